This is an optimization exercise on Yosys and OpenROAD, whose aim is small area, not a production implementation. RTL that was checked went through simulation tests only; none was proved equivalent to the original. Order is by start time. A run may have started before the one above it ended, and the first run may already hold edits. Not every run is shown, and edits may drop behaviour that the tests do not exercise. For runs 17 and 22, only the layout was checked, not whether the RTL still works. No driver is modelled on the clock port, so clocking that relies on it looks cheaper here than on a real chip.

## flow/constraint.sdc

```tcl
create_clock -name core_clock -period 5.0 [get_ports {CLOCK_50_I}]
set_input_delay 1.0000 -clock core_clock [delete_from_list [all_inputs] [get_ports {CLOCK_50_I}]]
set_output_delay 1.0000 -clock core_clock [all_outputs]
set_load 0.01 [all_outputs]
```

## flow/run.sh

```bash
#!/bin/bash
# synth_recipe.tcl (not shown) runs the flow's synth.tcl, then flattens the netlist and writes it again
# the make line also repeats each setting of config.mk as NAME=value (left out here)
make -C /OpenROAD-flow-scripts/flow DESIGN_CONFIG=/design/flow/config.mk WORK_HOME=/design/flow/orfs CLKGATE_MAP_FILE= SYNTH_SCRIPT=/design/flow/synth_recipe.tcl finish
```

## flow/config.mk

```make
export PLATFORM = sky130hd
export DESIGN_NAME = exercise2
export DESIGN_NICKNAME = exercise2
export VERILOG_FILES = /design/flow/design.v
export SDC_FILE = /design/flow/constraint.sdc
export NUM_CORES = 4
export LEC_CHECK = 0
export CAP_MARGIN = 20
export CORE_MARGIN = 2
export CORE_UTILIZATION = 40
export SLEW_MARGIN = 20
```

## flow/design.v

```verilog
`timescale 1ns/100ps
`default_nettype none
module convert_hex_to_seven_segment (
	input logic [3:0] hex_value,
	output logic [6:0] converted_value
);
always_comb begin
	case(hex_value)
		4'h1: converted_value = 7'b1111001;
		4'h2: converted_value = 7'b0100100;
		4'h3: converted_value = 7'b0110000;
		4'h4: converted_value = 7'b0011001;
		4'h5: converted_value = 7'b0010010;
		4'h6: converted_value = 7'b0000010;
		4'h7: converted_value = 7'b1111000;
		4'h8: converted_value = 7'b0000000;
		4'h9: converted_value = 7'b0011000;
		4'ha: converted_value = 7'b0001000;
		4'hb: converted_value = 7'b0000011;
		4'hc: converted_value = 7'b1000110;
		4'hd: converted_value = 7'b0100001;
		4'he: converted_value = 7'b0000110;
		4'hf: converted_value = 7'b0001110;
		4'h0: converted_value = 7'b1000000;
	endcase
end
endmodule
`timescale 1ns/100ps
`default_nettype none
module exercise2 (
		input logic CLOCK_50_I,                    
		input logic[3:0] PUSH_BUTTON_I,            
		input logic[17:0] SWITCH_I,                
		output logic[13:0] SEVEN_SEGMENT_N_O,      
		output logic[8:0] LED_GREEN_O              
);
logic resetn;
logic [4:0] clock_div_count;
logic clock_1kHz, clock_1kHz_buf;
logic [11:0] clock_1Hz_div_count;
logic clock_1Hz, clock_1Hz_buf;
logic [9:0] debounce_shift_reg [3:0];
logic [3:0] push_button_status, push_button_status_buf;
logic [3:0] led_green;
logic [7:0] counter;
logic [6:0] value_7_segment0, value_7_segment1;
logic stop_count;
logic direction;
assign resetn = ~SWITCH_I[17];
always_ff @ (posedge CLOCK_50_I or negedge resetn) begin
	if (resetn == 1'b0) begin
		clock_div_count <= 5'h00;
	end else begin
		if (clock_div_count < 'd24) begin
			clock_div_count <= clock_div_count + 5'd1;
		end else 
			clock_div_count <= 5'h00;		
	end
end
always_ff @ (posedge CLOCK_50_I or negedge resetn) begin
	if (resetn == 1'b0) begin
		clock_1kHz <= 1'b1;
	end else begin
		if (clock_div_count == 'd0) clock_1kHz <= ~clock_1kHz;
	end
end
always_ff @ (posedge CLOCK_50_I or negedge resetn) begin
	if (resetn == 1'b0) begin
		clock_1kHz_buf <= 1'b1;	
	end else begin
		clock_1kHz_buf <= clock_1kHz;
	end
end
always_ff @ (posedge CLOCK_50_I or negedge resetn) begin
	if (resetn == 1'b0) begin
		clock_1Hz_div_count <= 12'h000;
	end else begin
		if (clock_1Hz_div_count < 'd2499) begin
			clock_1Hz_div_count <= clock_1Hz_div_count + 12'd1;
		end else 
			clock_1Hz_div_count <= 12'h000;		
	end
end
always_ff @ (posedge CLOCK_50_I or negedge resetn) begin
	if (resetn == 1'b0) begin
		clock_1Hz <= 1'b1;
	end else begin
		if (clock_1Hz_div_count == 'd0) clock_1Hz <= ~clock_1Hz;
	end
end
always_ff @ (posedge CLOCK_50_I or negedge resetn) begin
	if (resetn == 1'b0) begin
		clock_1Hz_buf <= 1'b1;	
	end else begin
		clock_1Hz_buf <= clock_1Hz;
	end
end
always_ff @ (posedge CLOCK_50_I or negedge resetn) begin
	if (resetn == 1'b0) begin
		debounce_shift_reg[0] <= 10'd0;
		debounce_shift_reg[1] <= 10'd0;
		debounce_shift_reg[2] <= 10'd0;
		debounce_shift_reg[3] <= 10'd0;						
	end else begin
		if (clock_1kHz_buf == 1'b0 && clock_1kHz == 1'b1) begin
			debounce_shift_reg[0] <= {debounce_shift_reg[0][8:0], ~PUSH_BUTTON_I[0]};
			debounce_shift_reg[1] <= {debounce_shift_reg[1][8:0], ~PUSH_BUTTON_I[1]};
			debounce_shift_reg[2] <= {debounce_shift_reg[2][8:0], ~PUSH_BUTTON_I[2]};
			debounce_shift_reg[3] <= {debounce_shift_reg[3][8:0], ~PUSH_BUTTON_I[3]};									
		end
	end
end
always_ff @ (posedge CLOCK_50_I or negedge resetn) begin
	if (resetn == 1'b0) begin
		push_button_status <= 4'h0;
		push_button_status_buf <= 4'h0;
	end else begin
		push_button_status_buf <= push_button_status;
		push_button_status[0] <= |debounce_shift_reg[0];
		push_button_status[1] <= |debounce_shift_reg[1];
		push_button_status[2] <= |debounce_shift_reg[2];
		push_button_status[3] <= |debounce_shift_reg[3];						
	end
end
always_ff @ (posedge CLOCK_50_I or negedge resetn) begin
	if (resetn == 1'b0) begin
		led_green <= 4'h0;
		stop_count <= 1'b0;
		direction <= 1'b0;
	end else begin
		if (((counter[7:4] == 4'd5) && (counter[3:0] == 4'd9) && (direction == 1'b0)) ||
			((counter[7:4] == 4'd0) && (counter[3:0] == 4'd0) && (direction == 1'b1)))
			stop_count <= 1'b1;
		if (push_button_status_buf[0] == 1'b0 && push_button_status[0] == 1'b1) begin
			led_green[0] <= ~led_green[0];		
			stop_count <= ~stop_count;
			if ((counter[7:4] == 4'd5) && (counter[3:0] == 4'd9) && (direction == 1'b0))
				direction <= 1'b1;
			if ((counter[7:4] == 4'd0) && (counter[3:0] == 4'd0) && (direction == 1'b1))
				direction <= 1'b0;
		end
		if (push_button_status_buf[1] == 1'b0 && push_button_status[1] == 1'b1) begin
			led_green[1] <= ~led_green[1];
			if (!(((counter[7:4] == 4'd5) && (counter[3:0] == 4'd9)) ||
				((counter[7:4] == 4'd0) && (counter[3:0] == 4'd0))))
				direction <= 1'b0;
		end
		if (push_button_status_buf[2] == 1'b0 && push_button_status[2] == 1'b1) begin
			led_green[2] <= ~led_green[2];		
			if (!(((counter[7:4] == 4'd5) && (counter[3:0] == 4'd9)) ||
				((counter[7:4] == 4'd0) && (counter[3:0] == 4'd0))))
				direction <= 1'b1;
		end
		if (push_button_status_buf[3] == 1'b0 && push_button_status[3] == 1'b1) 
			led_green[3] <= ~led_green[3];
	end
end
always_ff @ (posedge CLOCK_50_I or negedge resetn) begin
	if (resetn == 1'b0) begin
		counter <= 8'h00;
	end else begin
		if (clock_1Hz_buf == 1'b0 && clock_1Hz == 1'b1) begin
			if (stop_count == 1'b0) begin
				if (direction == 1'b0) begin
					counter[3:0] <= counter[3:0] + 4'd1;
					if (counter[3:0] == 4'd9) begin
						counter[3:0] <= 4'd0;
						counter[7:4] <= counter[7:4] + 4'd1;
						if (counter[7:4] == 4'd5) begin
							counter[7:4] <= 4'd0;
						end
					end
				end else begin
					counter[3:0] <= counter[3:0] - 4'd1;
					if (counter[3:0] == 4'd0) begin
						counter[3:0] <= 4'd9;
						counter[7:4] <= counter[7:4] - 4'd1;
						if (counter[7:4] == 4'd0) begin
							counter[7:4] <= 4'd5;
						end
					end
				end
			end
		end
	end
end
convert_hex_to_seven_segment unit0 (
	.hex_value(counter[3:0]), 
	.converted_value(value_7_segment0)
);
convert_hex_to_seven_segment unit1 (
	.hex_value(counter[7:4]), 
	.converted_value(value_7_segment1)
);
assign	SEVEN_SEGMENT_N_O[6:0]   = value_7_segment0,
		SEVEN_SEGMENT_N_O[13:7]  = value_7_segment1;
assign LED_GREEN_O = {1'b0, 
						~PUSH_BUTTON_I[3], led_green[3], 
						~PUSH_BUTTON_I[2], led_green[2], 
						~PUSH_BUTTON_I[1], led_green[1], 
						~PUSH_BUTTON_I[0], led_green[0]};
endmodule
```

==> results of run 1 <==
==> synthesized netlist by cell type, drive strengths merged, types with 2 or more instances <==
cell type / number / share of area [%]
mux2: 38 / 11
nor2: 37 / 3.4
o21ai: 21 / 2.6
dfrtp: 79 / 49
nor2b: 9 / 1.4
o31ai: 3 / 0.55
mux2i: 7 / 1.7
a22o: 2 / 0.43
nand3: 16 / 2.0
nor3b: 2 / 0.37
a21boi: 2 / 0.37
buf: 6 / 0.83
dfstp: 4 / 2.6
nand2: 16 / 1.5
xor2: 6 / 1.3
or3b: 5 / 1.1
nand4: 3 / 0.46
nor3: 6 / 0.74
nand3b: 5 / 0.92
clkbuf: 13 / 1.2
xnor2: 10 / 2.2
o41ai: 2 / 0.43
nor4: 8 / 1.2
a21oi: 19 / 2.3
a211o: 3 / 0.86
ha: 14 / 4.3
a2111oi: 2 / 0.43
nand2b: 7 / 1.1
inv: 16 / 1.5
==> logic make-up after synthesis <==
kind of cell	count (synthesis)	share of synthesized area [%]
mux	45	12.2
simple gates	119	15.1
other cells	1	0.0922
xor+xnor	16	3.44
compound gates	65	10.1
buf+inv	35	3.51
fa+ha+maj	14	4.31
flops	83	51.2
==> critical path: stages, from the launching register on <==
cell and delay [ns]:
dfrtp_1 0.47, inv_1 0.14, ha_1 0.29, nor2b_1 0.10
or3b_2 0.47, o31ai_1 0.07, clkdlybuf4s50_1 0.57
==> per-stage QoR <==
stage          util (%)  std cells
2_1_floorplan         -        378
3_3_place_gp       45.1        520
3_5_place_dp       45.1        520
4_1_cts            47.0        535
5_1_grt            47.0        535
6_report           47.0        535
==> metal layers <==
metal	vias to the layer above	part of all wire, %	GRT usage, %
li1	1358	-	-
met1	1335	48	16.9
met2	55	47	22.4
met3	11	3.5	2.25
met4	0	1.4	5.81
met5	-	0	0
==> path summary, 6_finish.rpt <==
| kind | slack [ns] | to | start | depth (start not counted) |
|---|---|---|---|---|
| max in group asynchronous | 3.09 | debounce_shift_reg[3][8] | SWITCH_I[17] | 3 |
| min in group asynchronous | 1.13 | clock_1Hz_div_count[4] | SWITCH_I[17] | 2 |
| setup / recovery | 1.56 | SEVEN_SEGMENT_N_O[7] | counter[5] | 6 |
| setup reg to reg | 2.85 | counter[5] | counter[4] | 6 |
| hold / removal | 0.38 | push_button_status_buf[1] | push_button_status[1] | 0 |
| hold reg to reg | 0.38 | push_button_status_buf[1] | push_button_status[1] | 0 |
==> layout make-up <==
class	instances	area share, %
timing repair buffer	28	6.02
sequential	83	45.1
inverter	16	1.36
clock inverter	5	1.19
tap	133	3.60
multi-input combinational	260	40.0
clock buffer	10	2.76
==> run notes, run 1 <==
* Outcome: timing/DRC/antenna clean
* Vias at 2759
* Syn avg cell area at 10.8 um^2
* # nets final at 435
* Post-Syn Instances at 378
* WHS at 0.383 ns
* Syn. warnings at 3
* Final Cell Area at 4620 um^2
* Mapped Area at 4070 um^2
* Most common cell after layout, fill and taps aside: dfrtp_1
* Total Wirelength at 6.73 mm
* Final hold violations at 0
* Slew @ Worst Pin at 0.974 ns
* Clock Tree Buf Depth at 2
* Max Freq at 0.291 GHz
* First-pass GRT wire length at 12.2 mm
* Die Ht at 105 um
* Primary FF master, synth: dfrtp_1
* CTS tree: yes
* RSZ-0062 raised after global routing: false
* Post-synth EDFFs at 0
* GR Overflow Total at 0
* CP Data Required Time at 4.00 ns
* Relative slew margins at 35.1%
* Crit path kind: flop to output pin
* Most frequent cells in the layout: dfrtp_1 (79), mux2_2 (37), nor2_1 (37)
* Detailed-route DRC error count at 0
* # port buffers at 27
* Core area at 9820 um^2
* Final clock skew at 0.00934 ns
* Pin count of the biggest net entering global routing at 63
* Max Slew Vio Count at 0
* Total I/O pin count at 46
* Iter 0 DRT Violations at 160
* Worst-Skew Late Latency at 0.34 ns
* Vias per Instance at 5.16
* Post-synthesis cell type count at 53
* Overall global routing resource usage at 13.3%
* Max_cap viols at 0
* Initial antenna violation count at 0
* First drt pass iteration count at 4
* Tcrit/Tclk final at 68.8%
* Routed wire per std cell at 12.6 um
* Flops & latches, synth at 83
* Initial Util at 41.4%
* Filler Cell Count at 943
* Post-Place Setup Slack at 1.91 ns
* Async set or reset register ratio after synthesis at 100%
* Share of layout cells above drive strength 1 at 15.7%
* Cts repair resizes at 0
* Final ANT Viol Nets at 0
* Root Buffer: clkbuf_8
* Worst EP arrival at 2.44 ns
* Inserted Clock Buffers at 9
* Final GP Congestion at 0.757
* Multi-input gate area at 1850 um^2
* Sequential area share after synthesis at 51.2%
* Post-CTS Setup Repair Bufs at 0
* Worst-path fanout max at 8
* Horiz. Die Dim at 105 um
* Ant. Diodes at 0
* Depth of the CTS H-tree at 3
* Register Area at 2080 um^2
* Area post-placement at 4430 um^2
* Vias in the first global route at 2751
* # clock sinks at 83
* Hold Buf Count CTS at 0
* Die area at 11000 um^2
* Final setup fails at 0
* Clk slew on worst S/H paths at 0.08 ns
* Worst setup SP type: flop
* Standard-cell rows at 36
* PnR worst setup slack at 1.56 ns
* Area Overhead vs Synth at 13.5%
* Minimum clock period at 3.44 ns
* HP Class: flop to flop
* Final TNS setup at 0 ns
* CP endpoint kind: output pin
* Max FFs per register at 40
* Placed wire-length estimate at 4.50 mm
Power of run 1 is not shown: the default activity estimate is doubtful for this run.
==> run 2, diff against run 1 <==
==> flow/design.v (replaced) <==
`timescale 1ns/100ps
`default_nettype none
module convert_hex_to_seven_segment (
	input logic [3:0] hex_value,
	output logic [6:0] converted_value
);
always_comb begin
	case(hex_value)
		4'h1: converted_value = 7'b1111001;
		4'h2: converted_value = 7'b0100100;
		4'h3: converted_value = 7'b0110000;
		4'h4: converted_value = 7'b0011001;
		4'h5: converted_value = 7'b0010010;
		4'h6: converted_value = 7'b0000010;
		4'h7: converted_value = 7'b1111000;
		4'h8: converted_value = 7'b0000000;
		4'h9: converted_value = 7'b0011000;
		4'ha: converted_value = 7'b0001000;
		4'hb: converted_value = 7'b0000011;
		4'hc: converted_value = 7'b1000110;
		4'hd: converted_value = 7'b0100001;
		4'he: converted_value = 7'b0000110;
		4'hf: converted_value = 7'b0001110;
		4'h0: converted_value = 7'b1000000;
	endcase
end
endmodule
`timescale 1ns/100ps
`default_nettype none
module exercise2 (
		input logic CLOCK_50_I,
		input logic[3:0] PUSH_BUTTON_I,
		input logic[17:0] SWITCH_I,
		output logic[13:0] SEVEN_SEGMENT_N_O,
		output logic[8:0] LED_GREEN_O
);
localparam logic [3:0] PEND = 4'd15;
logic resetn;
logic [5:0] lo;
logic [6:0] hi;
logic [3:0] deb [3:0];
logic [3:0] led_green;
logic [3:0] units;
logic [2:0] tens;
logic stop_count, direction;
logic sample_tick, event_slot, count_tick;
logic [3:0] press;
logic at59, at00, at_limit;
assign resetn = ~SWITCH_I[17];
assign sample_tick = (lo == 6'd26);
assign event_slot  = (lo == 6'd28);
assign count_tick  = (hi == 7'd50) && (lo == 6'd1);
always_ff @ (posedge CLOCK_50_I or negedge resetn) begin
	if (resetn == 1'b0) begin
		lo <= 6'd0;
		hi <= 7'd0;
	end else begin
		if (lo == 6'd49) begin
			lo <= 6'd0;
			hi <= (hi == 7'd99) ? 7'd0 : hi + 7'd1;
		end else
			lo <= lo + 6'd1;
	end
end
genvar gi;
generate
for (gi = 0; gi < 4; gi = gi + 1) begin : g_deb
	always_ff @ (posedge CLOCK_50_I or negedge resetn) begin
		if (resetn == 1'b0) begin
			deb[gi] <= 4'd0;
		end else if (sample_tick) begin
			if (~PUSH_BUTTON_I[gi])
				deb[gi] <= (deb[gi] == 4'd0) ? PEND : 4'd10;
			else if (deb[gi] == PEND)
				deb[gi] <= 4'd9;
			else if (deb[gi] != 4'd0)
				deb[gi] <= deb[gi] - 4'd1;
		end
	end
	assign press[gi] = event_slot && (deb[gi] == PEND);
end
endgenerate
assign at59 = (tens == 3'd5) && (units == 4'd9);
assign at00 = (tens == 3'd0) && (units == 4'd0);
assign at_limit = (at59 && !direction) || (at00 && direction);
always_ff @ (posedge CLOCK_50_I or negedge resetn) begin
	if (resetn == 1'b0) begin
		led_green <= 4'h0;
		stop_count <= 1'b0;
		direction <= 1'b0;
	end else begin
		led_green <= led_green ^ press;
		if (press[0])
			stop_count <= ~stop_count;
		else if (at_limit)
			stop_count <= 1'b1;
		if (press[0] && at_limit)
			direction <= ~direction;
		if (!(at59 || at00)) begin
			if (press[2])
				direction <= 1'b1;
			else if (press[1])
				direction <= 1'b0;
		end
	end
end
always_ff @ (posedge CLOCK_50_I or negedge resetn) begin
	if (resetn == 1'b0) begin
		units <= 4'd0;
		tens <= 3'd0;
	end else if (count_tick && !stop_count) begin
		if (!direction) begin
			if (units == 4'd9) begin
				units <= 4'd0;
				tens <= (tens == 3'd5) ? 3'd0 : tens + 3'd1;
			end else
				units <= units + 4'd1;
		end else begin
			if (units == 4'd0) begin
				units <= 4'd9;
				tens <= (tens == 3'd0) ? 3'd5 : tens - 3'd1;
			end else
				units <= units - 4'd1;
		end
	end
end
convert_hex_to_seven_segment unit0 (
	.hex_value(units),
	.converted_value(SEVEN_SEGMENT_N_O[6:0])
);
convert_hex_to_seven_segment unit1 (
	.hex_value({1'b0, tens}),
	.converted_value(SEVEN_SEGMENT_N_O[13:7])
);
assign LED_GREEN_O = {1'b0,
						~PUSH_BUTTON_I[3], led_green[3],
						~PUSH_BUTTON_I[2], led_green[2],
						~PUSH_BUTTON_I[1], led_green[1],
						~PUSH_BUTTON_I[0], led_green[0]};
endmodule
==> run notes, run 2 <==
* Outcome: timing/DRC/antenna clean
* Adder-cell share of the synthesized area at 7.52% (+3.2 points)
* Depth of the CTS H-tree at 2 (-1)
* Inserted Clock Buffers at 5 (-4)
* Ant. Diodes at 0 (unchanged)
* Initial Util at 41.3% (-0.13 points)
* Max FFs per register at 16 (-60%)
* Initial antenna violation count at 0 (unchanged)
* HP Class: flop to flop
* Die area at 8200 um^2 (-25%)
* CP Data Required Time at 4.00 ns (about the same)
* Largest area contributor in the netlist: dfrtp_1
* Crit path kind: input port to output pin
* First-pass GRT wire length at 10.3 mm (-15%)
* Routed wire per std cell at 13.4 um (+6.5%)
* Final hold violations at 0 (unchanged)
* R2r startpoint: lo[0]
* # port buffers at 27 (unchanged)
* Largest family of logic cells by synthesized area: simple AND/OR/NAND/NOR gates
* CP endpoint kind: output pin
* Post-synth EDFFs at 0 (unchanged)
* Vias in the first global route at 2281 (-17%)
* Vias per Instance at 5.46 (+5.9%)
* Post-synth top area share at 35.1% (-14 points)
* Iter 0 DRT Violations at 115 (-28%)
* Vias at 2474 (-10%)
* Synth Area in Compound Gates at 20.1% (+9.9 points)
* Cts repair resizes at 0 (unchanged)
* Primary FF master, synth: dfrtp_1
* Hold Startpoint: led_green[0]
* Clk slew on worst S/H paths at 0.08 ns (about the same)
* Post-CTS Setup Repair Bufs at 0 (unchanged)
* Final clock skew at 0.00839 ns (-0.000947 ns)
* Placed wire-length estimate at 4.26 mm (-5.5%)
* Total I/O pin count at 46 (unchanged)
* Syn. warnings at 3 (unchanged)
* WHS at 0.468 ns (+0.0855 ns)
* Worst-Skew Late Latency at 0.29 ns (-0.05 ns)
* Slew @ Worst Pin at 0.678 ns (-0.296 ns)
* Post-synthesis mux area share at 3.76% (-8.5 points)
* Max_cap viols at 0 (unchanged)
* Hold Buf Count CTS at 0 (unchanged)
* GR Overflow Total at 0 (unchanged)
* Tcrit/Tclk final at 64.1% (-4.7 points)
* Standard-cell rows at 31 (-14%)
* Flops & latches, synth at 42 (-49%)
* Post-Syn Instances at 342 (-9.5%)
* Worst setup SP type: input port
* Most common cell in the netlist: dfrtp_1
* Die Ht at 90.5 um (-14%)
* Total Wirelength at 6.07 mm (-9.9%)
* Root Buffer: clkbuf_8
* Final setup fails at 0 (unchanged)
* RSZ-0062 raised after global routing: false
* Core area at 7250 um^2 (-26%)
* # clock sinks at 42 (-49%)
* Final Non-Filler Cells at 453 (-15%)
* CTS tree: yes
* Max Freq at 0.312 GHz (+7.4%)
* Minimum clock period at 3.20 ns (-0.237 ns)
* Final GP Congestion at 0.815 (+7.6%)
* Most common cell after layout, fill and taps aside: dfrtp_1
* Worst EP arrival at 2.20 ns (-0.24 ns)
* # nets final at 394 (-9.4%)
* Area Overhead vs Synth at 13.0%
* Horiz. Die Dim at 90.5 um (-14%)
* Final TNS setup at 0 ns (unchanged)
* Post-synthesis simple-gate area fraction at 23.3% (+8.2 points)
* First drt pass iteration count at 4 (unchanged)
* Post-Place Setup Slack at 1.81 ns (-0.108 ns)
* Syn avg cell area at 8.76 um^2 (-19%)
* Crit path launch: PUSH_BUTTON_I[1]
* Sequential area share after synthesis at 35.1% (-16 points)
* Detailed-route DRC error count at 0 (unchanged)
* Post-synth top cells: dfrtp_1 (42), o21ai_0 (26), nor2_1 (25), nand2_1 (23), inv_1 (21)
* Mapped Area at 3000 um^2 (-26%)
* Most frequent cells in the layout: dfrtp_1 (42), clkdlybuf4s50_1 (27), o21ai_0 (26)
* Ranking of synthesized cells by area: dfrtp_1 (35%), ha_1 (7.5%), o21ai_0 (4.3%)
* Async set or reset register ratio after synthesis at 100% (unchanged)
* Post-synthesis cell type count at 66 (+25%)
* Pin count of the biggest net entering global routing at 43 (-32%)
* Overall global routing resource usage at 15.0% (+1.6 points)
* Relative slew margins at 54.8% (+20 points)
* Worst-path fanout max at 6 (-2)
* Clock Tree Buf Depth at 2 (unchanged)
* Final ANT Viol Nets at 0 (unchanged)
* PnR worst setup slack at 1.80 ns (+0.237 ns)
* Max Slew Vio Count at 0 (unchanged)
* Cell Count Post-Placement at 445 (-14%)
* Post-Synth XOR/XNOR Area at 3.80% (+0.36 points)
* Share of layout cells above drive strength 1 at 6.21% (-9.5 points)
==> run 2: cells by family (layout without fill, tap and decap cells) <==
logic type / after synthesis / count (layout)
buffers and inverters: 46 / 58
AOI/OAI and AO/OA: 86 / 86
adders and majority gates: 18 / 18
muxes: 11 / 11
xor gates and xnor gates: 13 / 13
other: 1 / 1
and+or+nand+nor: 125 / 125
DFF: 42 / 42
==> run 2: final cells by class <==
class	instances	area, um^2
multi-input combinational	254	1750
timing repair buffer	28	278
clock inverter	2	12.5
inverter	22	82.6
clock buffer	6	82.6
fill	739	3870
tap	99	124
sequential	42	1050
==> run 2: worst max-delay path, cell delays in order <==
cell and delay (ns):
clkdlybuf4s50_1 0.52, inv_1 0.14, clkdlybuf4s50_1 0.54
==> run 2: through the flow <==
step | area [um^2] | util, %
after floorplan | 3000 | -
after global routing | 3380 | 46.7
after CTS | 3380 | 46.7
after detailed placement | 3290 | 45.4
final | 3380 | 46.7
after global placement | 3290 | 45.4
==> run 2: path summary, 6_finish.rpt <==
kind / endpoint / slack [ns] / cells after the start
hold reg to reg: led_green[0] / 0.47 / 1
hold / removal: led_green[0] / 0.47 / 1
max in group asynchronous: deb[3][0] / 3.48 / 3
setup / recovery: LED_GREEN_O[3] / 1.80 / 3
min in group asynchronous: lo[5] / 1.15 / 3
setup reg to reg: deb[2][3] / 2.43 / 6
==> run 2: routing by layer <==
layer | wire, um | part of all wire (%) | global-route usage, %
met4 | 27 | 0.45 | 3.97
met1 | 3010 | 50 | 20.5
met5 | 0 | 0 | 0
met3 | 230 | 3.8 | 2.59
met2 | 2790 | 46 | 24.3
Power of run 2 is not shown: the default activity estimate is doubtful for this run.
==> run 3, diff against run 2 <==
--- a/flow/config.mk
+++ b/flow/config.mk
@@ -5,6 +5,7 @@
 export SDC_FILE = /design/flow/constraint.sdc
 export NUM_CORES = 4
 export LEC_CHECK = 0
+export ABC_AREA = 1
 export CAP_MARGIN = 20
 export CORE_MARGIN = 2
 export CORE_UTILIZATION = 40
==> run notes, run 3 <==
* Global routing usage on met3 at 2.60% (+0.011 points)
* CTS tree: yes
* Clock Tree Buf Depth at 2 (unchanged)
* Routed wire per std cell at 10.7 um (-20%)
* Cts repair resizes at 0 (unchanged)
* Final clock skew at 0.00864 ns (+0.000244 ns)
* Core area at 7210 um^2 (-0.53%)
* Most common cell after layout, fill and taps aside: nand2_1
* First-pass GRT wire length at 10.5 mm (+2.1%)
* Max Slew Vio Count at 0 (unchanged)
* Final ANT Viol Nets at 0 (unchanged)
* Total Wirelength at 5.87 mm (-3.3%)
* Async set or reset register ratio after synthesis at 100% (unchanged)
* Final hold violations at 0 (unchanged)
* Final TNS setup at 0 ns (unchanged)
* Initial Util at 40.9% (-0.38 points)
* Relative slew margins at 42.0% (-13 points)
* Final GP Congestion at 0.802 (-1.6%)
* Ranking of synthesized cells by area: dfrtp_1 (36%), nand2_1 (14%), ha_1 (7.6%)
* Share of layout cells above drive strength 1 at 7.78% (+1.6 points)
* Overall global routing resource usage at 15.3% (+0.38 points)
* GR Overflow Total at 0 (unchanged)
* Depth of the CTS H-tree at 2 (unchanged)
* Fin util at 47.2% (+0.51 points)
* Syn. warnings at 3 (unchanged)
* Tcrit/Tclk final at 66.1% (+2.0 points)
* Pin count of the biggest net entering global routing at 24 (-44%)
* Post-synth EDFFs at 0 (unchanged)
* Syn avg cell area at 7.03 um^2 (-20%)
* Vias in the first global route at 2488 (+9.1%)
* Vias at 2677 (+8.2%)
* Vias per Instance at 4.88 (-11%)
* Detailed-route DRC error count at 0 (unchanged)
* Mapped Area at 2950 um^2 (-1.5%)
* Total I/O pin count at 46 (unchanged)
* Iter 0 DRT Violations at 135 (+17%)
* CP endpoint kind: output pin
* Hold Buf Count CTS at 0 (unchanged)
* Most frequent cells in the layout: nand2_1 (109), inv_1 (58), nor2_1 (43)
* # port buffers at 27 (unchanged)
* Max FFs per register at 16 (unchanged)
* Grt peak-use layer: met2
* Ant. Diodes at 0 (unchanged)
* Worst EP arrival at 2.30 ns (+0.10 ns)
* Post-Syn Instances at 420 (+23%)
* Final setup fails at 0 (unchanged)
* Worst-path fanout max at 8 (+2)
* Max Freq at 0.303 GHz (-3.0%)
* Post-CTS Setup Repair Bufs at 0 (unchanged)
* Placed wire-length estimate at 4.46 mm (+4.8%)
* Inserted Clock Buffers at 5 (unchanged)
* CP Data Required Time at 4.00 ns (about the same)
* Hold path depth at 1 (unchanged)
* Minimum clock period at 3.30 ns (+0.0995 ns)
* Horiz. Die Dim at 89.9 um (-0.70%)
* Primary FF master, synth: dfrtp_1
* Standard-cell rows at 31 (unchanged)
* # nets final at 490 (+24%)
* Worst-Skew Late Latency at 0.30 ns (about the same)
* Sequential area share after synthesis at 35.6% (+0.52 points)
* Root Buffer: clkbuf_8
* Post-synth top area share at 35.6% (+0.52 points)
* M2 GR Usage at 27.1% (+2.8 points)
* Slew @ Worst Pin at 0.869 ns (+0.191 ns)
* Outcome: timing/DRC/antenna clean
* Max_cap viols at 0 (unchanged)
* Post-synthesis cell type count at 33 (-50%)
* Initial antenna violation count at 0 (unchanged)
* # clock sinks at 42 (unchanged)
* Post-synth top cells: nand2_1 (109), inv_1 (58), nor2_1 (43), dfrtp_1 (42), o21ai_0 (41)
* Clk slew on worst S/H paths at 0.08 ns (about the same)
* RSZ-0062 raised after global routing: false
* Flops & latches, synth at 42 (unchanged)
* Die Ht at 89.9 um (-0.70%)
* First drt pass iteration count at 4 (unchanged)
* Most common cell in the netlist: nand2_1
* Worst R2R Path Depth at 6 (unchanged)
* Met1 Usage GRT at 19.4% (-1.2 points)
* Area Overhead vs Synth at 15.3%
* Crit path kind: flop to output pin
* HP Class: flop to flop
* Worst setup SP type: flop
* Die area at 8080 um^2 (-1.4%)
* Largest area contributor in the netlist: dfrtp_1
[run 3: cell count changes after synthesis, moves of 7 or more]
cell,delta
clkbuf_1,-14
inv_1,+37
mux2i_1,-9
nand2_1,+86
nand3_1,+18
nor2_1,+18
nor2b_1,-7
o21ai_0,+15
[run 3: worst paths after layout]
path	start	end	slack [ns]
max in group asynchronous	SWITCH_I[17]	tens[0]	3.04
min in group asynchronous	SWITCH_I[17]	deb[1][1]	1.18
worst min register to register	led_green[0]	led_green[0]	0.47
worst max-delay path	units[0]	SEVEN_SEGMENT_N_O[5]	1.70
worst min-delay path	led_green[0]	led_green[0]	0.47
worst max register to register	lo[1]	hi[3]	3.21
[run 3: per-stage QoR]
step                setup WS [ns]  std cells  hold slack (ns)  area [um^2]
floorplan                    2.70        420            0.486         2950
global placement             1.85        541            0.457         3310
detailed placement           1.85        541            0.460         3310
CTS                          1.69        549            0.477         3400
global route                 1.51        549            0.502         3400
finish                       1.70        549            0.468         3400
[run 3: area by class of cell]
| class | instances | area [um^2] |
|---|---|---|
| Timing Repair Buffer | 28 | 278 |
| Inverter | 64 | 241 |
| Multi-Input combinational cell | 308 | 1610 |
| Sequential cell | 42 | 1050 |
| Tap cell | 99 | 124 |
| Clock buffer | 6 | 82.6 |
| Clock inverter | 2 | 12.5 |
| Fill cell | 784 | 3810 |
[run 3: kinds of logic after synthesis]
| group | Yosys count | share of synthesized area (%) |
|---|---|---|
| xor+xnor | 7 | 2.08 |
| flops | 42 | 35.6 |
| buf+inv | 70 | 9.71 |
| compound gates | 71 | 13.1 |
| fa+ha+maj | 18 | 7.63 |
| simple gates | 211 | 31.8 |
| other cells | 1 | 0.127 |
[run 3: worst max-delay path, cell delays in order, from the launching register on]
cell and delay [ns]:
dfrtp_1 0.50, inv_1 0.19, ha_1 0.24, or2_2 0.28, a21oi_1 0.15, a31o_2 0.12
clkdlybuf4s50_1 0.52
[run 3: per-layer routing]
layer / part of all wire [%] / wire, um
met3: 3.4 / 197
met5: 0 / 0
met4: 1.1 / 65
met2: 46 / 2710
met1: 49 / 2890
Power of run 3 is not shown: the default activity estimate is doubtful for this run.
==> run 4, diff against run 3 <==
==> flow/flow/run.sh (new file) <==
#!/bin/bash
# Own layout flow: the standard ORFS flow with three changes that only
# affect how the layout is built:
#  * synthesis is the standard one (synth_recipe.tcl, same registers, names and
#    flip-flop cells) except that ABC maps the combinational logic with an
#    area-oriented script (flow/area.abc);
#  * port buffers are sky130_fd_sc_hd__buf_1 instead of the default pick;
#  * clock tree synthesis uses small clock buffers and no dummy loads.
# Every tool's full output goes to a log file in the work folder.
set -euo pipefail
W=$(pwd)
F=$W/flow
cp standard.sh flow_standard_copy.log
# synthesis script: synth_recipe.tcl with ORFS's synth.tcl replaced by a copy
# whose ABC step uses flow/area.abc
sed -e "s|^source \$::env(SCRIPTS_DIR)/synth_preamble.tcl|&\nset abc_args [lreplace \$abc_args 1 1 $F/area.abc]|" \
    "$FLOW_HOME/scripts/synth.tcl" > "$W/own_synth_core.tcl"
sed -e "s|\$::env(SCRIPTS_DIR)/synth.tcl|$W/own_synth_core.tcl|" synth_recipe.tcl > "$W/own_synth.tcl"
grep -q "area.abc" "$W/own_synth_core.tcl"
grep -q "own_synth_core" "$W/own_synth.tcl"
export BUFFER_PORTS_ARGS="-buffer_cell sky130_fd_sc_hd__buf_1"
export CTS_ARGS="$(cat $F/cts_args.txt)"
bash standard.sh SYNTH_SCRIPT="$W/own_synth.tcl" finish > "$W/flow_make.log" 2>&1
test -f out/final.def
==> flow/flow/area.abc (new file) <==
strash
&get -n
&deepsyn -T 20
&put
&get -n
&dch -f
&nf -a -R 1000
&put
topo
==> flow/flow/cts_args.txt (new file) <==
-sink_clustering_enable -repair_clock_nets -dont_use_dummy_load -root_buf sky130_fd_sc_hd__clkbuf_8 -buf_list sky130_fd_sc_hd__clkbuf_8 -sink_clustering_size 50 -sink_clustering_max_diameter 200
==> flow/standard.sh (new file) <==
#!/bin/bash
# synth_recipe.tcl (not shown) runs the flow's synth.tcl, then flattens the netlist and writes it again
# the make line also repeats each setting of config.mk as NAME=value (left out here)
make -C /OpenROAD-flow-scripts/flow DESIGN_CONFIG=/design/flow/config.mk WORK_HOME=/design/flow/orfs CLKGATE_MAP_FILE= SYNTH_SCRIPT=/design/flow/synth_recipe.tcl "${@:-finish}"
--- a/flow/config.mk
+++ b/flow/config.mk
@@ -5,7 +5,6 @@
 export SDC_FILE = /design/flow/constraint.sdc
 export NUM_CORES = 4
 export LEC_CHECK = 0
-export ABC_AREA = 1
 export CAP_MARGIN = 20
 export CORE_MARGIN = 2
 export CORE_UTILIZATION = 40
removed: flow/run.sh
==> run notes, run 4 <==
* Final ANT Viol Nets at 0 (unchanged)
* Most frequent cells in the layout: dfrtp_1 (42), nand2_1 (37), nor2_1 (33)
* Worst-path fanout max at 7 (-1)
* # clock sinks at 42 (unchanged)
* HP Class: flop to flop
* # port buffers at 27 (unchanged)
* Largest family of logic cells by synthesized area: simple AND/OR/NAND/NOR gates
* Routed wire per std cell at 12.2 um (+14%)
* Max FFs per register at 16 (unchanged)
* Max_cap viols at 0 (unchanged)
* Max Slew Vio Count at 0 (unchanged)
* Vias at 2011 (-25%)
* Inserted Clock Buffers at 5 (unchanged)
* Vias per Instance at 5.14 (+5.5%)
* Mapped Area at 2450 um^2 (-17%)
* Iter 0 DRT Violations at 98 (-27%)
* Flops & latches, synth at 42 (unchanged)
* Area Overhead vs Synth at 11.1%
* Sequential area share after synthesis at 42.9% (+7.3 points)
* Final setup fails at 0 (unchanged)
* Ranking of synthesized cells by area: dfrtp_1 (43%), ha_1 (9.2%), o21ai_0 (5.9%)
* RSZ-0062 raised after global routing: false
* Slew @ Worst Pin at 0.676 ns (-0.194 ns)
* Worst setup SP type: flop
* Primary FF master, synth: dfrtp_1
* Pin count of the biggest net entering global routing at 43 (+79%)
* Post-Synth XOR/XNOR Area at 5.01% (+2.9 points)
* Syn. warnings at 3 (unchanged)
* CP Data Required Time at 4.00 ns (about the same)
* Final clock skew at 0.00927 ns (+0.000639 ns)
* First-pass GRT wire length at 8.13 mm (-23%)
* Max Freq at 0.344 GHz (+14%)
* Post-synth EDFFs at 0 (unchanged)
* Worst-Skew Late Latency at 0.28 ns (-0.02 ns)
* Relative slew margins at 54.7% (+13 points)
* Ant. Diodes at 0 (unchanged)
* Die Ht at 82.3 um (-8.5%)
* Post-Syn Instances at 283 (-33%)
* Core area at 5920 um^2 (-18%)
* GR Overflow Total at 0 (unchanged)
* Die area at 6770 um^2 (-16%)
* Synth Area in Compound Gates at 17.7% (+4.6 points)
* Standard-cell rows at 28 (-9.7%)
* Initial Util at 41.4% (+0.47 points)
* Final TNS setup at 0 ns (unchanged)
* Post-synth top area share at 42.9% (+7.3 points)
* Most common cell in the netlist: dfrtp_1
* Final GP Congestion at 0.760 (-5.2%)
* Async set or reset register ratio after synthesis at 100% (unchanged)
* Depth of the CTS H-tree at 2 (unchanged)
* First drt pass iteration count at 4 (unchanged)
* Clock Tree Buf Depth at 2 (unchanged)
* Share of layout cells above drive strength 1 at 2.22% (-5.6 points)
* Detailed-route DRC error count at 0 (unchanged)
* Crit path kind: flop to output pin
* Post-CTS Setup Repair Bufs at 0 (unchanged)
* Root Buffer: clkbuf_8
* Worst EP arrival at 1.91 ns (-0.39 ns)
* Syn avg cell area at 8.66 um^2 (+23%)
* CTS tree: yes
* Total Wirelength at 4.77 mm (-19%)
* Outcome: timing/DRC/antenna clean
* Vias in the first global route at 1767 (-29%)
* Minimum clock period at 2.91 ns (-0.395 ns)
* Cts repair resizes at 0 (unchanged)
* CP endpoint kind: output pin
* Initial antenna violation count at 0 (unchanged)
* Post-synthesis cell type count at 37 (+12%)
* Clk slew on worst S/H paths at 0.07 ns (about the same)
* Horiz. Die Dim at 82.3 um (-8.5%)
* Placed wire-length estimate at 3.39 mm (-24%)
* Post-synthesis simple-gate area fraction at 22.3% (-9.5 points)
* Tcrit/Tclk final at 58.2% (-7.9 points)
* Final hold violations at 0 (unchanged)
* Total I/O pin count at 46 (unchanged)
* Post-synthesis mux area share at 0% (unchanged)
* Post-synth top cells: dfrtp_1 (42), nand2_1 (37), nor2_1 (33), o21ai_0 (29), a21oi_1 (19)
* # nets final at 359 (-27%)
* Adder-cell share of the synthesized area at 9.19% (+1.6 points)
* Overall global routing resource usage at 15.3% (-0.059 points)
* Most common cell after layout, fill and taps aside: dfrtp_1
* Hold Buf Count CTS at 0 (unchanged)
* Largest area contributor in the netlist: dfrtp_1
-- run 4: changes by cell type after synthesis, sizes merged, moves of 4 or more --
cell	before	now
nand2	112	37
inv	63	0
nand3	30	11
nor2	51	33
o21ai	46	29
clkinv	1	16
a21oi	11	19
buf	6	1
nor2b	0	5
xor2	4	9
nor4	0	4
o22ai	5	1
-- run 4: area by class of cell --
type / instances / area, um^2
fill: 597 / 3200
clock buffer: 5 / 68.8
sequential: 42 / 1050
inverter: 16 / 60.1
timing repair buffer: 29 / 116
multi-input combinational: 224 / 1330
tap: 75 / 93.8
-- run 4: final timing paths --
| kind | endpoint | cells after the start | slack, ns | startpoint |
|---|---|---|---|---|
| max in group asynchronous | tens[0] | 3 | 3.82 | SWITCH_I[17] |
| worst min-delay path | led_green[3] | 1 | 0.47 | led_green[3] |
| worst min register to register | led_green[3] | 1 | 0.47 | led_green[3] |
| worst max register to register | deb[3][3] | 5 | 2.74 | lo[4] |
| min in group asynchronous | deb[3][3] | 3 | 0.80 | SWITCH_I[17] |
| worst max-delay path | SEVEN_SEGMENT_N_O[3] | 6 | 2.09 | units[0] |
-- run 4: stage by stage --
| step | instances | hold WS [ns] | util [%] | cell area (um^2) | worst slack [ns] |
|---|---|---|---|---|---|
| 2_1_floorplan | 283 | 0.446 | - | 2450 | 2.62 |
| 3_3_place_gp | 386 | 0.454 | 44.8 | 2650 | 2.37 |
| 3_5_place_dp | 386 | 0.456 | 44.8 | 2650 | 2.40 |
| 4_1_cts | 391 | 0.474 | 46.0 | 2720 | 2.08 |
| 5_1_grt | 391 | 0.501 | 46.0 | 2720 | 1.85 |
| 6_report | 391 | 0.468 | 46.0 | 2720 | 2.09 |
-- run 4: layer usage --
layer  global-route usage [%]  share of wire, %  wire length (um)  vias to the layer above
li1                         -                 -                 -                     1070
met1                     21.8                52              2480                      904
met3                     2.93               3.4               160                        5
met5                        0                 0                 0                        -
met2                     23.8                43              2070                       32
met4                     4.00               1.1                54                        0
-- run 4: worst max-delay path: stages, from the launching register on --
cell and delay (ns):
dfrtp_1 0.47, clkinv_1 0.22, ha_1 0.37, o21ai_0 0.22, a21oi_1 0.06, a21oi_1 0.13
buf_1 0.16
-- run 4: cell families (layout without fill, tap and decap cells) --
logic type	after synthesis	after routing
simple gates	117	117
compound gates	74	74
flops	42	42
fa+ha+maj	18	18
buf+inv	17	50
xor+xnor	14	14
other cells	1	1
Power of run 4 is not shown: the default activity estimate is doubtful for this run.
==> run 5, diff against run 4 <==
--- a/flow/design.v
+++ b/flow/design.v
@@ -4,26 +4,29 @@
 	input logic [3:0] hex_value,
 	output logic [6:0] converted_value
 );
-always_comb begin
-	case(hex_value)
-		4'h1: converted_value = 7'b1111001;
-		4'h2: converted_value = 7'b0100100;
-		4'h3: converted_value = 7'b0110000;
-		4'h4: converted_value = 7'b0011001;
-		4'h5: converted_value = 7'b0010010;
-		4'h6: converted_value = 7'b0000010;
-		4'h7: converted_value = 7'b1111000;
-		4'h8: converted_value = 7'b0000000;
-		4'h9: converted_value = 7'b0011000;
-		4'ha: converted_value = 7'b0001000;
-		4'hb: converted_value = 7'b0000011;
-		4'hc: converted_value = 7'b1000110;
-		4'hd: converted_value = 7'b0100001;
-		4'he: converted_value = 7'b0000110;
-		4'hf: converted_value = 7'b0001110;
-		4'h0: converted_value = 7'b1000000;
-	endcase
-end
+logic [3:0] u;
+assign u = hex_value;
+assign converted_value[0] = ~(u[3] | u[1]) & (u[2] ^ u[0]);                    
+assign converted_value[1] = u[2] & (u[1] ^ u[0]);                               
+assign converted_value[2] = ~u[2] & u[1] & ~u[0];                               
+assign converted_value[3] = u[2] ? ~(u[1] ^ u[0]) : (~u[1] & u[0]);             
+assign converted_value[4] = u[0] | (u[2] & ~u[1]);                              
+assign converted_value[5] = ~u[3] & ((~u[2] & (u[1] | u[0])) | (u[1] & u[0]));  
+assign converted_value[6] = ~u[3] & ((~u[2] & ~u[1]) | (u[2] & u[1] & u[0]));  
+endmodule
+module convert_tens_to_seven_segment (
+	input logic [2:0] tens_value,
+	output logic [6:0] converted_value
+);
+logic [2:0] t;
+assign t = tens_value;
+assign converted_value[0] = ~t[1] & (t[2] ^ t[0]);    
+assign converted_value[1] = t[2] & t[0];              
+assign converted_value[2] = t[1] & ~t[0];             
+assign converted_value[3] = ~t[1] & (t[2] ^ t[0]);    
+assign converted_value[4] = t[2] | t[0];              
+assign converted_value[5] = ~t[2] & (t[1] | t[0]);    
+assign converted_value[6] = ~t[2] & ~t[1];            
 endmodule
 `timescale 1ns/100ps
 `default_nettype none
@@ -35,6 +38,10 @@
 		output logic[8:0] LED_GREEN_O
 );
 localparam logic [3:0] PEND = 4'd15;
+localparam logic [15:0] LO_F = 16'd40290;    
+localparam logic [5:0]  LO_RESET = 6'd34;
+localparam logic [15:0] HI_F = 16'd14790;    
+localparam logic [6:0]  HI_RESET = 7'd33;
 logic resetn;
 logic [5:0] lo;
 logic [6:0] hi;
@@ -47,19 +54,17 @@
 logic [3:0] press;
 logic at59, at00, at_limit;
 assign resetn = ~SWITCH_I[17];
-assign sample_tick = (lo == 6'd26);
-assign event_slot  = (lo == 6'd28);
-assign count_tick  = (hi == 7'd50) && (lo == 6'd1);
+assign sample_tick = (lo & 6'b101011) == 6'b000000;
+assign event_slot  = (lo & 6'b101110) == 6'b000000;
+assign count_tick  = ((lo & 6'b111010) == 6'b000000) && ((hi & 7'b1111010) == 7'b0110000);
 always_ff @ (posedge CLOCK_50_I or negedge resetn) begin
 	if (resetn == 1'b0) begin
-		lo <= 6'd0;
-		hi <= 7'd0;
+		lo <= LO_RESET;
+		hi <= HI_RESET;
 	end else begin
-		if (lo == 6'd49) begin
-			lo <= 6'd0;
-			hi <= (hi == 7'd99) ? 7'd0 : hi + 7'd1;
-		end else
-			lo <= lo + 6'd1;
+		lo <= {lo[4:0], LO_F[{lo[5], lo[3], lo[1], lo[0]}]};
+		if (sample_tick)
+			hi <= {hi[5:0], HI_F[{hi[6], hi[4], hi[1], hi[0]}]};
 	end
 end
 genvar gi;
@@ -128,8 +133,8 @@
 	.hex_value(units),
 	.converted_value(SEVEN_SEGMENT_N_O[6:0])
 );
-convert_hex_to_seven_segment unit1 (
-	.hex_value({1'b0, tens}),
+convert_tens_to_seven_segment unit1 (
+	.tens_value(tens),
 	.converted_value(SEVEN_SEGMENT_N_O[13:7])
 );
 assign LED_GREEN_O = {1'b0,
==> flow/flow/run.sh (replaced) <==
#!/bin/bash
# Own layout flow: the standard ORFS flow (standard.sh) with changes that
# only affect how the layout is built, not what it is measured against:
#  * synthesis is the standard one (synth_recipe.tcl: same registers, names and
#    flip-flop cells), except that adders are not pre-mapped to ha/fa cells
#    and ABC maps the combinational logic with an area script (flow/area.abc);
#  * port buffers are sky130_fd_sc_hd__buf_1;
#  * clock tree synthesis uses the arguments in flow/cts_args.txt.
# Each tool's full output is kept in the ORFS logs and in flow_make.log.
set -euo pipefail
W=$(pwd)
F=$W/flow
cp standard.sh flow_standard_copy.log
sed -e "s|^source \$::env(SCRIPTS_DIR)/synth_preamble.tcl|&\nset abc_args [lreplace \$abc_args 1 1 $F/area.abc]|" \
    "$FLOW_HOME/scripts/synth.tcl" > "$W/own_synth_core.tcl"
sed -e "s|\$::env(SCRIPTS_DIR)/synth.tcl|$W/own_synth_core.tcl|" synth_recipe.tcl > "$W/own_synth.tcl"
grep -q "area.abc" "$W/own_synth_core.tcl"
grep -q "own_synth_core" "$W/own_synth.tcl"
export BUFFER_PORTS_ARGS="-buffer_cell sky130_fd_sc_hd__buf_1"
export CTS_ARGS="$(cat $F/cts_args.txt)"
bash standard.sh SYNTH_SCRIPT="$W/own_synth.tcl" ADDER_MAP_FILE= finish > "$W/flow_make.log" 2>&1
test -f out/final.def
==> flow/flow/area.abc (replaced) <==
strash
&get -n
&deepsyn -I 4 -J 50
&put
&get -n
&dch -f
&nf -a -R 1000
&put
topo
==> flow/flow/cts_args.txt (replaced) <==
-sink_clustering_enable -repair_clock_nets -dont_use_dummy_load -root_buf sky130_fd_sc_hd__clkbuf_8 -buf_list sky130_fd_sc_hd__clkbuf_8
==> run notes, run 5 <==
* Inserted Clock Buffers at 5 (unchanged)
* Crit path kind: flop to output pin
* Core area at 4750 um^2 (-20%)
* Largest stage delay, worst path at 0.58 ns (+0.11 ns)
* Cts repair resizes at 0 (unchanged)
* Final hold violations at 0 (unchanged)
* Pin count of the biggest net entering global routing at 43 (unchanged)
* Standard-cell rows at 25 (-11%)
* Total Wirelength at 3.69 mm (-23%)
* Max Freq at 0.373 GHz (+8.6%)
* Post-CTS Setup Repair Bufs at 0 (unchanged)
* Max Slew Vio Count at 0 (unchanged)
* Final setup fails at 0 (unchanged)
* Crit path launch: units[0]
* Final TNS setup at 0 ns (unchanged)
* First drt pass iteration count at 4 (unchanged)
* Post-synthesis cell type count at 34 (-8.1%)
* CP endpoint kind: output pin
* Post-synth EDFFs at 0 (unchanged)
* Total I/O pin count at 46 (unchanged)
* Primary FF master, synth: dfrtp_1
* Syn. warnings at 2 (-1)
* Post-synth top cells: dfrtp_1 (38), nor2_1 (38), nand2_1 (24), o21ai_0 (16), a21oi_1 (12)
* Vias per Instance at 5.19 (+0.86%)
* Routed wire per std cell at 11.7 um (-4.0%)
* RSZ-0062 raised after global routing: false
* HP Class: flop to flop
* Vias at 1634 (-19%)
* Minimum clock period at 2.68 ns (-0.229 ns)
* # nets final at 273 (-24%)
* Ranking of synthesized cells by area: dfrtp_1 (48%), nor2_1 (7.2%), dfstp_2 (5.3%)
* Async set or reset register ratio after synthesis at 100% (unchanged)
* CTS tree: yes
* Detailed-route DRC error count at 0 (unchanged)
* Horiz. Die Dim at 74.4 um (-9.5%)
* Largest area contributor in the netlist: dfrtp_1
* Slew @ Worst Pin at 1.01 ns (+0.333 ns)
* # clock sinks at 42 (unchanged)
* Worst setup SP type: flop
* Most frequent cells in the layout: nor2_1 (38), dfrtp_1 (38), buf_1 (27)
* Flops & latches, synth at 42 (unchanged)
* R2r startpoint: hi[5]
* CP max stage cell: dfrtp_1
* Vias in the first global route at 1484 (-16%)
* Worst-path fanout max at 12 (+5)
* # port buffers at 27 (unchanged)
* Buf/Inv on CP at 1 (-1)
* Mapped Area at 1980 um^2 (-19%)
* CP top delay family: flip-flops
* Area Overhead vs Synth at 13.2%
* Max_cap viols at 0 (unchanged)
* Worst EP arrival at 1.68 ns (-0.23 ns)
* Die area at 5540 um^2 (-18%)
* Final ANT Viol Nets at 0 (unchanged)
* Iter 0 DRT Violations at 38 (-61%)
* Die Ht at 74.4 um (-9.5%)
* Hold Startpoint: lo[2]
* Ant. Diodes at 0 (unchanged)
* GR Overflow Total at 0 (unchanged)
* Sequential area share after synthesis at 53.2% (+10 points)
* Overall global routing resource usage at 15.6% (+0.34 points)
* Outcome: timing/DRC/antenna clean
* Placed wire-length estimate at 2.57 mm (-24%)
* Clock Tree Buf Depth at 2 (unchanged)
* Depth of the CTS H-tree at 2 (unchanged)
* First-pass GRT wire length at 6.60 mm (-19%)
* Relative slew margins at 32.1% (-23 points)
* Syn avg cell area at 9.22 um^2 (+6.6%)
* CP Data Required Time at 4.00 ns (about the same)
* Initial Util at 41.7% (+0.33 points)
* Worst path most repeated cell: nand2_1
* Final clock skew at 0.00852 ns (-0.000754 ns)
* Tcrit/Tclk final at 53.6% (-4.6 points)
* Hold Buf Count CTS at 0 (unchanged)
* Final GP Congestion at 0.769 (+1.2%)
* Root Buffer: clkbuf_8
* Clk slew on worst S/H paths at 0.07 ns (about the same)
* Share of layout cells above drive strength 1 at 4.84% (+2.6 points)
* Max FFs per register at 16 (unchanged)
* Post-Syn Instances at 215 (-24%)
* Critical path cell sequence: nand2_1, nand2_1, o221ai_1, nor3_1, buf_1
* Worst-Skew Late Latency at 0.28 ns (about the same)
* Initial antenna violation count at 0 (unchanged)
* Post-synth top area share at 47.9% (+5.0 points)
run 5: cell count changes in the layout (fill, tap and decap cells not counted), sizes merged, moves of 7 or more:
cell / before / now
nand2: 37 / 24
ha: 18 / 0
nand3: 11 / 4
a21oi: 19 / 12
o21ai: 29 / 16
clkinv: 16 / 9
run 5: cell type report:
class	instances	area, um^2
Tap cell	67	83.8
Timing Repair Buffer	30	124
Sequential cell	42	1060
Fill cell	491	2510
Multi-Input combinational cell	162	878
Inverter	9	33.8
Clock buffer	5	68.8
run 5: cell families after synthesis:
kind of cell | after synthesis | synth area share [%]
muxes | 2 | 1.14
xor gates and xnor gates | 14 | 6.18
AOI/OAI and AO/OA | 45 | 13.5
other | 1 | 0.189
DFF | 42 | 53.2
and+or+nand+nor | 100 | 23.3
buffers and inverters | 11 | 2.46
run 5: through the flow:
stage	cell area, um^2	setup slack (ns)	utilization, %	hold WS, ns	std cells
final	2240	2.32	47.2	0.386	315
after global routing	2240	2.16	47.2	0.408	315
after CTS	2240	2.31	47.2	0.394	315
after detailed placement	2180	2.62	45.8	0.379	310
after global placement	2180	2.62	45.8	0.365	310
after floorplan	1980	2.78	-	0.354	215
run 5: per-layer routing:
metal / share of wire, % / up-vias / GRT usage (%) / wire [um]
met5: 0 / - / 0 / 0
met4: 1.6 / 0 / 6.94 / 59
met1: 49 / 771 / 20.3 / 1820
met2: 44 / 45 / 24.4 / 1630
li1: - / 811 / - / -
met3: 4.8 / 7 / 4.47 / 176
run 5: path summary, 6_finish.rpt:
kind | to | slack [ns] | depth (start not counted)
min in group asynchronous | lo[4] | 0.80 | 3
max in group asynchronous | deb[2][3] | 3.83 | 3
worst min-delay path | lo[3] | 0.39 | 0
worst max register to register | tens[1] | 2.62 | 6
worst max-delay path | SEVEN_SEGMENT_N_O[0] | 2.32 | 5
worst min register to register | lo[3] | 0.39 | 0
Power of run 5 is not shown: the default activity estimate is doubtful for this run.
==> run 6, diff against run 5 <==
==> flow/flow/cts_args.txt (replaced) <==
-sink_clustering_enable -repair_clock_nets -dont_use_dummy_load -root_buf sky130_fd_sc_hd__clkbuf_4 -buf_list sky130_fd_sc_hd__clkbuf_4
--- a/flow/config.mk
+++ b/flow/config.mk
@@ -7,5 +7,5 @@
 export LEC_CHECK = 0
 export CAP_MARGIN = 20
 export CORE_MARGIN = 2
-export CORE_UTILIZATION = 40
+export CORE_UTILIZATION = 60
 export SLEW_MARGIN = 20
==> run notes, run 6 <==
* Relative slew margins at 42.6% (+10 points)
* Ranking of synthesized cells by area: dfrtp_1 (48%), nor2_1 (7.2%), dfstp_2 (5.3%)
* Filler Cell Count at 258 (-47%)
* Worst setup SP type: flop
* Primary FF master, synth: dfrtp_1
* Final GP Congestion at 0.794 (+3.3%)
* Max_cap viols at 0 (unchanged)
* Die area at 3780 um^2 (-32%)
* Post-Place Setup Slack at 2.61 ns (-0.0133 ns)
* Cts repair resizes at 0 (unchanged)
* Final clock skew at 0.00948 ns (+0.000961 ns)
* Post-synth top cells: dfrtp_1 (38), nor2_1 (38), nand2_1 (24), o21ai_0 (16), a21oi_1 (12)
* Core area at 3100 um^2 (-35%)
* Hold Startpoint: lo[2]
* Max FFs per register at 16 (unchanged)
* Final ANT Viol Nets at 0 (unchanged)
* Critical R2R Capture: tens[1]
* Crit path kind: flop to output pin
* Iter 0 DRT Violations at 59 (+55%)
* Depth of the CTS H-tree at 2 (unchanged)
* Ant. Diodes at 0 (unchanged)
* Clock Tree Buf Depth at 2 (unchanged)
* Root Buffer: clkbuf_4
* Multi-input gate area at 878 um^2 (unchanged)
* Detailed-route DRC error count at 0 (unchanged)
* Post-CTS Setup Repair Bufs at 0 (unchanged)
* Placed wire-length estimate at 2.84 mm (+11%)
* Post-Syn Instances at 215 (unchanged)
* Flops & latches, synth at 42 (unchanged)
* Post-synth EDFFs at 0 (unchanged)
* Register Area at 1060 um^2 (unchanged)
* # clock sinks at 42 (unchanged)
* Inserted Clock Buffers at 5 (unchanged)
* Worst reg-to-reg setup slack at 2.61 ns (about the same)
* Sequential area share after synthesis at 53.2% (unchanged)
* Clk slew on worst S/H paths at 0.11 ns (+0.04 ns)
* Worst-Skew Late Latency at 0.34 ns (+0.06 ns)
* Hold Buf Count CTS at 0 (unchanged)
* Total I/O pin count at 46 (unchanged)
* Initial Util at 63.9% (+22 points)
* Standard-cell rows at 20 (-20%)
* Tcrit/Tclk final at 55.5% (+1.9 points)
* Worst EP arrival at 1.78 ns (+0.10 ns)
* Async set or reset register ratio after synthesis at 100% (unchanged)
* Die Ht at 61.5 um (-17%)
* CP Data Required Time at 4.00 ns (about the same)
* Share of layout cells above drive strength 1 at 4.45% (-0.39 points)
* Worst R2R Path Depth at 6 (unchanged)
* Most frequent cells in the layout: nor2_1 (38), dfrtp_1 (38), buf_1 (27)
* Total Wirelength at 3.87 mm (+4.8%)
* First-pass GRT wire length at 6.35 mm (-3.9%)
* CP endpoint kind: output pin
* # nets final at 272 (-0.37%)
* Slew @ Worst Pin at 0.854 ns (-0.155 ns)
* Final setup fails at 0 (unchanged)
* Vias in the first global route at 1499 (+1.0%)
* Max Slew Vio Count at 0 (unchanged)
* Final TNS setup at 0 ns (unchanged)
* Routed wire per std cell at 13.3 um (+13%)
* Outcome: timing/DRC/antenna clean
* Overall global routing resource usage at 23.6% (+7.9 points)
* Pin count of the biggest net entering global routing at 43 (unchanged)
* HP Class: flop to flop
* Worst-path fanout max at 12 (unchanged)
* Mapped Area at 1980 um^2 (unchanged)
* Worst hold endpoint: lo[3]
* CTS tree: yes
* GR Overflow Total at 0 (unchanged)
* Post-synth top area share at 47.9% (unchanged)
* Minimum clock period at 2.78 ns (+0.0961 ns)
* Vias per Instance at 5.57 (+7.3%)
* Max Freq at 0.360 GHz (-3.5%)
* Syn. warnings at 2 (unchanged)
* RSZ-0062 raised after global routing: false
* Largest area contributor in the netlist: dfrtp_1
* Vias at 1620 (-0.86%)
* Initial antenna violation count at 0 (unchanged)
* Final hold violations at 0 (unchanged)
* Horiz. Die Dim at 61.5 um (-17%)
* PnR worst setup slack at 2.22 ns (-0.0961 ns)
* # port buffers at 27 (unchanged)
* Hold path depth at 0 (unchanged)
* Syn avg cell area at 9.22 um^2 (unchanged)
* R2r startpoint: hi[5]
* Post-synthesis cell type count at 34 (unchanged)
* First drt pass iteration count at 4 (unchanged)
* Area Overhead vs Synth at 9.78%
[run 6: cell count changes in the layout (fill, tap and decap cells not counted)]
cell	before	now
buf_4	3	2
clkbuf_4	0	5
clkbuf_8	5	0
[run 6: per-layer routing]
metal | part of all wire (%) | track usage [%] | vias up
met5 | 0 | 0 | -
met4 | 1.4 | 8.51 | 0
met3 | 3.9 | 6.30 | 7
met2 | 51 | 42.7 | 40
met1 | 43 | 26.4 | 764
li1 | - | - | 809
[run 6: logic make-up after synthesis]
| group | after synthesis | synth area share, % |
|---|---|---|
| AO/OA/AOI/OAI | 45 | 13.5 |
| XOR/XNOR | 14 | 6.18 |
| buffers and inverters | 11 | 2.46 |
| flip-flops | 42 | 53.2 |
| multiplexers | 2 | 1.14 |
| other | 1 | 0.189 |
| AND/OR/NAND/NOR | 100 | 23.3 |
[run 6: layout make-up]
type	instances	area share, %
timing repair buffer	29	5.34
tap	44	2.53
inverter	9	1.55
multi-input combinational	162	40.3
clock buffer	5	1.72
sequential	42	48.5
[run 6: how the worst max path moves through the flow]
stage	slack, ns	endpoint	from
4_1_cts	2.21	SEVEN_SEGMENT_N_O[0]	units[0]
3_5_place_dp	2.61	LED_GREEN_O[3]	PUSH_BUTTON_I[1]
5_1_grt	2.06	SEVEN_SEGMENT_N_O[0]	units[0]
3_3_place_gp	2.65	LED_GREEN_O[3]	PUSH_BUTTON_I[1]
6_report	2.22	SEVEN_SEGMENT_N_O[0]	units[0]
2_1_floorplan	2.78	SEVEN_SEGMENT_N_O[10]	tens[0]
[run 6: stage by stage]
stage | cell area (um^2) | std cells | hold slack, ns | util (%)
detailed placement | 2140 | 286 | 0.368 | 69.0
global route | 2180 | 291 | 0.416 | 70.2
finish | 2180 | 291 | 0.396 | 70.2
CTS | 2180 | 291 | 0.397 | 70.2
global placement | 2140 | 286 | 0.365 | 69.0
floorplan | 1980 | 215 | 0.354 | -
[run 6: worst max-delay path, stage by stage (launching register included)]
cell and delay (ns):
dfrtp_1 0.59, nand2_1 0.18, nand2_1 0.14, o221ai_1 0.18
nor3_1 0.17, buf_1 0.17
Power of run 6 is not shown: the default activity estimate is doubtful for this run.
==> run 7, diff against run 6 <==
--- a/flow/flow/run.sh
+++ b/flow/flow/run.sh
@@ -5,7 +5,10 @@
 #    flip-flop cells), except that adders are not pre-mapped to ha/fa cells
 #    and ABC maps the combinational logic with an area script (flow/area.abc);
 #  * port buffers are sky130_fd_sc_hd__buf_1;
-#  * clock tree synthesis uses the arguments in flow/cts_args.txt.
+#  * the clock: if flow/clkbufs.txt exists ("K cell"), just before CTS the
+#    clock sinks are split by position into K groups, each driven by its own
+#    clock buffer at the group's centroid (flow/clkbufs.tcl), and TritonCTS
+#    then has nothing left to do; otherwise CTS runs with flow/cts_args.txt.
 # Each tool's full output is kept in the ORFS logs and in flow_make.log.
 set -euo pipefail
 W=$(pwd)
@@ -16,7 +19,13 @@
 sed -e "s|\$::env(SCRIPTS_DIR)/synth.tcl|$W/own_synth_core.tcl|" synth_recipe.tcl > "$W/own_synth.tcl"
 grep -q "area.abc" "$W/own_synth_core.tcl"
 grep -q "own_synth_core" "$W/own_synth.tcl"
+export OWN_FLOW_DIR=$F
 export BUFFER_PORTS_ARGS="-buffer_cell sky130_fd_sc_hd__buf_1"
-export CTS_ARGS="$(cat $F/cts_args.txt)"
+if [[ -f $F/clkbufs.txt ]]; then
+  export PRE_CTS_TCL=$F/clkbufs.tcl
+  export CTS_ARGS="-sink_clustering_enable -repair_clock_nets -dont_use_dummy_load"
+else
+  export CTS_ARGS="$(cat $F/cts_args.txt)"
+fi
 bash standard.sh SYNTH_SCRIPT="$W/own_synth.tcl" ADDER_MAP_FILE= finish > "$W/flow_make.log" 2>&1
 test -f out/final.def
==> flow/flow/clkbufs.tcl (new file) <==
# Split the clock sinks into K groups by position and drive each group from
# its own clock buffer placed at the group's centroid; the clock port then
# feeds only these K buffers.
proc own_clock_buffers {K cell} {
  set block [ord::get_db_block]
  set dbu [$block getDbUnitsPerMicron]
  set sinks {}
  foreach pin [get_pins -of_objects [get_nets CLOCK_50_I]] {
    if {[get_property $pin direction] != "input"} { continue }
    set inst [[sta::sta_to_db_pin $pin] getInst]
    set b [$inst getBBox]
    lappend sinks [list [expr {([$b xMin] + [$b xMax]) / 2}] [expr {([$b yMin] + [$b yMax]) / 2}] $pin]
  }
  set n [llength $sinks]
  set xs [lsort -integer [lmap s $sinks {lindex $s 0}]]
  set ys [lsort -integer [lmap s $sinks {lindex $s 1}]]
  set axis [expr {([lindex $xs end] - [lindex $xs 0]) >= ([lindex $ys end] - [lindex $ys 0]) ? 0 : 1}]
  set sinks [lsort -integer -index $axis $sinks]
  for {set k 0} {$k < $K} {incr k} {
    set first [expr {$k * $n / $K}]
    set last [expr {($k + 1) * $n / $K - 1}]
    set grp [lrange $sinks $first $last]
    set sx 0; set sy 0; set pins {}
    foreach s $grp { incr sx [lindex $s 0]; incr sy [lindex $s 1]; lappend pins [lindex $s 2] }
    set cx [expr {double($sx) / [llength $grp] / $dbu}]
    set cy [expr {double($sy) / [llength $grp] / $dbu}]
    insert_buffer -buffer_cell $cell -net CLOCK_50_I -load_pins $pins \
      -location [list $cx $cy] -buffer_name clkbuf_own_$k -net_name clknet_own_$k
  }
}

# K and the buffer cell come from flow/clkbufs.txt
set own_clk_cfg [split [string trim [read [open $::env(OWN_FLOW_DIR)/clkbufs.txt]]]]
own_clock_buffers [lindex $own_clk_cfg 0] [lindex $own_clk_cfg 1]
--- a/flow/config.mk
+++ b/flow/config.mk
@@ -8,4 +8,5 @@
 export CAP_MARGIN = 20
 export CORE_MARGIN = 2
 export CORE_UTILIZATION = 60
+export GPL_TIMING_DRIVEN = 0
 export SLEW_MARGIN = 20
==> run notes, run 7 <==
* Final GP Congestion at 0.791 (-0.44%)
* Area post-placement at 2150 um^2 (+0.70%)
* RSZ-0062 raised after global routing: false
* Multi-input gate area at 885 um^2 (+0.71%)
* Die Ht at 61.5 um (unchanged)
* Detailed-route DRC error count at 0 (unchanged)
* Initial antenna violation count at 0 (unchanged)
* Post-synth top area share at 47.9% (unchanged)
* Largest stage delay, worst path at 0.58 ns (about the same)
* Sequential area share after synthesis at 53.2% (unchanged)
* Hold Buf Count CTS at 0 (unchanged)
* Horiz. Die Dim at 61.5 um (unchanged)
* Total I/O pin count at 46 (unchanged)
* Vias in the first global route at 1431 (-4.5%)
* Clk slew on worst S/H paths at 0.11 ns (about the same)
* Final ANT Viol Nets at 0 (unchanged)
* Max FFs per register at 16 (unchanged)
* Overall global routing resource usage at 22.2% (-1.3 points)
* Initial Util at 63.9% (unchanged)
* Ant. Diodes at 0 (unchanged)
* Max Freq at 0.367 GHz (+1.8%)
* Syn avg cell area at 9.22 um^2 (unchanged)
* Die area at 3780 um^2 (unchanged)
* CP Data Required Time at 4.00 ns (about the same)
* Vias per Instance at 5.53 (-0.65%)
* Filler Cell Count at 265 (+2.7%)
* Vias at 1615 (-0.31%)
* Max_cap viols at 0 (unchanged)
* Relative slew margins at 28.7% (-14 points)
* Total Wirelength at 3.65 mm (-5.7%)
* # clock sinks at 42 (unchanged)
* Slew @ Worst Pin at 1.06 ns (+0.206 ns)
* HP Class: flop to flop
* Worst reg-to-reg setup slack at 2.64 ns (+0.03 ns)
* Most frequent cells in the layout: nor2_1 (38), dfrtp_1 (38), buf_1 (27)
* First drt pass iteration count at 4 (unchanged)
* Flops & latches, synth at 42 (unchanged)
* Syn. warnings at 2 (unchanged)
* Post-synth top cells: dfrtp_1 (38), nor2_1 (38), nand2_1 (24), o21ai_0 (16), a21oi_1 (12)
* Fin util at 70.6% (+0.48 points)
* Area Overhead vs Synth at 10.5%
* Cts repair resizes at 0 (unchanged)
* Core area at 3100 um^2 (unchanged)
* Final hold violations at 0 (unchanged)
* First-pass GRT wire length at 6.11 mm (-3.8%)
* CP max stage cell: dfrtp_1
* Routed wire per std cell at 12.5 um (-6.0%)
* Share of layout cells above drive strength 1 at 5.65% (+1.2 points)
* Mapped Area at 1980 um^2 (unchanged)
* Worst setup SP type: flop
* PnR worst setup slack at 2.27 ns (+0.0493 ns)
* Worst path most repeated cell: nand2_1
* Ranking of synthesized cells by area: dfrtp_1 (48%), nor2_1 (7.2%), dfstp_2 (5.3%)
* Max Slew Vio Count at 0 (unchanged)
* Inserted Clock Buffers at 5 (unchanged)
* Placed wire-length estimate at 2.69 mm (-5.5%)
* Outcome: timing/DRC/antenna clean
* Post-synthesis cell type count at 34 (unchanged)
* Iter 0 DRT Violations at 61 (+3.4%)
* Register Area at 1060 um^2 (unchanged)
* Async set or reset register ratio after synthesis at 100% (unchanged)
* Final TNS setup at 0 ns (unchanged)
* Tcrit/Tclk final at 54.5% (-0.99 points)
* Critical path cell sequence: nand2_1, nand2_1, o221ai_1, nor3_1, buf_1
* Post-Syn Instances at 215 (unchanged)
* Final Cell Area at 2190 um^2 (+0.69%)
* # port buffers at 27 (unchanged)
* CTS tree: yes
* Worst-path fanout max at 12 (unchanged)
* CP endpoint kind: output pin
* GR Overflow Total at 0 (unchanged)
* Final setup fails at 0 (unchanged)
* Largest area contributor in the netlist: dfrtp_1
* Crit path kind: flop to output pin
* Post-CTS Setup Repair Bufs at 0 (unchanged)
* Final clock skew at 0.0147 ns (+0.00524 ns)
* Minimum clock period at 2.73 ns (-0.0493 ns)
* Pin count of the biggest net entering global routing at 43 (unchanged)
* Post-synth EDFFs at 0 (unchanged)
* Primary FF master, synth: dfrtp_1
* Worst-Skew Late Latency at 0.34 ns (about the same)
* Standard-cell rows at 20 (unchanged)
* Post-Place Setup Slack at 2.63 ns (+0.0243 ns)
* # nets final at 273 (+0.37%)
* Worst EP arrival at 1.73 ns (-0.05 ns)
[run 7: worst paths after layout]
path                               from                   end  cells past startpoint
min                               lo[2]                 lo[3]                      0
min in group asynchronous  SWITCH_I[17]             deb[1][2]                      2
max                            units[0]  SEVEN_SEGMENT_N_O[0]                      5
min reg2reg                       lo[2]                 lo[3]                      0
max reg2reg                       lo[3]             deb[1][3]                      6
max in group asynchronous  SWITCH_I[17]             deb[2][3]                      2
[run 7: per-stage QoR]
step,std cells,hold slack (ns)
4_1_cts,292,0.397
3_5_place_dp,287,0.373
6_report,292,0.408
5_1_grt,292,0.428
3_3_place_gp,286,0.364
2_1_floorplan,215,0.354
[run 7: layer usage]
| metal | GRT usage [%] | routed length, um |
|---|---|---|
| met1 | 27.4 | 1660 |
| met5 | 0 | 0 |
| met2 | 37.1 | 1770 |
| met4 | 8.81 | 68 |
| met3 | 5.88 | 155 |
[run 7: layout make-up, without the clock buffers]
class,count,area share (%)
Sequential cell,42,48.2
Tap cell,44,2.51
Buffer,2,0.685
Timing Repair Buffer,28,4.97
Multi-Input combinational cell,162,40.4
Inverter,9,1.60
[run 7: critical path: cells and delay by family, from the launching register on]
| kind | cells | cell delay (ns) |
|---|---|---|
| buf+inv | 1 | 0.17 |
| flops | 1 | 0.58 |
| simple gates | 3 | 0.45 |
| compound gates | 1 | 0.18 |
[run 7: logic make-up after synthesis]
| group | after synthesis | share of synthesized area, % |
|---|---|---|
| other | 1 | 0.189 |
| DFF | 42 | 53.2 |
| buffers and inverters | 11 | 2.46 |
| AOI/OAI and AO/OA | 45 | 13.5 |
| and+or+nand+nor | 100 | 23.3 |
| xor gates and xnor gates | 14 | 6.18 |
| muxes | 2 | 1.14 |
Power of run 7 is not shown: the default activity estimate is doubtful for this run.
==> run 8, diff against run 7 <==
==> flow/flow/clkbufs.txt (new file) <==
4 sky130_fd_sc_hd__clkbuf_4
==> run notes, run 8 <==
* GR Overflow Total at 0 (unchanged)
* Final ANT Viol Nets at 0 (unchanged)
* Vias in the first global route at 1450 (+1.3%)
* Clk slew on worst S/H paths at 0.11 ns (about the same)
* Worst EP arrival at 1.55 ns (-0.18 ns)
* First drt pass iteration count at 4 (unchanged)
* Tcrit/Tclk final at 51.1% (-3.4 points)
* Worst-path fanout max at 12 (unchanged)
* Relative slew margins at 31.4% (+2.7 points)
* Ant. Diodes at 0 (unchanged)
* Post-Syn Instances at 215 (unchanged)
* Initial Util at 63.9% (unchanged)
* Final clock skew at 0.0133 ns (-0.00140 ns)
* Max_cap viols at 0 (unchanged)
* Area Overhead vs Synth at 10.2%
* Initial antenna violation count at 0 (unchanged)
* Overall global routing resource usage at 20.7% (-1.5 points)
* # port buffers at 27 (unchanged)
* Flops & latches, synth at 42 (unchanged)
* Max FFs per register at 16 (unchanged)
* Post-synthesis cell type count at 34 (unchanged)
* Most frequent cells in the layout: nor2_1 (38), dfrtp_1 (38), buf_1 (27)
* CP endpoint kind: output pin
* Primary FF master, synth: dfrtp_1
* Syn. warnings at 2 (unchanged)
* Detailed-route DRC error count at 0 (unchanged)
* Post-CTS Setup Repair Bufs at 0 (unchanged)
* Core area at 3100 um^2 (unchanged)
* Hold Buf Count CTS at 0 (unchanged)
* Pin count of the biggest net entering global routing at 43 (unchanged)
* Vias at 1605 (-0.62%)
* Fin util at 70.4% (-0.24 points)
* Worst-Skew Late Latency at 0.17 ns (-0.17 ns)
* Largest area contributor in the netlist: dfrtp_1
* Max Freq at 0.392 GHz (+6.8%)
* Mapped Area at 1980 um^2 (unchanged)
* Outcome: timing/DRC/antenna clean
* Max Slew Vio Count at 0 (unchanged)
* Async set or reset register ratio after synthesis at 100% (unchanged)
* Crit path kind: flop to output pin
* Final TNS setup at 0 ns (unchanged)
* Slew @ Worst Pin at 1.02 ns (-0.0402 ns)
* Hold path depth at 0 (unchanged)
* Cell Count Post-Placement at 287 (unchanged)
* Filler Cell Count at 267 (+0.75%)
* Syn avg cell area at 9.22 um^2 (unchanged)
* Standard-cell rows at 20 (unchanged)
* Final setup fails at 0 (unchanged)
* Horiz. Die Dim at 61.5 um (unchanged)
* Final GP Congestion at 0.791 (unchanged)
* Post-synth top cells: dfrtp_1 (38), nor2_1 (38), nand2_1 (24), o21ai_0 (16), a21oi_1 (12)
* Final hold violations at 0 (unchanged)
* Minimum clock period at 2.55 ns (-0.172 ns)
* Share of layout cells above drive strength 1 at 5.26% (-0.38 points)
* Final Non-Filler Cells at 291 (-0.34%)
* Cts repair resizes at 0 (unchanged)
* # nets final at 272 (-0.37%)
* Post-synth EDFFs at 0 (unchanged)
* Vias per Instance at 5.52 (-0.28%)
* Sequential area share after synthesis at 53.2% (unchanged)
* Ranking of synthesized cells by area: dfrtp_1 (48%), nor2_1 (7.2%), dfstp_2 (5.3%)
* Routed wire per std cell at 12.5 um (about the same)
* Total I/O pin count at 46 (unchanged)
* Worst R2R Path Depth at 6 (unchanged)
* RSZ-0062 raised after global routing: false
* Worst setup SP type: flop
* Die Ht at 61.5 um (unchanged)
* First-pass GRT wire length at 6.10 mm (-0.11%)
* Iter 0 DRT Violations at 69 (+13%)
* Die area at 3780 um^2 (unchanged)
* HP Class: flop to flop
* Post-synth top area share at 47.9% (unchanged)
* Placed wire-length estimate at 2.69 mm (unchanged)
* Total Wirelength at 3.64 mm (-0.33%)
* CP Data Required Time at 4.00 ns (about the same)
[run 8: cell counts after synthesis]
Identical to the previous run, type by type.
[run 8: final timing paths]
path | start | to | slack (ns)
max reg2reg | lo[3] | deb[1][3] | 2.66
min in group asynchronous | SWITCH_I[17] | lo[3] | 0.88
min reg2reg | lo[2] | lo[3] | 0.38
min | lo[2] | lo[3] | 0.38
max | units[0] | SEVEN_SEGMENT_N_O[0] | 2.45
max in group asynchronous | SWITCH_I[17] | hi[6] | 3.70
[run 8: cells by family after synthesis]
kind of cell	after synthesis	synth area share, %
flops	42	53.2
compound gates	45	13.5
buf+inv	11	2.46
simple gates	100	23.3
mux	2	1.14
other cells	1	0.189
xor+xnor	14	6.18
[run 8: worst max-delay path: stages (launching register included)]
cell	delay, ns
dfrtp_1	0.59
nand2_1	0.15
nand2_1	0.14
o221ai_1	0.18
nor3_1	0.17
buf_1	0.17
[run 8: final cells by class, without the clock buffers]
type | instances | area (um^2) | area share, %
Sequential cell | 42 | 1060 | 48.3
Buffer | 2 | 15.0 | 0.687
Timing Repair Buffer | 28 | 109 | 4.98
Multi-Input combinational cell | 162 | 885 | 40.5
Tap cell | 44 | 55.1 | 2.52
Inverter | 9 | 35.0 | 1.60
[run 8: stage by stage]
step                instance area (um^2)  worst slack [ns]  hold slack (ns)
floorplan                           1980              2.78            0.354
global placement                    2140              2.29            0.364
detailed placement                  2150              2.63            0.373
CTS                                 2180              2.63            0.367
global route                        2180              2.36            0.411
finish                              2180              2.45            0.376
[run 8: per-layer routing]
layer / share of wire, % / GRT usage [%] / up-vias
met5: 0 / 0 / -
met4: 1.7 / 3.65 / 0
met3: 4.2 / 1.89 / 7
met2: 48 / 37.6 / 40
met1: 46 / 27.4 / 751
li1: - / - / 807
Power of run 8 is not shown: the default activity estimate is doubtful for this run.
==> run 9, diff against run 8 <==
--- a/flow/flow/run.sh
+++ b/flow/flow/run.sh
@@ -4,7 +4,8 @@
 #  * synthesis is the standard one (synth_recipe.tcl: same registers, names and
 #    flip-flop cells), except that adders are not pre-mapped to ha/fa cells
 #    and ABC maps the combinational logic with an area script (flow/area.abc);
-#  * port buffers are sky130_fd_sc_hd__buf_1;
+#  * port buffers are sky130_fd_sc_hd__buf_1, and buffers from synthesis are
+#    removed at floorplan (REMOVE_ABC_BUFFERS);
 #  * the clock: if flow/clkbufs.txt exists ("K cell"), just before CTS the
 #    clock sinks are split by position into K groups, each driven by its own
 #    clock buffer at the group's centroid (flow/clkbufs.tcl), and TritonCTS
@@ -21,6 +22,9 @@
 grep -q "own_synth_core" "$W/own_synth.tcl"
 export OWN_FLOW_DIR=$F
 export BUFFER_PORTS_ARGS="-buffer_cell sky130_fd_sc_hd__buf_1"
+# drop the buffers synthesis put between ports at floorplan, as the
+# timing-driven placement would otherwise do
+export REMOVE_ABC_BUFFERS=1
 if [[ -f $F/clkbufs.txt ]]; then
   export PRE_CTS_TCL=$F/clkbufs.tcl
   export CTS_ARGS="-sink_clustering_enable -repair_clock_nets -dont_use_dummy_load"
removed: flow/flow/clkbufs.txt
==> run notes, run 9 <==
* Multi-input gate area at 885 um^2 (unchanged)
* Horiz. Die Dim at 61.5 um (unchanged)
* Final setup fails at 0 (unchanged)
* Max FFs per register at 16 (unchanged)
* Largest area contributor in the netlist: dfrtp_1
* Filler Cell Count at 269 (+0.75%)
* First-pass GRT wire length at 6.24 mm (+2.3%)
* Post-synthesis cell type count at 34 (unchanged)
* Worst path most repeated cell: nand2_1
* Placed wire-length estimate at 2.65 mm (-1.3%)
* Largest stage delay, worst path at 0.58 ns (about the same)
* # clock sinks at 42
* Worst setup SP type: flop
* Post-CTS Setup Repair Bufs at 0 (unchanged)
* Initial Util at 63.9% (unchanged)
* Relative slew margins at 30.5% (-0.92 points)
* Overall global routing resource usage at 22.9% (+2.1 points)
* Routed wire per std cell at 12.6 um (+0.48%)
* # nets final at 271 (-0.37%)
* CP endpoint kind: output pin
* Crit path kind: flop to output pin
* Syn. warnings at 2 (unchanged)
* Total Wirelength at 3.64 mm (+0.14%)
* CTS tree: yes
* Post-synth top area share at 47.9% (unchanged)
* Final Cell Area at 2170 um^2 (-0.46%)
* Max Freq at 0.369 GHz (-5.8%)
* # port buffers at 27 (unchanged)
* Hold Buf Count CTS at 0 (unchanged)
* Worst EP arrival at 1.71 ns (+0.16 ns)
* Final hold violations at 0 (unchanged)
* GR Overflow Total at 0 (unchanged)
* CP top delay family: flip-flops
* Minimum clock period at 2.71 ns (+0.156 ns)
* Core area at 3100 um^2 (unchanged)
* Sequential area share after synthesis at 53.2% (unchanged)
* Inserted Clock Buffers at 5
* Final ANT Viol Nets at 0 (unchanged)
* Vias at 1637 (+2.0%)
* Flops & latches, synth at 42 (unchanged)
* Syn avg cell area at 9.22 um^2 (unchanged)
* Tcrit/Tclk final at 54.2% (+3.1 points)
* Async set or reset register ratio after synthesis at 100% (unchanged)
* Most frequent cells in the layout: nor2_1 (38), dfrtp_1 (38), buf_1 (27)
* Ant. Diodes at 0 (unchanged)
* Die area at 3780 um^2 (unchanged)
* Slew @ Worst Pin at 1.03 ns (+0.0137 ns)
* CP Data Required Time at 4.00 ns (about the same)
* Detailed-route DRC error count at 0 (unchanged)
* Post-synth top cells: dfrtp_1 (38), nor2_1 (38), nand2_1 (24), o21ai_0 (16), a21oi_1 (12)
* Final GP Congestion at 0.828 (+4.7%)
* Primary FF master, synth: dfrtp_1
* Buf/Inv on CP at 1 (unchanged)
* RSZ-0062 raised after global routing: false
* Ranking of synthesized cells by area: dfrtp_1 (48%), nor2_1 (7.2%), dfstp_2 (5.3%)
* Cts repair resizes at 0 (unchanged)
* Fin util at 70.1% (-0.32 points)
* Area post-placement at 2140 um^2 (-0.81%)
* Area Overhead vs Synth at 9.65%
* Post-Syn Instances at 215 (unchanged)
* Register Area at 1060 um^2 (unchanged)
* Mapped Area at 1980 um^2 (unchanged)
* Post-synth EDFFs at 0 (unchanged)
* CP max stage cell: dfrtp_1
* Vias in the first global route at 1481 (+2.1%)
* HP Class: flop to flop
* Iter 0 DRT Violations at 114 (+65%)
* Initial antenna violation count at 0 (unchanged)
* Worst-Skew Late Latency at 0.34 ns (+0.17 ns)
* Total I/O pin count at 46 (unchanged)
* PnR worst setup slack at 2.29 ns (-0.156 ns)
* Max_cap viols at 0 (unchanged)
* Max Slew Vio Count at 0 (unchanged)
* Vias per Instance at 5.64 (+2.3%)
* First drt pass iteration count at 4 (unchanged)
* Final clock skew at 0.0192 ns (+0.00587 ns)
* Pin count of the biggest net entering global routing at 43 (unchanged)
* Share of layout cells above drive strength 1 at 4.88% (-0.39 points)
* Clk slew on worst S/H paths at 0.11 ns (about the same)
* Die Ht at 61.5 um (unchanged)
* Worst-path fanout max at 12 (unchanged)
* Outcome: timing/DRC/antenna clean
* Final TNS setup at 0 ns (unchanged)
* Critical path cell sequence: nand2_1, nand2_1, o221ai_1, nor3_1, buf_1
* Standard-cell rows at 20 (unchanged)
* Post-Place Setup Slack at 2.64 ns (+0.00529 ns)
==> run 9: final cells by class, without the clock buffers <==
class                      instances  share of cell area, %
sequential                        42                   48.6
multi-input combinational        162                   40.7
tap                               44                   2.53
inverter                           9                   1.61
timing repair buffer              28                   4.89
==> run 9: kinds of logic after synthesis <==
family | share of synthesized area [%]
flip-flops | 53.2
AND/OR/NAND/NOR | 23.3
AO/OA/AOI/OAI | 13.5
other | 0.189
buffers and inverters | 2.46
multiplexers | 1.14
XOR/XNOR | 6.18
==> run 9: worst paths after layout <==
| check | startpoint | to | slack [ns] | cells after the start |
|---|---|---|---|---|
| max | units[0] | SEVEN_SEGMENT_N_O[0] | 2.29 | 5 |
| min | lo[2] | lo[3] | 0.39 | 0 |
| max reg2reg | hi[5] | tens[1] | 2.61 | 6 |
| min reg2reg | lo[2] | lo[3] | 0.39 | 0 |
| max in group asynchronous | SWITCH_I[17] | deb[1][2] | 3.85 | 2 |
| min in group asynchronous | SWITCH_I[17] | deb[2][2] | 0.72 | 2 |
==> run 9: through the flow <==
| stage | hold slack, ns | cells |
|---|---|---|
| floorplan | 0.354 | 213 |
| global placement | 0.364 | 284 |
| detailed placement | 0.371 | 285 |
| CTS | 0.398 | 290 |
| global route | 0.402 | 290 |
| finish | 0.394 | 290 |
==> run 9: metal layers <==
metal / GRT usage (%) / share of wire (%) / wire [um] / up-vias
li1: - / - / - / 806
met1: 27.3 / 44 / 1610 / 781
met2: 40.0 / 50 / 1830 / 48
met3: 5.67 / 5.2 / 188 / 2
met4: 8.21 / 0.49 / 18 / 0
met5: 0 / 0 / 0 / -
Power of run 9 is not shown: the default activity estimate is doubtful for this run.
==> run 10, diff against run 9 <==
==> flow/flow/clkbufs.txt (new file) <==
4 sky130_fd_sc_hd__clkbuf_4
==> run notes, run 10 <==
* # port buffers at 27 (unchanged)
* Vias in the first global route at 1480 (-0.068%)
* Standard-cell rows at 20 (unchanged)
* Routed wire per std cell at 12.7 um (+1.5%)
* Post-synthesis cell type count at 34 (unchanged)
* Worst setup SP type: flop
* GR Overflow Total at 0 (unchanged)
* Register Area at 1060 um^2 (unchanged)
* Ant. Diodes at 0 (unchanged)
* Post-Synth XOR/XNOR Area at 6.18% (unchanged)
* Outcome: timing/DRC/antenna clean
* Total Wirelength at 3.68 mm (+1.2%)
* Top routing layer in use: met4
* CP endpoint kind: output pin
* Overall global routing resource usage at 21.3% (-1.6 points)
* Async set or reset register ratio after synthesis at 100% (unchanged)
* Share of layout cells above drive strength 1 at 4.49% (-0.39 points)
* Initial antenna violation count at 0 (unchanged)
* Post-Syn Instances at 215 (unchanged)
* Total I/O pin count at 46 (unchanged)
* Final hold violations at 0 (unchanged)
* Tcrit/Tclk final at 51.0% (-3.2 points)
* Synth Area in Compound Gates at 13.5% (unchanged)
* DR WL met3 at 119 um (-37%)
* # nets final at 270 (-0.37%)
* Met2 WL at 1.80 mm (-1.8%)
* Hold Buf Count CTS at 0 (unchanged)
* Multi-input gate area at 885 um^2 (unchanged)
* Syn avg cell area at 9.22 um^2 (unchanged)
* Ranking of synthesized cells by area: dfrtp_1 (48%), nor2_1 (7.2%), dfstp_2 (5.3%)
* Mapped Area at 1980 um^2 (unchanged)
* Crit path kind: flop to output pin
* M1 WL at 1.72 mm (+7.2%)
* HP Class: flop to flop
* Final TNS setup at 0 ns (unchanged)
* Worst EP arrival at 1.55 ns (-0.16 ns)
* Max_cap viols at 0 (unchanged)
* Max Slew Vio Count at 0 (unchanged)
* Iter 0 DRT Violations at 120 (+5.3%)
* Primary FF master, synth: dfrtp_1
* Clk slew on worst S/H paths at 0.12 ns (about the same)
* Pin count of the biggest net entering global routing at 43 (unchanged)
* Final GP Congestion at 0.828 (unchanged)
* Vias per Instance at 5.63 (-0.33%)
* Worst-Skew Late Latency at 0.17 ns (-0.17 ns)
* Post-CTS Setup Repair Bufs at 0 (unchanged)
* Adder-cell share of the synthesized area at 0% (unchanged)
* First drt pass iteration count at 4 (unchanged)
* Final setup fails at 0 (unchanged)
* Max FFs per register at 16 (unchanged)
* Area Overhead vs Synth at 9.27%
* Post-synth top cells: dfrtp_1 (38), nor2_1 (38), nand2_1 (24), o21ai_0 (16), a21oi_1 (12)
* Final ANT Viol Nets at 0 (unchanged)
* Minimum clock period at 2.55 ns (-0.159 ns)
* Post-synthesis simple-gate area fraction at 23.3% (unchanged)
* CP Data Required Time at 4.00 ns (about the same)
* Vias at 1626 (-0.67%)
* Flops & latches, synth at 42 (unchanged)
* Final clock skew at 0.0124 ns (-0.00674 ns)
* Post-synth EDFFs at 0 (unchanged)
* Post-synthesis mux area share at 1.14% (unchanged)
* Filler Cell Count at 273 (+1.5%)
* Relative slew margins at 30.1% (-0.39 points)
* Core area at 3100 um^2 (unchanged)
* Syn. warnings at 2 (unchanged)
* Detailed-route DRC error count at 0 (unchanged)
* Sequential area share after synthesis at 53.2% (unchanged)
* Slew @ Worst Pin at 1.04 ns (+0.00580 ns)
* Worst-path fanout max at 12 (unchanged)
* Largest area contributor in the netlist: dfrtp_1
* Horiz. Die Dim at 61.5 um (unchanged)
* Placed wire-length estimate at 2.65 mm (unchanged)
* RSZ-0062 raised after global routing: false
* Post-synth top area share at 47.9% (unchanged)
* Initial Util at 63.9% (unchanged)
* Max Freq at 0.392 GHz (+6.2%)
* Largest family of logic cells by synthesized area: simple AND/OR/NAND/NOR gates
* Die Ht at 61.5 um (unchanged)
* Die area at 3780 um^2 (unchanged)
* First-pass GRT wire length at 6.20 mm (-0.55%)
* Most frequent cells in the layout: nor2_1 (38), dfrtp_1 (38), buf_1 (27)
* Cts repair resizes at 0 (unchanged)
## run 10: layer usage
layer | vias up | GRT usage, %
li1 | 807 | -
met1 | 774 | 28.3
met2 | 39 | 39.5
met3 | 6 | 0.840
met4 | 0 | 3.04
met5 | - | 0
## run 10: through the flow
stage                     util [%]  worst slack, ns  area [um^2]  instances  hold slack [ns]
after floorplan                  -             2.82         1970        213            0.354
after global placement        68.5             2.33         2120        284            0.364
after detailed placement      68.9             2.64         2140        285            0.371
after CTS                     69.8             2.63         2170        289            0.370
after global routing          69.8             2.29         2170        289            0.400
final                         69.8             2.45         2170        289            0.394
## run 10: area by class of cell, without the clock buffers
| cell class | instances | share of cell area, % |
|---|---|---|
| sequential | 42 | 48.7 |
| timing repair buffer | 28 | 4.91 |
| tap | 44 | 2.54 |
| multi-input combinational | 162 | 40.8 |
| inverter | 9 | 1.62 |
## run 10: critical path: stages, from the launching register on
cell      delay, ns
dfrtp_1        0.58
nand2_1        0.15
nand2_1        0.14
o221ai_1       0.18
nor3_1         0.16
buf_1          0.17
## run 10: final timing paths
kind	startpoint	end	slack, ns	cells after the start
max in group asynchronous	SWITCH_I[17]	stop_count	3.69	2
hold reg to reg	lo[2]	lo[3]	0.39	0
setup / recovery	units[0]	SEVEN_SEGMENT_N_O[0]	2.45	5
setup reg to reg	hi[5]	tens[1]	2.65	6
hold / removal	lo[2]	lo[3]	0.39	0
min in group asynchronous	SWITCH_I[17]	deb[3][2]	0.88	2
## run 10: kinds of logic (layout without fill, tap and decap cells)
kind of cell,Yosys count,after routing
xor gates and xnor gates,14,14
DFF,42,42
buffers and inverters,11,41
AOI/OAI and AO/OA,45,45
and+or+nand+nor,100,100
muxes,2,2
other,1,1
Power of run 10 is not shown: the default activity estimate is doubtful for this run.
==> run 11, diff against run 10 <==
--- a/flow/design.v
+++ b/flow/design.v
@@ -37,7 +37,6 @@
 		output logic[13:0] SEVEN_SEGMENT_N_O,
 		output logic[8:0] LED_GREEN_O
 );
-localparam logic [3:0] PEND = 4'd15;
 localparam logic [15:0] LO_F = 16'd40290;    
 localparam logic [5:0]  LO_RESET = 6'd34;
 localparam logic [15:0] HI_F = 16'd14790;    
@@ -70,19 +69,21 @@
 genvar gi;
 generate
 for (gi = 0; gi < 4; gi = gi + 1) begin : g_deb
+	logic [3:0] q, n;
+	logic s;
+	assign q = deb[gi];
+	assign s = ~PUSH_BUTTON_I[gi];
+	assign n[0] = s | (q[0] & ~q[2] & q[3]) | (~q[0] & q[1] & ~q[3]) | (~q[0] & ~q[1] & q[2] & q[3]);
+	assign n[1] = s | q[0];
+	assign n[2] = s | q[1];
+	assign n[3] = q[2] | (s & (q[3] | q[0]));
 	always_ff @ (posedge CLOCK_50_I or negedge resetn) begin
-		if (resetn == 1'b0) begin
-			deb[gi] <= 4'd0;
-		end else if (sample_tick) begin
-			if (~PUSH_BUTTON_I[gi])
-				deb[gi] <= (deb[gi] == 4'd0) ? PEND : 4'd10;
-			else if (deb[gi] == PEND)
-				deb[gi] <= 4'd9;
-			else if (deb[gi] != 4'd0)
-				deb[gi] <= deb[gi] - 4'd1;
-		end
+		if (resetn == 1'b0)
+			deb[gi] <= 4'b0000;
+		else if (sample_tick)
+			deb[gi] <= n;
 	end
-	assign press[gi] = event_slot && (deb[gi] == PEND);
+	assign press[gi] = event_slot && (q[0] & q[2] & ~q[3]);    
 end
 endgenerate
 assign at59 = (tens == 3'd5) && (units == 4'd9);
==> run notes, run 11 <==
* Most frequent cells in the layout: dfrtp_1 (38), buf_1 (27), nor2_1 (14)
* Worst EP arrival at 2.72 ns (+1.17 ns)
* Tcrit/Tclk final at 51.9% (+0.91 points)
* Global routing usage on met3 at 1.28% (+0.44 points)
* Met1 Usage GRT at 25.5% (-2.8 points)
* Die Ht at 60.9 um (-1.0%)
* Post-synth top area share at 49.0% (+1.1 points)
* CP endpoint kind: flop
* M2 GR Usage at 31.8% (-7.8 points)
* CP Data Required Time at 5.12 ns (+1.12 ns)
* Final ANT Viol Nets at 0 (unchanged)
* GR Overflow Total at 0 (unchanged)
* Worst-Skew Late Latency at 0.17 ns (about the same)
* Max_cap viols at 0 (unchanged)
* Adder-cell share of the synthesized area at 0% (unchanged)
* PnR worst setup slack at 2.40 ns (-0.0456 ns)
* Largest stage delay, worst path at 0.54 ns (-0.04 ns)
* Slew @ Worst Pin at 0.854 ns (-0.184 ns)
* Grt peak-use layer: met2
* Buf/Inv on CP at 1 (unchanged)
* Routed wire per std cell at 12.7 um (-0.40%)
* Iter 0 DRT Violations at 100 (-17%)
* Post-synth EDFFs at 0 (unchanged)
* Share of layout cells above drive strength 1 at 6.28% (+1.8 points)
* Worst-path fanout max at 4 (-8)
* Ant. Diodes at 0 (unchanged)
* Final TNS setup at 0 ns (unchanged)
* Post-synth top cells: dfrtp_1 (38), nor2_1 (14), o22a_1 (12), o21ai_0 (11)
* Syn. warnings at 2 (unchanged)
* Worst setup SP type: flop
* Post-synthesis mux area share at 2.90% (+1.8 points)
* Critical path cell sequence: clkinv_1, nor4_1, nand3_1, or2_0, nor4_1, nand2_1, or4_1, nand2_1
* Vias at 1398 (-14%)
* Flops & latches, synth at 42 (unchanged)
* Hold Buf Count CTS at 0 (unchanged)
* Mapped Area at 1940 um^2 (-2.1%)
* Final setup fails at 0 (unchanged)
* Post-Place Setup Slack at 2.34 ns (-0.297 ns)
* Overall global routing resource usage at 18.1% (-3.1 points)
* RSZ-0062 raised after global routing: false
* Minimum clock period at 2.60 ns (+0.0456 ns)
* CP top delay family: simple AND/OR/NAND/NOR gates
* Horiz. Die Dim at 60.9 um (-1.0%)
* CP max stage cell: dfstp_2
* Clk slew on worst S/H paths at 0.11 ns (about the same)
* Vias in the first global route at 1255 (-15%)
* First-pass GRT wire length at 5.30 mm (-15%)
* Initial Util at 63.6% (-0.35 points)
* Detailed-route DRC error count at 0 (unchanged)
* Max Slew Vio Count at 0 (unchanged)
* Final GP Congestion at 0.743 (-10%)
* Pin count of the biggest net entering global routing at 43 (unchanged)
* Total I/O pin count at 46 (unchanged)
* Synth Area in Compound Gates at 16.6% (+3.1 points)
* Largest family of logic cells by synthesized area: compound AO/OA/AOI/OAI gates
* Vias per Instance at 5.57 (-1.0%)
* Post-Synth XOR/XNOR Area at 7.22% (+1.0 points)
* Standard-cell rows at 20 (unchanged)
* Post-CTS Setup Repair Bufs at 0 (unchanged)
* Multi-input gate area at 808 um^2 (-8.6%)
* Initial antenna violation count at 0 (unchanged)
* Syn avg cell area at 10.8 um^2 (+18%)
* Most common cell in the netlist: dfrtp_1
* Async set or reset register ratio after synthesis at 100% (unchanged)
* Most common cell after layout, fill and taps aside: dfrtp_1
* Relative slew margins at 42.5% (+12 points)
* Max Freq at 0.385 GHz (-1.8%)
* Core area at 3050 um^2 (-1.6%)
* Register Area at 1060 um^2 (unchanged)
* Post-synthesis cell type count at 31 (-8.8%)
* # port buffers at 27 (unchanged)
* Outcome: timing/DRC/antenna clean
* HP Class: flop to flop
* Max FFs per register at 16 (unchanged)
* Placed wire-length estimate at 2.36 mm (-11%)
* Largest area contributor in the netlist: dfrtp_1
* Post-synthesis simple-gate area fraction at 14.4% (-8.8 points)
* Final hold violations at 0 (unchanged)
* Cts repair resizes at 0 (unchanged)
* Area Overhead vs Synth at 8.45%
* Ranking of synthesized cells by area: dfrtp_1 (49%), dfstp_2 (5.4%), o22a_1 (5.4%)
* Sequential area share after synthesis at 54.4% (+1.2 points)
* Final clock skew at 0.00969 ns (-0.00276 ns)
* # nets final at 232 (-14%)
* Primary FF master, synth: dfrtp_1
* Filler Cell Count at 273 (unchanged)
* Die area at 3710 um^2 (-2.0%)
* Crit path kind: flop to flop
* First drt pass iteration count at 4 (unchanged)
* Post-Syn Instances at 179 (-17%)
* Total Wirelength at 3.19 mm (-13%)
-- run 11: cell count changes in the layout (fill, tap and decap cells not counted), sizes merged, moves of 4 or more --
cell / previous run / this run
a22o: 1 / 5
o22a: 0 / 12
and3: 7 / 1
nor3: 9 / 4
a21oi: 12 / 7
o31ai: 0 / 4
o21a: 0 / 4
nor2b: 1 / 5
nor2: 38 / 14
nand2: 24 / 10
o21ai: 16 / 11
-- run 11: per-stage QoR --
| step | util (%) | hold slack [ns] | instance area [um^2] | cells |
|---|---|---|---|---|
| floorplan | - | 0.354 | 1900 | 173 |
| global placement | 67.2 | 0.361 | 2050 | 244 |
| detailed placement | 68.0 | 0.362 | 2070 | 247 |
| CTS | 68.9 | 0.362 | 2100 | 251 |
| global route | 68.9 | 0.395 | 2100 | 251 |
| finish | 68.9 | 0.384 | 2100 | 251 |
-- run 11: kinds of logic after synthesis --
| logic type | Yosys count |
|---|---|
| AND/OR/NAND/NOR | 53 |
| AO/OA/AOI/OAI | 46 |
| XOR/XNOR | 16 |
| buffers and inverters | 16 |
| other | 1 |
| flip-flops | 42 |
| multiplexers | 5 |
-- run 11: layout make-up, without the clock buffers --
class / instances / share of cell area, %
sequential: 42 / 50.2
multi-input combinational: 121 / 38.4
timing repair buffer: 30 / 5.53
tap: 44 / 2.62
inverter: 10 / 1.84
-- run 11: final timing paths --
kind | from | to | slack [ns] | cells past startpoint
worst max register to register | hi[5] | tens[2] | 2.40 | 8
min in group asynchronous | SWITCH_I[17] | deb[1][0] | 0.88 | 2
worst min-delay path | lo[2] | lo[3] | 0.38 | 0
max in group asynchronous | SWITCH_I[17] | deb[3][3] | 3.71 | 2
worst max-delay path | hi[5] | tens[2] | 2.40 | 8
worst min register to register | lo[2] | lo[3] | 0.38 | 0
-- run 11: layer usage --
layer	vias up	share of wire, %	wire length [um]
met5	-	0	0
met4	0	1.3	40
met3	4	3.0	94
met2	26	49	1550
met1	679	47	1500
li1	689	-	-
Power of run 11 is not shown: the default activity estimate is doubtful for this run.
==> run 12, diff against run 11 <==
--- a/flow/config.mk
+++ b/flow/config.mk
@@ -5,8 +5,8 @@
 export SDC_FILE = /design/flow/constraint.sdc
 export NUM_CORES = 4
 export LEC_CHECK = 0
-export CAP_MARGIN = 20
+export CAP_MARGIN = 0
 export CORE_MARGIN = 2
 export CORE_UTILIZATION = 60
 export GPL_TIMING_DRIVEN = 0
-export SLEW_MARGIN = 20
+export SLEW_MARGIN = 0
==> run notes, run 12 <==
* Overall global routing resource usage at 18.4% (+0.26 points)
* First-pass GRT wire length at 5.40 mm (+1.9%)
* Post-synth EDFFs at 0 (unchanged)
* RSZ-0062 raised after global routing: false
* Horiz. Die Dim at 60.9 um (unchanged)
* Mapped Area at 1940 um^2 (unchanged)
* Relative slew margins at 36.6% (-5.9 points)
* Post-Syn Instances at 179 (unchanged)
* Initial antenna violation count at 0 (unchanged)
* Final TNS setup at 0 ns (unchanged)
* Syn avg cell area at 10.8 um^2 (unchanged)
* Max Freq at 0.371 GHz (-3.7%)
* Routed wire per std cell at 13.2 um (+3.8%)
* Final ANT Viol Nets at 0 (unchanged)
* Cts repair resizes at 0 (unchanged)
* Tcrit/Tclk final at 53.9% (+2.0 points)
* Max_cap viols at 0 (unchanged)
* Total I/O pin count at 46 (unchanged)
* Ant. Diodes at 0 (unchanged)
* Worst-path fanout max at 4 (unchanged)
* Filler Cell Count at 263 (-3.7%)
* Ranking of synthesized cells by area: dfrtp_1 (49%), dfstp_2 (5.4%), o22a_1 (5.4%)
* Die area at 3710 um^2 (unchanged)
* Most frequent cells in the layout: dfrtp_1 (38), buf_1 (27), nor2_1 (14)
* Vias per Instance at 5.69 (+2.1%)
* Clk slew on worst S/H paths at 0.11 ns (about the same)
* Area Overhead vs Synth at 8.45% (unchanged)
* Final GP Congestion at 0.743 (unchanged)
* Total Wirelength at 3.29 mm (+3.4%)
* Max Slew Vio Count at 0 (unchanged)
* Syn. warnings at 2 (unchanged)
* Async set or reset register ratio after synthesis at 100% (unchanged)
* Largest area contributor in the netlist: dfrtp_1
* Final setup fails at 0 (unchanged)
* Hold Buf Count CTS at 0 (unchanged)
* HP Class: flop to flop
* Vias in the first global route at 1244 (-0.88%)
* Most common cell in the netlist: dfrtp_1
* Flops & latches, synth at 42 (unchanged)
* Final clock skew at 0.00428 ns (-0.00540 ns)
* Primary FF master, synth: dfrtp_1
* Pin count of the biggest net entering global routing at 43 (unchanged)
* # port buffers at 27 (unchanged)
* First drt pass iteration count at 4 (unchanged)
* GR Overflow Total at 0 (unchanged)
* Minimum clock period at 2.70 ns (+0.0984 ns)
* Post-CTS Setup Repair Bufs at 0 (unchanged)
* Placed wire-length estimate at 2.38 mm (+0.78%)
* Max FFs per register at 16 (unchanged)
* Core area at 3050 um^2 (unchanged)
* Standard-cell rows at 20 (unchanged)
* Sequential area share after synthesis at 54.4% (unchanged)
* Initial Util at 63.6% (unchanged)
* Share of layout cells above drive strength 1 at 5.83% (-0.45 points)
* Slew @ Worst Pin at 0.942 ns (+0.0881 ns)
* Worst setup SP type: flop
* Post-synth top cells: dfrtp_1 (38), nor2_1 (14), o22a_1 (12), o21ai_0 (11)
* # nets final at 231 (-0.43%)
* Post-synth top area share at 49.0% (unchanged)
* Vias at 1422 (+1.7%)
* Detailed-route DRC error count at 0 (unchanged)
* Crit path kind: flop to flop
* Worst EP arrival at 2.81 ns (+0.09 ns)
* Worst-Skew Late Latency at 0.17 ns (about the same)
* Outcome: timing/DRC/antenna clean
* Most common cell after layout, fill and taps aside: dfrtp_1
* Post-synthesis cell type count at 31 (unchanged)
* CP Data Required Time at 5.11 ns (about the same)
* Die Ht at 60.9 um (unchanged)
* Final hold violations at 0 (unchanged)
* Iter 0 DRT Violations at 100 (unchanged)
* CP endpoint kind: flop
run 12: stage by stage:
step	instances	util [%]	cell area, um^2	hold WS (ns)	worst slack, ns
4_1_cts	250	68.9	2100	0.362	2.27
3_3_place_gp	244	67.2	2050	0.361	0.353
3_5_place_dp	246	68.0	2070	0.362	2.34
2_1_floorplan	173	-	1900	0.354	1.32
5_1_grt	250	68.9	2100	0.397	2.15
6_report	250	68.9	2100	0.385	2.30
run 12: cells by family after synthesis:
| group | Yosys count | synth area share [%] |
|---|---|---|
| DFF | 42 | 54.4 |
| xor gates and xnor gates | 16 | 7.22 |
| buffers and inverters | 16 | 4.26 |
| muxes | 5 | 2.90 |
| AOI/OAI and AO/OA | 46 | 16.6 |
| and+or+nand+nor | 53 | 14.4 |
| other | 1 | 0.193 |
run 12: path summary, 6_finish.rpt:
check	startpoint	to	slack (ns)	cells after the start
worst max-delay path	hi[5]	tens[2]	2.30	8
worst min register to register	lo[2]	lo[3]	0.39	0
worst max register to register	hi[5]	tens[2]	2.30	8
max in group asynchronous	SWITCH_I[17]	deb[3][3]	3.71	2
worst min-delay path	lo[2]	lo[3]	0.39	0
min in group asynchronous	SWITCH_I[17]	hi[2]	0.88	2
run 12: routing by layer:
| metal | track usage [%] | part of all wire (%) | vias up |
|---|---|---|---|
| li1 | - | - | 688 |
| met1 | 25.6 | 47 | 690 |
| met2 | 33.0 | 48 | 39 |
| met3 | 1.28 | 3.6 | 5 |
| met4 | 1.86 | 1.1 | 0 |
| met5 | 0 | 0 | - |
run 12: critical path, cell delays in order (launching register included):
cell	delay, ns
dfstp_2	0.54
clkinv_1	0.09
nor4_1	0.34
nand3_1	0.16
or2_0	0.30
nor4_1	0.48
nand2_1	0.17
or4_1	0.48
nand2_1	0.08
run 12: final cells by class, without the clock buffers:
| cell class | instances | area, um^2 | area share [%] |
|---|---|---|---|
| inverters | 10 | 38.8 | 1.84 |
| well taps | 44 | 55.1 | 2.62 |
| repair buffers | 29 | 116 | 5.53 |
| flip-flops and latches | 42 | 1060 | 50.2 |
| multi-input cells | 121 | 808 | 38.4 |
Power of run 12 is not shown: the default activity estimate is doubtful for this run.
==> run 13, diff against run 12 <==
==> flow/config.mk (replaced) <==
export PLATFORM = sky130hd
export DESIGN_NAME = exercise2
export DESIGN_NICKNAME = exercise2
export VERILOG_FILES = /design/flow/design.v
export SDC_FILE = /design/flow/constraint.sdc
export NUM_CORES = 4
export LEC_CHECK = 0
export CAP_MARGIN = 5
export CORE_MARGIN = 2
export CORE_UTILIZATION = 70
export GPL_TIMING_DRIVEN = 0
export SLEW_MARGIN = 5
==> run notes, run 13 <==
* Total I/O pin count at 46 (unchanged)
* Most frequent cells in the layout: dfrtp_1 (38), buf_1 (27), nor2_1 (14)
* Async set or reset register ratio after synthesis at 100% (unchanged)
* Final GP Congestion at 0.799 (+7.5%)
* Most common cell after layout, fill and taps aside: dfrtp_1
* Met1 Usage GRT at 29.5% (+4.0 points)
* Minimum clock period at 2.67 ns (-0.0271 ns)
* Largest stage delay, worst path at 0.54 ns (about the same)
* Synth Area in Compound Gates at 16.6% (unchanged)
* Relative slew margins at 34.2% (-2.4 points)
* # port buffers at 27 (unchanged)
* Worst EP arrival at 2.78 ns (-0.03 ns)
* Final clock skew at 0.00979 ns (+0.00550 ns)
* HP Class: flop to flop
* Tcrit/Tclk final at 53.4% (-0.54 points)
* Adder-cell share of the synthesized area at 0% (unchanged)
* Area Overhead vs Synth at 7.61%
* Post-synth top cells: dfrtp_1 (38), nor2_1 (14), o22a_1 (12), o21ai_0 (11)
* Max Freq at 0.375 GHz (+1.0%)
* Total Wirelength at 3.23 mm (-1.8%)
* Post-Syn Instances at 179 (unchanged)
* Final setup fails at 0 (unchanged)
* CP endpoint kind: flop
* Post-synthesis mux area share at 2.90% (unchanged)
* Die Ht at 56.7 um (-6.9%)
* Sequential area share after synthesis at 54.4% (unchanged)
* Horiz. Die Dim at 56.7 um (-6.9%)
* Largest family of logic cells by synthesized area: compound AO/OA/AOI/OAI gates
* Worst-path fanout max at 4 (unchanged)
* Placed wire-length estimate at 2.38 mm (about the same)
* Post-synth top area share at 49.0% (unchanged)
* Initial antenna violation count at 0 (unchanged)
* CP Data Required Time at 5.11 ns (about the same)
* Post-synth EDFFs at 0 (unchanged)
* Syn avg cell area at 10.8 um^2 (unchanged)
* Cts repair resizes at 0 (unchanged)
* Most common cell in the netlist: dfrtp_1
* Max_cap viols at 0 (unchanged)
* Die area at 3210 um^2 (-13%)
* Final ANT Viol Nets at 0 (unchanged)
* Grt peak-use layer: met2
* Initial Util at 72.2% (+8.7 points)
* GR Overflow Total at 0 (unchanged)
* Post-synthesis simple-gate area fraction at 14.4% (unchanged)
* Post-synthesis cell type count at 31 (unchanged)
* Syn. warnings at 2 (unchanged)
* Iter 0 DRT Violations at 100 (unchanged)
* First drt pass iteration count at 4 (unchanged)
* Global routing usage on met3 at 0.922% (-0.36 points)
* Worst setup SP type: flop
* Routed wire per std cell at 13.6 um (+3.6%)
* Clk slew on worst S/H paths at 0.11 ns (about the same)
* Crit path kind: flop to flop
* First-pass GRT wire length at 5.66 mm (+4.7%)
* Vias per Instance at 5.84 (+2.7%)
* Core area at 2690 um^2 (-12%)
* CP max stage cell: dfstp_2
* CP top delay family: simple AND/OR/NAND/NOR gates
* Outcome: timing/DRC/antenna clean
* Ant. Diodes at 0 (unchanged)
* Final hold violations at 0 (unchanged)
* Post-Synth XOR/XNOR Area at 7.22% (unchanged)
* Detailed-route DRC error count at 0 (unchanged)
* Post-CTS Setup Repair Bufs at 0 (unchanged)
* Share of layout cells above drive strength 1 at 5.83% (unchanged)
* RSZ-0062 raised after global routing: false
* Overall global routing resource usage at 21.5% (+3.1 points)
* # nets final at 231 (unchanged)
* Ranking of synthesized cells by area: dfrtp_1 (49%), dfstp_2 (5.4%), o22a_1 (5.4%)
* Vias at 1384 (-2.7%)
* Vias in the first global route at 1336 (+7.4%)
* Slew @ Worst Pin at 0.978 ns (+0.0358 ns)
* M2 GR Usage at 38.5% (+5.5 points)
* Mapped Area at 1940 um^2 (unchanged)
* Critical path cell sequence: clkinv_1, nor4_1, nand3_1, or2_0, nor4_1, nand2_1, or4_1, nand2_1
* Primary FF master, synth: dfrtp_1
* Pin count of the biggest net entering global routing at 43 (unchanged)
* Max Slew Vio Count at 0 (unchanged)
* Hold Buf Count CTS at 0 (unchanged)
* Worst-Skew Late Latency at 0.17 ns (about the same)
* Buf/Inv on CP at 1 (unchanged)
* Flops & latches, synth at 42 (unchanged)
* Final TNS setup at 0 ns (unchanged)
* Standard-cell rows at 19 (-5.0%)
* Largest area contributor in the netlist: dfrtp_1
* Max FFs per register at 16 (unchanged)
-- run 13: cell counts after synthesis --
Identical to the previous run, type by type.
-- run 13: logic make-up after synthesis --
logic type | count (synthesis)
and+or+nand+nor | 53
muxes | 5
other | 1
xor gates and xnor gates | 16
buffers and inverters | 16
AOI/OAI and AO/OA | 46
DFF | 42
-- run 13: area by class of cell, without the clock buffers --
class,instances,area [um^2]
sequential,42,1060
multi-input combinational,121,808
fill,185,598
timing repair buffer,29,116
inverter,10,38.8
tap,31,38.8
-- run 13: per-layer routing --
layer	share of wire, %	up-vias
li1	-	683
met1	45	666
met2	49	30
met3	4.1	5
met4	1.9	0
met5	0	-
-- run 13: worst paths after layout --
path / from / end / slack, ns / depth (start not counted)
min reg2reg: lo[4] / lo[5] / 0.39 / 0
min: lo[4] / lo[5] / 0.39 / 0
max reg2reg: hi[5] / tens[2] / 2.33 / 8
max in group asynchronous: SWITCH_I[17] / direction / 3.69 / 2
max: hi[5] / tens[2] / 2.33 / 8
min in group asynchronous: SWITCH_I[17] / deb[1][0] / 0.87 / 2
-- run 13: stage by stage --
step | cells | cell area (um^2) | utilization [%] | hold WS [ns] | setup slack, ns
floorplan | 173 | 1900 | - | 0.354 | 1.32
global placement | 231 | 2040 | 75.8 | 0.361 | 0.422
detailed placement | 233 | 2060 | 76.6 | 0.366 | 2.33
CTS | 237 | 2090 | 77.7 | 0.366 | 2.33
global route | 237 | 2090 | 77.7 | 0.403 | 2.13
finish | 237 | 2090 | 77.7 | 0.390 | 2.33
Power of run 13 is not shown: the default activity estimate is doubtful for this run.
==> run 14, diff against run 13 <==
==> flow/flow/run.sh (replaced) <==
#!/bin/bash
# Own layout flow: the standard ORFS flow (standard.sh) with changes that
# only affect how the layout is built, not what it is measured against:
#  * synthesis is the standard one (synth_recipe.tcl: same registers, names and
#    flip-flop cells), except that adders are not pre-mapped to ha/fa cells
#    and ABC maps the combinational logic with an area script.  Each script
#    in flow/abc/ is tried (in parallel, in scratch copies of the ORFS work
#    folder) and the one giving the smallest synthesised area is used for the
#    real run;
#  * port buffers are sky130_fd_sc_hd__buf_1, and buffers from synthesis are
#    removed at floorplan (REMOVE_ABC_BUFFERS);
#  * the clock: if flow/clkbufs.txt exists ("K cell"), just before CTS the
#    clock sinks are split by position into K groups, each driven by its own
#    clock buffer at the group's centroid (flow/clkbufs.tcl), and TritonCTS
#    then has nothing left to do; otherwise CTS runs with flow/cts_args.txt.
# Each tool's full output is kept in the ORFS logs and in the *.log files here.
set -euo pipefail
W=$(pwd)
F=$W/flow
cp standard.sh flow_standard_copy.log
export OWN_FLOW_DIR=$F
export BUFFER_PORTS_ARGS="-buffer_cell sky130_fd_sc_hd__buf_1"
# drop the buffers synthesis put between ports at floorplan, as the
# timing-driven placement would otherwise do
export REMOVE_ABC_BUFFERS=1
if [[ -f $F/clkbufs.txt ]]; then
  export PRE_CTS_TCL=$F/clkbufs.tcl
  export CTS_ARGS="-sink_clustering_enable -repair_clock_nets -dont_use_dummy_load"
else
  export CTS_ARGS="$(cat $F/cts_args.txt)"
fi

# synthesis scripts: synth_recipe.tcl with ORFS's synth.tcl replaced by a copy
# whose ABC step uses the given script
make_synth() {  # name abc-script
  sed -e "s|^source \$::env(SCRIPTS_DIR)/synth_preamble.tcl|&\nset abc_args [lreplace \$abc_args 1 1 $2]|" \
      "$FLOW_HOME/scripts/synth.tcl" > "$W/own_synth_core_$1.tcl"
  sed -e "s|\$::env(SCRIPTS_DIR)/synth.tcl|$W/own_synth_core_$1.tcl|" synth_recipe.tcl > "$W/own_synth_$1.tcl"
  grep -q "$2" "$W/own_synth_core_$1.tcl"
  grep -q "own_synth_core_$1" "$W/own_synth_$1.tcl"
}

names=()
for s in "$F"/abc/*.abc; do
  n=$(basename "$s" .abc)
  names+=("$n")
  make_synth "$n" "$s"
  sed -e "s|$W/orfs|$W/try_$n|g" standard.sh > "$W/try_$n.sh"
  grep -q "try_$n" "$W/try_$n.sh"
  bash "$W/try_$n.sh" SYNTH_SCRIPT="$W/own_synth_$n.tcl" ADDER_MAP_FILE= synth > "$W/try_$n.log" 2>&1 &
done
wait
best=""
best_area=""
for n in "${names[@]}"; do
  st=$(find "$W/try_$n" -name synth_stat.txt | head -1)
  a=$(grep -m1 "Chip area for module" "$st" | awk '{print $NF}' || true)
  echo "$n $a" >> "$W/synth_choice.log"
  cp "$(find "$W/try_$n" -name 1_2_yosys.log | head -1)" "$W/try_${n}_yosys.log" || true
  if [[ -n "$a" ]] && { [[ -z "$best_area" ]] || awk -v a="$a" -v b="$best_area" 'BEGIN{exit !(a < b)}'; }; then
    best=$n; best_area=$a
  fi
done
echo "chosen $best $best_area" >> "$W/synth_choice.log"
rm -rf "$W"/try_*/
test -n "$best"
bash standard.sh SYNTH_SCRIPT="$W/own_synth_$best.tcl" ADDER_MAP_FILE= finish > "$W/flow_make.log" 2>&1
test -f out/final.def
==> flow/flow/abc/a1_base.abc (new file) <==
strash
&get -n
&deepsyn -I 4 -J 50
&put
&get -n
&dch -f
&nf -a -R 1000
&put
topo
==> flow/flow/abc/a2_ds2.abc (new file) <==
strash
&get -n
&deepsyn -I 10 -J 200 -S 2
&put
&get -n
&dch -f
&nf -a -R 1000
&put
topo
==> flow/flow/abc/a3_mapa.abc (new file) <==
strash
&get -n
&deepsyn -I 4 -J 50
&put
dch -f
map -a
topo
==> flow/flow/abc/a4_nfE.abc (new file) <==
strash
&get -n
&deepsyn -I 4 -J 50
&put
&get -n
&dch -f
&nf -a -R 1000 -E 10
&put
topo
==> flow/flow/abc/a5_nfp.abc (new file) <==
strash
&get -n
&deepsyn -I 4 -J 50
&put
&get -n
&dch -f
&nf -p -a -R 1000
&put
topo
==> flow/config.mk (replaced) <==
export PLATFORM = sky130hd
export DESIGN_NAME = exercise2
export DESIGN_NICKNAME = exercise2
export VERILOG_FILES = /design/flow/design.v
export SDC_FILE = /design/flow/constraint.sdc
export NUM_CORES = 4
export LEC_CHECK = 0
export CAP_MARGIN = 20
export CORE_MARGIN = 2
export CORE_UTILIZATION = 60
export GPL_TIMING_DRIVEN = 0
export SLEW_MARGIN = 20
removed: flow/flow/area.abc
removed: flow/flow/cts_args.txt
==> run notes, run 14 <==
* Slew @ Worst Pin at 0.688 ns (-0.290 ns)
* Tcrit/Tclk final at 51.2% (-2.1 points)
* Total Wirelength at 3.33 mm (+3.0%)
* Vias at 1401 (+1.2%)
* Syn avg cell area at 10.6 um^2 (-2.4%)
* Post-Syn Instances at 183 (+2.2%)
* Sequential area share after synthesis at 54.5% (+0.11 points)
* Total I/O pin count at 46 (unchanged)
* Die Ht at 60.8 um (+7.4%)
* Clk slew on worst S/H paths at 0.11 ns (about the same)
* Most frequent cells in the layout: dfrtp_1 (38), buf_1 (27)
* Die area at 3700 um^2 (+15%)
* GR Overflow Total at 0 (unchanged)
* Flops & latches, synth at 42 (unchanged)
* CP endpoint kind: output pin
* Final clock skew at 0.0121 ns (+0.00228 ns)
* Worst-path fanout max at 12 (+8)
* Final hold violations at 0 (unchanged)
* Final TNS setup at 0 ns (unchanged)
* Max_cap viols at 0 (unchanged)
* Filler Cell Count at 268 (+45%)
* Core area at 3050 um^2 (+14%)
* Post-synth EDFFs at 0 (unchanged)
* Max FFs per register at 16 (unchanged)
* Routed wire per std cell at 13.1 um (-4.2%)
* Iter 0 DRT Violations at 81 (-19%)
* Cts repair resizes at 0 (unchanged)
* Share of layout cells above drive strength 1 at 6.16% (+0.34 points)
* Hold Buf Count CTS at 0 (unchanged)
* Most common cell after layout, fill and taps aside: dfrtp_1
* Minimum clock period at 2.56 ns (-0.107 ns)
* Primary FF master, synth: dfrtp_1
* Ant. Diodes at 0 (unchanged)
* Mapped Area at 1940 um^2 (-0.19%)
* Ranking of synthesized cells by area: dfrtp_1 (49%), dfstp_2 (5.4%), o22a_1 (5.4%)
* Grt peak-use layer: met2
* HP Class: flop to flop
* Initial antenna violation count at 0 (unchanged)
* Vias in the first global route at 1243 (-7.0%)
* Pin count of the biggest net entering global routing at 43 (unchanged)
* Register Area at 1060 um^2 (unchanged)
* Overall global routing resource usage at 18.7% (-2.7 points)
* Largest area contributor in the netlist: dfrtp_1
* CP Data Required Time at 4.00 ns (-1.11 ns)
* Post-synth top area share at 49.1% (+0.095 points)
* RSZ-0062 raised after global routing: false
* Post-CTS Setup Repair Bufs at 0 (unchanged)
* Syn. warnings at 2 (unchanged)
* Horiz. Die Dim at 60.8 um (+7.4%)
* # nets final at 236 (+2.2%)
* Met1 Usage GRT at 27.6% (-1.9 points)
* Post-synthesis cell type count at 32 (+3.2%)
* First-pass GRT wire length at 5.46 mm (-3.6%)
* Multi-input gate area at 790 um^2 (-2.3%)
* Standard-cell rows at 20 (+1)
* First drt pass iteration count at 4 (unchanged)
* Most common cell in the netlist: dfrtp_1
* Final setup fails at 0 (unchanged)
* Crit path kind: flop to output pin
* Relative slew margins at 54.1% (+20 points)
* Worst-Skew Late Latency at 0.17 ns (about the same)
* M2 GR Usage at 32.4% (-6.1 points)
* Post-synth top cells: dfrtp_1 (38), clkinv_1 (14), nand2_1 (13), nor2_1 (13), o21ai_0 (13)
* Worst EP arrival at 1.56 ns (-1.22 ns)
* Area Overhead vs Synth at 8.59%
* Detailed-route DRC error count at 0 (unchanged)
* CP max stage cell: dfrtp_1
* Vias per Instance at 5.49 (-5.9%)
* Max Freq at 0.390 GHz (+4.2%)
* Async set or reset register ratio after synthesis at 100% (unchanged)
* Final GP Congestion at 0.748 (-6.4%)
* Largest stage delay, worst path at 0.55 ns (about the same)
* # port buffers at 27 (unchanged)
* Outcome: timing/DRC/antenna clean
* Final ANT Viol Nets at 0 (unchanged)
* Max Slew Vio Count at 0 (unchanged)
* Critical path cell sequence: xnor2_1, a22o_1, nor3b_1, buf_1
* Initial Util at 63.4% (-8.8 points)
* Global routing usage on met3 at 0.853% (-0.069 points)
* Placed wire-length estimate at 2.42 mm (+1.6%)
* Worst setup SP type: flop
==> run 14: kinds of logic after synthesis <==
group,count (synthesis),synth area share (%)
and+or+nand+nor,49,12.8
xor gates and xnor gates,16,7.23
AOI/OAI and AO/OA,49,16.8
muxes,6,3.42
buffers and inverters,20,5.04
other,1,0.194
DFF,42,54.5
==> run 14: path summary, 6_finish.rpt <==
kind	endpoint	slack, ns	start	cells after the start
worst max-delay path	SEVEN_SEGMENT_N_O[0]	2.44	units[0]	4
worst min-delay path	lo[3]	0.38	lo[2]	0
worst max register to register	tens[1]	2.55	hi[5]	6
worst min register to register	lo[3]	0.38	lo[2]	0
max in group asynchronous	hi[6]	3.70	SWITCH_I[17]	2
min in group asynchronous	deb[3][1]	0.87	SWITCH_I[17]	2
==> run 14: cell type report, without the clock buffers <==
| type | count | area share, % |
|---|---|---|
| inverter | 14 | 2.56 |
| timing repair buffer | 30 | 5.65 |
| multi-input combinational | 121 | 37.5 |
| sequential | 42 | 50.2 |
| tap | 44 | 2.62 |
==> run 14: routing by layer <==
metal | vias up | share of wire, %
met5 | - | 0
met4 | 0 | 0.30
met3 | 2 | 2.7
met2 | 22 | 48
met1 | 681 | 49
li1 | 696 | -
==> run 14: critical path, delay by kind of cell, from the launching register on <==
family	cells	cell delay (ns)
AO/OA/AOI/OAI	1	0.18
XOR/XNOR	1	0.31
buffers and inverters	1	0.17
AND/OR/NAND/NOR	1	0.18
flip-flops	1	0.55
==> run 14: through the flow <==
step                      utilization (%)  hold WS (ns)  setup slack (ns)  cells  area (um^2)
after floorplan                         -         0.354              1.27    177         1890
after global placement               67.1         0.361             0.245    248         2050
after detailed placement             67.9         0.369              2.59    251         2070
after CTS                            68.9         0.368              2.59    255         2100
after global routing                 68.9         0.396              2.28    255         2100
final                                68.9         0.379              2.44    255         2100
Power of run 14 is not shown: the default activity estimate is doubtful for this run.
==> run 15, diff against run 14 <==
--- a/flow/design.v
+++ b/flow/design.v
@@ -4,29 +4,26 @@
 	input logic [3:0] hex_value,
 	output logic [6:0] converted_value
 );
-logic [3:0] u;
-assign u = hex_value;
-assign converted_value[0] = ~(u[3] | u[1]) & (u[2] ^ u[0]);                    
-assign converted_value[1] = u[2] & (u[1] ^ u[0]);                               
-assign converted_value[2] = ~u[2] & u[1] & ~u[0];                               
-assign converted_value[3] = u[2] ? ~(u[1] ^ u[0]) : (~u[1] & u[0]);             
-assign converted_value[4] = u[0] | (u[2] & ~u[1]);                              
-assign converted_value[5] = ~u[3] & ((~u[2] & (u[1] | u[0])) | (u[1] & u[0]));  
-assign converted_value[6] = ~u[3] & ((~u[2] & ~u[1]) | (u[2] & u[1] & u[0]));  
-endmodule
-module convert_tens_to_seven_segment (
-	input logic [2:0] tens_value,
-	output logic [6:0] converted_value
-);
-logic [2:0] t;
-assign t = tens_value;
-assign converted_value[0] = ~t[1] & (t[2] ^ t[0]);    
-assign converted_value[1] = t[2] & t[0];              
-assign converted_value[2] = t[1] & ~t[0];             
-assign converted_value[3] = ~t[1] & (t[2] ^ t[0]);    
-assign converted_value[4] = t[2] | t[0];              
-assign converted_value[5] = ~t[2] & (t[1] | t[0]);    
-assign converted_value[6] = ~t[2] & ~t[1];            
+always_comb begin
+	case(hex_value)
+		4'h1: converted_value = 7'b1111001;
+		4'h2: converted_value = 7'b0100100;
+		4'h3: converted_value = 7'b0110000;
+		4'h4: converted_value = 7'b0011001;
+		4'h5: converted_value = 7'b0010010;
+		4'h6: converted_value = 7'b0000010;
+		4'h7: converted_value = 7'b1111000;
+		4'h8: converted_value = 7'b0000000;
+		4'h9: converted_value = 7'b0011000;
+		4'ha: converted_value = 7'b0001000;
+		4'hb: converted_value = 7'b0000011;
+		4'hc: converted_value = 7'b1000110;
+		4'hd: converted_value = 7'b0100001;
+		4'he: converted_value = 7'b0000110;
+		4'hf: converted_value = 7'b0001110;
+		4'h0: converted_value = 7'b1000000;
+	endcase
+end
 endmodule
 `timescale 1ns/100ps
 `default_nettype none
@@ -86,8 +83,8 @@
 	assign press[gi] = event_slot && (q[0] & q[2] & ~q[3]);    
 end
 endgenerate
-assign at59 = (tens == 3'd5) && (units == 4'd9);
-assign at00 = (tens == 3'd0) && (units == 4'd0);
+assign at59 = tens_is_last && units_is_last;
+assign at00 = tens_is_first && units_is_first;
 assign at_limit = (at59 && !direction) || (at00 && direction);
 always_ff @ (posedge CLOCK_50_I or negedge resetn) begin
 	if (resetn == 1'b0) begin
@@ -110,34 +107,49 @@
 		end
 	end
 end
+logic [3:0] units_next;
+logic [2:0] tens_next;
+logic units_wrap, tens_wrap, units_is_first, units_is_last, tens_is_first, tens_is_last;
+logic [6:0] units_seg, tens_seg;
+assign units_next[0] = (~units[0]);
+assign units_next[1] = (units[0] & units[1] & direction) | (~units[0] & units[1] & ~direction) | (~units[0] & ~units[1] & ~units[2] & direction) | (units[0] & ~units[1] & ~units[3] & ~direction);
+assign units_next[2] = (~units[0] & units[2] & ~direction) | (units[0] & units[2] & direction) | (units[0] & ~units[1] & ~units[2] & ~direction) | (~units[0] & units[3] & direction) | (~units[0] & units[1] & ~units[2] & direction);
+assign units_next[3] = (~units[0] & units[3] & ~direction) | (units[0] & units[3] & direction) | (~units[0] & ~units[1] & units[2] & direction) | (units[0] & units[1] & units[2] & ~direction);
+assign units_wrap = (units[0] & units[3] & ~direction) | (~units[0] & ~units[1] & units[2] & direction);
+assign units_seg[0] = (units[0] & ~units[1] & units[2]) | (~units[0] & ~units[1] & ~units[2] & ~units[3]);
+assign units_seg[1] = (~units[0] & units[1] & units[2]) | (units[0] & ~units[1] & ~units[2] & ~units[3]);
+assign units_seg[2] = (~units[0] & units[1] & ~units[2]);
+assign units_seg[3] = (units[0] & units[2]) | (units[0] & units[3]) | (~units[0] & ~units[1] & ~units[2] & ~units[3]);
+assign units_seg[4] = (units[0]) | (~units[1] & ~units[2] & ~units[3]);
+assign units_seg[5] = (units[1] & ~units[2]) | (units[0] & units[2]);
+assign units_seg[6] = (~units[1] & units[2]) | (units[0] & units[2]);
+assign units_is_first = (~units[0] & ~units[1] & units[2]);
+assign units_is_last = (units[0] & units[3]);
+assign tens_next[0] = (~tens[0]);
+assign tens_next[1] = (tens[2] & direction) | (~tens[1] & ~tens[2] & ~direction);
+assign tens_next[2] = (tens[1] & ~direction) | (~tens[1] & ~tens[2] & direction);
+assign tens_wrap = (~tens[0] & tens[1] & direction) | (tens[0] & ~tens[1] & ~tens[2] & ~direction);
+assign tens_seg[0] = (tens[2]);
+assign tens_seg[1] = (tens[0] & ~tens[1] & ~tens[2]);
+assign tens_seg[2] = (~tens[0] & ~tens[1] & ~tens[2]);
+assign tens_seg[3] = (tens[2]);
+assign tens_seg[4] = (tens[0]) | (tens[2]);
+assign tens_seg[5] = (tens[0] & tens[2]) | (tens[0] & tens[1]) | (~tens[0] & ~tens[1] & ~tens[2]);
+assign tens_seg[6] = (~tens[0] & tens[1]) | (tens[0] & tens[2]);
+assign tens_is_first = (~tens[0] & tens[1]);
+assign tens_is_last = (tens[0] & ~tens[1] & ~tens[2]);
 always_ff @ (posedge CLOCK_50_I or negedge resetn) begin
 	if (resetn == 1'b0) begin
-		units <= 4'd0;
-		tens <= 3'd0;
+		units <= 4'd4;    
+		tens <= 3'd2;     
 	end else if (count_tick && !stop_count) begin
-		if (!direction) begin
-			if (units == 4'd9) begin
-				units <= 4'd0;
-				tens <= (tens == 3'd5) ? 3'd0 : tens + 3'd1;
-			end else
-				units <= units + 4'd1;
-		end else begin
-			if (units == 4'd0) begin
-				units <= 4'd9;
-				tens <= (tens == 3'd0) ? 3'd5 : tens - 3'd1;
-			end else
-				units <= units - 4'd1;
-		end
+		units <= units_next;
+		if (units_wrap)
+			tens <= tens_next;
 	end
 end
-convert_hex_to_seven_segment unit0 (
-	.hex_value(units),
-	.converted_value(SEVEN_SEGMENT_N_O[6:0])
-);
-convert_tens_to_seven_segment unit1 (
-	.tens_value(tens),
-	.converted_value(SEVEN_SEGMENT_N_O[13:7])
-);
+assign SEVEN_SEGMENT_N_O[6:0]  = units_seg;
+assign SEVEN_SEGMENT_N_O[13:7] = tens_seg;
 assign LED_GREEN_O = {1'b0,
 						~PUSH_BUTTON_I[3], led_green[3],
 						~PUSH_BUTTON_I[2], led_green[2],
==> run notes, run 15 <==
* Post-Synth XOR/XNOR Area at 5.89% (-1.3 points)
* Worst-Skew Late Latency at 0.17 ns (about the same)
* R2r startpoint: lo[3]
* Outcome: timing/DRC/antenna clean
* Post-synth top cells: clkinv_1 (38), dfrtp_1 (36), a21oi_1 (23), nor2_1 (20), o21ai_0 (17)
* Final TNS setup at 0 ns (unchanged)
* Hold path depth at 0 (unchanged)
* Flops & latches, synth at 42 (unchanged)
* CP Data Required Time at 5.07 ns (+1.07 ns)
* Sequential area share after synthesis at 54.8% (+0.24 points)
* CP endpoint kind: flop
* Share of layout cells above drive strength 1 at 4.74% (-1.4 points)
* Tcrit/Tclk final at 61.9% (+11 points)
* Final ANT Viol Nets at 0 (unchanged)
* Buf/Inv on CP at 2 (+1)
* CP top delay family: simple AND/OR/NAND/NOR gates
* Pin count of the biggest net entering global routing at 43 (unchanged)
* Worst-path fanout max at 21 (+9)
* Max FFs per register at 16 (unchanged)
* DR WL met3 at 141 um (+58%)
* RSZ-0062 raised after global routing: false
* Async set or reset register ratio after synthesis at 100% (unchanged)
* Final clock skew at 0.0129 ns (+0.000844 ns)
* First-pass GRT wire length at 5.73 mm (+4.9%)
* Total Wirelength at 3.45 mm (+3.6%)
* CP max stage cell: clkinv_1
* # nets final at 257 (+8.9%)
* Core area at 3050 um^2 (unchanged)
* Syn. warnings at 2 (unchanged)
* Post-CTS Setup Repair Bufs at 0 (unchanged)
* Mapped Area at 1930 um^2 (-0.19%)
* Most frequent cells in the layout: clkinv_1 (37), dfrtp_1 (36), buf_1 (27)
* Syn avg cell area at 9.25 um^2 (-13%)
* Minimum clock period at 3.10 ns (+0.536 ns)
* Post-synth top area share at 46.6% (-2.5 points)
* Post-Syn Instances at 209 (+14%)
* HP Class: flop to flop
* Ant. Diodes at 0 (unchanged)
* Hold Buf Count CTS at 0 (unchanged)
* Cts repair resizes at 0 (unchanged)
* Post-synthesis cell type count at 21 (-34%)
* Iter 0 DRT Violations at 132 (+63%)
* Crit path launch: lo[3]
* Placed wire-length estimate at 2.50 mm (+3.5%)
* Ranking of synthesized cells by area: dfrtp_1 (47%), dfstp_2 (8.2%), clkinv_1 (7.4%)
* Met2 WL at 1.69 mm (+6.8%)
* Largest family of logic cells by synthesized area: compound AO/OA/AOI/OAI gates
* Worst hold endpoint: lo[5]
* Synth Area in Compound Gates at 18.6% (+1.8 points)
* Post-synthesis mux area share at 0% (-3.4 points)
* Standard-cell rows at 20 (unchanged)
* Horiz. Die Dim at 60.8 um (about the same)
* Die Ht at 60.8 um (about the same)
* Area Overhead vs Synth at 6.60%
* Most common cell in the netlist: clkinv_1
* Vias per Instance at 5.36 (-2.5%)
* Total I/O pin count at 46 (unchanged)
* Critical R2R Capture: deb[1][3]
* Worst reg-to-reg setup slack at 1.90 ns (-0.65 ns)
* Max_cap viols at 0 (unchanged)
* Clk slew on worst S/H paths at 0.10 ns (about the same)
* Final setup fails at 0 (unchanged)
* Routed wire per std cell at 12.5 um (-4.3%)
* Max Slew Vio Count at 0 (unchanged)
* Primary FF master, synth: dfrtp_1
* Worst setup SP type: flop
* Largest area contributor in the netlist: dfrtp_1
* Post-synth EDFFs at 0 (unchanged)
* Detailed-route DRC error count at 0 (unchanged)
* Slew @ Worst Pin at 0.970 ns (+0.282 ns)
* # port buffers at 27 (unchanged)
* Final hold violations at 0 (unchanged)
* Relative slew margins at 35.1% (-19 points)
* Hold Startpoint: lo[4]
* Initial antenna violation count at 0 (unchanged)
* Adder-cell share of the synthesized area at 0% (unchanged)
* M1 WL at 1.62 mm (-1.7%)
* First drt pass iteration count at 4 (unchanged)
* Overall global routing resource usage at 20.1% (+1.3 points)
* Top routing layer in use: met3
* Vias at 1478 (+5.5%)
* Max Freq at 0.323 GHz (-17%)
* GR Overflow Total at 0 (unchanged)
* Most common cell after layout, fill and taps aside: clkinv_1
* Initial Util at 63.3% (-0.12 points)
* Largest stage delay, worst path at 0.77 ns (+0.22 ns)
* Worst EP arrival at 3.16 ns (+1.60 ns)
* Crit path kind: flop to flop
* Worst R2R Path Depth at 7 (+1)
* Critical path cell sequence: nor3_1, clkinv_1, nor2_1, clkinv_1, nor2_1, o21ai_0, o21a_1
* Vias in the first global route at 1308 (+5.2%)
* Final GP Congestion at 0.761 (+1.8%)
* Post-synthesis simple-gate area fraction at 10.0% (-2.8 points)
* Die area at 3690 um^2 (-0.18%)
run 15: changes by cell type after synthesis, moves of 3 or more:
cell / before / now
a21oi_1: 12 / 23
a22o_1: 3 / 0
a22oi_1: 0 / 9
and2_0: 3 / 0
clkinv_1: 14 / 38
mux2_1: 5 / 0
nor2_1: 13 / 20
nor3b_1: 3 / 0
o21ai_0: 13 / 17
o22a_1: 12 / 0
o22ai_1: 0 / 5
run 15: kinds of logic (layout without fill, tap and decap cells):
kind of cell	count (synthesis)	in the layout
AOI/OAI and AO/OA	62	62
xor gates and xnor gates	13	13
buffers and inverters	46	69
DFF	42	42
other	1	1
and+or+nand+nor	45	45
run 15: layout make-up, without the clock buffers:
cell class	instances	area, um^2
Tap cell	44	55.1
Sequential cell	42	1060
Multi-Input combinational cell	121	672
Inverter	38	144
Fill cell	273	992
Timing Repair Buffer	27	101
run 15: worst max path at each step:
stage | to | slack (ns) | depth (start not counted)
2_1_floorplan | deb[1][3] | 2.63 | 7
3_3_place_gp | deb[2][3] | 2.00 | 7
3_5_place_dp | deb[1][3] | 1.91 | 7
4_1_cts | deb[1][3] | 1.91 | 7
5_1_grt | deb[1][3] | 1.52 | 7
6_report | deb[1][3] | 1.90 | 7
run 15: worst reg2reg max path, delay by kind of cell, from the launching register on:
kind | cells | cell delay (ns)
AO/OA/AOI/OAI | 2 | 0.26
flip-flops | 1 | 0.41
buffers and inverters | 2 | 0.90
AND/OR/NAND/NOR | 3 | 1.43
run 15: metal layers:
metal,GRT usage [%],up-vias
met5,0,-
met4,1.86,0
met3,1.28,0
met2,35.5,32
met1,28.5,698
li1,-,748
run 15: metrics by stage:
step           utilization [%]  hold slack [ns]  instances  setup slack [ns]  cell area [um^2]
6_report                  67.5            0.397        276              1.90              2060
5_1_grt                   67.5            0.418        276              1.52              2060
4_1_cts                   67.5            0.383        276              1.91              2060
3_5_place_dp              66.5            0.375        272              1.91              2030
3_3_place_gp              66.5            0.369        272              2.00              2030
2_1_floorplan                -            0.354        201              2.63              1870
Power of run 15 is not shown: the default activity estimate is doubtful for this run.
==> run 16, diff against run 15 <==
==> flow/flow/abc/a6_amap.abc (new file) <==
strash
&get -n
&deepsyn -I 4 -J 50
&put
dch -f
amap
topo
==> flow/flow/abc/a7_mapa2.abc (new file) <==
strash
&get -n
&deepsyn -I 4 -J 50
&put
dch
map -a
topo
==> flow/flow/abc/a8_mapa3.abc (new file) <==
strash
&get -n
&deepsyn -I 4 -J 50
&put
dch -f
map -a
strash
dch -f
map -a
topo
==> flow/flow/abc/a9_mapa5.abc (new file) <==
strash
&get -n
&deepsyn -I 10 -J 200 -S 2
&put
dch -f
map -a
topo
==> run notes, run 16 <==
* RSZ-0062 raised after global routing: false
* Most common cell after layout, fill and taps aside: dfrtp_1
* CP max stage cell: clkinv_1
* Die Ht at 60.5 um (-0.42%)
* Sequential area share after synthesis at 55.3% (+0.50 points)
* Overall global routing resource usage at 19.0% (-1.0 points)
* Post-synth EDFFs at 0 (unchanged)
* Largest area contributor in the netlist: dfrtp_1
* Crit path kind: flop to flop
* Total I/O pin count at 46 (unchanged)
* Core area at 3050 um^2 (unchanged)
* Vias per Instance at 5.38 (+0.53%)
* Critical path cell sequence: nor3_1, clkinv_1, nor2_1, clkinv_1, nor2_1, o21ai_0, o21a_1
* Routed wire per std cell at 12.3 um (-1.9%)
* Initial antenna violation count at 0 (unchanged)
* CP endpoint kind: flop
* Worst hold endpoint: lo[3]
* R2r startpoint: lo[3]
* Relative slew margins at 40.8% (+5.7 points)
* Worst setup SP type: flop
* Async set or reset register ratio after synthesis at 100% (unchanged)
* Final Non-Filler Cells at 274 (-0.72%)
* Initial Util at 62.7% (-0.57 points)
* Final ANT Viol Nets at 0 (unchanged)
* Iter 0 DRT Violations at 78 (-41%)
* PnR worst setup slack at 2.05 ns (+0.151 ns)
* Hold Buf Count CTS at 0 (unchanged)
* Hold path depth at 0 (unchanged)
* Largest stage delay, worst path at 0.75 ns (-0.02 ns)
* Worst R2R Path Depth at 7 (unchanged)
* Post-synth top area share at 47.0% (+0.43 points)
* M2 GR Usage at 34.8% (-0.70 points)
* Met1 Usage GRT at 26.1% (-2.5 points)
* Area Overhead vs Synth at 6.66% (about the same)
* Max_cap viols at 0 (unchanged)
* Hold Startpoint: lo[2]
* Cell Count Post-Placement at 270 (-0.74%)
* Post-synth top cells: dfrtp_1 (36), clkinv_1 (35), a21oi_1 (26), nor2_1 (21), o21ai_0 (15)
* CP top delay family: simple AND/OR/NAND/NOR gates
* Final TNS setup at 0 ns (unchanged)
* Cts repair resizes at 0 (unchanged)
* # nets final at 255 (-0.78%)
* Slew @ Worst Pin at 0.879 ns (-0.0904 ns)
* Flops & latches, synth at 42 (unchanged)
* Max FFs per register at 16 (unchanged)
* Pin count of the biggest net entering global routing at 43 (unchanged)
* Buf/Inv on CP at 2 (unchanged)
* CP Data Required Time at 5.07 ns (about the same)
* Standard-cell rows at 20 (unchanged)
* Worst EP arrival at 3.01 ns (-0.15 ns)
* Vias at 1475 (-0.20%)
* Syn avg cell area at 9.25 um^2 (about the same)
* GR Overflow Total at 0 (unchanged)
* HP Class: flop to flop
* Syn. warnings at 2 (unchanged)
* Max Slew Vio Count at 0 (unchanged)
* Post-CTS Setup Repair Bufs at 0 (unchanged)
* Mapped Area at 1920 um^2 (-0.91%)
* Ranking of synthesized cells by area: dfrtp_1 (47%), dfstp_2 (8.2%), clkinv_1 (6.9%)
* Worst-path fanout max at 22 (+4.8%)
* Clk slew on worst S/H paths at 0.11 ns (about the same)
* Worst-Skew Late Latency at 0.17 ns (about the same)
* Final GP Congestion at 0.736 (-3.3%)
* Most common cell in the netlist: dfrtp_1
* Die area at 3660 um^2 (-0.84%)
* Critical R2R Capture: deb[2][3]
* Placed wire-length estimate at 2.47 mm (-1.3%)
* Tcrit/Tclk final at 58.9% (-3.0 points)
* Total Wirelength at 3.36 mm (-2.6%)
* Post-Syn Instances at 207 (-0.96%)
* Grt peak-use layer: met2
* Max Freq at 0.339 GHz (+5.1%)
* Worst reg-to-reg setup slack at 2.05 ns (+0.15 ns)
* Global routing usage on met3 at 1.28% (unchanged)
* # port buffers at 27 (unchanged)
* Filler Cell Count at 262 (-4.0%)
* Vias in the first global route at 1324 (+1.2%)
* Horiz. Die Dim at 60.5 um (-0.42%)
* First-pass GRT wire length at 5.54 mm (-3.3%)
* Share of layout cells above drive strength 1 at 4.78% (+0.041 points)
* Ant. Diodes at 0 (unchanged)
* First drt pass iteration count at 4 (unchanged)
* Detailed-route DRC error count at 0 (unchanged)
* Minimum clock period at 2.95 ns (-0.151 ns)
* Most frequent cells in the layout: dfrtp_1 (36), clkinv_1 (34), buf_1 (27)
* Final Cell Area at 2040 um^2 (-0.85%)
* Post-Place Setup Slack at 2.06 ns (+0.146 ns)
* Primary FF master, synth: dfrtp_1
* Final hold violations at 0 (unchanged)
* Final setup fails at 0 (unchanged)
* Final clock skew at 0.00720 ns (-0.00571 ns)
* Outcome: timing/DRC/antenna clean
* Area post-placement at 2010 um^2 (-0.86%)
* Post-synthesis cell type count at 20 (-4.8%)
==> run 16: worst max path at each step <==
| stage | startpoint | to | slack [ns] | depth (start not counted) |
|---|---|---|---|---|
| floorplan | lo[3] | deb[1][3] | 2.66 | 8 |
| global placement | lo[3] | deb[1][3] | 2.05 | 8 |
| detailed placement | lo[3] | deb[2][3] | 2.06 | 7 |
| CTS | lo[3] | deb[2][3] | 2.05 | 7 |
| global route | lo[3] | deb[2][3] | 1.60 | 7 |
| finish | lo[3] | deb[2][3] | 2.05 | 7 |
==> run 16: cell families (layout without fill, tap and decap cells) <==
logic type	after synthesis	in the layout	synth area share, %
buf+inv	43	66	9.99
xor+xnor	13	13	5.94
compound gates	61	61	18.2
flops	42	42	55.3
other cells	1	1	0.196
simple gates	47	47	10.5
==> run 16: worst register-to-register path: cells and delay by family, from the launching register on <==
family	cells	cell delay, ns
buffers and inverters	2	0.88
AO/OA/AOI/OAI	2	0.27
AND/OR/NAND/NOR	3	1.30
flip-flops	1	0.41
==> run 16: cell type report, without the clock buffers <==
cell class | instances | area (um^2) | share of cell area (%)
inverters | 35 | 133 | 6.49
multi-input cells | 122 | 666 | 32.6
flip-flops and latches | 42 | 1060 | 51.8
well taps | 44 | 55.1 | 2.69
repair buffers | 27 | 101 | 4.96
==> run 16: layer usage <==
layer  share of wire [%]  up-vias
li1                    -      733
met1                  46      706
met2                  49       32
met3                 3.4        4
met4                 1.1        0
met5                   0        -
==> run 16: per-stage QoR <==
| step | hold slack [ns] | utilization [%] |
|---|---|---|
| after floorplan | 0.354 | - |
| after global placement | 0.358 | 65.9 |
| after detailed placement | 0.372 | 65.9 |
| after CTS | 0.367 | 66.9 |
| after global routing | 0.410 | 66.9 |
| final | 0.392 | 66.9 |
Power of run 16 is not shown: the default activity estimate is doubtful for this run.
==> run 17, diff against run 16 <==
--- a/flow/design.v
+++ b/flow/design.v
@@ -34,33 +34,34 @@
 		output logic[13:0] SEVEN_SEGMENT_N_O,
 		output logic[8:0] LED_GREEN_O
 );
-localparam logic [15:0] LO_F = 16'd40290;    
-localparam logic [5:0]  LO_RESET = 6'd34;
-localparam logic [15:0] HI_F = 16'd14790;    
-localparam logic [6:0]  HI_RESET = 7'd33;
+localparam logic [15:0] LO_F = 16'd25500;    
+localparam logic [6:0]  LO_RESET = 7'd10;
+localparam logic [15:0] HI_F = 16'd14662;    
+localparam logic [5:0]  HI_RESET = 6'd1;
 logic resetn;
-logic [5:0] lo;
-logic [6:0] hi;
+logic [6:0] lo;
+logic [5:0] hi;
 logic [3:0] deb [3:0];
 logic [3:0] led_green;
 logic [3:0] units;
 logic [2:0] tens;
 logic stop_count, direction;
-logic sample_tick, event_slot, count_tick;
+logic sample_tick, event_slot, lo_slot1, count_tick;
 logic [3:0] press;
 logic at59, at00, at_limit;
 assign resetn = ~SWITCH_I[17];
-assign sample_tick = (lo & 6'b101011) == 6'b000000;
-assign event_slot  = (lo & 6'b101110) == 6'b000000;
-assign count_tick  = ((lo & 6'b111010) == 6'b000000) && ((hi & 7'b1111010) == 7'b0110000);
+assign sample_tick = (lo & 7'b0111101) == 7'b0110100;
+assign event_slot  = (lo & 7'b1110101) == 7'b1010000;
+assign lo_slot1    = (lo & 7'b1011101) == 7'b0010100;
+assign count_tick  = lo_slot1 && ((hi & 6'b010111) == 6'b010111);
 always_ff @ (posedge CLOCK_50_I or negedge resetn) begin
 	if (resetn == 1'b0) begin
 		lo <= LO_RESET;
 		hi <= HI_RESET;
 	end else begin
-		lo <= {lo[4:0], LO_F[{lo[5], lo[3], lo[1], lo[0]}]};
-		if (sample_tick)
-			hi <= {hi[5:0], HI_F[{hi[6], hi[4], hi[1], hi[0]}]};
+		lo <= {lo[5:0], LO_F[{lo[6], lo[5], lo[4], lo[1]}]};
+		if (lo_slot1)
+			hi <= {hi[4:0], HI_F[{hi[5], hi[4], hi[1], hi[0]}]};
 	end
 end
 genvar gi;
==> run notes, run 17 <==
* Worst hold endpoint: lo[2]
* Post-synth EDFFs at 0 (unchanged)
* HP Class: flop to flop
* Pin count of the biggest net entering global routing at 43 (unchanged)
* Standard-cell rows at 20 (unchanged)
* Final setup fails at 0 (unchanged)
* Max_cap viols at 0 (unchanged)
* Share of layout cells above drive strength 1 at 4.05% (-0.73 points)
* Post-synth top cells: clkinv_1 (40), nor2_1 (40), dfrtp_1 (37), a21oi_1 (25), o21ai_0 (14)
* Post-CTS Setup Repair Bufs at 0 (unchanged)
* Most common cell after layout, fill and taps aside: nor2_1
* Worst setup SP type: flop
* Post-synthesis cell type count at 25 (+25%)
* Sequential area share after synthesis at 54.5% (-0.78 points)
* Most frequent cells in the layout: nor2_1 (40), clkinv_1 (39), dfrtp_1 (37)
* DR WL met3 at 90 um (-22%)
* CP Data Required Time at 5.10 ns (+0.03 ns)
* Max FFs per register at 16 (unchanged)
* Hold path depth at 0 (unchanged)
* Iter 0 DRT Violations at 109 (+40%)
* Worst-Skew Late Latency at 0.17 ns (about the same)
* Die Ht at 60.9 um (+0.60%)
* Outcome: timing/DRC/antenna clean
* Total Wirelength at 3.43 mm (+2.0%)
* Slew @ Worst Pin at 0.989 ns (+0.110 ns)
* Hold Buf Count CTS at 0 (unchanged)
* Final TNS setup at 0 ns (unchanged)
* Core area at 3050 um^2 (unchanged)
* Worst EP arrival at 2.80 ns (-0.21 ns)
* Vias at 1558 (+5.6%)
* Placed wire-length estimate at 2.58 mm (+4.2%)
* Vias in the first global route at 1315 (-0.68%)
* Minimum clock period at 2.70 ns (-0.248 ns)
* Ant. Diodes at 0 (unchanged)
* Final GP Congestion at 0.773 (+5.0%)
* Final ANT Viol Nets at 0 (unchanged)
* Post-Syn Instances at 224 (+8.2%)
* Primary FF master, synth: dfrtp_1
* Vias per Instance at 5.35 (-0.54%)
* Flops & latches, synth at 42 (unchanged)
* Routed wire per std cell at 11.8 um (-3.9%)
* Area Overhead vs Synth at 6.58% (about the same)
* Initial antenna violation count at 0 (unchanged)
* Horiz. Die Dim at 60.9 um (+0.60%)
* Final clock skew at 0.00958 ns (+0.00238 ns)
* Relative slew margins at 33.4% (-7.4 points)
* Critical R2R Capture: tens[1]
* Async set or reset register ratio after synthesis at 100% (unchanged)
* Initial Util at 63.6% (+0.82 points)
* Worst-path fanout max at 7 (-68%)
* Top routing layer in use: met4
* M1 WL at 1.62 mm (+4.6%)
* Ranking of synthesized cells by area: dfrtp_1 (48%), clkinv_1 (7.7%), nor2_1 (7.7%)
* R2r startpoint: lo[0]
* Max Slew Vio Count at 0 (unchanged)
* Syn avg cell area at 8.66 um^2 (-6.4%)
* Post-synth top area share at 47.7% (+0.68 points)
* Hold Startpoint: lo[1]
* # nets final at 272 (+6.7%)
* Max Freq at 0.371 GHz (+9.2%)
* Filler Cell Count at 277 (+5.7%)
* First-pass GRT wire length at 5.53 mm (-0.25%)
* Final hold violations at 0 (unchanged)
* Clk slew on worst S/H paths at 0.11 ns (about the same)
* Die area at 3710 um^2 (+1.2%)
* Worst R2R Path Depth at 14 (+7)
* CP endpoint kind: flop
* Syn. warnings at 2 (unchanged)
* # port buffers at 27 (unchanged)
* Detailed-route DRC error count at 0 (unchanged)
* First drt pass iteration count at 4 (unchanged)
* Met2 WL at 1.67 mm (+0.72%)
* Total I/O pin count at 46 (unchanged)
* RSZ-0062 raised after global routing: false
* Crit path kind: flop to flop
* Tcrit/Tclk final at 54.0% (-5.0 points)
* Overall global routing resource usage at 19.3% (+0.30 points)
* GR Overflow Total at 0 (unchanged)
* Worst reg-to-reg setup slack at 2.30 ns (+0.25 ns)
* Mapped Area at 1940 um^2 (+1.3%)
* Largest area contributor in the netlist: dfrtp_1
* Cts repair resizes at 0 (unchanged)
==> run 17: kinds of logic (layout without fill, tap and decap cells) <==
family,after synthesis,count (layout),share of synthesized area [%]
other cells,1,1,0.193
simple gates,67,67,14.6
buf+inv,48,71,10.8
compound gates,66,66,19.9
flops,42,42,54.5
==> run 17: cell type report, without the clock buffers <==
cell class,instances,area (um^2),area share [%]
timing repair buffer,27,101,4.90
inverter,40,151,7.32
multi-input combinational,134,673,32.5
tap,44,55.1,2.66
sequential,42,1060,51.1
==> run 17: how the worst max path moves through the flow <==
stage	startpoint	cells after the start	to	slack, ns
after CTS	lo[0]	14	tens[1]	2.36
after floorplan	lo[0]	14	tens[1]	2.74
after global routing	lo[0]	14	tens[1]	1.95
final	lo[0]	14	tens[1]	2.30
after detailed placement	lo[0]	14	tens[1]	2.38
after global placement	lo[0]	14	tens[1]	2.40
==> run 17: metal layers <==
metal | vias to the layer above | global-route usage [%]
li1 | 806 | -
met1 | 718 | 26.4
met2 | 28 | 34.9
met3 | 6 | 0.853
met4 | 0 | 3.11
met5 | - | 0
==> run 17: per-stage QoR <==
| stage | util (%) | cells | hold slack (ns) | setup WS (ns) | area (um^2) |
|---|---|---|---|---|---|
| 3_3_place_gp | 66.7 | 287 | 0.377 | 2.40 | 2040 |
| 5_1_grt | 67.7 | 291 | 0.415 | 1.95 | 2070 |
| 2_1_floorplan | - | 216 | 0.367 | 2.74 | 1880 |
| 3_5_place_dp | 66.8 | 287 | 0.389 | 2.38 | 2040 |
| 4_1_cts | 67.7 | 291 | 0.396 | 2.36 | 2070 |
| 6_report | 67.7 | 291 | 0.408 | 2.30 | 2070 |
==> run 17: critical path, stage by stage, from the launching register on <==
cell and delay, ns:
dfrtp_1 0.41, nor2_1 0.11, nand3_1 0.12, nor2_1 0.34
clkinv_1 0.26, nor2_1 0.19, nand4_1 0.16, clkinv_1 0.09
o221ai_1 0.24, clkinv_1 0.12, o21ai_0 0.15, clkinv_1 0.13
o21ai_0 0.11, a31oi_1 0.16, a21oi_1 0.06
Power of run 17 is not shown: the default activity estimate is doubtful for this run.
==> run 18, diff against run 17 <==
--- a/flow/design.v
+++ b/flow/design.v
@@ -71,17 +71,17 @@
 	logic s;
 	assign q = deb[gi];
 	assign s = ~PUSH_BUTTON_I[gi];
-	assign n[0] = s | (q[0] & ~q[2] & q[3]) | (~q[0] & q[1] & ~q[3]) | (~q[0] & ~q[1] & q[2] & q[3]);
+	assign n[0] = s | (q[3] & q[2] & ~(q[1] & q[0]));
 	assign n[1] = s | q[0];
 	assign n[2] = s | q[1];
-	assign n[3] = q[2] | (s & (q[3] | q[0]));
+	assign n[3] = q[2] | (s & (q[3] | q[1]));
 	always_ff @ (posedge CLOCK_50_I or negedge resetn) begin
 		if (resetn == 1'b0)
 			deb[gi] <= 4'b0000;
 		else if (sample_tick)
 			deb[gi] <= n;
 	end
-	assign press[gi] = event_slot && (q[0] & q[2] & ~q[3]);    
+	assign press[gi] = event_slot && (q[0] & ~q[3]);    
 end
 endgenerate
 assign at59 = tens_is_last && units_is_last;
==> run notes, run 18 <==
* Syn. warnings at 2 (unchanged)
* Iter 0 DRT Violations at 61 (-44%)
* Hold Buf Count CTS at 0 (unchanged)
* Worst path most repeated cell: nor3_1
* Post-synthesis mux area share at 0% (unchanged)
* Critical path cell sequence: clkinv_1, nor3_1, o21bai_1, a31o_1, nor3_1, buf_1
* Flops & latches, synth at 42 (unchanged)
* Total Wirelength at 3.23 mm (-5.7%)
* CP Data Required Time at 4.00 ns (-1.10 ns)
* Async set or reset register ratio after synthesis at 100% (unchanged)
* Worst-path fanout max at 6 (-1)
* Final ANT Viol Nets at 0 (unchanged)
* Final hold violations at 0 (unchanged)
* Detailed-route DRC error count at 0 (unchanged)
* Share of layout cells above drive strength 1 at 5.21% (+1.2 points)
* Core area at 3000 um^2 (-1.6%)
* Initial antenna violation count at 0 (unchanged)
* RSZ-0062 raised after global routing: false
* Largest family of logic cells by synthesized area: compound AO/OA/AOI/OAI gates
* Crit path kind: flop to output pin
* Mapped Area at 1860 um^2 (-4.1%)
* First-pass GRT wire length at 5.51 mm (-0.36%)
* Vias at 1429 (-8.3%)
* Post-synthesis simple-gate area fraction at 12.2% (-2.4 points)
* Most common cell after layout, fill and taps aside: dfrtp_1
* Pin count of the biggest net entering global routing at 43 (unchanged)
* Placed wire-length estimate at 2.34 mm (-9.1%)
* Post-CTS Setup Repair Bufs at 0 (unchanged)
* Cts repair resizes at 0 (unchanged)
* Ranking of synthesized cells by area: dfrtp_1 (50%), o22a_1 (8.0%), dfstp_2 (7.1%)
* Post-Syn Instances at 188 (-16%)
* Post-synth top area share at 49.8% (+2.1 points)
* Worst setup SP type: flop
* Die Ht at 59.7 um (-1.9%)
* Standard-cell rows at 20 (unchanged)
* CP max stage cell: dfrtp_1
* Final Non-Filler Cells at 244 (-16%)
* Post-synth EDFFs at 0 (unchanged)
* Max Slew Vio Count at 0 (unchanged)
* Vias per Instance at 5.86 (+9.4%)
* Largest stage delay, worst path at 0.45 ns (+0.04 ns)
* Most frequent cells in the layout: dfrtp_1 (37), nor2_1 (30), buf_1 (27)
* Die area at 3560 um^2 (-3.9%)
* Syn avg cell area at 9.90 um^2 (+14%)
* Initial Util at 62.0% (-1.6 points)
* Post-synthesis cell type count at 27 (+8.0%)
* Minimum clock period at 2.58 ns (-0.123 ns)
* # port buffers at 27 (unchanged)
* Worst-Skew Late Latency at 0.17 ns (about the same)
* GR Overflow Total at 0 (unchanged)
* Slew @ Worst Pin at 0.738 ns (-0.252 ns)
* Area Overhead vs Synth at 6.25%
* Tcrit/Tclk final at 51.5% (-2.5 points)
* Synth Area in Compound Gates at 22.7% (+2.8 points)
* Horiz. Die Dim at 59.7 um (-1.9%)
* CP endpoint kind: output pin
* Total I/O pin count at 46 (unchanged)
* HP Class: flop to flop
* Outcome: timing/DRC/antenna clean
* Final TNS setup at 0 ns (unchanged)
* Post-Synth XOR/XNOR Area at 0% (unchanged)
* Final setup fails at 0 (unchanged)
* Primary FF master, synth: dfrtp_1
* Max FFs per register at 16 (unchanged)
* Adder-cell share of the synthesized area at 0% (unchanged)
* Relative slew margins at 50.8% (+17 points)
* First drt pass iteration count at 4 (unchanged)
* Final clock skew at 0.00992 ns (+0.000344 ns)
* Sequential area share after synthesis at 56.8% (+2.3 points)
* Post-synth top cells: dfrtp_1 (37), nor2_1 (31), clkinv_1 (24), o22a_1 (17)
* Largest area contributor in the netlist: dfrtp_1
* Worst EP arrival at 1.58 ns (-1.22 ns)
* WHS at 0.399 ns (-0.00931 ns)
* Max Freq at 0.388 GHz (+4.8%)
* Clk slew on worst S/H paths at 0.11 ns (about the same)
* Max_cap viols at 0 (unchanged)
* Ant. Diodes at 0 (unchanged)
* Vias in the first global route at 1309 (-0.46%)
* Overall global routing resource usage at 19.3% (about the same)
* Routed wire per std cell at 13.2 um (+12%)
* # nets final at 236 (-13%)
* Most common cell in the netlist: dfrtp_1
* Final GP Congestion at 0.813 (+5.1%)
* Cell Count Post-Placement at 240 (-16%)
run 18: through the flow:
step                      utilization [%]  area (um^2)  setup WS (ns)
after floorplan                         -         1800           2.73
after global placement               64.7         1940           2.72
after detailed placement             64.8         1940           2.63
after CTS                            65.8         1970           2.63
after global routing                 65.8         1980           2.30
final                                65.8         1980           2.42
run 18: area by class of cell, without the clock buffers:
cell class	count	area, um^2
flip-flops and latches	42	1060
fillers	264	1030
multi-input cells	114	656
repair buffers	27	101
inverters	24	91.3
well taps	33	41.3
run 18: kinds of logic (layout without fill, tap and decap cells):
kind of cell / count (synthesis) / after routing
AO/OA/AOI/OAI: 60 / 60
AND/OR/NAND/NOR: 53 / 53
flip-flops: 42 / 42
buffers and inverters: 32 / 55
other: 1 / 1
run 18: per-layer routing:
metal,global-route usage (%),vias to the layer above,wire length (um)
li1,-,708,-
met1,28.5,681,1540
met2,32.6,37,1550
met3,1.08,3,105
met4,2.54,0,34
met5,0,-,0
run 18: final timing paths:
| check | start | to | slack [ns] | cells past startpoint |
|---|---|---|---|---|
| worst min register to register | lo[2] | lo[3] | 0.40 | 0 |
| min in group asynchronous | SWITCH_I[17] | lo[6] | 0.89 | 2 |
| worst max register to register | lo[0] | tens[2] | 2.64 | 11 |
| max in group asynchronous | SWITCH_I[17] | lo[2] | 3.68 | 2 |
| worst min-delay path | lo[2] | lo[3] | 0.40 | 0 |
| worst max-delay path | units[1] | SEVEN_SEGMENT_N_O[0] | 2.42 | 6 |
run 18: critical path, delay by kind of cell (launching register included):
kind                   cells  cell delay [ns]
flip-flops                 1             0.45
AND/OR/NAND/NOR            2             0.30
AO/OA/AOI/OAI              2             0.36
buffers and inverters      2             0.30
Power of run 18 is not shown: the default activity estimate is doubtful for this run.
==> run 19, diff against run 18 <==
--- a/flow/design.v
+++ b/flow/design.v
@@ -34,34 +34,33 @@
 		output logic[13:0] SEVEN_SEGMENT_N_O,
 		output logic[8:0] LED_GREEN_O
 );
-localparam logic [15:0] LO_F = 16'd25500;    
-localparam logic [6:0]  LO_RESET = 7'd10;
-localparam logic [15:0] HI_F = 16'd14662;    
-localparam logic [5:0]  HI_RESET = 6'd1;
+localparam logic [15:0] LO_F = 16'd40290;    
+localparam logic [5:0]  LO_RESET = 6'd34;
+localparam logic [15:0] HI_F = 16'd14790;    
+localparam logic [6:0]  HI_RESET = 7'd33;
 logic resetn;
-logic [6:0] lo;
-logic [5:0] hi;
+logic [5:0] lo;
+logic [6:0] hi;
 logic [3:0] deb [3:0];
 logic [3:0] led_green;
 logic [3:0] units;
 logic [2:0] tens;
 logic stop_count, direction;
-logic sample_tick, event_slot, lo_slot1, count_tick;
+logic sample_tick, event_slot, count_tick;
 logic [3:0] press;
 logic at59, at00, at_limit;
 assign resetn = ~SWITCH_I[17];
-assign sample_tick = (lo & 7'b0111101) == 7'b0110100;
-assign event_slot  = (lo & 7'b1110101) == 7'b1010000;
-assign lo_slot1    = (lo & 7'b1011101) == 7'b0010100;
-assign count_tick  = lo_slot1 && ((hi & 6'b010111) == 6'b010111);
+assign sample_tick = (lo & 6'b101011) == 6'b000000;
+assign event_slot  = (lo & 6'b101110) == 6'b000000;
+assign count_tick  = ((lo & 6'b111010) == 6'b000000) && ((hi & 7'b1111010) == 7'b0110000);
 always_ff @ (posedge CLOCK_50_I or negedge resetn) begin
 	if (resetn == 1'b0) begin
 		lo <= LO_RESET;
 		hi <= HI_RESET;
 	end else begin
-		lo <= {lo[5:0], LO_F[{lo[6], lo[5], lo[4], lo[1]}]};
-		if (lo_slot1)
-			hi <= {hi[4:0], HI_F[{hi[5], hi[4], hi[1], hi[0]}]};
+		lo <= {lo[4:0], LO_F[{lo[5], lo[3], lo[1], lo[0]}]};
+		if (sample_tick)
+			hi <= {hi[5:0], HI_F[{hi[6], hi[4], hi[1], hi[0]}]};
 	end
 end
 genvar gi;
==> flow/flow/run.sh (replaced) <==
#!/bin/bash
# Own layout flow: the standard ORFS flow (standard.sh) with changes that
# only affect how the layout is built, not what it is measured against:
#  * synthesis is the standard one (synth_recipe.tcl: same registers, names and
#    flip-flop cells), except that adders are not pre-mapped to ha/fa cells
#    and ABC maps the combinational logic with an area script (flow/area.abc);
#  * port buffers are sky130_fd_sc_hd__buf_1, and buffers from synthesis are
#    removed at floorplan (REMOVE_ABC_BUFFERS);
#  * the clock: if flow/clkbufs.txt exists ("K cell"), just before CTS the
#    clock sinks are split by position into K groups, each driven by its own
#    clock buffer at the group's centroid (flow/clkbufs.tcl), and TritonCTS
#    then has nothing left to do; otherwise CTS runs with flow/cts_args.txt.
# Each tool's full output is kept in the ORFS logs and in flow_make.log.
set -euo pipefail
W=$(pwd)
F=$W/flow
cp standard.sh flow_standard_copy.log
sed -e "s|^source \$::env(SCRIPTS_DIR)/synth_preamble.tcl|&\nset abc_args [lreplace \$abc_args 1 1 $F/area.abc]|" \
    "$FLOW_HOME/scripts/synth.tcl" > "$W/own_synth_core.tcl"
sed -e "s|\$::env(SCRIPTS_DIR)/synth.tcl|$W/own_synth_core.tcl|" synth_recipe.tcl > "$W/own_synth.tcl"
grep -q "area.abc" "$W/own_synth_core.tcl"
grep -q "own_synth_core" "$W/own_synth.tcl"
export OWN_FLOW_DIR=$F
export BUFFER_PORTS_ARGS="-buffer_cell sky130_fd_sc_hd__buf_1"
# drop the buffers synthesis put between ports at floorplan, as the
# timing-driven placement would otherwise do
export REMOVE_ABC_BUFFERS=1
if [[ -f $F/clkbufs.txt ]]; then
  export PRE_CTS_TCL=$F/clkbufs.tcl
  export CTS_ARGS="-sink_clustering_enable -repair_clock_nets -dont_use_dummy_load"
else
  export CTS_ARGS="$(cat $F/cts_args.txt)"
fi
bash standard.sh SYNTH_SCRIPT="$W/own_synth.tcl" ADDER_MAP_FILE= finish > "$W/flow_make.log" 2>&1
test -f out/final.def
==> flow/flow/area.abc (new file) <==
strash
&get -n
&deepsyn -I 4 -J 50
&put
&get -n
&dch -f
&nf -a -R 1000
&put
topo
==> flow/flow/cts_args.txt (new file) <==
-sink_clustering_enable -repair_clock_nets -dont_use_dummy_load -root_buf sky130_fd_sc_hd__clkbuf_4 -buf_list sky130_fd_sc_hd__clkbuf_4
removed: flow/flow/abc/a1_base.abc
removed: flow/flow/abc/a2_ds2.abc
removed: flow/flow/abc/a3_mapa.abc
removed: flow/flow/abc/a4_nfE.abc
removed: flow/flow/abc/a5_nfp.abc
removed: flow/flow/abc/a6_amap.abc
removed: flow/flow/abc/a7_mapa2.abc
removed: flow/flow/abc/a8_mapa3.abc
removed: flow/flow/abc/a9_mapa5.abc
==> run notes, run 19 <==
* Outcome: timing/DRC/antenna clean
* Horiz. Die Dim at 59.6 um (-0.16%)
* Max FFs per register at 16 (unchanged)
* Most frequent cells in the layout: dfrtp_1 (36), buf_1 (27), nand2_1 (21)
* Post-CTS Setup Repair Bufs at 0 (unchanged)
* Met2 WL at 1.49 mm (-4.4%)
* Final hold violations at 0 (unchanged)
* CP endpoint kind: output pin
* Worst-path fanout max at 7 (+1)
* Hold Buf Count CTS at 0 (unchanged)
* Post-synth top cells: dfrtp_1 (36), nand2_1 (21), nor2_1 (14), o22a_1 (14), a21oi_1 (12)
* Ranking of synthesized cells by area: dfrtp_1 (49%), dfstp_2 (8.5%), o22a_1 (6.6%)
* RSZ-0062 raised after global routing: false
* Post-synth EDFFs at 0 (unchanged)
* First drt pass iteration count at 4 (unchanged)
* First-pass GRT wire length at 5.19 mm (-5.8%)
* Worst EP arrival at 1.59 ns (about the same)
* # port buffers at 27 (unchanged)
* M1 WL at 1.49 mm (-3.1%)
* Top routing layer in use: met3
* Total I/O pin count at 46 (unchanged)
* Final TNS setup at 0 ns (unchanged)
* Most common cell after layout, fill and taps aside: dfrtp_1
* Buf/Inv on CP at 2 (unchanged)
* Final GP Congestion at 0.822 (+1.2%)
* Largest stage delay, worst path at 0.51 ns (+0.06 ns)
* Share of layout cells above drive strength 1 at 7.61% (+2.4 points)
* DR WL met3 at 117 um (+11%)
* Mapped Area at 1850 um^2 (-0.34%)
* Flops & latches, synth at 42 (unchanged)
* Most common cell in the netlist: dfrtp_1
* Post-Syn Instances at 171 (-9.0%)
* HP Class: flop to flop
* Fin util at 66.5% (+0.71 points)
* Vias in the first global route at 1192 (-8.9%)
* Relative slew margins at 52.2% (+1.4 points)
* Post-synthesis simple-gate area fraction at 12.6% (+0.31 points)
* CP max stage cell: dfrtp_1
* Initial antenna violation count at 0 (unchanged)
* Sequential area share after synthesis at 57.1% (+0.26 points)
* Detailed-route DRC error count at 0 (unchanged)
* Initial Util at 61.7% (-0.21 points)
* Total Wirelength at 3.09 mm (-4.3%)
* Die area at 3550 um^2 (-0.32%)
* Worst path most repeated cell: nand2_1
* Syn avg cell area at 10.8 um^2 (+9.6%)
* Standard-cell rows at 20 (unchanged)
* Primary FF master, synth: dfrtp_1
* Critical path cell sequence: clkinv_1, nand2_1, nor2_1, a21oi_1, nand2_1, nor3_1, buf_1
* Final clock skew at 0.00546 ns (-0.00446 ns)
* Post-Synth XOR/XNOR Area at 4.72% (+4.7 points)
* Crit path kind: flop to output pin
* Routed wire per std cell at 13.4 um (+1.5%)
* Cts repair resizes at 0 (unchanged)
* Vias per Instance at 5.60 (-4.5%)
* Largest family of logic cells by synthesized area: compound AO/OA/AOI/OAI gates
* Pin count of the biggest net entering global routing at 43 (unchanged)
* Final setup fails at 0 (unchanged)
* Synth Area in Compound Gates at 16.5% (-6.1 points)
* Vias at 1287 (-9.9%)
* Worst setup SP type: flop
* Post-synthesis mux area share at 4.25% (+4.3 points)
* Post-synthesis cell type count at 27 (unchanged)
* Tcrit/Tclk final at 51.7% (+0.21 points)
* Iter 0 DRT Violations at 59 (-3.3%)
* Area Overhead vs Synth at 7.76%
* Die Ht at 59.6 um (-0.16%)
* Placed wire-length estimate at 2.22 mm (-5.3%)
* Clk slew on worst S/H paths at 0.11 ns (about the same)
* Core area at 3000 um^2 (unchanged)
* Overall global routing resource usage at 18.3% (-1.0 points)
* Max Freq at 0.387 GHz (-0.41%)
* Slew @ Worst Pin at 0.710 ns (-0.0273 ns)
* Final ANT Viol Nets at 0 (unchanged)
* # nets final at 222 (-5.9%)
* Ant. Diodes at 0 (unchanged)
* Adder-cell share of the synthesized area at 0% (unchanged)
* CP Data Required Time at 4.00 ns (about the same)
* Async set or reset register ratio after synthesis at 100% (unchanged)
* Minimum clock period at 2.59 ns (+0.0106 ns)
* Max Slew Vio Count at 0 (unchanged)
* Worst-Skew Late Latency at 0.17 ns (about the same)
* Syn. warnings at 2 (unchanged)
* Largest area contributor in the netlist: dfrtp_1
* GR Overflow Total at 0 (unchanged)
* Post-synth top area share at 48.6% (-1.2 points)
* Max_cap viols at 0 (unchanged)
* CP top delay family: flip-flops
## run 19: final cells by class, without the clock buffers
cell class	count	area (um^2)
multi-input combinational	114	716
fill	249	1000
tap	33	41.3
sequential	42	1060
inverter	7	27.5
timing repair buffer	30	125
## run 19: final timing paths
check                        startpoint              endpoint  slack (ns)  depth (start not counted)
max                            units[0]  SEVEN_SEGMENT_N_O[0]        2.41                          7
min                               lo[4]                 lo[5]        0.39                          0
max reg2reg                       lo[3]             direction        2.99                          7
min reg2reg                       lo[4]                 lo[5]        0.39                          0
max in group asynchronous  SWITCH_I[17]                 hi[3]        3.70                          2
min in group asynchronous  SWITCH_I[17]             deb[1][2]        0.88                          2
## run 19: logic make-up after synthesis
| family | Yosys count |
|---|---|
| AOI/OAI and AO/OA | 45 |
| xor gates and xnor gates | 10 |
| buffers and inverters | 15 |
| DFF | 42 |
| muxes | 7 |
| other | 1 |
| and+or+nand+nor | 51 |
## run 19: layer usage
metal	track usage [%]	up-vias
met5	0	-
met2	32.2	32
met4	1.59	0
li1	-	648
met1	26.1	607
met3	1.31	0
## run 19: worst register-to-register path, cell delays in order (launching register included)
cell and delay [ns]:
dfrtp_1 0.46, nor4_1 0.67, nand2_1 0.11, nor2_1 0.33, nor2_1 0.07, a21oi_1 0.12, nor2_1 0.05, a31oi_1 0.14
## run 19: metrics by stage
step | std cells | hold slack [ns] | cell area (um^2) | setup slack (ns)
after detailed placement | 226 | 0.372 | 1970 | 2.63
after global placement | 223 | 0.362 | 1940 | 0.629
after floorplan | 163 | 0.355 | 1790 | 1.57
final | 230 | 0.393 | 2000 | 2.41
after global routing | 230 | 0.416 | 2000 | 2.22
after CTS | 230 | 0.380 | 2000 | 2.63
Power of run 19 is not shown: the default activity estimate is doubtful for this run.
==> run 20, diff against run 19 <==
==> flow/flow/run.sh: back to that of run 14 <==
==> flow/flow/abc/a1_base.abc (new file) <==
strash
&get -n
&deepsyn -I 4 -J 50
&put
&get -n
&dch -f
&nf -a -R 1000
&put
topo
==> flow/flow/abc/a2_ds2.abc (new file) <==
strash
&get -n
&deepsyn -I 10 -J 200 -S 2
&put
&get -n
&dch -f
&nf -a -R 1000
&put
topo
==> flow/flow/abc/a3_mapa.abc (new file) <==
strash
&get -n
&deepsyn -I 4 -J 50
&put
dch -f
map -a
topo
==> flow/flow/abc/a4_nfE.abc (new file) <==
strash
&get -n
&deepsyn -I 4 -J 50
&put
&get -n
&dch -f
&nf -a -R 1000 -E 10
&put
topo
==> flow/flow/abc/a5_nfp.abc (new file) <==
strash
&get -n
&deepsyn -I 4 -J 50
&put
&get -n
&dch -f
&nf -p -a -R 1000
&put
topo
==> flow/flow/abc/a6_amap.abc (new file) <==
strash
&get -n
&deepsyn -I 4 -J 50
&put
dch -f
amap
topo
==> flow/flow/abc/a7_mapa2.abc (new file) <==
strash
&get -n
&deepsyn -I 4 -J 50
&put
dch
map -a
topo
==> flow/flow/abc/a8_mapa3.abc (new file) <==
strash
&get -n
&deepsyn -I 4 -J 50
&put
dch -f
map -a
strash
dch -f
map -a
topo
==> flow/flow/abc/a9_mapa5.abc (new file) <==
strash
&get -n
&deepsyn -I 10 -J 200 -S 2
&put
dch -f
map -a
topo
removed: flow/flow/area.abc
removed: flow/flow/cts_args.txt
==> run notes, run 20 <==
* Outcome: timing/DRC/antenna clean
* Worst R2R Path Depth at 8 (+1)
* Async set or reset register ratio after synthesis at 100% (unchanged)
* Max_cap viols at 0 (unchanged)
* Placed wire-length estimate at 2.52 mm (+14%)
* Post-synth top cells: dfrtp_1 (36), clkinv_1 (30), nor2_1 (24), a21oi_1 (20), nand2_1 (13)
* Largest area contributor in the netlist: dfrtp_1
* Tcrit/Tclk final at 57.3% (+5.6 points)
* Total Wirelength at 3.42 mm (+10%)
* Sequential area share after synthesis at 57.2% (+0.077 points)
* Worst-Skew Late Latency at 0.17 ns (about the same)
* CP Data Required Time at 4.00 ns (about the same)
* Initial antenna violation count at 0 (unchanged)
* Post-synthesis cell type count at 23 (-15%)
* Core area at 3000 um^2 (unchanged)
* Critical path cell sequence: clkinv_1, nor2_1, clkinv_1, o22ai_1, nor2_1, buf_1
* Die Ht at 59.6 um (about the same)
* Worst EP arrival at 1.86 ns (+0.27 ns)
* Worst setup SP type: flop
* HP Class: flop to flop
* Fin util at 65.7% (-0.83 points)
* # port buffers at 27 (unchanged)
* Vias per Instance at 5.70 (+1.8%)
* Iter 0 DRT Violations at 105 (+78%)
* Relative slew margins at 53.7% (+1.5 points)
* Final TNS setup at 0 ns (unchanged)
* Clk slew on worst S/H paths at 0.11 ns (about the same)
* Pin count of the biggest net entering global routing at 43 (unchanged)
* CP endpoint kind: output pin
* Post-synth EDFFs at 0 (unchanged)
* Standard-cell rows at 20 (unchanged)
* Filler Cell Count at 257 (+3.2%)
* First-pass GRT wire length at 5.89 mm (+13%)
* Final hold violations at 0 (unchanged)
* Cell Count Post-Placement at 248 (+9.7%)
* Ranking of synthesized cells by area: dfrtp_1 (49%), dfstp_2 (8.5%), clkinv_1 (6.1%)
* Largest stage delay, worst path at 0.58 ns (+0.07 ns)
* Cts repair resizes at 0 (unchanged)
* Final ANT Viol Nets at 0 (unchanged)
* Post-CTS Setup Repair Bufs at 0 (unchanged)
* Post-synth top area share at 48.6% (+0.066 points)
* Max Freq at 0.349 GHz (-9.7%)
* Die area at 3550 um^2 (-0.12%)
* GR Overflow Total at 0 (unchanged)
* Final clock skew at 0.0155 ns (+0.0100 ns)
* Hold path depth at 0 (unchanged)
* Vias in the first global route at 1376 (+15%)
* Max FFs per register at 16 (unchanged)
* Primary FF master, synth: dfrtp_1
* RSZ-0062 raised after global routing: false
* R2r startpoint: lo[3]
* Vias at 1436 (+12%)
* Total I/O pin count at 46 (unchanged)
* CP max stage cell: dfstp_2
* Minimum clock period at 2.86 ns (+0.278 ns)
* Ant. Diodes at 0 (unchanged)
* Mapped Area at 1850 um^2 (-0.13%)
* First drt pass iteration count at 4 (unchanged)
* Most common cell in the netlist: dfrtp_1
* Final Non-Filler Cells at 252 (+9.6%)
* Crit path kind: flop to output pin
* Final GP Congestion at 0.756 (-8.0%)
* Horiz. Die Dim at 59.6 um (about the same)
* Worst reg-to-reg setup slack at 2.35 ns (-0.64 ns)
* Slew @ Worst Pin at 0.694 ns (-0.0165 ns)
* Most common cell after layout, fill and taps aside: dfrtp_1
* Post-Syn Instances at 195 (+14%)
* Worst hold endpoint: lo[5]
* Max Slew Vio Count at 0 (unchanged)
* Hold Startpoint: lo[4]
* Final setup fails at 0 (unchanged)
* Initial Util at 61.7% (-0.083 points)
* Syn. warnings at 2 (unchanged)
* Hold Buf Count CTS at 0 (unchanged)
* Flops & latches, synth at 42 (unchanged)
* # nets final at 244 (+9.9%)
* Area Overhead vs Synth at 6.55%
* Syn avg cell area at 9.50 um^2 (-12%)
* Overall global routing resource usage at 20.6% (+2.3 points)
* Routed wire per std cell at 13.6 um (+0.83%)
* Share of layout cells above drive strength 1 at 5.48% (-2.1 points)
* Critical R2R Capture: deb[2][0]
* Most frequent cells in the layout: dfrtp_1 (36), clkinv_1 (29), buf_1 (27)
* Worst-path fanout max at 6 (-1)
* Detailed-route DRC error count at 0 (unchanged)
==> run 20: layout make-up, without the clock buffers <==
class	count	area (um^2)	area share [%]
flip-flops and latches	42	1060	53.6
multi-input cells	115	621	31.5
inverters	30	114	5.77
repair buffers	28	109	5.52
well taps	33	41.3	2.09
==> run 20: metal layers <==
metal | up-vias | track usage [%] | routed length [um]
met1 | 693 | 27.4 | 1580
met2 | 26 | 38.5 | 1720
met3 | 2 | 1.09 | 100
li1 | 715 | - | -
met4 | 0 | 1.90 | 14
met5 | - | 0 | 0
==> run 20: worst max path at each step <==
stage,start,end,slack [ns],cells after the start
floorplan,lo[3],deb[1][0],2.43,7
global placement,lo[3],deb[2][0],1.82,7
detailed placement,units[2],SEVEN_SEGMENT_N_O[1],2.37,6
CTS,units[2],SEVEN_SEGMENT_N_O[1],2.36,6
global route,units[2],SEVEN_SEGMENT_N_O[1],1.96,6
finish,units[2],SEVEN_SEGMENT_N_O[1],2.14,6
==> run 20: stage by stage <==
stage,hold WS (ns),setup slack (ns),area [um^2]
5_1_grt,0.422,1.96,1970
4_1_cts,0.372,2.36,1970
3_3_place_gp,0.363,1.82,1930
3_5_place_dp,0.364,2.37,1940
2_1_floorplan,0.347,2.43,1790
6_report,0.387,2.14,1970
==> run 20: cell families (layout without fill, tap and decap cells) <==
kind of cell	after synthesis	in the layout	synth area share, %
AO/OA/AOI/OAI	60	60	20.4
flip-flops	42	42	57.2
XOR/XNOR	1	1	0.473
buffers and inverters	38	62	9.32
AND/OR/NAND/NOR	53	53	12.4
other	1	1	0.203
==> run 20: critical path: cells and delay by family, from the launching register on <==
family	cells	cell delay (ns)
flops	1	0.58
buf+inv	3	0.42
simple gates	2	0.41
compound gates	1	0.29
Power of run 20 is not shown: the default activity estimate is doubtful for this run.
==> run 21, diff against run 20 <==
==> flow/flow/abc/b1_amap3.abc (new file) <==
strash
&get -n
&deepsyn -I 10 -J 200 -S 2
&put
dch -f
amap
topo
==> flow/flow/abc/b2_amap4.abc (new file) <==
strash
&get -n
&deepsyn -I 4 -J 50
&put
dch -f
amap -m
topo
==> flow/flow/abc/b3_amap6.abc (new file) <==
strash
&get -n
&deepsyn -I 4 -J 50
&put
dch -f
amap -F 100 -A 50
topo
==> flow/flow/abc/b4_amap11.abc (new file) <==
strash
&get -n
&deepsyn -I 10 -J 200 -S 4
&put
dch -f
amap
topo
==> flow/flow/abc/b5_amap9.abc (new file) <==
strash
&get -n
&deepsyn -I 10 -J 200 -S 2
&put
dch -f
amap -m
topo
removed: flow/flow/abc/a2_ds2.abc
removed: flow/flow/abc/a5_nfp.abc
removed: flow/flow/abc/a8_mapa3.abc
removed: flow/flow/abc/a9_mapa5.abc
==> run notes, run 21 <==
* Largest area contributor in the netlist: dfrtp_1
* # nets final at 241 (-1.2%)
* Max Slew Vio Count at 0 (unchanged)
* Core area at 2980 um^2 (-0.83%)
* Worst-Skew Late Latency at 0.17 ns (about the same)
* Ant. Diodes at 0 (unchanged)
* Critical path cell sequence: clkinv_1, o22ai_1, o21bai_1, nor3_1, or2_0, o21a_1, buf_1
* Share of layout cells above drive strength 1 at 5.56% (+0.076 points)
* Die area at 3530 um^2 (-0.45%)
* Standard-cell rows at 20 (unchanged)
* Slew @ Worst Pin at 0.803 ns (+0.110 ns)
* Hold path depth at 0 (unchanged)
* Primary FF master, synth: dfrtp_1
* Vias in the first global route at 1303 (-5.3%)
* Area Overhead vs Synth at 6.31%
* Mapped Area at 1840 um^2 (-0.47%)
* Initial Util at 61.9% (+0.22 points)
* R2r startpoint: lo[3]
* Worst hold endpoint: lo[5]
* Vias per Instance at 5.56 (-2.4%)
* PnR worst setup slack at 2.09 ns (-0.0500 ns)
* Final clock skew at 0.0115 ns (-0.00395 ns)
* Largest stage delay, worst path at 0.55 ns (-0.03 ns)
* Max Freq at 0.343 GHz (-1.7%)
* Post-synth top area share at 48.9% (+0.23 points)
* Sequential area share after synthesis at 57.4% (+0.27 points)
* Syn avg cell area at 9.55 um^2 (+0.56%)
* CP endpoint kind: output pin
* Hold Startpoint: lo[4]
* Worst setup SP type: flop
* Post-Place Setup Slack at 2.23 ns (-0.141 ns)
* Cts repair resizes at 0 (unchanged)
* Worst-path fanout max at 11 (+5)
* CP Data Required Time at 4.00 ns (about the same)
* Post-Syn Instances at 193 (-1.0%)
* Max_cap viols at 0 (unchanged)
* Final hold violations at 0 (unchanged)
* Vias at 1385 (-3.6%)
* CP top delay family: flip-flops
* Worst EP arrival at 1.91 ns (+0.05 ns)
* Detailed-route DRC error count at 0 (unchanged)
* Outcome: timing/DRC/antenna clean
* Most frequent cells in the layout: dfrtp_1 (36), clkinv_1 (27), buf_1 (27)
* Most common cell in the netlist: dfrtp_1
* Post-synthesis cell type count at 23 (unchanged)
* Post-synth EDFFs at 0 (unchanged)
* HP Class: flop to flop
* CP max stage cell: dfrtp_1
* Final GP Congestion at 0.775 (+2.5%)
* Final setup fails at 0 (unchanged)
* Clk slew on worst S/H paths at 0.11 ns (about the same)
* Final TNS setup at 0 ns (unchanged)
* Critical R2R Capture: deb[1][0]
* First drt pass iteration count at 4 (unchanged)
* Total Wirelength at 3.17 mm (-7.2%)
* Hold Buf Count CTS at 0 (unchanged)
* Horiz. Die Dim at 59.4 um (-0.23%)
* Minimum clock period at 2.91 ns (+0.0500 ns)
* Worst R2R Path Depth at 7 (-1)
* Total I/O pin count at 46 (unchanged)
* Iter 0 DRT Violations at 91 (-13%)
* Crit path kind: flop to output pin
* Die Ht at 59.4 um (-0.23%)
* First-pass GRT wire length at 5.44 mm (-7.6%)
* Final ANT Viol Nets at 0 (unchanged)
* RSZ-0062 raised after global routing: false
* Placed wire-length estimate at 2.29 mm (-8.9%)
* # port buffers at 27 (unchanged)
* Async set or reset register ratio after synthesis at 100% (unchanged)
* Tcrit/Tclk final at 58.3% (+1.0 points)
* Most common cell after layout, fill and taps aside: dfrtp_1
* WHS at 0.393 ns (+0.00632 ns)
* Routed wire per std cell at 12.7 um (-6.1%)
* Max FFs per register at 16 (unchanged)
* Post-CTS Setup Repair Bufs at 0 (unchanged)
* Relative slew margins at 46.4% (-7.3 points)
* Buf/Inv on CP at 2 (-1)
* Worst reg-to-reg setup slack at 2.20 ns (-0.15 ns)
* Post-synth top cells: dfrtp_1 (36), clkinv_1 (28), nor2_1 (24), a21oi_1 (19), nand2_1 (12)
* Syn. warnings at 2 (unchanged)
* Flops & latches, synth at 42 (unchanged)
* GR Overflow Total at 0 (unchanged)
* Pin count of the biggest net entering global routing at 43 (unchanged)
* Ranking of synthesized cells by area: dfrtp_1 (49%), dfstp_2 (8.6%), clkinv_1 (5.7%)
* Overall global routing resource usage at 19.5% (-1.1 points)
* Initial antenna violation count at 0 (unchanged)
[run 21: cell count changes after synthesis, moves of 2 or more]
cell,before,now
a22oi_1,0,2
a31oi_1,6,4
clkinv_1,30,28
nand3_1,0,2
o21ai_0,6,10
o22a_1,9,11
o22ai_1,12,9
o32ai_1,2,0
[run 21: routing by layer]
layer  global-route usage [%]  share of wire (%)  vias to the layer above
li1                         -                  -                      711
met1                     26.1                 49                      642
met2                     35.3                 47                       27
met3                     1.09                3.0                        5
met4                     3.57                1.8                        0
met5                        0                  0                        -
[run 21: through the flow]
stage / instance area (um^2) / std cells / util [%]
3_5_place_dp: 1930 / 245 / 64.8
3_3_place_gp: 1930 / 245 / 64.7
2_1_floorplan: 1780 / 185 / -
5_1_grt: 1960 / 249 / 65.8
4_1_cts: 1960 / 249 / 65.8
6_report: 1960 / 249 / 65.8
[run 21: final cells by class, without the clock buffers]
type | instances | area [um^2]
Fill cell | 265 | 1020
Inverter | 28 | 106
Multi-Input combinational cell | 115 | 622
Sequential cell | 42 | 1060
Tap cell | 33 | 41.3
Timing Repair Buffer | 27 | 101
[run 21: how the worst max path moves through the flow]
| stage | from | end | slack (ns) | cells past startpoint |
|---|---|---|---|---|
| floorplan | units[2] | SEVEN_SEGMENT_N_O[3] | 2.19 | 6 |
| global placement | lo[3] | deb[1][0] | 1.77 | 7 |
| detailed placement | lo[3] | deb[1][0] | 2.23 | 7 |
| CTS | lo[3] | deb[1][0] | 2.21 | 7 |
| global route | units[0] | SEVEN_SEGMENT_N_O[3] | 1.84 | 7 |
| finish | units[0] | SEVEN_SEGMENT_N_O[3] | 2.09 | 7 |
[run 21: logic make-up after synthesis]
kind of cell / share of synthesized area [%]
compound gates: 20.8
simple gates: 12.1
flops: 57.4
buf+inv: 8.96
xor+xnor: 0.475
other cells: 0.203
Power of run 21 is not shown: the default activity estimate is doubtful for this run.
==> run 22, diff against run 21 <==
--- a/flow/design.v
+++ b/flow/design.v
@@ -36,8 +36,8 @@
 );
 localparam logic [15:0] LO_F = 16'd40290;    
 localparam logic [5:0]  LO_RESET = 6'd34;
-localparam logic [15:0] HI_F = 16'd14790;    
-localparam logic [6:0]  HI_RESET = 7'd33;
+localparam logic [15:0] HI_F = 16'd40035;    
+localparam logic [6:0]  HI_RESET = 7'd0;
 logic resetn;
 logic [5:0] lo;
 logic [6:0] hi;
@@ -52,7 +52,7 @@
 assign resetn = ~SWITCH_I[17];
 assign sample_tick = (lo & 6'b101011) == 6'b000000;
 assign event_slot  = (lo & 6'b101110) == 6'b000000;
-assign count_tick  = ((lo & 6'b111010) == 6'b000000) && ((hi & 7'b1111010) == 7'b0110000);
+assign count_tick  = ((lo & 6'b111010) == 6'b000000) && ((hi & 7'b1110110) == 7'b0100100);
 always_ff @ (posedge CLOCK_50_I or negedge resetn) begin
 	if (resetn == 1'b0) begin
 		lo <= LO_RESET;
@@ -112,36 +112,36 @@
 logic units_wrap, tens_wrap, units_is_first, units_is_last, tens_is_first, tens_is_last;
 logic [6:0] units_seg, tens_seg;
 assign units_next[0] = (~units[0]);
-assign units_next[1] = (units[0] & units[1] & direction) | (~units[0] & units[1] & ~direction) | (~units[0] & ~units[1] & ~units[2] & direction) | (units[0] & ~units[1] & ~units[3] & ~direction);
-assign units_next[2] = (~units[0] & units[2] & ~direction) | (units[0] & units[2] & direction) | (units[0] & ~units[1] & ~units[2] & ~direction) | (~units[0] & units[3] & direction) | (~units[0] & units[1] & ~units[2] & direction);
-assign units_next[3] = (~units[0] & units[3] & ~direction) | (units[0] & units[3] & direction) | (~units[0] & ~units[1] & units[2] & direction) | (units[0] & units[1] & units[2] & ~direction);
-assign units_wrap = (units[0] & units[3] & ~direction) | (~units[0] & ~units[1] & units[2] & direction);
-assign units_seg[0] = (units[0] & ~units[1] & units[2]) | (~units[0] & ~units[1] & ~units[2] & ~units[3]);
-assign units_seg[1] = (~units[0] & units[1] & units[2]) | (units[0] & ~units[1] & ~units[2] & ~units[3]);
+assign units_next[1] = (units[0] & units[1] & direction) | (~units[0] & units[1] & ~direction) | (units[0] & ~units[1] & ~units[3] & ~direction) | (~units[0] & units[3] & direction) | (~units[0] & ~units[1] & units[2] & direction);
+assign units_next[2] = (~units[0] & units[2] & ~direction) | (units[0] & units[2] & direction) | (units[0] & ~units[1] & units[2]) | (~units[0] & units[1] & units[2]) | (~units[0] & units[3] & direction) | (units[0] & units[1] & ~units[2] & ~direction);
+assign units_next[3] = (~units[0] & units[3] & ~direction) | (units[0] & units[3] & direction) | (units[0] & units[1] & units[2] & ~direction) | (~units[0] & ~units[1] & ~units[2] & ~units[3] & direction);
+assign units_wrap = (units[0] & units[3] & ~direction) | (~units[0] & ~units[1] & ~units[2] & ~units[3] & direction);
+assign units_seg[0] = (~units[0] & ~units[1] & units[2]) | (units[0] & ~units[1] & ~units[2] & ~units[3]);
+assign units_seg[1] = (~units[0] & units[1] & units[2]) | (units[0] & ~units[1] & units[2]);
 assign units_seg[2] = (~units[0] & units[1] & ~units[2]);
-assign units_seg[3] = (units[0] & units[2]) | (units[0] & units[3]) | (~units[0] & ~units[1] & ~units[2] & ~units[3]);
-assign units_seg[4] = (units[0]) | (~units[1] & ~units[2] & ~units[3]);
-assign units_seg[5] = (units[1] & ~units[2]) | (units[0] & units[2]);
-assign units_seg[6] = (~units[1] & units[2]) | (units[0] & units[2]);
-assign units_is_first = (~units[0] & ~units[1] & units[2]);
+assign units_seg[3] = (units[0] & ~units[1] & ~units[2]) | (~units[0] & ~units[1] & units[2]) | (units[0] & units[1] & units[2]);
+assign units_seg[4] = (units[0]) | (~units[1] & units[2]);
+assign units_seg[5] = (units[1] & ~units[2]) | (units[0] & units[1]) | (units[0] & ~units[2] & ~units[3]);
+assign units_seg[6] = (~units[1] & ~units[2] & ~units[3]) | (units[0] & units[1] & units[2]);
+assign units_is_first = (~units[0] & ~units[1] & ~units[2] & ~units[3]);
 assign units_is_last = (units[0] & units[3]);
 assign tens_next[0] = (~tens[0]);
-assign tens_next[1] = (tens[2] & direction) | (~tens[1] & ~tens[2] & ~direction);
-assign tens_next[2] = (tens[1] & ~direction) | (~tens[1] & ~tens[2] & direction);
-assign tens_wrap = (~tens[0] & tens[1] & direction) | (tens[0] & ~tens[1] & ~tens[2] & ~direction);
-assign tens_seg[0] = (tens[2]);
-assign tens_seg[1] = (tens[0] & ~tens[1] & ~tens[2]);
-assign tens_seg[2] = (~tens[0] & ~tens[1] & ~tens[2]);
-assign tens_seg[3] = (tens[2]);
+assign tens_next[1] = (~tens[0] & tens[1] & ~direction) | (~tens[0] & tens[2] & direction) | (tens[0] & tens[1] & direction) | (tens[0] & ~tens[1] & ~tens[2] & ~direction);
+assign tens_next[2] = (tens[0] & tens[1] & ~direction) | (tens[0] & tens[2] & direction) | (~tens[0] & tens[2] & ~direction) | (~tens[0] & ~tens[1] & ~tens[2] & direction);
+assign tens_wrap = (tens[0] & tens[2] & ~direction) | (~tens[0] & ~tens[1] & ~tens[2] & direction);
+assign tens_seg[0] = (~tens[0] & tens[2]) | (tens[0] & ~tens[1] & ~tens[2]);
+assign tens_seg[1] = (tens[0] & tens[2]);
+assign tens_seg[2] = (~tens[0] & tens[1]);
+assign tens_seg[3] = (~tens[0] & tens[2]) | (tens[0] & ~tens[1] & ~tens[2]);
 assign tens_seg[4] = (tens[0]) | (tens[2]);
-assign tens_seg[5] = (tens[0] & tens[2]) | (tens[0] & tens[1]) | (~tens[0] & ~tens[1] & ~tens[2]);
-assign tens_seg[6] = (~tens[0] & tens[1]) | (tens[0] & tens[2]);
-assign tens_is_first = (~tens[0] & tens[1]);
-assign tens_is_last = (tens[0] & ~tens[1] & ~tens[2]);
+assign tens_seg[5] = (tens[1]) | (tens[0] & ~tens[2]);
+assign tens_seg[6] = (~tens[1] & ~tens[2]);
+assign tens_is_first = (~tens[0] & ~tens[1] & ~tens[2]);
+assign tens_is_last = (tens[0] & tens[2]);
 always_ff @ (posedge CLOCK_50_I or negedge resetn) begin
 	if (resetn == 1'b0) begin
-		units <= 4'd4;    
-		tens <= 3'd2;     
+		units <= 4'd0;    
+		tens <= 3'd0;     
 	end else if (count_tick && !stop_count) begin
 		units <= units_next;
 		if (units_wrap)
==> run notes, run 22 <==
* HP Class: flop to flop
* Post-synth EDFFs at 0 (unchanged)
* Max FFs per register at 16 (unchanged)
* Standard-cell rows at 20 (unchanged)
* PnR worst setup slack at 2.09 ns (+0.00915 ns)
* Iter 0 DRT Violations at 131 (+44%)
* Vias at 1437 (+3.8%)
* Post-Place Setup Slack at 2.29 ns (+0.0595 ns)
* Slew @ Worst Pin at 0.898 ns (+0.0947 ns)
* Relative slew margins at 40.1% (-6.3 points)
* Vias in the first global route at 1267 (-2.8%)
* Ant. Diodes at 0 (unchanged)
* Met2 WL at 1.48 mm (+0.27%)
* GR Overflow Total at 0 (unchanged)
* # port buffers at 27 (unchanged)
* Final setup fails at 0 (unchanged)
* Die area at 3540 um^2 (+0.13%)
* Max Slew Vio Count at 0 (unchanged)
* DR WL met3 at 120 um (+25%)
* Total I/O pin count at 46 (unchanged)
* Final GP Congestion at 0.717 (-7.4%)
* Syn. warnings at 2 (unchanged)
* Filler Cell Count at 270 (+1.9%)
* Multi-input gate area at 648 um^2 (+4.2%)
* Max_cap viols at 0 (unchanged)
* Routed wire per std cell at 12.5 um (-2.1%)
* Crit path kind: flop to output pin
* Horiz. Die Dim at 59.5 um (about the same)
* Most common cell after layout, fill and taps aside: dfrtp_1
* # nets final at 241 (unchanged)
* Final clock skew at 0.00714 ns (-0.00437 ns)
* First-pass GRT wire length at 5.39 mm (-0.90%)
* Flops & latches, synth at 42 (unchanged)
* Mapped Area at 1850 um^2 (+0.14%)
* RSZ-0062 raised after global routing: false
* Pin count of the biggest net entering global routing at 43 (unchanged)
* Worst-path fanout max at 10 (-1)
* Total Wirelength at 3.10 mm (-2.1%)
* Share of layout cells above drive strength 1 at 3.70% (-1.9 points)
* CP Data Required Time at 4.00 ns (about the same)
* Initial antenna violation count at 0 (unchanged)
* Vias per Instance at 5.77 (+3.8%)
* Worst-Skew Late Latency at 0.17 ns (about the same)
* Most common cell in the netlist: dfrtp_1
* Detailed-route DRC error count at 0 (unchanged)
* Placed wire-length estimate at 2.30 mm (+0.40%)
* Sequential area share after synthesis at 57.1% (-0.35 points)
* Largest area contributor in the netlist: dfrtp_1
* Overall global routing resource usage at 19.1% (-0.41 points)
* Post-synth top area share at 54.2% (+5.4 points)
* CP endpoint kind: output pin
* Final TNS setup at 0 ns (unchanged)
* Syn avg cell area at 9.61 um^2 (+0.66%)
* Post-Syn Instances at 192 (-0.52%)
* Hold Buf Count CTS at 0 (unchanged)
* Area Overhead vs Synth at 6.71%
* Worst EP arrival at 1.91 ns (about the same)
* Post-CTS Setup Repair Bufs at 0 (unchanged)
* Worst setup SP type: flop
* Most frequent cells in the layout: dfrtp_1 (40), nor2_1 (31), buf_1 (27)
* Final hold violations at 0 (unchanged)
* Post-synth top cells: dfrtp_1 (40), nor2_1 (32), clkinv_1 (25), a21oi_1 (17), o22a_1 (17)
* Clk slew on worst S/H paths at 0.11 ns (about the same)
* First drt pass iteration count at 4 (unchanged)
* Outcome: timing/DRC/antenna clean
* Max Freq at 0.344 GHz (+0.31%)
* Register Area at 1050 um^2 (-0.47%)
* M1 WL at 1.46 mm (-5.5%)
* Initial Util at 62.0% (+0.084 points)
* Minimum clock period at 2.91 ns (-0.00915 ns)
* Die Ht at 59.5 um (about the same)
* Async set or reset register ratio after synthesis at 100% (unchanged)
* Top routing layer in use: met4
* Post-synthesis cell type count at 24 (+4.3%)
* Core area at 2980 um^2 (unchanged)
* Cts repair resizes at 0 (unchanged)
* Primary FF master, synth: dfrtp_1
* Tcrit/Tclk final at 58.1% (-0.18 points)
* Final ANT Viol Nets at 0 (unchanged)
* Ranking of synthesized cells by area: dfrtp_1 (54%), o22a_1 (8.1%), nor2_1 (6.5%)
## run 22: cell types whose count changed after synthesis, moves of 2 or more
cell / before / now
nor2_1: 24 / 32
o22a_1: 11 / 17
dfrtp_1: 36 / 40
dfstp_2: 6 / 2
nor3_1: 9 / 5
o21ai_0: 10 / 6
clkinv_1: 28 / 25
o22ai_1: 9 / 6
a21oi_1: 19 / 17
nand2_1: 12 / 14
nand3_1: 2 / 0
## run 22: logic make-up after synthesis
logic type	Yosys count	share of synthesized area, %
AO/OA/AOI/OAI	60	21.9
buffers and inverters	32	7.93
flip-flops	42	57.1
other	1	0.203
AND/OR/NAND/NOR	57	12.9
## run 22: path summary, 6_finish.rpt
check	startpoint	end	slack, ns	cells past startpoint
min in group asynchronous	SWITCH_I[17]	deb[1][3]	0.88	2
min	lo[2]	lo[3]	0.38	0
max	units[0]	SEVEN_SEGMENT_N_O[0]	2.09	7
max in group asynchronous	SWITCH_I[17]	stop_count	3.69	2
max reg2reg	lo[5]	hi[0]	2.30	5
min reg2reg	lo[2]	lo[3]	0.38	0
## run 22: through the flow
stage          hold WS, ns  instances  util, %  area [um^2]
6_report             0.378        249     66.1         1970
4_1_cts              0.355        249     66.1         1970
2_1_floorplan        0.347        185        -         1790
3_5_place_dp         0.355        245     65.1         1940
5_1_grt              0.387        249     66.1         1970
3_3_place_gp         0.356        245     65.0         1940
## run 22: layer usage
metal / global-route usage [%] / vias to the layer above
li1: - / 715
met1: 26.9 / 682
met2: 33.9 / 35
met3: 1.09 / 5
met4: 1.95 / 0
met5: 0 / -
## run 22: layout make-up, without the clock buffers
cell class | instances | area share (%)
sequential | 42 | 53.5
multi-input combinational | 118 | 32.9
timing repair buffer | 27 | 5.15
inverter | 25 | 4.83
tap | 33 | 2.10
## run 22: worst max-delay path, cell delays in order, from the launching register on
cell and delay, ns:
dfrtp_1 0.53, clkinv_1 0.25, o22ai_1 0.26, nor2_1 0.08
nor2_1 0.19, clkinv_1 0.11, nor2_1 0.15, buf_1 0.16
Power of run 22 is not shown: the default activity estimate is doubtful for this run.
==> run 23, diff against run 22 <==
==> flow/design.v: back to that of run 18 <==
==> run notes, run 23 <==
* Area post-placement at 1920 um^2 (-1.1%)
* CP max stage cell: dfrtp_1
* Buf/Inv on CP at 2 (-1)
* Final GP Congestion at 0.780 (+8.8%)
* Largest stage delay, worst path at 0.47 ns (-0.06 ns)
* Die Ht at 59.3 um (-0.29%)
* Max Freq at 0.362 GHz (+5.2%)
* Initial Util at 61.6% (-0.38 points)
* Ranking of synthesized cells by area: dfrtp_1 (50%), o22a_1 (8.6%), dfstp_2 (7.2%)
* CP Data Required Time at 4.00 ns (about the same)
* Worst-Skew Late Latency at 0.17 ns (about the same)
* # port buffers at 27 (unchanged)
* Final Cell Area at 1950 um^2 (-0.95%)
* Total I/O pin count at 46 (unchanged)
* Outcome: timing/DRC/antenna clean
* RSZ-0062 raised after global routing: false
* Cts repair resizes at 0 (unchanged)
* Most frequent cells in the layout: dfrtp_1 (37), buf_1 (27), nor2_1 (22)
* Overall global routing resource usage at 18.4% (-0.76 points)
* Post-synthesis mux area share at 0.546% (+0.55 points)
* Post-Synth XOR/XNOR Area at 0% (unchanged)
* Mapped Area at 1830 um^2 (-0.61%)
* Sequential area share after synthesis at 57.6% (+0.56 points)
* Final hold violations at 0 (unchanged)
* Die area at 3520 um^2 (-0.57%)
* CP top delay family: compound AO/OA/AOI/OAI gates
* Final TNS setup at 0 ns (unchanged)
* Relative slew margins at 50.6% (+11 points)
* Syn avg cell area at 10.1 um^2 (+4.9%)
* Post-synthesis cell type count at 23 (-4.2%)
* Iter 0 DRT Violations at 90 (-31%)
* Max FFs per register at 16 (unchanged)
* Crit path kind: flop to output pin
* Flops & latches, synth at 42 (unchanged)
* Tcrit/Tclk final at 55.2% (-2.9 points)
* Vias per Instance at 5.73 (-0.77%)
* Synth Area in Compound Gates at 22.6% (+0.68 points)
* Largest area contributor in the netlist: dfrtp_1
* Vias in the first global route at 1242 (-2.0%)
* Max_cap viols at 0 (unchanged)
* First-pass GRT wire length at 5.22 mm (-3.2%)
* Max Slew Vio Count at 0 (unchanged)
* # nets final at 230 (-4.6%)
* Initial antenna violation count at 0 (unchanged)
* Worst EP arrival at 1.76 ns (-0.15 ns)
* Most common cell after layout, fill and taps aside: dfrtp_1
* Final setup fails at 0 (unchanged)
* Area Overhead vs Synth at 6.34%
* Register Area at 1060 um^2 (+0.36%)
* GR Overflow Total at 0 (unchanged)
* Post-synth top area share at 50.5% (-3.8 points)
* Total Wirelength at 3.03 mm (-2.3%)
* Worst-path fanout max at 8 (-2)
* Vias at 1363 (-5.1%)
* Placed wire-length estimate at 2.20 mm (-4.6%)
* Core area at 2980 um^2 (unchanged)
* Final clock skew at 0.0128 ns (+0.00569 ns)
* CP endpoint kind: output pin
* Routed wire per std cell at 12.7 um (+2.2%)
* HP Class: flop to flop
* Critical path cell sequence: clkinv_1, o22ai_1, a21oi_1, nor2_1, nor2_1, a21oi_1, buf_1
* Filler Cell Count at 254 (-5.9%)
* Clk slew on worst S/H paths at 0.10 ns (about the same)
* Horiz. Die Dim at 59.3 um (-0.29%)
* Post-Syn Instances at 182 (-5.2%)
* Post-synth top cells: dfrtp_1 (37), nor2_1 (23), clkinv_1 (20), o22a_1 (18), a21oi_1 (16)
* Worst setup SP type: flop
* Primary FF master, synth: dfrtp_1
* Ant. Diodes at 0 (unchanged)
* Share of layout cells above drive strength 1 at 5.37% (+1.7 points)
* Post-CTS Setup Repair Bufs at 0 (unchanged)
* Minimum clock period at 2.76 ns (-0.145 ns)
* Post-synth EDFFs at 0 (unchanged)
* Post-synthesis simple-gate area fraction at 11.7% (-1.2 points)
* Multi-input gate area at 644 um^2 (-0.58%)
* Detailed-route DRC error count at 0 (unchanged)
* Standard-cell rows at 20 (unchanged)
* First drt pass iteration count at 4 (unchanged)
* Largest family of logic cells by synthesized area: compound AO/OA/AOI/OAI gates
* Slew @ Worst Pin at 0.740 ns (-0.158 ns)
* Most common cell in the netlist: dfrtp_1
* Adder-cell share of the synthesized area at 0% (unchanged)
* Async set or reset register ratio after synthesis at 100% (unchanged)
* Pin count of the biggest net entering global routing at 43 (unchanged)
* Final ANT Viol Nets at 0 (unchanged)
* Syn. warnings at 2 (unchanged)
* Hold Buf Count CTS at 0 (unchanged)
## run 23: changes by cell type after synthesis, moves of 3 or more
cell / before / now
clkinv_1: 25 / 20
nor2_1: 32 / 23
a31oi_1: 4 / 1
dfrtp_1: 40 / 37
o21ai_0: 6 / 9
dfstp_2: 2 / 5
nor3b_1: 0 / 4
## run 23: final timing paths
| path | startpoint | endpoint | slack [ns] | depth (start not counted) |
|---|---|---|---|---|
| setup / recovery | units[0] | SEVEN_SEGMENT_N_O[3] | 2.24 | 7 |
| hold / removal | lo[2] | lo[3] | 0.40 | 0 |
| setup reg to reg | lo[0] | tens[1] | 2.65 | 12 |
| hold reg to reg | lo[2] | lo[3] | 0.40 | 0 |
| max in group asynchronous | SWITCH_I[17] | units[0] | 3.70 | 2 |
| min in group asynchronous | SWITCH_I[17] | lo[6] | 0.88 | 2 |
## run 23: stage by stage
step | cells | utilization [%] | hold WS (ns) | setup slack (ns)
5_1_grt | 238 | 65.5 | 0.415 | 2.03
2_1_floorplan | 174 | - | 0.367 | 2.43
6_report | 238 | 65.5 | 0.404 | 2.24
4_1_cts | 238 | 65.4 | 0.383 | 2.46
3_3_place_gp | 234 | 64.4 | 0.378 | 2.50
3_5_place_dp | 234 | 64.4 | 0.381 | 2.47
## run 23: worst reg2reg max path: cells and delay by family (launching register included)
| family | cells | cell delay [ns] |
|---|---|---|
| simple gates | 4 | 0.86 |
| buf+inv | 3 | 0.33 |
| flops | 1 | 0.42 |
| compound gates | 5 | 0.67 |
## run 23: per-layer routing
metal	up-vias	GRT usage (%)	routed length, um
li1	692	-	-
met1	648	26.2	1450
met2	21	32.2	1480
met3	2	0.873	89
met4	0	1.95	18
met5	-	0	0
## run 23: cells by family after synthesis
kind of cell,Yosys count
multiplexers,1
AO/OA/AOI/OAI,61
other,1
buffers and inverters,28
AND/OR/NAND/NOR,49
flip-flops,42
## run 23: layout make-up, without the clock buffers
type | instances | area share, %
multi-input combinational | 112 | 33.0
sequential | 42 | 54.2
timing repair buffer | 27 | 5.20
inverter | 20 | 3.91
tap | 33 | 2.12
Power of run 23 is not shown: the default activity estimate is doubtful for this run.

==> what the ideal ports hide <==
No port has a modelled driver above. Below, the same layouts with a new extraction and two added sets of constraints. Step 1 assumes that a clkbuf_16 drives the clock port and a buf_2 every other input. Step 2, shift: input delay + t, output delay - t, t = (earliest + latest rising clock arrival at the registers) / 2. This alone moves slack from input paths to output paths. a / b / c = no drivers / after step 1 / after step 2; a / b = the first two.
run	t (ns)	setup WS [ns]	hold WS [ns]	slew at the worst register clock pin (ns)
run 1	0.363	1.559 / 1.531 / 1.894	0.383 / 0.383 / 0.383	0.08 / 0.08
run 2	0.318	1.796 / 1.769 / 1.769	0.468 / 0.468 / 0.468	0.09 / 0.09
run 3	0.319	1.697 / 1.669 / 1.807	0.468 / 0.468 / 0.468	0.08 / 0.08
run 4	0.304	2.091 / 2.065 / 2.370	0.468 / 0.468 / 0.468	0.07 / 0.07
run 5	0.306	2.320 / 2.295 / 2.588	0.386 / 0.386 / 0.386	0.07 / 0.07
run 6	0.361	2.224 / 2.203 / 2.564	0.396 / 0.396 / 0.396	0.11 / 0.11
run 7	0.357	2.274 / 2.252 / 2.610	0.408 / 0.408 / 0.408	0.11 / 0.11
run 8	0.204	2.446 / 2.405 / 2.609	0.376 / 0.376 / 0.376	0.11 / 0.11
run 9	0.353	2.290 / 2.267 / 2.608	0.394 / 0.394 / 0.394	0.11 / 0.11
run 10	0.208	2.449 / 2.409 / 2.614	0.394 / 0.394 / 0.394	0.12 / 0.12
run 11	0.206	2.403 / 2.403 / 2.403	0.384 / 0.384 / 0.384	0.11 / 0.11
run 12	0.205	2.305 / 2.305 / 2.305	0.385 / 0.385 / 0.385	0.11 / 0.11
run 13	0.201	2.332 / 2.332 / 2.332	0.390 / 0.390 / 0.390	0.11 / 0.11
run 14	0.203	2.439 / 2.403 / 2.549	0.379 / 0.379 / 0.379	0.12 / 0.12
run 15	0.200	1.903 / 1.903 / 1.903	0.397 / 0.397 / 0.397	0.11 / 0.11
run 16	0.205	2.054 / 2.054 / 2.054	0.392 / 0.392 / 0.392	0.11 / 0.11
run 17	0.199	2.301 / 2.302 / 2.302	0.408 / 0.408 / 0.408	0.11 / 0.11
run 18	0.202	2.424 / 2.386 / 2.587	0.399 / 0.399 / 0.399	0.11 / 0.11
run 19	0.199	2.414 / 2.379 / 2.578	0.393 / 0.393 / 0.393	0.11 / 0.11
run 20	0.203	2.136 / 2.097 / 2.300	0.387 / 0.387 / 0.387	0.12 / 0.12
run 21	0.201	2.086 / 2.048 / 2.199	0.393 / 0.393 / 0.393	0.11 / 0.11
run 22	0.200	2.095 / 2.058 / 2.257	0.378 / 0.378 / 0.378	0.11 / 0.11
run 23	0.203	2.239 / 2.200 / 2.403	0.404 / 0.404 / 0.404	0.11 / 0.11
After both steps every run listed still meets setup and hold. The setup slack of run 2, which loses most, moves by -0.027 ns with the drivers and by -0.027 ns with both steps.
